Source: an optimization exercise on an open RTL-to-GDS flow (aim: small area, a short achievable clock period and few clock cycles). Production flows keep margins and buffers that such runs may drop.
RTL that was checked went through simulation tests only; none was proved equivalent to the original.
Order is by start time. A run may have started before the one above it ended, and the first run may already hold edits.
Not every run is shown, and edits may drop behaviour that the tests do not exercise.
For runs 2 and 4, only the layout was checked, not whether the RTL still works.
No activity file was given, so power comes from the tool's default toggle rates.

`flow/config.mk`:
```
export PLATFORM = sky130hd
export DESIGN_NAME = JAM
export DESIGN_NICKNAME = JAM
export VERILOG_FILES = /design/flow/design.v
export SDC_FILE = /design/flow/constraint.sdc
export NUM_CORES = 4
export LEC_CHECK = 0
export CAP_MARGIN = 20
export CORE_MARGIN = 2
export CORE_UTILIZATION = 40
export SLEW_MARGIN = 20
```
`flow/constraint.sdc`:
```
create_clock -name core_clock -period 5.0 [get_ports {CLK}]
set_input_delay 1.0000 -clock core_clock [delete_from_list [all_inputs] [get_ports {CLK}]]
set_output_delay 1.0000 -clock core_clock [all_outputs]
set_load 0.01 [all_outputs]
```
`flow/design.v`:
```
module JAM (
           input CLK,
           input RST,
           output reg [2:0] W,
           output reg [2:0] J,
           input [6:0] Cost,
           output reg [3:0] MatchCount,
           output reg [9:0] MinCost,
           output reg Valid );
reg [2:0] dictionary [7:0];
reg [2:0] dictionary_tmp [7:0];
reg [2:0] ptr0;
reg [2:0] ptr1;
wire [2:0] dic_cmpl = dictionary[ptr0];
wire [2:0] dic_cmpr = dictionary[ptr0+3'd1];
wire is_r_bigger_l = dic_cmpr > dic_cmpl;
reg [2:0] replace_ptr;
wire [2:0] replace = dictionary[replace_ptr];
reg [2:0] min_num_ptr;
reg find_flg0,find_flg1, finish_flg;
reg [2:0] tran_ptr_max;
reg [2:0] tran_ptr_min;
wire [2:0] tran_cmp = tran_ptr_max - tran_ptr_min;
reg [9:0] TotalCost;
localparam FSM_FIND_DIC_IDLE = 0,
           FSM_FIND_DIC_1 = 1,
           FSM_FIND_DIC_2 = 2,
           FSM_FIND_DIC_3 = 3;
localparam FSM_COST_IDLE = 0,
           FSM_COST_1 = 1,  
           FSM_COST_2 = 2,  
           FSM_COST_3 = 3;  
reg [1:0] cur_state0, nxt_state0;
reg [1:0] cur_state1, nxt_state1, cur_state_tmp1;
wire first_state = cur_state_tmp1!=cur_state1;
integer i;
wire fsm0_1_flg = is_r_bigger_l==1;
wire fsm0_2_flg = finish_flg;
wire fsm0_3_flg = (tran_cmp==0) || (tran_cmp==1);
wire fsm1_1_flg = (find_flg1==1);
reg fsm0_finish_flg;
reg fsm1_finish_flg;
wire all_done = cur_state0==FSM_FIND_DIC_1 && ptr0==7;
always @(posedge CLK) begin
    if(RST) begin
        fsm0_finish_flg <= 1;
    end
    else begin
        case(cur_state0)
            FSM_FIND_DIC_1: begin
                fsm0_finish_flg <= 0;
            end
            FSM_FIND_DIC_3: begin
                if (fsm0_3_flg) begin
                    fsm0_finish_flg <= 1;
                end
            end
        endcase
    end
end
always @(posedge CLK) begin
    if(RST) begin
        fsm1_finish_flg <= 1;
    end
    else begin
        case(cur_state1)
            FSM_COST_1: begin
                fsm1_finish_flg <= 0;
            end
            FSM_COST_2: begin
                fsm1_finish_flg <= 1;
            end
        endcase
    end
end
always @(posedge CLK) begin
    if(RST) begin
        cur_state0 <= FSM_FIND_DIC_IDLE;
    end
    else begin
        cur_state0 <= nxt_state0;
    end
end
always @(*) begin
    case(cur_state0)
        FSM_FIND_DIC_IDLE: begin
            if(fsm1_finish_flg) begin
                nxt_state0 = FSM_FIND_DIC_1;
            end
            else begin
                nxt_state0 = FSM_FIND_DIC_IDLE;
            end
        end
        FSM_FIND_DIC_1: begin
            if(fsm0_1_flg) begin
                nxt_state0 = FSM_FIND_DIC_2;
            end
            else begin
                if(ptr0==7) begin
                    nxt_state0 = FSM_FIND_DIC_IDLE;
                end
                else begin
                    nxt_state0 = FSM_FIND_DIC_1;
                end
            end
        end
        FSM_FIND_DIC_2: begin
            if(fsm0_2_flg) begin
                nxt_state0 = FSM_FIND_DIC_3;
            end
            else begin
                nxt_state0 = FSM_FIND_DIC_2;
            end
        end
        FSM_FIND_DIC_3: begin
            if(fsm0_3_flg) begin
                nxt_state0 = FSM_FIND_DIC_IDLE;
            end
            else begin
                nxt_state0 = FSM_FIND_DIC_3;
            end
        end
        default begin
            nxt_state0 = FSM_FIND_DIC_IDLE;
        end
    endcase
end
always @(posedge CLK) begin
    if(RST) begin
        cur_state1 <= FSM_COST_IDLE;
    end
    else begin
        cur_state1 <= nxt_state1;
    end
end
always @(posedge CLK) begin
    cur_state_tmp1 <= cur_state1;
end
always @(*) begin
    case(cur_state1)
        FSM_COST_IDLE: begin
            if(fsm0_finish_flg)
                nxt_state1 = FSM_COST_1;
            else begin
                if(all_done) begin
                    nxt_state1 = FSM_COST_3;
                end
                else begin
                    nxt_state1 = FSM_COST_IDLE;
                end
            end
        end
        FSM_COST_1: begin
            if(fsm1_1_flg) begin
                nxt_state1 = FSM_COST_2;
            end
            else begin
                nxt_state1 = FSM_COST_1;
            end
        end
        FSM_COST_2: begin
            nxt_state1 = FSM_COST_IDLE;
        end
        FSM_COST_3: begin
            nxt_state1 = FSM_COST_IDLE;
        end
        default begin
            nxt_state1 = FSM_COST_IDLE;
        end
    endcase
end
always @(posedge CLK) begin
    if(RST) begin
        finish_flg<=0;
    end
    else begin
        case(cur_state0)
            FSM_FIND_DIC_2: begin
                if(ptr0==7)
                    finish_flg <= 1;
                else
                    finish_flg<=0;
            end
            default begin
                finish_flg<=0;
            end
        endcase
    end
end
always @(posedge CLK) begin
    if(RST) begin
        for(i=0; i<8; i=i+1) begin
            dictionary[i] <= i;
        end
    end
    else begin
        case(cur_state0)
            FSM_FIND_DIC_2: begin
                if(fsm0_2_flg) begin
                    if(find_flg0) begin
                        dictionary[replace_ptr] <= dictionary[min_num_ptr];
                        dictionary[min_num_ptr] <= dictionary[replace_ptr];
                    end
                end
            end
            FSM_FIND_DIC_3: begin
                dictionary[tran_ptr_max] <= dictionary[tran_ptr_min];
                dictionary[tran_ptr_min] <= dictionary[tran_ptr_max];
            end
            default begin
                if(all_done) begin
                    for(i=0; i<8; i=i+1) begin
                        dictionary[i] <= i;
                    end
                end
                else begin
                    for(i=0; i<8; i=i+1) begin
                        dictionary[i] <= dictionary[i];
                    end
                end
            end
        endcase
    end
end
always @(posedge CLK) begin
    if(RST) begin
        for(i=0; i<8; i=i+1) begin
            dictionary_tmp[i] <= i;
        end
    end
    else begin
        case(cur_state1)
            FSM_COST_IDLE: begin
                if(fsm0_finish_flg) begin
                    for(i=0; i<8; i=i+1) begin
                        dictionary_tmp[i] <= dictionary[i];
                    end
                end
            end
            default begin
            end
        endcase
    end
end
always @(posedge CLK) begin
    if(RST) begin
        ptr0 <= 0;
    end
    else begin
        case(cur_state0)
            FSM_FIND_DIC_IDLE: begin
                ptr0 <= 6;
            end
            FSM_FIND_DIC_1: begin
                if(fsm0_1_flg)
                    ptr0 <= ptr0;
                else
                    ptr0 <= ptr0 - 1;
            end
            FSM_FIND_DIC_2: begin
                ptr0 <= ptr0 + 1;
            end
            FSM_FIND_DIC_3: begin
                ptr0 <= 0;
            end
            default begin
            end
        endcase
    end
end
always @(posedge CLK) begin
    if(RST) begin
        ptr1 <= 0;
    end
    else begin
        case(cur_state1)
            FSM_COST_IDLE: begin
                ptr1 <= 0;
            end
            FSM_COST_1: begin
                ptr1 <= ptr1 + 1;
            end
            FSM_COST_2: begin
                ptr1 <= 6;
            end
            default begin
            end
        endcase
    end
end
always @(posedge CLK) begin
    if(RST) begin
        replace_ptr <= 0;
    end
    else begin
        case(cur_state0)
            FSM_FIND_DIC_IDLE: begin
                replace_ptr <= 0;
            end
            FSM_FIND_DIC_1: begin
                if(fsm0_1_flg)
                    replace_ptr <= ptr0;
            end
            default begin
            end
        endcase
    end
end
always @(posedge CLK) begin
    if(RST) begin
        min_num_ptr <= 3'd0;
    end
    else begin
        case(cur_state0)
            FSM_FIND_DIC_IDLE: begin
                min_num_ptr <= 3'd0;
            end
            FSM_FIND_DIC_2: begin
                if ({1'b0,ptr0}+4'd1 <= 4'd7) begin
                    if (dictionary[ptr0+3'd1]>replace) begin
                        min_num_ptr <= ptr0+3'd1;
                    end
                end
            end
            default begin
            end
        endcase
    end
end
always @(posedge CLK) begin
    if(RST) begin
        find_flg0 <= 1'b0;
    end
    else begin
        case(cur_state0)
            FSM_FIND_DIC_IDLE: begin
                find_flg0 <= 1'b0;
            end
            FSM_FIND_DIC_2: begin
                if (dictionary[ptr0+3'd1]>replace) begin
                    find_flg0 <= 1'b1;
                end
            end
            FSM_FIND_DIC_3: begin
                find_flg0 <= 1'b0;
            end
            default begin
            end
        endcase
    end
end
always @(posedge CLK) begin
    if(RST) begin
        find_flg1 <= 1'b0;
    end
    else begin
        case(cur_state1)
            FSM_COST_IDLE: begin
                find_flg1 <= 1'b0;
            end
            FSM_COST_1: begin
                if (ptr1==7) begin
                    find_flg1 <= 1'b1;
                end
            end
            FSM_COST_2: begin
                find_flg1 <= 1'b0;
            end
            default begin
            end
        endcase
    end
end
always @(posedge CLK) begin
    if(RST) begin
        tran_ptr_max <= 3'd0;
        tran_ptr_min <= 3'd0;
    end
    else begin
        case(cur_state0)
            FSM_FIND_DIC_IDLE: begin
                tran_ptr_max <= 3'd0;
                tran_ptr_min <= 3'd0;
            end
            FSM_FIND_DIC_2: begin
                if(fsm0_2_flg) begin
                    tran_ptr_max <= 3'd7;
                    tran_ptr_min <= replace_ptr+3'd1;
                end
            end
            FSM_FIND_DIC_3: begin
                tran_ptr_max <= tran_ptr_max-3'd1;
                tran_ptr_min <= tran_ptr_min+3'd1;
            end
            default begin
            end
        endcase
    end
end
always @(posedge CLK) begin
    if(RST) begin
        W <= 3'd0;
        J <= 3'd0;
        TotalCost <= 10'd0;
    end
    else begin
        case(cur_state1)
            FSM_COST_1: begin
                W <= ptr1;
                J <= dictionary_tmp[ptr1];
                if(!first_state)
                    TotalCost <= TotalCost + {3'd0, Cost};
            end
            default begin
                W <= 3'd0;
                J <= 3'd0;
                TotalCost <= 10'd0;
            end
        endcase
    end
end
always @(posedge CLK) begin
    if(RST) begin
        MinCost <= {10{1'b1}};
        MatchCount <= 4'd0;
    end
    else begin
        case(cur_state1)
            FSM_COST_2: begin
                if(TotalCost == MinCost) begin
                    MatchCount <= MatchCount + 4'd1;
                end
                else if(TotalCost <= MinCost) begin
                    MatchCount <= 4'd1;
                    MinCost <= TotalCost;
                end
            end
            default begin
            end
        endcase
    end
end
reg last_flg;
always @(posedge CLK) begin
    if(RST) begin
        last_flg <= 1'd0;
    end
    else begin
        if(all_done) begin
            last_flg <= 1'd1;
        end
    end
end
always @(posedge CLK) begin
    if(RST) begin
        Valid <= 1'd0;
    end
    else begin
        if(last_flg && cur_state1==FSM_COST_2) begin
            Valid <= 1'd1;
        end
        else begin
            Valid <= 1'd0;
        end
    end
end
endmodule
```
`flow/run.sh`:
```
#!/bin/bash
# synth_recipe.tcl (not shown) runs the flow's synth.tcl, then flattens the netlist and writes it again
# the make line also repeats each setting of config.mk as NAME=value (left out here)
make -C /OpenROAD-flow-scripts/flow DESIGN_CONFIG=/design/flow/config.mk WORK_HOME=/design/flow/orfs CLKGATE_MAP_FILE= SYNTH_SCRIPT=/design/flow/synth_recipe.tcl finish
```
==> summary.md, run 1 <==
| Metric | Value |
|---|---|
| Power Total | around 0.0035 W |
| Leakage power | between 3 and 4 nW |
| P&R area growth vs syn | 13.6% |
| Drt pass-1 iters | 5 |
| Syn Inst Count | approximately 770 |
| Reg2Reg Depth | 10 |
| Fin crit share | about 72% |
| Placed cell count | slightly below 1k |
| Flops & latches, synth | between 100 and 150 |
| Post-synth EDFFs | 24 |
| Yosys warns | 2 |
| Synth Area per Inst | 9.51 um2 |
| Starting Density | 40.9% |
| Slew HR | 28.7% |
| Final Hold Fails | 0 |
| FF-to-FF Start | ptr0[0] |
| R2R Setup Slk | about 1.4 ns |
| Most used DFF post-synth | dfxtp_1 |
| Hold_buf cts | 0 |
| Fin cells | 1023 |
| Vias in the first global route | 6025 |
| Avg Vias per Cell | ~6.0 |
| DRC Markers | 0 |
| RePlAce Congestion | 0.865 |
| WL final | 19800 um |
| DRT antenna net count | 0 |
| Critical Path Source Type | register |
| Die Y | 139 um |
| Dpl hpwl | ~14000 um |
| CP Capture Type | register |
| Seq/Total Area, Yosys | a little under two fifths |
| Post-CTS setup repair buffer count | 0 |
| Setup Skew | 0.00928 ns |
| Vias | between 6k and 7k |
| Largest net degree at the start of global routing | a little over 70 |
| Synth cell types | 73 |
| WS Path Type | reg -> reg |
| CTS sink cnt | ~120 |
| Max_cap viols | 0 |
| Clock buffer depth | 2 |
| Pwr Density | ~420 nW/um2 |
| Post-cts resize count | 0 |
| RSZ-0062 raised after global routing | false |
| Slowest-stage cell, CP | dfxtp_1 |
| Status | complete, no violations |
| Peak Freq | roughly 280 MHz |
| Most used cell, CP | ha_1 |
| Mapped Area | 7340 um2 |
| Syn nets | slightly above 800 |
| Crit. Startpoint | ptr0[0] |
| Clock root cell | clkbuf_16 |
| Req. time, crit path | ~5.3 ns |
| H-tree levels | 4 |
| CP max stage delay | 0.64 ns |
| Row count | 49 |
| Nets | 836 |
| Setup TNS | 0 ns |
| Die width | 139 um |
| Crit path max fanout | 11 |
| Antenna cells | 0 |
| CP cell instances | inv_1 > ha_1 > mux4_2 > mux2_2 > ha_1 > nor2b_1 > o21a_1 > o211a_1 > or4_1 > a21oi_1 |
| Die ar. | roughly 19000 um2 |
| Clk slew on worst S/H paths | 0.06 ns |
| Hold depth | 0 |
| CTS tree | done |
| First-pass GRT wire length | approximately 32000 um |
| Minimum clock period | between 3 and 4 ns |
| Initial DRC count | between 700 and 800 |
| Share of flip-flops with an asynchronous set or reset | 0% |
| Hold WC Path Type | reg -> reg |
| Gr usage total | around 21% |
| Max Slew Vio Count | 0 |
| Num CTS Buffers | 17 |
| Core area | 18000 um2 |
| Final-report setup violation count | 0 |
| Global route total overflow | 0 |
| CP arrival | roughly 3.9 ns |
| Io pins | 30 |
| Share of cells above drive strength 1 | approximately 11% |
| PortBufs | 29 |
| WL/cell | a little under 20 um |
| Worst VDD drop | 0.320 mV |
| Worst-Skew Late Latency | approximately 0.42 ns |
| Antenna violations before repair | 0 |
| Worst slew pin tran | slightly above 1 ns |
==> cell type report <==
type	instances	area [um2]
clock buffers	17	425
flip-flops and latches	124	2720
repair buffers	32	308
multi-input cells	573	4300
clock inverters	15	173
well taps	229	287
inverters	33	124
fillers	1691	9630
==> power by group <==
part	total [W]	switching [W]	internal (W)
Combinational	0.000963	0.000551	0.000412
Clock	0.00125	0.000471	0.000780
Sequential	0.00126	0.000139	0.00112
==> cells in the final DEF (no fill, tap or decap), drive strengths merged, types with 5 or more instances in the layout <==
cell type	n
a22oi	15
nor2	51
and2	5
o211ai	7
clkbuf	17
a211oi	11
and3	10
nand3b	6
nand2	95
o21ai	26
nor2b	14
nor3	10
dfxtp	100
clkinv	7
o31ai	5
a21o	11
a31oi	10
or3	9
nand3	39
inv	34
mux4	31
o21a	5
o22ai	14
a21oi	61
clkdlybuf4s50	28
mux2	12
nand2b	7
edfxtp	24
ha	44
mux2i	24
a221oi	6
==> worst max-delay path: cells and delay by family, from the launching register on <==
kind                     cells  cell delay (ns)
buffers and inverters        1             0.15
adder cells (fa/ha/maj)      2             0.82
flip-flops                   1             0.64
AND/OR/NAND/NOR              2             0.61
multiplexers                 2             0.64
AO/OA/AOI/OAI                3             0.64
==> metrics by stage <==
step	util (%)	instance area, um2	worst slack, ns	hold WS [ns]
global placement	43.1	7740	1.57	0.416
CTS	46.4	8340	1.41	0.425
global route	46.4	8340	1.12	0.445
detailed placement	43.1	7740	1.43	0.417
floorplan	-	7340	1.48	0.393
finish	46.4	8340	1.42	0.424
==> routing by layer <==
metal / up-vias / wire, um / GRT usage, %
met5: - / 0 / 0
li1: 2876 / - / -
met2: 246 / 9380 / 33.6
met3: 54 / 1360 / 4.40
met1: 2975 / 8510 / 26.7
met4: 0 / 571 / 8.88
==> logic make-up (layout without fill, tap and decap cells) <==
group	after synthesis	in the layout	share of synthesized area (%)
simple gates	258	258	16.8
compound gates	196	196	18.3
xor+xnor	6	6	0.716
flops	124	124	37.1
fa+ha+maj	46	46	8.05
mux	67	67	14.6
buf+inv	75	97	4.33
==> worst min-delay path by stage <==
stage             startpoint                 to  slack, ns
6_report       cur_state1[0]  cur_state_tmp1[0]       0.42
5_1_grt        cur_state1[0]  cur_state_tmp1[0]       0.44
4_1_cts        cur_state1[0]  cur_state_tmp1[0]       0.42
3_5_place_dp   cur_state1[0]  cur_state_tmp1[0]       0.42
3_3_place_gp   cur_state1[0]  cur_state_tmp1[0]       0.42
2_1_floorplan  cur_state1[1]  cur_state_tmp1[1]       0.39
==> synthesized netlist by cell type, types with 4 or more instances <==
| library cell | instances | share of area [%] |
|---|---|---|
| a211o_1 | 4 | 0.48 |
| a211oi_1 | 10 | 1.0 |
| a21o_1 | 11 | 1.1 |
| a21oi_1 | 58 | 4.0 |
| a221oi_1 | 5 | 0.60 |
| a22oi_1 | 12 | 1.2 |
| a31oi_1 | 10 | 0.85 |
| and2_1 | 5 | 0.43 |
| and3_1 | 10 | 0.85 |
| buf_2 | 11 | 0.75 |
| clkbuf_1 | 27 | 1.4 |
| dfxtp_1 | 100 | 27 |
| edfxtp_1 | 24 | 9.8 |
| ha_1 | 44 | 7.5 |
| inv_1 | 32 | 1.6 |
| mux2_1 | 4 | 0.61 |
| mux2_2 | 8 | 1.2 |
| mux2i_1 | 24 | 3.3 |
| mux4_2 | 31 | 9.5 |
| nand2_1 | 95 | 4.9 |
| nand2b_1 | 7 | 0.60 |
| nand3_1 | 39 | 2.7 |
| nand3b_1 | 6 | 0.61 |
| nor2_1 | 50 | 2.6 |
| nor2b_1 | 14 | 1.2 |
| nor3_1 | 9 | 0.61 |
| o211ai_1 | 7 | 0.72 |
| o21a_1 | 5 | 0.51 |
| o21ai_0 | 20 | 1.4 |
| o21ai_1 | 6 | 0.41 |
| o21bai_1 | 4 | 0.41 |
| o22ai_1 | 14 | 1.2 |
| o31ai_1 | 5 | 0.51 |
| or3_1 | 8 | 0.68 |
| xnor2_1 | 4 | 0.48 |
Testbench counts, summed over its fixed seeds: cycles 10,752,360.
==> inputs of run 2 (changes only) <==
==> flow/design.v (replaced) <==
module JAM (
           input CLK,
           input RST,
           output reg [2:0] W,
           output reg [2:0] J,
           input [6:0] Cost,
           output reg [3:0] MatchCount,
           output reg [9:0] MinCost,
           output reg Valid );
localparam ST_FIRST = 3'd0,   
           ST_MATCH = 3'd1,   
           ST_SCAN  = 3'd2,   
           ST_FINAL = 3'd3,   
           ST_CNT   = 3'd4,   
           ST_DONE  = 3'd5;
reg [2:0] st;           
reg [6:0] nv  [0:7];    
reg [7:0] D   [0:7];    
reg [2:0] way [0:7];    
reg [2:0] p   [0:7];    
reg [7:0] m;            
reg [7:0] s;            
reg [2:0] i;            
reg [2:0] cstart;       
reg       fst;          
reg [6:0] nvq;          
reg signed [9:0] Kq;    
reg [7:0] Dq;           
reg [7:0] minval;
reg [2:0] minj;
reg [6:0] mu;           
reg signed [8:0] off;   
reg       walking;
reg [2:0] wj;
reg [7:0] mrow;
reg [7:0] bits;
reg       rowend;
reg [7:0] Z   [0:7];    
reg [7:0] Rm;           
reg [7:0] Cm;           
reg       elim;         
reg       ryser;
reg [7:0] kd;           
reg [7:0] S;            
reg [3:0] rs  [0:7];    
reg [3:0] tq;           
reg       tneg;
reg       tv;
reg       tlast;
integer k, r;
wire [6:0] nv_J = nv[J];
wire       m_J  = m[J];
wire [2:0] p_J  = p[J];
wire       m_mj = m[minj];
wire [2:0] p_mj = p[minj];
wire [7:0] cand1 = {1'b0, Cost} + {1'b0, nvq};
wire signed [9:0] cand2 = Kq + $signed({3'd0, Cost});
wire       impr  = cand2 < $signed({2'd0, Dq});
wire       c2    = cand2 < $signed({2'd0, minval});
wire       c3    = Dq < minval;
wire       newmin = fst || ((st == ST_FIRST) ? (cand1 < minval) : (impr ? c2 : c3));
wire [7:0] newD  = (st == ST_FIRST) ? cand1 : (impr ? cand2[7:0] : Dq);
wire [2:0] endj  = newmin ? J : minj;
wire [7:0] endd  = newmin ? newD : minval;
wire       endm  = newmin ? m_J : m_mj;
wire [2:0] endp  = newmin ? p_J : p_mj;
wire signed [8:0] offn = $signed({1'b0, Dq}) - $signed({2'd0, Cost}) - $signed({2'd0, nv_J});
wire [2:0] J1 = J + 3'd1;
wire       rowlast = (J1 == cstart);
reg [2:0] nxt, fus;
reg       has_nxt;
always @(*) begin
    nxt = 3'd0;
    has_nxt = 1'b0;
    fus = 3'd0;
    for (k = 7; k >= 0; k = k - 1) begin
        if (k > J && !s[k]) begin
            nxt = k;
            has_nxt = 1'b1;
        end
        if (!s[k]) fus = k;
    end
end
wire [2:0] jn = (st == ST_SCAN) ? nxt : (st == ST_MATCH) ? fus : J1;
wire [6:0] nv_n = nv[jn];
wire [7:0] D_n  = D[jn];
wire       s_n  = s[jn];
wire [6:0] nvn_n = nv_n + (s_n ? (mu - D_n[6:0]) : 7'd0);
wire signed [8:0] offs = (st == ST_MATCH) ? offn : off;
wire signed [9:0] Kn = offs + $signed({3'd0, nv_n});
wire [2:0] wr = way[wj];
reg [2:0] wc;
reg       wfound;
always @(*) begin
    wc = 3'd0;
    wfound = 1'b0;
    for (k = 0; k < 8; k = k + 1)
        if (m[k] && p[k] == wr) begin
            wc = k;
            wfound = 1'b1;
        end
end
wire       xlt   = fst || (cand1 < mrow);
wire       xeq   = (cand1 == mrow);
wire [7:0] oh    = 8'd1 << J;
wire [7:0] bitsn = xlt ? oh : (xeq ? (bits | oh) : bits);
wire [7:0] mrown = xlt ? cand1 : mrow;
function onehot8;
    input [7:0] v;
    begin
        onehot8 = (v != 8'd0) && ((v & (v - 8'd1)) == 8'd0);
    end
endfunction
reg [7:0] rdel, cdel, xr, yc;
always @(*) begin
    rdel = 8'd0;
    cdel = 8'd0;
    for (r = 0; r < 8; r = r + 1) begin
        xr = Z[r] & Cm;
        if (Rm[r] && onehot8(xr)) begin
            rdel[r] = 1'b1;
            cdel = cdel | xr;
        end
    end
    for (k = 0; k < 8; k = k + 1) begin
        for (r = 0; r < 8; r = r + 1)
            yc[r] = Z[r][k] & Rm[r];
        if (Cm[k] && onehot8(yc)) begin
            cdel[k] = 1'b1;
            rdel = rdel | yc;
        end
    end
end
wire [7:0] Cleft = Cm & ~cdel;
reg       rz;
reg [4:0] esum;
reg       sg;
reg [1:0] tt;
reg [3:0] odd, term;
always @(*) begin
    rz = 1'b0;
    esum = 5'd0;
    sg = 1'b0;
    tt = 2'd0;
    for (r = 0; r < 8; r = r + 1) begin
        if (Rm[r]) begin
            case (rs[r])
            4'd0: rz = 1'b1;
            4'd2: esum = esum + 5'd1;
            4'd3: begin sg = ~sg; tt = tt + 2'd3; end
            4'd4: esum = esum + 5'd2;
            4'd5: tt = tt + 2'd1;
            4'd6: begin esum = esum + 5'd1; sg = ~sg; tt = tt + 2'd3; end
            4'd7: begin sg = ~sg; tt = tt + 2'd2; end
            4'd8: esum = esum + 5'd3;
            default: ;
            endcase
        end
    end
    case ({sg, tt})
    3'b000: odd = 4'd1;
    3'b001: odd = 4'd5;
    3'b010: odd = 4'd9;
    3'b011: odd = 4'd13;
    3'b100: odd = 4'd15;
    3'b101: odd = 4'd11;
    3'b110: odd = 4'd7;
    default: odd = 4'd3;
    endcase
    term = odd << esum[1:0];
    if (rz || esum >= 5'd4) term = 4'd0;
end
wire [7:0] kdn = ((kd | ~Cm) + 8'd1) & Cm;
wire [7:0] tb  = kdn & ~(kdn - 8'd1);
wire [7:0] Sn  = S ^ tb;
wire       tadd = |(Sn & tb);
always @(posedge CLK) begin
    if (RST) begin
        st <= ST_FIRST;
        W <= 3'd0;
        J <= 3'd0;
        cstart <= 3'd0;
        i <= 3'd0;
        m <= 8'd0;
        s <= 8'd0;
        fst <= 1'b1;
        nvq <= 7'd0;
        walking <= 1'b0;
        rowend <= 1'b0;
        MinCost <= 10'd0;
        MatchCount <= 4'd0;
        Valid <= 1'b0;
        Rm <= 8'hff;
        Cm <= 8'hff;
        elim <= 1'b1;
        ryser <= 1'b0;
        kd <= 8'd0;
        S <= 8'd0;
        tv <= 1'b0;
        tlast <= 1'b0;
        for (k = 0; k < 8; k = k + 1) begin
            nv[k] <= 7'd0;
            rs[k] <= 4'd0;
        end
    end else begin
        if (walking) begin
            p[wj] <= wr;
            m[wj] <= 1'b1;
            if (wfound) wj <= wc;
            else walking <= 1'b0;
        end
        rowend <= 1'b0;
        MinCost <= MinCost - ((st == ST_FINAL && W == 3'd0) ? {3'd0, nvq} : 10'd0)
                           + (rowend ? {2'd0, mrow} : 10'd0);
        case (st)
        ST_FIRST, ST_SCAN: begin
            if (st == ST_FIRST) begin
                nv[J] <= nvq;
                s[J] <= 1'b0;
                D[J] <= cand1;
            end else if (impr) begin
                D[J] <= cand2[7:0];
                way[J] <= W;
            end
            if (newmin) begin
                minval <= newD;
                minj <= J;
            end
            fst <= 1'b0;
            if ((st == ST_FIRST) ? !rowlast : has_nxt) begin
                J <= jn;
                nvq <= nvn_n;
                Kq <= Kn;
                Dq <= D_n;
            end else begin
                if (st == ST_FIRST)
                    for (k = 0; k < 8; k = k + 1) way[k] <= i;
                s[endj] <= 1'b1;
                fst <= 1'b1;
                if (!endm) begin
                    mu <= endd[6:0];
                    walking <= 1'b1;
                    wj <= endj;
                    i <= i + 3'd1;
                    W <= (i == 3'd7) ? 3'd0 : i + 3'd1;
                    J <= fus;
                    cstart <= fus;
                    nvq <= nv[fus];
                    st <= (i == 3'd7) ? ST_FINAL : ST_FIRST;
                end else begin
                    W <= endp;
                    J <= endj;
                    Dq <= endd;
                    st <= ST_MATCH;
                end
            end
        end
        ST_MATCH: begin
            off <= offn;
            J <= jn;
            Kq <= Kn;
            Dq <= D_n;
            fst <= 1'b1;
            st <= ST_SCAN;
        end
        ST_FINAL: begin
            if (W == 3'd0) begin
                nv[J] <= nvq;
                s[J] <= 1'b0;
            end
            mrow <= mrown;
            bits <= bitsn;
            fst <= rowlast;
            J <= jn;
            nvq <= nvn_n;
            if (rowlast) begin
                Z[W] <= bitsn;
                rowend <= 1'b1;
                W <= W + 3'd1;
                if (W == 3'd7) st <= ST_CNT;
            end
        end
        ST_CNT: begin
            if (tv) MatchCount <= tneg ? MatchCount - tq : MatchCount + tq;
            if (tlast) begin
                Valid <= 1'b1;
                st <= ST_DONE;
            end
            if (elim) begin
                if (rdel != 8'd0) begin
                    Rm <= Rm & ~rdel;
                    Cm <= Cleft;
                    if (Cleft == 8'd0) begin
                        MatchCount <= 4'd1;
                        Valid <= 1'b1;
                        st <= ST_DONE;
                    end
                end else begin
                    elim <= 1'b0;
                    ryser <= 1'b1;
                end
            end
            if (ryser) begin
                tq <= term;
                tneg <= (^S) ^ (^Cm);
                tv <= 1'b1;
                kd <= kdn;
                S <= Sn;
                for (k = 0; k < 8; k = k + 1)
                    if (|(Z[k] & tb)) rs[k] <= tadd ? rs[k] + 4'd1 : rs[k] - 4'd1;
                if (kdn == 8'd0) begin
                    ryser <= 1'b0;
                    tlast <= 1'b1;
                end
            end
        end
        default: begin
        end
        endcase
    end
end
endmodule
==> summary.md, run 2 <==
| Metric | Value |
|---|---|
| Clock network power share | between 10% and 20% |
| WHS Endpoint | kd[1] |
| Slowest-stage cell, CP | fa_1 |
| Hold depth | 2 |
| Pwr Density | roughly 630 nW/um2 |
| Status | failed layout checks |
| Share of cells above drive strength 1 | a little under a quarter |
| Worst-Skew Late Latency | 0.65 ns |
| Worst reg2reg path endpoint | tq[1] |
| Vias in the first global route | approximately 26k |
| CP arrival | approximately 8.7 ns |
| Hold Path Origin | kd[1] |
| FF-to-FF Start | rs[0][1] |
| Initial DRC count | between 2k and 3k |
| RSZ-0062 raised after global routing | true |
| CP max stage delay | between 0.5 and 0.6 ns |
| Clk slew on worst S/H paths | roughly 0.06 ns |
| Global route total overflow | 0 |
| Final Hold Fails | 0 |
| Synth cell types | between 90 and 100 |
| Hold WC Path Type | reg -> reg |
| Nets | 3620 |
| Flip-flop and latch area | 11700 um2 |
| Reg2Reg Depth | 38 |
| Antenna cells | 0 |
| Fail Reasons | negative setup slack |
| RePlAce Congestion | between 0.9 and 1 |
| Clock root cell | clkbuf_16 |
| Die Y | ~280 um |
| Share of flip-flops with an asynchronous set or reset | 0% |
| Seq/Total Area, Yosys | approximately two fifths |
| Post-DP Area | ~34000 um2 |
| Net Sw Frac | roughly 40% |
| Largest net degree at the start of global routing | 78 |
| Post-synth EDFFs | ~300 |
| Minimum clock period | between 8 and 9 ns |
| DRT antenna net count | 0 |
| Biggest regs | D (64), Z (64), nv (56) |
| R2R Setup Slk | -3.28 ns |
| Row count | slightly below 100 |
| Most frequent cells in the layout | buf_4 (422), edfxtp_1 (301), nand2_1 (290), nor2_1 (205), inv_1 (166) |
| Crit path max fanout | 4 |
| Core area | between 70000 and 80000 um2 |
| Peak Freq | 121 MHz |
| Num CTS Buffers | between 50 and 60 |
| CP Capture Type | register |
| Starting Density | between 40% and 50% |
| Req. time, crit path | between 5 and 6 ns |
| Leakage power | 14.6 nW |
| WL final | ~100000 um |
| Max_cap viols | 0 |
| Die ar. | ~77000 um2 |
| Mapped Area | 29700 um2 |
| Post-route cell area | 36900 um2 |
| Most common cell after layout, fill and taps aside | buf_4 |
| Reg power frac | between 20% and 30% |
| Slew HR | around a quarter |
| CTS sink cnt | around 430 |
| Yosys warns | 2 |
| Synth Area per Inst | between 9 and 10 um2 |
| Part of the power in combinational logic | between 50% and 60% |
| Final worst slack | -3.28 ns |
| Crit. Startpoint | rs[0][1] |
| Syn Inst Count | just over 3k |
| WL/cell | approximately 23 um |
| Commonest cells post-synth | edfxtp_1 (301), nand2_1 (295), nor2_1 (217), a21oi_1 (190), inv_1 (176) |
| Count leader, synth | edfxtp_1 |
| CTS tree | done |
| Drt pass-1 iters | 9 |
| Antenna violations before repair | 1 |
| Flops & latches, synth | about 430 |
| Most used cell, CP | fa_1 |
| Avg Vias per Cell | 5.97 |
| Worst VDD drop | about 0.53 mV |
| P&R area growth vs syn | 24.2% |
| Setup Skew | 0.0606 ns |
| Vias | between 20k and 30k |
| Dpl hpwl | approximately 76000 um |
| Io pins | 30 |
| Most used DFF post-synth | edfxtp_1 |
| Critical Path Source Type | register |
| Synth area leader | edfxtp_1 |
| Gr usage total | approximately a quarter |
| Share of the synthesized area in the top cell type | a little over 30% |
| Clock buffer depth | 3 |
| Final-report setup violation count | 6 |
| Setup TNS | -13.30 ns |
| Switching pwr | 0.00921 W |
| Hold_buf cts | 0 |
| P_int | approximately 0.014 W |
| Max Slew Vio Count | 0 |
| Worst slew pin tran | roughly 1.1 ns |
| WS Path Type | reg -> reg |
| Fill count | about 6.6k |
| DRC Markers | 0 |
| Area of the multi-input gates | 17500 um2 |
| PortBufs | 29 |
| Fin crit share | 166% |
| Die width | 277 um |
| First-pass GRT wire length | between 150000 and 200000 um |
| Synth area leaders | edfxtp_1 (30%), dfxtp_1 (9.0%), ha_1 (6.4%) |
| H-tree levels | 2 |
| Syn nets | around 3.3k |
==> run 2: cell types whose count changed in the layout (fill, tap and decap cells not counted), sizes merged, moves of 49 or more <==
cell | before | now
a21oi | 61 | 190
and2 | 5 | 89
buf | 4 | 454
edfxtp | 24 | 301
ha | 44 | 152
inv | 34 | 180
mux2 | 12 | 61
mux2i | 24 | 88
nand2 | 95 | 295
nand3 | 39 | 88
nor2 | 51 | 217
o21ai | 26 | 152
xnor2 | 4 | 107
xor2 | 2 | 69
==> run 2: cell families (layout without fill, tap and decap cells) <==
family | Yosys count | count (layout) | share of synthesized area (%)
XOR/XNOR | 178 | 178 | 5.38
flip-flops | 434 | 434 | 39.3
multiplexers | 195 | 195 | 8.80
buffers and inverters | 345 | 758 | 4.44
AND/OR/NAND/NOR | 958 | 958 | 15.6
adder cells (fa/ha/maj) | 195 | 195 | 9.02
AO/OA/AOI/OAI | 750 | 750 | 17.4
==> run 2: layout make-up <==
class / count / area share (%)
Multi-Input combinational cell: 2276 / 47.5
Clock buffer: 60 / 3.71
Tap cell: 959 / 3.25
Inverter: 178 / 1.83
Timing Repair Buffer: 482 / 10.8
Sequential cell: 434 / 31.7
Clock inverter: 38 / 1.25
==> run 2: timing repair <==
action	in CTS	in global routing
setup buffers	25	17
endpoints found under the setup margin	63	60
pin swaps	60	91
resized for setup	73	88
gates cloned	2	0
==> run 2: per-stage QoR <==
stage	util [%]	power [W]	std cells	setup slack (ns)	hold slack, ns
after floorplan	-	0.0124	3055	-3.30	0.431
after global placement	46.5	0.0170	4291	-3.26	0.442
after detailed placement	46.5	0.0173	4291	-3.40	0.448
after CTS	49.7	0.0222	4415	-3.31	0.457
after global routing	50.4	0.0246	4427	-3.65	0.482
final	50.4	0.0232	4427	-3.28	0.455
==> run 2: power by group through the flow <==
stage / logic (W) / registers [W] / clock network, W
global route: 0.0149 / 0.00541 / 0.00425
finish: 0.0138 / 0.00536 / 0.00404
CTS: 0.0128 / 0.00535 / 0.00410
global placement: 0.0116 / 0.00539 / 0
floorplan: 0.00720 / 0.00522 / 0
detailed placement: 0.0118 / 0.00541 / 0
==> run 2: how the worst max path moves through the flow <==
| stage | end | slack, ns | depth (start not counted) |
|---|---|---|---|
| floorplan | tq[2] | -3.30 | 39 |
| global placement | tq[0] | -3.26 | 39 |
| detailed placement | tq[0] | -3.40 | 39 |
| CTS | tq[2] | -3.31 | 38 |
| global route | tq[2] | -3.65 | 38 |
| finish | tq[1] | -3.28 | 38 |
==> run 2: routing by layer <==
layer,wire length [um],global-route usage [%],vias up
met5,0,0,-
met4,3290,8.39,0
met3,8450,5.13,200
met2,46300,41.7,1128
met1,43600,34.9,13000
li1,-,-,12100
==> run 2: critical path: cells and delay by family (launching register included) <==
kind	cells	cell delay (ns)
flip-flops	1	0.33
AND/OR/NAND/NOR	16	2.83
buffers and inverters	5	0.26
adder cells (fa/ha/maj)	7	3.21
AO/OA/AOI/OAI	10	1.49
==> inputs of run 3 (changes only) <==
--- a/flow/design.v
+++ b/flow/design.v
@@ -15,5 +15,5 @@
            ST_DONE  = 3'd5;
 reg [2:0] st;           
-reg [6:0] nv  [0:7];    
+reg [7:0] nv  [0:7];    
 reg [7:0] D   [0:7];    
 reg [2:0] way [0:7];    
@@ -33,15 +33,7 @@
 reg       walking;
 reg [2:0] wj;
-reg [7:0] mrow;
-reg [7:0] bits;
 reg       rowend;
-reg [7:0] Z   [0:7];    
-reg [7:0] Rm;           
-reg [7:0] Cm;           
 reg       elim;         
 reg       ryser;
-reg [7:0] kd;           
-reg [7:0] S;            
-reg [3:0] rs  [0:7];    
 reg [3:0] tq;           
 reg       tneg;
@@ -49,5 +41,13 @@
 reg       tlast;
 integer k, r;
-wire [6:0] nv_J = nv[J];
+wire [7:0] mrow = minval;        
+wire [7:0] bits = Kq[7:0];       
+wire [7:0] Rm   = m;             
+wire [7:0] Cm   = s;             
+wire [7:0] kd   = minval;        
+wire [7:0] S    = Dq;            
+wire [7:0] nv_J = nv[J];
+wire [7:0] Joh  = 8'd1 << J;
+wire [7:0] mjoh = 8'd1 << minj;
 wire       m_J  = m[J];
 wire [2:0] p_J  = p[J];
@@ -55,7 +55,10 @@
 wire [2:0] p_mj = p[minj];
 wire [7:0] cand1 = {1'b0, Cost} + {1'b0, nvq};
-wire signed [9:0] cand2 = Kq + $signed({3'd0, Cost});
-wire       impr  = cand2 < $signed({2'd0, Dq});
-wire       c2    = cand2 < $signed({2'd0, minval});
+wire signed [9:0] cost_s   = {3'd0, Cost};
+wire signed [9:0] Dq_s     = {2'd0, Dq};
+wire signed [9:0] minval_s = {2'd0, minval};
+wire signed [9:0] cand2 = Kq + cost_s;
+wire       impr  = cand2 < Dq_s;
+wire       c2    = cand2 < minval_s;
 wire       c3    = Dq < minval;
 wire       newmin = fst || ((st == ST_FIRST) ? (cand1 < minval) : (impr ? c2 : c3));
@@ -65,5 +68,5 @@
 wire       endm  = newmin ? m_J : m_mj;
 wire [2:0] endp  = newmin ? p_J : p_mj;
-wire signed [8:0] offn = $signed({1'b0, Dq}) - $signed({2'd0, Cost}) - $signed({2'd0, nv_J});
+wire signed [8:0] offn = {1'b0, Dq} - {2'd0, Cost} - {2'd0, nv_J[6:0]};
 wire [2:0] J1 = J + 3'd1;
 wire       rowlast = (J1 == cstart);
@@ -82,11 +85,12 @@
     end
 end
-wire [2:0] jn = (st == ST_SCAN) ? nxt : (st == ST_MATCH) ? fus : J1;
-wire [6:0] nv_n = nv[jn];
-wire [7:0] D_n  = D[jn];
-wire       s_n  = s[jn];
-wire [6:0] nvn_n = nv_n + (s_n ? (mu - D_n[6:0]) : 7'd0);
+wire [7:0] nv_a  = nv[J1];
+wire [6:0] nvn_a = s[J1] ? nv_a[6:0] + mu : nv_a[6:0];
+wire [2:0] jb    = (st == ST_SCAN && has_nxt) ? nxt : fus;
+wire [7:0] nv_b  = nv[jb];
+wire [7:0] D_b   = D[jb];
 wire signed [8:0] offs = (st == ST_MATCH) ? offn : off;
-wire signed [9:0] Kn = offs + $signed({3'd0, nv_n});
+wire signed [9:0] nvb_s = {3'd0, nv_b[6:0]};
+wire signed [9:0] Kn = offs + nvb_s;
 wire [2:0] wr = way[wj];
 reg [2:0] wc;
@@ -117,5 +121,5 @@
     cdel = 8'd0;
     for (r = 0; r < 8; r = r + 1) begin
-        xr = Z[r] & Cm;
+        xr = D[r] & Cm;
         if (Rm[r] && onehot8(xr)) begin
             rdel[r] = 1'b1;
@@ -125,5 +129,5 @@
     for (k = 0; k < 8; k = k + 1) begin
         for (r = 0; r < 8; r = r + 1)
-            yc[r] = Z[r][k] & Rm[r];
+            yc[r] = D[r][k] & Rm[r];
         if (Cm[k] && onehot8(yc)) begin
             cdel[k] = 1'b1;
@@ -133,29 +137,43 @@
 end
 wire [7:0] Cleft = Cm & ~cdel;
-reg       rz;
-reg [4:0] esum;
-reg       sg;
-reg [1:0] tt;
-reg [3:0] odd, term;
-always @(*) begin
-    rz = 1'b0;
-    esum = 5'd0;
-    sg = 1'b0;
-    tt = 2'd0;
-    for (r = 0; r < 8; r = r + 1) begin
-        if (Rm[r]) begin
-            case (rs[r])
-            4'd0: rz = 1'b1;
-            4'd2: esum = esum + 5'd1;
-            4'd3: begin sg = ~sg; tt = tt + 2'd3; end
-            4'd4: esum = esum + 5'd2;
-            4'd5: tt = tt + 2'd1;
-            4'd6: begin esum = esum + 5'd1; sg = ~sg; tt = tt + 2'd3; end
-            4'd7: begin sg = ~sg; tt = tt + 2'd2; end
-            4'd8: esum = esum + 5'd3;
-            default: ;
-            endcase
-        end
+function [5:0] fcode;    
+    input [3:0] n;
+    input       alive;
+    begin
+        if (!alive) fcode = 6'b0_00_0_00;
+        else case (n)
+        4'd0: fcode = 6'b1_00_0_00;
+        4'd1: fcode = 6'b0_00_0_00;
+        4'd2: fcode = 6'b0_01_0_00;
+        4'd3: fcode = 6'b0_00_1_11;
+        4'd4: fcode = 6'b0_10_0_00;
+        4'd5: fcode = 6'b0_00_0_01;
+        4'd6: fcode = 6'b0_01_1_11;
+        4'd7: fcode = 6'b0_00_1_10;
+        default: fcode = 6'b0_11_0_00;
+        endcase
     end
+endfunction
+wire [5:0] fc0 = fcode(nv[0][3:0], Rm[0]);
+wire [5:0] fc1 = fcode(nv[1][3:0], Rm[1]);
+wire [5:0] fc2 = fcode(nv[2][3:0], Rm[2]);
+wire [5:0] fc3 = fcode(nv[3][3:0], Rm[3]);
+wire [5:0] fc4 = fcode(nv[4][3:0], Rm[4]);
+wire [5:0] fc5 = fcode(nv[5][3:0], Rm[5]);
+wire [5:0] fc6 = fcode(nv[6][3:0], Rm[6]);
+wire [5:0] fc7 = fcode(nv[7][3:0], Rm[7]);
+wire       rz   = fc0[5] | fc1[5] | fc2[5] | fc3[5] | fc4[5] | fc5[5] | fc6[5] | fc7[5];
+wire [2:0] e01  = fc0[4:3] + fc1[4:3];
+wire [2:0] e23  = fc2[4:3] + fc3[4:3];
+wire [2:0] e45  = fc4[4:3] + fc5[4:3];
+wire [2:0] e67  = fc6[4:3] + fc7[4:3];
+wire [3:0] e03  = e01 + e23;
+wire [3:0] e47  = e45 + e67;
+wire [4:0] esum = e03 + e47;
+wire       sg   = fc0[2] ^ fc1[2] ^ fc2[2] ^ fc3[2] ^ fc4[2] ^ fc5[2] ^ fc6[2] ^ fc7[2];
+wire [1:0] tt   = ((fc0[1:0] + fc1[1:0]) + (fc2[1:0] + fc3[1:0]))
+                + ((fc4[1:0] + fc5[1:0]) + (fc6[1:0] + fc7[1:0]));
+reg [3:0] odd;
+always @(*) begin
     case ({sg, tt})
     3'b000: odd = 4'd1;
@@ -168,11 +186,11 @@
     default: odd = 4'd3;
     endcase
-    term = odd << esum[1:0];
-    if (rz || esum >= 5'd4) term = 4'd0;
 end
-wire [7:0] kdn = ((kd | ~Cm) + 8'd1) & Cm;
-wire [7:0] tb  = kdn & ~(kdn - 8'd1);
-wire [7:0] Sn  = S ^ tb;
-wire       tadd = |(Sn & tb);
+wire [3:0] term = (rz || esum >= 5'd4) ? 4'd0 : (odd << esum[1:0]);
+wire [7:0] ykd = ~kd & Cm;
+wire [7:0] tb  = ykd & ~(ykd - 8'd1);
+wire [7:0] kdn = (kd & ~(tb - 8'd1)) | tb;
+wire       tadd = |(~S & tb);
+wire       klast = (kd == Cm);
 always @(posedge CLK) begin
     if (RST) begin
@@ -191,16 +209,10 @@
         MatchCount <= 4'd0;
         Valid <= 1'b0;
-        Rm <= 8'hff;
-        Cm <= 8'hff;
         elim <= 1'b1;
         ryser <= 1'b0;
-        kd <= 8'd0;
-        S <= 8'd0;
         tv <= 1'b0;
         tlast <= 1'b0;
-        for (k = 0; k < 8; k = k + 1) begin
-            nv[k] <= 7'd0;
-            rs[k] <= 4'd0;
-        end
+        for (k = 0; k < 8; k = k + 1)
+            nv[k] <= 8'd0;
     end else begin
         if (walking) begin
@@ -216,5 +228,5 @@
         ST_FIRST, ST_SCAN: begin
             if (st == ST_FIRST) begin
-                nv[J] <= nvq;
+                nv[J] <= {1'b0, nvq};
                 s[J] <= 1'b0;
                 D[J] <= cand1;
@@ -229,12 +241,11 @@
             fst <= 1'b0;
             if ((st == ST_FIRST) ? !rowlast : has_nxt) begin
-                J <= jn;
-                nvq <= nvn_n;
+                J <= (st == ST_FIRST) ? J1 : jb;
+                nvq <= nvn_a;
                 Kq <= Kn;
-                Dq <= D_n;
+                Dq <= D_b;
             end else begin
                 if (st == ST_FIRST)
                     for (k = 0; k < 8; k = k + 1) way[k] <= i;
-                s[endj] <= 1'b1;
                 fst <= 1'b1;
                 if (!endm) begin
@@ -246,7 +257,8 @@
                     J <= fus;
                     cstart <= fus;
-                    nvq <= nv[fus];
+                    nvq <= nv_b[6:0];
                     st <= (i == 3'd7) ? ST_FINAL : ST_FIRST;
                 end else begin
+                    s <= (s & ~((st == ST_FIRST) ? Joh : 8'd0)) | (newmin ? Joh : mjoh);
                     W <= endp;
                     J <= endj;
@@ -258,7 +270,8 @@
         ST_MATCH: begin
             off <= offn;
-            J <= jn;
+            nv[J] <= nv_J - Dq;
+            J <= jb;
             Kq <= Kn;
-            Dq <= D_n;
+            Dq <= D_b;
             fst <= 1'b1;
             st <= ST_SCAN;
@@ -266,17 +279,23 @@
         ST_FINAL: begin
             if (W == 3'd0) begin
-                nv[J] <= nvq;
+                nv[J] <= {1'b0, nvq};
                 s[J] <= 1'b0;
             end
-            mrow <= mrown;
-            bits <= bitsn;
+            minval <= mrown;
+            Kq <= {2'd0, bitsn};
             fst <= rowlast;
-            J <= jn;
-            nvq <= nvn_n;
+            J <= J1;
+            nvq <= nvn_a;
             if (rowlast) begin
-                Z[W] <= bitsn;
+                D[W] <= bitsn;
                 rowend <= 1'b1;
                 W <= W + 3'd1;
-                if (W == 3'd7) st <= ST_CNT;
+                if (W == 3'd7) begin
+                    st <= ST_CNT;
+                    m <= 8'hff;
+                    s <= 8'hff;
+                    for (k = 0; k < 8; k = k + 1)
+                        nv[k] <= 8'd0;
+                end
             end
         end
@@ -289,6 +308,6 @@
             if (elim) begin
                 if (rdel != 8'd0) begin
-                    Rm <= Rm & ~rdel;
-                    Cm <= Cleft;
+                    m <= Rm & ~rdel;
+                    s <= Cleft;
                     if (Cleft == 8'd0) begin
                         MatchCount <= 4'd1;
@@ -299,4 +318,6 @@
                     elim <= 1'b0;
                     ryser <= 1'b1;
+                    minval <= 8'd0;
+                    Dq <= 8'd0;
                 end
             end
@@ -305,9 +326,9 @@
                 tneg <= (^S) ^ (^Cm);
                 tv <= 1'b1;
-                kd <= kdn;
-                S <= Sn;
+                minval <= kdn;
+                Dq <= S ^ tb;
                 for (k = 0; k < 8; k = k + 1)
-                    if (|(Z[k] & tb)) rs[k] <= tadd ? rs[k] + 4'd1 : rs[k] - 4'd1;
-                if (kdn == 8'd0) begin
+                    if (|(D[k] & tb)) nv[k][3:0] <= tadd ? nv[k][3:0] + 4'd1 : nv[k][3:0] - 4'd1;
+                if (klast) begin
                     ryser <= 1'b0;
                     tlast <= 1'b1;
==> summary.md, run 3 <==
| Metric | Value |
|---|---|
| Status | failed layout checks |
| Fail Reasons | negative setup slack |
| Share of the synthesized area in the top cell type | 26.2% |
| Most used DFF post-synth | edfxtp_1 |
| Worst hold slack | 0.471 ns |
| WL met2 | approximately 50000 um |
| Seq/Total Area, Yosys | 31.7% |
| Synth cell types | 89 |
| Slew HR | about a quarter |
| RSZ-0062 raised after global routing | true |
| Biggest regs | D (64), nv (56) |
| Worst slew pin tran | about 1.1 ns |
| Initial DRC count | roughly 3.2k |
| Pwr Density | ~710 nW/um2 |
| Die ar. | about 65000 um2 |
| Vias in the first global route | between 20k and 25k |
| P&R area growth vs syn | 21.5% |
| Share of cells above drive strength 1 | about a fifth |
| Max reg flops | between 60 and 70 |
| Commonest cells post-synth | nand2_1 (290), edfxtp_1 (221), nor2_1 (180), a21oi_1 (176), ha_1 (169) |
| Clk slew on worst S/H paths | 0.05 ns |
| Die Y | between 200 and 300 um |
| Highest routed metal layer | met4 |
| Crit path max fanout | 5 |
| Synth Area in Simple Gates | about 16% |
| PortBufs | 29 |
| First-pass GRT wire length | between 150000 and 200000 um |
| Post-route cell area | approximately 31000 um2 |
| Syn Inst Count | 2796 |
| Mapped Area | approximately 25000 um2 |
| Antenna violations before repair | 0 |
| Mux contribution to synthesized area | 8.56% |
| Metal3 WL | 11300 um |
| WL/cell | between 20 and 30 um |
| Avg Vias per Cell | ~6.4 |
| Worst VDD drop | 0.310 mV |
| Leakage power | ~12 nW |
| Complex-gate fraction of the synthesized area | 21.8% |
| CTS sink cnt | 290 |
| Fin crit share | 103% |
| CP Capture Type | register |
| Fill count | ~6k |
| Max Slew Vio Count | 0 |
| Setup Skew | 0.0226 ns |
| Biggest register | D |
| H-tree levels | 2 |
| Clock buffer depth | 3 |
| Most frequent cells in the layout | buf_4 (373), nand2_1 (287), edfxtp_1 (221), nor2_1 (170), a21oi_1 (167) |
| Flip-flop and latch area | 8020 um2 |
| Post-Synth Adder-Cell Area | between 10% and 20% |
| Syn nets | between 3k and 4k |
| WL final | roughly 110000 um |
| Vias | about 25k |
| Post-DP Area | a little under 30000 um2 |
| Final-report setup violation count | 31 |
| Starting Density | 40.3% |
| Share of flip-flops with an asynchronous set or reset | 0% |
| Combinational family with the most area after synthesis | compound AO/OA/AOI/OAI gates |
| Synth Area per Inst | between 9 and 10 um2 |
| DRT antenna net count | 0 |
| Most common cell after layout, fill and taps aside | buf_4 |
| Drt pass-1 iters | 6 |
| Die width | 256 um |
| Row count | 92 |
| CTS tree | done |
| Yosys warns | 1 |
| XOR/XNOR Fraction of Synth Area | roughly 4.7% |
| Gr usage total | 33.1% |
| Critical Path Source Type | input port |
| Worst-Skew Late Latency | approximately 0.57 ns |
| Global route total overflow | 0 |
| Post-synth EDFFs | 221 |
| Flops & latches, synth | just under 300 |
| Nets | between 3k and 4k |
| Count leader, synth | nand2_1 |
| CP arrival | between 5 and 6 ns |
| Largest net degree at the start of global routing | 50 |
| Peak Freq | between 150 and 200 MHz |
| DRC Markers | 0 |
| M1 WL | between 40000 and 50000 um |
| Max_cap viols | 0 |
| RePlAce Congestion | ~1 |
| Req. time, crit path | approximately 5.4 ns |
| Num CTS Buffers | 38 |
| Final Hold Fails | 0 |
| Hold WC Path Type | reg -> reg |
| Minimum clock period | between 5 and 6 ns |
| WS Path Type | in -> reg |
| Clock root cell | clkbuf_16 |
| Dpl hpwl | ~86000 um |
| Synth area leader | edfxtp_1 |
| Synth area leaders | edfxtp_1 (26%), ha_1 (8.4%), dfxtp_1 (5.5%) |
| Core area | 62900 um2 |
| R2R Setup Slk | -0.05 ns |
| Final worst slack | -0.171 ns |
| Hold_buf cts | 0 |
| Area of the multi-input gates | 16500 um2 |
| Io pins | 30 |
-- run 3: cell types whose count changed after synthesis, sizes merged, moves of 18 or more --
cell	change
edfxtp	-80
dfxtp	-64
and2	-53
o22ai	+46
mux2	-37
nor2	-37
a22oi	+25
xnor2	-25
o21ai	-23
a211oi	+19
buf	+18
clkbuf	+18
-- run 3: logic make-up after synthesis --
family / Yosys count
simple gates: 831
compound gates: 800
buf+inv: 370
flops: 290
fa+ha+maj: 216
mux: 153
xor+xnor: 136
-- run 3: per-stage QoR --
stage               total power, W  setup WS (ns)  setup TNS [ns]  utilization (%)  std cells
finish                      0.0220         -0.171           -2.21             48.9       3926
global route                0.0231         -0.343          -13.06             48.9       3925
CTS                         0.0212        -0.0779           -1.26             48.3       3906
detailed placement          0.0180          -1.30         -134.15             45.9       3826
global placement            0.0178          -1.22         -146.90             45.9       3824
floorplan                   0.0123         -0.299           -9.31                -       2796
-- run 3: report_power, final --
group / internal [W] / leakage [nW] / switching, W
registers: 0.00357 / 2.68 / 0.000758
logic: 0.00635 / 8.80 / 0.00850
clock network: 0.00164 / 0.584 / 0.00116
-- run 3: final timing paths --
kind / from / to / cells after the start
min reg2reg: cstart[0] / cstart[0] / 2
max: Cost[1] / W[1] / 25
min: cstart[0] / cstart[0] / 2
max reg2reg: Kq[1] / W[1] / 24
-- run 3: metal layers --
| metal | vias to the layer above | track usage, % |
|---|---|---|
| li1 | 11000 | - |
| met5 | - | 0 |
| met3 | 358 | 6.46 |
| met1 | 12400 | 43.8 |
| met4 | 0 | 18.0 |
| met2 | 1526 | 50.9 |
-- run 3: worst max-delay path, stage by stage --
cell and delay (ns):
buf_8 0.10, buf_4 0.13, ha_1 0.28, a21o_1 0.21, a21oi_2 0.17, o21bai_1 0.10
a21oi_2 0.18, o21bai_1 0.08, a21o_1 0.19, ha_1 0.31, nand4_1 0.14, a21oi_2 0.18
a2111oi_4 0.06, buf_4 0.16, a221oi_4 0.32, a31oi_4 0.13, buf_12 0.15, mux2i_4 0.19
inv_4 0.13, mux2i_4 0.33, o221ai_4 0.17, buf_6 0.16, a221oi_2 0.28, a311oi_1 0.08
o41ai_1 0.34
-- run 3: cell type report --
type | count | area share (%)
timing repair buffer | 418 | 10.8
antenna | 1 | 0.00814
clock inverter | 22 | 0.781
sequential | 290 | 26.1
multi-input combinational | 2137 | 53.6
inverter | 167 | 2.05
tap | 846 | 3.44
clock buffer | 45 | 3.25
-- run 3: timing repair --
item                       CTS  global route
setup buffers               13            17
pin swaps                   31            38
resized for setup           47            60
gates cloned                 0             2
setup endpoints to repair   76            66
Testbench counts for the RTL of run 3, summed over its fixed seeds: cycles 4,688.
==> inputs of run 4 (changes only) <==
==> flow/design.v (replaced) <==
module JAM (
           input CLK,
           input RST,
           output reg [2:0] W,
           output reg [2:0] J,
           input [6:0] Cost,
           output reg [3:0] MatchCount,
           output reg [9:0] MinCost,
           output reg Valid );
localparam ST_FIRST = 3'd0,   
           ST_MATCH = 3'd1,   
           ST_SCAN  = 3'd2,   
           ST_FINAL = 3'd3,   
           ST_FLUSH = 3'd4,   
           ST_CNT   = 3'd5,   
           ST_DONE  = 3'd6;
reg [2:0] st;           
reg       fst;          
reg [2:0] cstart;       
reg signed [9:0] X;     
reg [7:0] Dq;           
reg [7:0] nv  [0:7];    
reg [7:0] D   [0:7];    
reg [2:0] way [0:7];    
reg [2:0] p   [0:7];    
reg [7:0] m;            
reg [7:0] s;            
reg [2:0] i;            
reg [7:0] minval;       
reg [2:0] minj;
reg [6:0] mu;           
reg signed [8:0] off;   
reg       walking;
reg [2:0] wj;
reg       bv;
reg [2:0] bt;
reg [2:0] bj;
reg [2:0] bW;
reg       blast;
reg       bfst;
reg [7:0] bcand;        
reg       bnew;         
reg       bimpr;        
reg       beq;          
reg       elim;         
reg       ryser;
reg [3:0] tq;           
reg       tneg;
reg       tv;
reg       tlast;
wire [7:0] mrow = minval;        
wire [7:0] bits = Dq;            
wire [7:0] Rm   = m;             
wire [7:0] Cm   = s;             
wire [7:0] kd   = minval;        
wire [7:0] S    = Dq;            
integer k, r;
wire       bsrch = bv && (bt == ST_FIRST || bt == ST_SCAN);
wire       bfin  = bv && (bt == ST_FINAL);
wire [2:0] endj  = bnew ? bj : minj;
wire [7:0] endd  = bnew ? bcand : minval;
wire       endm  = m[endj];
wire [2:0] endp  = p[endj];
wire       bend  = bsrch && blast;               
wire       bdone = bend && !endm;                
wire [2:0] gj    = bfst ? bj : minj;
wire       gdone = bfst || !m[gj];
wire       wrong = bend && bnew && !bfst && !(gdone && !endm);
wire [7:0] minv_e = (bsrch && bnew) ? bcand : minval;
wire [2:0] minj_e = (bsrch && bnew) ? bj : minj;
wire [6:0] mu_e   = bdone ? endd[6:0] : mu;
wire [7:0] bj_oh  = 8'd1 << bj;
wire [7:0] bitsf  = bnew ? bj_oh : (beq ? (bits | bj_oh) : bits);
wire [7:0] mrowf  = bnew ? bcand : mrow;
wire [7:0] mrow_e = bfin ? mrowf : mrow;
wire       bwrD   = bv && (bt == ST_FIRST || (bt == ST_SCAN && bimpr));
wire [7:0] nv_J = nv[J];
wire [7:0] cand1 = {1'b0, Cost} + {1'b0, X[6:0]};
wire signed [9:0] cost_s   = {3'd0, Cost};
wire signed [9:0] Dq_s     = {2'd0, Dq};
wire signed [9:0] minv_s   = {2'd0, minv_e};
wire signed [9:0] cand2 = X + cost_s;
wire       impr  = cand2 < Dq_s;
wire       c2    = cand2 < minv_s;
wire       c3    = Dq < minv_e;
wire       newmin = fst || ((st == ST_FIRST) ? (cand1 < minv_e) : (impr ? c2 : c3));
wire [7:0] newD  = (st == ST_FIRST) ? cand1 : (impr ? cand2[7:0] : Dq);
wire       xlt   = fst || (cand1 < mrow_e);
wire       xeq   = (cand1 == mrow_e);
wire signed [8:0] offn = {1'b0, Dq} - {2'd0, Cost} - {2'd0, nv_J[6:0]};
wire [2:0] J1 = J + 3'd1;
wire       rowlast = (J1 == cstart);
wire [7:0] J_oh = 8'd1 << J;
reg [2:0] nxt, fus, fus2;
reg       has_nxt;
always @(*) begin
    nxt = 3'd0;
    has_nxt = 1'b0;
    fus = 3'd0;
    fus2 = 3'd0;
    for (k = 7; k >= 0; k = k - 1) begin
        if (k > J && !s[k]) begin
            nxt = k;
            has_nxt = 1'b1;
        end
        if (!s[k]) fus = k;
        if (!s[k] && k != J) fus2 = k;
    end
end
wire alast = (st == ST_SCAN) ? !has_nxt : rowlast;
wire [7:0] nv_a  = nv[J1];
wire [6:0] nvn_a = s[J1] ? nv_a[6:0] + mu_e : nv_a[6:0];
wire [2:0] jb    = (st == ST_SCAN) ? nxt : fus2;
wire [7:0] nv_b  = nv[jb];
wire [7:0] D_b   = (bwrD && bj == jb) ? bcand : D[jb];
wire signed [8:0] offs = (st == ST_MATCH) ? offn : off;
wire signed [9:0] nvb_s = {3'd0, nv_b[6:0]};
wire signed [9:0] Kn = offs + nvb_s;
wire [2:0] sgj   = fst ? J : minj_e;
wire       sgdone = fst || !m[sgj];
wire [7:0] nv_f  = nv[fus];
wire [2:0] wr = way[wj];
reg [2:0] wc;
reg       wfound;
always @(*) begin
    wc = 3'd0;
    wfound = 1'b0;
    for (k = 0; k < 8; k = k + 1)
        if (m[k] && p[k] == wr) begin
            wc = k;
            wfound = 1'b1;
        end
end
function onehot8;
    input [7:0] v;
    begin
        onehot8 = (v != 8'd0) && ((v & (v - 8'd1)) == 8'd0);
    end
endfunction
reg [7:0] rdel, cdel, xr, yc;
always @(*) begin
    rdel = 8'd0;
    cdel = 8'd0;
    for (r = 0; r < 8; r = r + 1) begin
        xr = D[r] & Cm;
        if (Rm[r] && onehot8(xr)) begin
            rdel[r] = 1'b1;
            cdel = cdel | xr;
        end
    end
    for (k = 0; k < 8; k = k + 1) begin
        for (r = 0; r < 8; r = r + 1)
            yc[r] = D[r][k] & Rm[r];
        if (Cm[k] && onehot8(yc)) begin
            cdel[k] = 1'b1;
            rdel = rdel | yc;
        end
    end
end
wire [7:0] Cleft = Cm & ~cdel;
function [5:0] fcode;    
    input [3:0] n;
    input       alive;
    begin
        if (!alive) fcode = 6'b0_00_0_00;
        else case (n)
        4'd0: fcode = 6'b1_00_0_00;
        4'd1: fcode = 6'b0_00_0_00;
        4'd2: fcode = 6'b0_01_0_00;
        4'd3: fcode = 6'b0_00_1_11;
        4'd4: fcode = 6'b0_10_0_00;
        4'd5: fcode = 6'b0_00_0_01;
        4'd6: fcode = 6'b0_01_1_11;
        4'd7: fcode = 6'b0_00_1_10;
        default: fcode = 6'b0_11_0_00;
        endcase
    end
endfunction
wire [5:0] fc0 = fcode(nv[0][3:0], Rm[0]);
wire [5:0] fc1 = fcode(nv[1][3:0], Rm[1]);
wire [5:0] fc2 = fcode(nv[2][3:0], Rm[2]);
wire [5:0] fc3 = fcode(nv[3][3:0], Rm[3]);
wire [5:0] fc4 = fcode(nv[4][3:0], Rm[4]);
wire [5:0] fc5 = fcode(nv[5][3:0], Rm[5]);
wire [5:0] fc6 = fcode(nv[6][3:0], Rm[6]);
wire [5:0] fc7 = fcode(nv[7][3:0], Rm[7]);
wire       rz   = fc0[5] | fc1[5] | fc2[5] | fc3[5] | fc4[5] | fc5[5] | fc6[5] | fc7[5];
wire [2:0] e01  = fc0[4:3] + fc1[4:3];
wire [2:0] e23  = fc2[4:3] + fc3[4:3];
wire [2:0] e45  = fc4[4:3] + fc5[4:3];
wire [2:0] e67  = fc6[4:3] + fc7[4:3];
wire [3:0] e03  = e01 + e23;
wire [3:0] e47  = e45 + e67;
wire [4:0] esum = e03 + e47;
wire       sg   = fc0[2] ^ fc1[2] ^ fc2[2] ^ fc3[2] ^ fc4[2] ^ fc5[2] ^ fc6[2] ^ fc7[2];
wire [1:0] tt   = ((fc0[1:0] + fc1[1:0]) + (fc2[1:0] + fc3[1:0]))
                + ((fc4[1:0] + fc5[1:0]) + (fc6[1:0] + fc7[1:0]));
reg [3:0] odd;
always @(*) begin
    case ({sg, tt})
    3'b000: odd = 4'd1;
    3'b001: odd = 4'd5;
    3'b010: odd = 4'd9;
    3'b011: odd = 4'd13;
    3'b100: odd = 4'd15;
    3'b101: odd = 4'd11;
    3'b110: odd = 4'd7;
    default: odd = 4'd3;
    endcase
end
wire [3:0] term = (rz || esum >= 5'd4) ? 4'd0 : (odd << esum[1:0]);
wire [7:0] ykd = ~kd & Cm;
wire [7:0] tb  = ykd & ~(ykd - 8'd1);
wire [7:0] kdn = (kd & ~(tb - 8'd1)) | tb;
wire       tadd = |(~S & tb);
wire       klast = (kd == Cm);
always @(posedge CLK) begin
    if (RST) begin
        st <= ST_FIRST;
        W <= 3'd0;
        J <= 3'd0;
        cstart <= 3'd0;
        i <= 3'd0;
        m <= 8'd0;
        s <= 8'd0;
        fst <= 1'b1;
        X <= 10'sd0;
        bv <= 1'b0;
        walking <= 1'b0;
        MinCost <= 10'd0;
        MatchCount <= 4'd0;
        Valid <= 1'b0;
        elim <= 1'b1;
        ryser <= 1'b0;
        tv <= 1'b0;
        tlast <= 1'b0;
        for (k = 0; k < 8; k = k + 1)
            nv[k] <= 8'd0;
    end else begin
        if (walking) begin
            p[wj] <= wr;
            m[wj] <= 1'b1;
            if (wfound) wj <= wc;
            else walking <= 1'b0;
        end
        if (bwrD) D[bj] <= bcand;
        if (bv && bt == ST_SCAN && bimpr) way[bj] <= bW;
        if (bsrch && bnew) begin
            minval <= bcand;
            minj <= bj;
        end
        if (bfin) begin
            minval <= mrowf;
            Dq <= bitsf;
            if (blast) begin
                D[bW] <= bitsf;
                MinCost <= MinCost + {2'd0, mrowf};
            end
        end
        if (bend) begin
            if (bt == ST_FIRST)
                for (k = 0; k < 8; k = k + 1) way[k] <= i;
            if (!endm) begin
                mu <= endd[6:0];
                walking <= 1'b1;
                wj <= endj;
                i <= i + 3'd1;
            end else begin
                s <= s | (8'd1 << endj);
            end
        end
        bv <= 1'b0;
        if (wrong) begin
            fst <= 1'b1;
            if (!endm) begin
                W <= (i == 3'd7) ? 3'd0 : i + 3'd1;
                J <= fus;
                cstart <= fus;
                X <= {3'd0, nv_f[6:0]};
                st <= (i == 3'd7) ? ST_FINAL : ST_FIRST;
            end else begin
                W <= endp;
                J <= endj;
                Dq <= endd;
                st <= ST_MATCH;
            end
        end else begin
            bt <= st;
            bj <= J;
            bW <= W;
            blast <= alast;
            bfst <= fst;
            case (st)
            ST_FIRST, ST_SCAN: begin
                bv <= 1'b1;
                bcand <= newD;
                bnew <= newmin;
                bimpr <= impr;
                if (st == ST_FIRST) begin
                    nv[J] <= {1'b0, X[6:0]};
                    s[J] <= 1'b0;
                end
                fst <= 1'b0;
                if (!alast) begin
                    J <= (st == ST_FIRST) ? J1 : jb;
                    X <= (st == ST_FIRST) ? {3'd0, nvn_a} : Kn;
                    Dq <= D_b;
                end else begin
                    fst <= 1'b1;
                    if (sgdone) begin
                        W <= (i == 3'd7) ? 3'd0 : i + 3'd1;
                        J <= fus;
                        cstart <= fus;
                        X <= {3'd0, nv_f[6:0]};
                        st <= (i == 3'd7) ? ST_FINAL : ST_FIRST;
                    end else begin
                        W <= p[sgj];
                        J <= sgj;
                        Dq <= minv_e;
                        st <= ST_MATCH;
                    end
                end
            end
            ST_MATCH: begin
                off <= offn;
                nv[J] <= nv_J - Dq;
                J <= jb;
                X <= Kn;
                Dq <= D_b;
                fst <= 1'b1;
                st <= ST_SCAN;
            end
            ST_FINAL: begin
                bv <= 1'b1;
                bcand <= cand1;
                bnew <= xlt;
                beq <= xeq;
                if (W == 3'd0) begin
                    nv[J] <= {1'b0, X[6:0]};
                    s[J] <= 1'b0;
                    MinCost <= MinCost - {3'd0, X[6:0]};
                end
                fst <= rowlast;
                J <= J1;
                X <= {3'd0, nvn_a};
                if (rowlast) begin
                    W <= W + 3'd1;
                    if (W == 3'd7) st <= ST_FLUSH;
                end
            end
            ST_FLUSH: begin
                st <= ST_CNT;
                m <= 8'hff;
                s <= 8'hff;
                for (k = 0; k < 8; k = k + 1)
                    nv[k] <= 8'd0;
            end
            ST_CNT: begin
                if (tv) MatchCount <= tneg ? MatchCount - tq : MatchCount + tq;
                if (tlast) begin
                    Valid <= 1'b1;
                    st <= ST_DONE;
                end
                if (elim) begin
                    if (rdel != 8'd0) begin
                        m <= Rm & ~rdel;
                        s <= Cleft;
                        if (Cleft == 8'd0) begin
                            MatchCount <= 4'd1;
                            Valid <= 1'b1;
                            st <= ST_DONE;
                        end
                    end else begin
                        elim <= 1'b0;
                        ryser <= 1'b1;
                        minval <= 8'd0;
                        Dq <= 8'd0;
                    end
                end
                if (ryser) begin
                    tq <= term;
                    tneg <= (^S) ^ (^Cm);
                    tv <= 1'b1;
                    minval <= kdn;
                    Dq <= S ^ tb;
                    for (k = 0; k < 8; k = k + 1)
                        if (|(D[k] & tb)) nv[k][3:0] <= tadd ? nv[k][3:0] + 4'd1 : nv[k][3:0] - 4'd1;
                    if (klast) begin
                        ryser <= 1'b0;
                        tlast <= 1'b1;
                    end
                end
            end
            default: begin
            end
            endcase
        end
    end
end
endmodule
==> summary.md, run 4 <==
| Metric | Value |
|---|---|
| Status | complete, no violations |
| Synth area leaders | edfxtp_1 (26%), ha_1 (7.6%), mux4_2 (6.3%) |
| Synth area leader | edfxtp_1 |
| Complex-gate fraction of the synthesized area | a little over a fifth |
| Share of the synthesized area in the top cell type | roughly 26% |
| WL/cell | between 20 and 30 um |
| Hold_buf cts | 0 |
| Core area | between 60000 and 70000 um2 |
| Antenna cells | 0 |
| Commonest cells post-synth | nand2_1 (410), nor2_1 (235), edfxtp_1 (233), a21oi_1 (165), ha_1 (164) |
| Post-route cell area | approximately 30000 um2 |
| Seq/Total Area, Yosys | between 30% and 40% |
| Antenna violations before repair | 5 |
| Max_cap viols | 0 |
| Die ar. | about 70000 um2 |
| Drt pass-1 iters | 9 |
| Leakage power | about 12 nW |
| Largest net degree at the start of global routing | 44 |
| Post-DP Area | 29000 um2 |
| Synth cell types | between 90 and 100 |
| Clk slew on worst S/H paths | about 0.06 ns |
| Cell family with most CP delay | adder cells |
| Post-Synth Adder-Cell Area | a little over a tenth |
| CP Capture Type | register |
| First-pass GRT wire length | ~170000 um |
| Syn Inst Count | 3037 |
| Max Slew Vio Count | 0 |
| Biggest regs | D (64), nv (56) |
| Pwr Density | about 470 nW/um2 |
| Yosys warns | 1 |
| Global route total overflow | 0 |
| RePlAce Congestion | around 1.1 |
| Final worst slack | 0.204 ns |
| Initial DRC count | around 3.6k |
| Crit path max fanout | 5 |
| Syn nets | 3247 |
| Worst slew pin tran | between 1 and 1.5 ns |
| Io pins | 30 |
| Die Y | approximately 260 um |
| Peak Freq | between 200 and 250 MHz |
| Worst-Skew Late Latency | around 0.60 ns |
| Vias in the first global route | 25.3k |
| DRT antenna net count | 0 |
| Most common cell after layout, fill and taps aside | nand2_1 |
| Hold WC Path Type | reg -> reg |
| Req. time, crit path | 5.44 ns |
| Share of flip-flops with an asynchronous set or reset | 0% |
| CTS tree | done |
| DRC Markers | 0 |
| Slowest-stage cell, CP | fa_1 |
| Starting Density | 40.3% |
| Critical Path Source Type | register |
| Setup Skew | 0.0244 ns |
| Gr usage total | about a third |
| Mapped Area | approximately 27000 um2 |
| Vias | about 26k |
| Most used DFF post-synth | edfxtp_1 |
| Clock buffer depth | 3 |
| Fin crit share | a little over nine tenths |
| Avg Vias per Cell | about 6.6 |
| Dpl hpwl | 90900 um |
| RSZ-0062 raised after global routing | false |
| WS Path Type | reg -> reg |
| Minimum clock period | roughly 4.8 ns |
| XOR/XNOR Fraction of Synth Area | under 10% |
| Worst VDD drop | around 0.26 mV |
| Synth Area per Inst | between 8 and 9 um2 |
| Most used cell, CP | fa_1 |
| Count leader, synth | nand2_1 |
| Die width | between 200 and 300 um |
| Final Hold Fails | 0 |
| WL final | roughly 120000 um |
| Most frequent cells in the layout | nand2_1 (410), edfxtp_1 (233), nor2_1 (233), buf_4 (196) |
| Mux contribution to synthesized area | approximately a tenth |
| CTS sink cnt | 302 |
| H-tree levels | 2 |
| Final-report setup violation count | 0 |
| CP arrival | 5.24 ns |
| Synth Area in Simple Gates | 18.0% |
| P&R area growth vs syn | 12.8% |
| Flops & latches, synth | a little over 300 |
| Num CTS Buffers | 39 |
| Max reg flops | 64 |
| Share of cells above drive strength 1 | between 10% and 20% |
| CP cell instances | inv_1 > ha_1 > a21o_1 > nand2_1 > fa_1 > fa_1 > inv_1 > fa_1 > fa_1 > ha_1 > fa_1 > nor3_1 > nand4_1 > or2_2 > nor2_1 |
| Slew HR | a little under a fifth |
| Row count | 95 |
| Biggest register | D |
| Clock root cell | clkbuf_16 |
| Post-synth EDFFs | around 230 |
| Buffers & Inverters on Critical Path | 2 |
| Setup TNS | 0 ns |
| Nets | about 3.3k |
| Combinational family with the most area after synthesis | compound AO/OA/AOI/OAI gates |
| CP max stage delay | 0.57 ns |
| PortBufs | 29 |
| Place WS | between 0.04 and 0.05 ns |
==> run 4: kinds of logic after synthesis <==
group | Yosys count
AOI/OAI and AO/OA | 841
xor gates and xnor gates | 137
adders and majority gates | 203
buffers and inverters | 357
DFF | 302
muxes | 161
and+or+nand+nor | 1036
==> run 4: what timing repair did <==
action,CTS,global route
resized for setup,0,7
buffers inserted,0,6
setup endpoints to repair,0,8
==> run 4: metal layers <==
metal  share of wire (%)  vias up  track usage, %
met5               0.039        -               0
met4                 6.6        6            19.1
met3                 9.9      370            7.17
met2                  44     1697            51.1
met1                  40    12900            43.9
li1                    -    11500               -
==> run 4: layout make-up <==
class | count | area, um2
Tap cell | 873 | 1090
Timing Repair Buffer | 229 | 1830
Clock buffer | 42 | 1010
Clock inverter | 30 | 303
Inverter | 145 | 544
Multi-Input combinational cell | 2378 | 17300
Fill cell | 6419 | 36500
Sequential cell | 302 | 8380
==> run 4: path summary, 6_finish.rpt <==
| kind | cells past startpoint | end | startpoint | slack (ns) |
|---|---|---|---|---|
| worst max-delay path | 15 | tq[1] | nv[3][0] | 0.20 |
| worst min-delay path | 2 | X[9] | X[9] | 0.49 |
| worst max register to register | 15 | tq[1] | nv[3][0] | 0.20 |
| worst min register to register | 2 | X[9] | X[9] | 0.49 |
==> run 4: worst register-to-register path: stages (launching register included) <==
cell and delay [ns]:
edfxtp_1 0.40, inv_1 0.21, ha_1 0.23, a21o_1 0.15, nand2_1 0.09, fa_1 0.49
fa_1 0.57, inv_1 0.05, fa_1 0.51, fa_1 0.43, ha_1 0.23, fa_1 0.47
nor3_1 0.18, nand4_1 0.18, or2_2 0.34, nor2_1 0.11
==> run 4: metrics by stage <==
stage	instances	hold WS (ns)	total power, W	util (%)
after CTS	3993	0.479	0.0140	45.4
after global routing	3999	0.495	0.0149	45.5
after floorplan	3037	0.406	0.00842	-
after global placement	3921	0.462	0.0109	43.4
final	3999	0.487	0.0142	45.5
after detailed placement	3921	0.471	0.0110	43.4
==> run 4: where the power goes <==
| group | switching [W] | internal (W) |
|---|---|---|
| combinational | 0.00450 | 0.00306 |
| sequential | 0.000449 | 0.00319 |
| clock | 0.00128 | 0.00169 |
==> inputs of run 5 (changes only) <==
--- a/flow/design.v
+++ b/flow/design.v
@@ -64,10 +64,9 @@
 wire       bend  = bsrch && blast;               
 wire       bdone = bend && !endm;                
-wire [2:0] gj    = bfst ? bj : minj;
-wire       gdone = bfst || !m[gj];
-wire       wrong = bend && bnew && !bfst && !(gdone && !endm);
+wire       m_bj  = m[bj];
+wire       wrong = bend && bnew && !bfst && (m[minj] || m_bj);
 wire [7:0] minv_e = (bsrch && bnew) ? bcand : minval;
 wire [2:0] minj_e = (bsrch && bnew) ? bj : minj;
-wire [6:0] mu_e   = bdone ? endd[6:0] : mu;
+wire [6:0] mu_e   = bend ? endd[6:0] : mu;
 wire [7:0] bj_oh  = 8'd1 << bj;
 wire [7:0] bitsf  = bnew ? bj_oh : (beq ? (bits | bj_oh) : bits);
@@ -134,6 +133,12 @@
 function onehot8;
     input [7:0] v;
+    reg [3:0] a1, m1;
+    reg [1:0] a2, m2;
     begin
-        onehot8 = (v != 8'd0) && ((v & (v - 8'd1)) == 8'd0);
+        a1 = {v[7] | v[6], v[5] | v[4], v[3] | v[2], v[1] | v[0]};
+        m1 = {v[7] & v[6], v[5] & v[4], v[3] & v[2], v[1] & v[0]};
+        a2 = {a1[3] | a1[2], a1[1] | a1[0]};
+        m2 = {m1[3] | m1[2] | (a1[3] & a1[2]), m1[1] | m1[0] | (a1[1] & a1[0])};
+        onehot8 = (a2[1] ^ a2[0]) ? !(m2[1] | m2[0]) : 1'b0;
     end
 endfunction
@@ -185,15 +190,24 @@
 wire [5:0] fc6 = fcode(nv[6][3:0], Rm[6]);
 wire [5:0] fc7 = fcode(nv[7][3:0], Rm[7]);
-wire       rz   = fc0[5] | fc1[5] | fc2[5] | fc3[5] | fc4[5] | fc5[5] | fc6[5] | fc7[5];
-wire [2:0] e01  = fc0[4:3] + fc1[4:3];
-wire [2:0] e23  = fc2[4:3] + fc3[4:3];
-wire [2:0] e45  = fc4[4:3] + fc5[4:3];
-wire [2:0] e67  = fc6[4:3] + fc7[4:3];
-wire [3:0] e03  = e01 + e23;
-wire [3:0] e47  = e45 + e67;
-wire [4:0] esum = e03 + e47;
-wire       sg   = fc0[2] ^ fc1[2] ^ fc2[2] ^ fc3[2] ^ fc4[2] ^ fc5[2] ^ fc6[2] ^ fc7[2];
-wire [1:0] tt   = ((fc0[1:0] + fc1[1:0]) + (fc2[1:0] + fc3[1:0]))
-                + ((fc4[1:0] + fc5[1:0]) + (fc6[1:0] + fc7[1:0]));
+reg        prz, psg;
+reg  [2:0] pe01, pe23, pe45, pe67;
+reg  [1:0] pt01, pt23, pt45, pt67;
+reg        pneg, pv, plast;
+always @(posedge CLK) begin
+    prz  <= fc0[5] | fc1[5] | fc2[5] | fc3[5] | fc4[5] | fc5[5] | fc6[5] | fc7[5];
+    psg  <= fc0[2] ^ fc1[2] ^ fc2[2] ^ fc3[2] ^ fc4[2] ^ fc5[2] ^ fc6[2] ^ fc7[2];
+    pe01 <= fc0[4:3] + fc1[4:3];
+    pe23 <= fc2[4:3] + fc3[4:3];
+    pe45 <= fc4[4:3] + fc5[4:3];
+    pe67 <= fc6[4:3] + fc7[4:3];
+    pt01 <= fc0[1:0] + fc1[1:0];
+    pt23 <= fc2[1:0] + fc3[1:0];
+    pt45 <= fc4[1:0] + fc5[1:0];
+    pt67 <= fc6[1:0] + fc7[1:0];
+end
+wire       rz   = prz;
+wire       sg   = psg;
+wire [4:0] esum = (pe01 + pe23) + (pe45 + pe67);
+wire [1:0] tt   = (pt01 + pt23) + (pt45 + pt67);
 reg [3:0] odd;
 always @(*) begin
@@ -211,6 +225,12 @@
 wire [3:0] term = (rz || esum >= 5'd4) ? 4'd0 : (odd << esum[1:0]);
 wire [7:0] ykd = ~kd & Cm;
-wire [7:0] tb  = ykd & ~(ykd - 8'd1);
-wire [7:0] kdn = (kd & ~(tb - 8'd1)) | tb;
+reg  [7:0] por;          
+always @(*) begin
+    por[0] = ykd[0];
+    for (k = 1; k < 8; k = k + 1)
+        por[k] = por[k-1] | ykd[k];
+end
+wire [7:0] tb  = ykd & ~{por[6:0], 1'b0};
+wire [7:0] kdn = (kd & por) | tb;
 wire       tadd = |(~S & tb);
 wire       klast = (kd == Cm);
@@ -233,4 +253,6 @@
         elim <= 1'b1;
         ryser <= 1'b0;
+        pv <= 1'b0;
+        plast <= 1'b0;
         tv <= 1'b0;
         tlast <= 1'b0;
@@ -273,5 +295,5 @@
         if (wrong) begin
             fst <= 1'b1;
-            if (!endm) begin
+            if (!m_bj) begin
                 W <= (i == 3'd7) ? 3'd0 : i + 3'd1;
                 J <= fus;
@@ -280,7 +302,7 @@
                 st <= (i == 3'd7) ? ST_FINAL : ST_FIRST;
             end else begin
-                W <= endp;
-                J <= endj;
-                Dq <= endd;
+                W <= p[bj];
+                J <= bj;
+                Dq <= bcand;
                 st <= ST_MATCH;
             end
@@ -378,8 +400,11 @@
                     end
                 end
+                tq <= term;
+                tneg <= pneg;
+                tv <= pv;
+                tlast <= plast;
                 if (ryser) begin
-                    tq <= term;
-                    tneg <= (^S) ^ (^Cm);
-                    tv <= 1'b1;
+                    pneg <= (^S) ^ (^Cm);
+                    pv <= 1'b1;
                     minval <= kdn;
                     Dq <= S ^ tb;
@@ -388,5 +413,5 @@
                     if (klast) begin
                         ryser <= 1'b0;
-                        tlast <= 1'b1;
+                        plast <= 1'b1;
                     end
                 end
==> summary.md, run 5 <==
| Metric | Value |
|---|---|
| Slew HR | 14.8% |
| Yosys warns | 1 |
| Vias | about 26k |
| CTS tree | done |
| DRC Markers | 0 |
| PortBufs | 29 |
| Antenna violations before repair | 3 |
| Final-report setup violation count | 0 |
| Crit path max fanout | 7 |
| Setup Skew | about 0.038 ns |
| Die width | about 270 um |
| Clk slew on worst S/H paths | approximately 0.06 ns |
| CP cell instances | mux4_2 > mux2i_1 > buf_4 > fa_1 > ha_1 > xnor2_1 > o21ai_0 > ha_1 > fa_1 > a21o_1 > a21oi_1 > nor2b_1 > o21ai_0 > nand2b_1 > a21oi_1 > nor2_1 > xnor2_1 > nand3_1 > a21oi_1 |
| First-pass GRT wire length | 167000 um |
| Seq/Total Area, Yosys | between 30% and 40% |
| Mapped Area | roughly 28000 um2 |
| Most used DFF post-synth | edfxtp_1 |
| Share of flip-flops with an asynchronous set or reset | 0% |
| Most used cell, CP | a21oi_1 |
| Hold WC Path Type | reg -> reg |
| Critical Path Source Type | register |
| Dpl hpwl | ~86000 um |
| P&R area growth vs syn | 12.5% |
| Most frequent cells in the layout | nand2_1 (291), nor2_1 (236), edfxtp_1 (234), a21oi_1 (192) |
| CP arrival | 5.29 ns |
| Share of cells above drive strength 1 | 14.1% |
| Largest net degree at the start of global routing | 59 |
| Syn Inst Count | roughly 3.0k |
| Status | complete, no violations |
| Initial DRC count | roughly 3.5k |
| Vias in the first global route | ~25k |
| Synth area leaders | edfxtp_1 (25%), ha_1 (7.8%), dfxtp_1 (6.9%) |
| Global route total overflow | 0 |
| Row count | between 90 and 100 |
| Gr usage total | 31.6% |
| Synth Area per Inst | between 9 and 10 um2 |
| Nets | 3228 |
| Fin crit share | between 90% and 100% |
| WL/cell | around 29 um |
| Final Hold Fails | 0 |
| Io pins | 30 |
| WS Path Type | reg -> reg |
| Hold_buf cts | 0 |
| Fill count | around 6.5k |
| H-tree levels | 2 |
| Slowest-stage cell, CP | edfxtp_1 |
| Max_cap viols | 0 |
| Synth area leader | edfxtp_1 |
| Clock buffer depth | 3 |
| Drt pass-1 iters | 8 |
| Count leader, synth | nand2_1 |
| Peak Freq | 209 MHz |
| Max reg flops | between 60 and 70 |
| Flip-flop and latch area | about 9000 um2 |
| DRT antenna net count | 0 |
| Worst slew pin tran | between 1 and 1.5 ns |
| Avg Vias per Cell | between 6 and 7 |
| Final worst slack | 0.224 ns |
| CP max stage delay | 0.52 ns |
| Pwr Density | between 500 and 600 nW/um2 |
| Minimum clock period | about 4.8 ns |
| Max Slew Vio Count | 0 |
| Setup TNS | 0 ns |
| Share of the synthesized area in the top cell type | 25.4% |
| Starting Density | between 40 and 50% |
| WL final | ~110000 um |
| Area of the multi-input gates | roughly 17000 um2 |
| CP Capture Type | register |
| Num CTS Buffers | between 40 and 50 |
| Post-cts resize count | 0 |
| Biggest register | D |
| CTS sink cnt | 330 |
| Commonest cells post-synth | nand2_1 (291), nor2_1 (236), edfxtp_1 (234), a21oi_1 (193), ha_1 (173) |
| Core area | 68600 um2 |
| Post-synth EDFFs | about 230 |
| Flops & latches, synth | 330 |
| Most common cell after layout, fill and taps aside | nand2_1 |
| Worst-Skew Late Latency | 0.61 ns |
| Syn nets | between 3k and 4k |
| Synth cell types | between 100 and 150 |
| Die ar. | between 70000 and 80000 um2 |
| Clock root cell | clkbuf_16 |
| Post-CTS setup repair buffer count | 0 |
| Biggest regs | D (64), nv (56) |
| Worst VDD drop | 0.294 mV |
| RePlAce Congestion | approximately 1.1 |
| Die Y | 267 um |
| Place WS | approximately 0.066 ns |
| Leakage power | between 10 and 15 nW |
| Req. time, crit path | between 5 and 6 ns |
## run 5: kinds of logic (layout without fill, tap and decap cells)
group,Yosys count,after routing,share of synthesized area [%]
AND/OR/NAND/NOR,895,895,15.7
AO/OA/AOI/OAI,834,834,20.8
buffers and inverters,347,434,5.35
flip-flops,330,330,32.3
adder cells (fa/ha/maj),207,207,10.2
multiplexers,207,207,11.1
XOR/XNOR,140,140,4.46
other,0,1,0
## run 5: stage by stage
stage               util (%)  hold WS, ns  instance area [um2]  instances  total power (W)
finish                  45.4        0.456                31100       3979           0.0169
global route            45.4        0.480                31100       3978           0.0178
CTS                     45.3        0.456                31100       3977           0.0167
detailed placement      43.2        0.447                29600       3899           0.0133
global placement        43.2        0.452                29600       3899           0.0132
floorplan                  -        0.400                27700       2960           0.0103
## run 5: cell type report
cell class,instances,share of cell area [%]
Tap cell,931,3.74
Clock buffer,56,3.75
Multi-Input combinational cell,2283,55.5
Clock inverter,22,0.928
Inverter,148,1.78
Sequential cell,330,28.8
Antenna cell,1,0.00804
Timing Repair Buffer,208,5.50
## run 5: critical path, delay by kind of cell, from the launching register on
family	cells	cell delay, ns
fa+ha+maj	4	1.49
mux	2	0.81
flops	1	0.52
buf+inv	1	0.19
compound gates	6	1.04
simple gates	4	0.34
xor+xnor	2	0.32
## run 5: where the power goes
group | internal [W] | switching (W) | leakage (nW) | total (W)
Clock | 0.00196 | 0.00135 | 0.711 | 0.00331
Sequential | 0.00352 | 0.000532 | 3.02 | 0.00405
Combinational | 0.00387 | 0.00563 | 8.14 | 0.00950
## run 5: worst paths after layout
kind | endpoint | from | cells past startpoint | slack (ns)
max reg2reg | X[8] | nv[6][0] | 19 | 0.22
min | tlast | plast | 2 | 0.46
min reg2reg | tlast | plast | 2 | 0.46
max | X[8] | nv[6][0] | 19 | 0.22
## run 5: routing by layer
layer	GRT usage, %	vias to the layer above	share of wire, %
met4	17.8	2	6.3
met2	47.1	1616	43
li1	-	11300	-
met3	6.88	394	10
met1	42.4	12700	41
met5	0	-	0.012
Testbench counts for the RTL of run 5, summed over its fixed seeds: cycles 4,752.
==> inputs of run 6 (changes only) <==
--- a/flow/design.v
+++ b/flow/design.v
@@ -72,19 +72,21 @@
 wire [7:0] bitsf  = bnew ? bj_oh : (beq ? (bits | bj_oh) : bits);
 wire [7:0] mrowf  = bnew ? bcand : mrow;
-wire [7:0] mrow_e = bfin ? mrowf : mrow;
 wire       bwrD   = bv && (bt == ST_FIRST || (bt == ST_SCAN && bimpr));
 wire [7:0] nv_J = nv[J];
-wire [7:0] cand1 = {1'b0, Cost} + {1'b0, X[6:0]};
-wire signed [9:0] cost_s   = {3'd0, Cost};
-wire signed [9:0] Dq_s     = {2'd0, Dq};
-wire signed [9:0] minv_s   = {2'd0, minv_e};
-wire signed [9:0] cand2 = X + cost_s;
-wire       impr  = cand2 < Dq_s;
-wire       c2    = cand2 < minv_s;
-wire       c3    = Dq < minv_e;
-wire       newmin = fst || ((st == ST_FIRST) ? (cand1 < minv_e) : (impr ? c2 : c3));
-wire [7:0] newD  = (st == ST_FIRST) ? cand1 : (impr ? cand2[7:0] : Dq);
-wire       xlt   = fst || (cand1 < mrow_e);
-wire       xeq   = (cand1 == mrow_e);
+wire [7:0] Y_e = (bv && bnew) ? bcand : minval;    
+wire signed [9:0] cost_s = {3'd0, Cost};
+wire signed [9:0] Y_s    = {2'd0, Y_e};
+wire signed [9:0] Dq_s   = {2'd0, Dq};
+wire signed [9:0] Tm     = Y_s - X;
+wire signed [9:0] TD     = Dq_s - X;
+wire       lt    = cost_s < Tm;       
+wire       eqm   = cost_s == Tm;      
+wire       impr  = cost_s < TD;       
+wire       c3    = Dq < Y_e;
+wire signed [9:0] sum = X + cost_s;
+wire       newmin = fst || ((st == ST_FIRST) ? lt : (impr ? lt : c3));
+wire [7:0] newD  = (st == ST_SCAN && !impr) ? Dq : sum[7:0];
+wire       xlt   = fst || lt;
+wire       xeq   = eqm;
 wire signed [8:0] offn = {1'b0, Dq} - {2'd0, Cost} - {2'd0, nv_J[6:0]};
 wire [2:0] J1 = J + 3'd1;
@@ -355,5 +357,5 @@
             ST_FINAL: begin
                 bv <= 1'b1;
-                bcand <= cand1;
+                bcand <= sum[7:0];
                 bnew <= xlt;
                 beq <= xeq;
--- a/flow/config.mk
+++ b/flow/config.mk
@@ -9,3 +9,4 @@
 export CORE_MARGIN = 2
 export CORE_UTILIZATION = 40
+export SETUP_SLACK_MARGIN = 0.8
 export SLEW_MARGIN = 20
==> summary.md, run 6 <==
| Metric | Value |
|---|---|
| Final-report setup violation count | 0 |
| DRT antenna net count | 0 |
| Setup TNS | 0 ns |
| Hold_buf cts | 0 |
| CP arrival | about 4.7 ns |
| Biggest register | D |
| Antenna cells | 0 |
| Most common cell after layout, fill and taps aside | nand2_1 |
| Fill count | between 6k and 7k |
| CTS sink cnt | 330 |
| Starting Density | roughly two fifths |
| Core area | 68800 um2 |
| Complex-gate fraction of the synthesized area | 19.2% |
| Avg Vias per Cell | 6.48 |
| Leakage power | 12.3 nW |
| Clk slew on worst S/H paths | ~0.060 ns |
| Power Total | 0.0158 W |
| Yosys warns | 1 |
| Synth Area per Inst | ~9.4 um2 |
| RSZ-0062 raised after global routing | true |
| Io pins | 30 |
| WL/cell | around 28 um |
| Synth area leaders | edfxtp_1 (25%), ha_1 (8.0%), dfxtp_1 (6.9%) |
| Most frequent cells in the layout | nand2_1 (256), edfxtp_1 (234), nor2_1 (224), buf_4 (198), ha_1 (174) |
| Share of flip-flops with an asynchronous set or reset | 0% |
| Final Hold Fails | 0 |
| DRC Markers | 0 |
| Status | complete, no violations |
| Flip-flop and latch area | 8970 um2 |
| Worst-Skew Late Latency | 0.59 ns |
| Clock buffer depth | 3 |
| Setup Skew | between 0.03 and 0.04 ns |
| Num CTS Buffers | 43 |
| Max reg flops | 64 |
| Post-synth EDFFs | between 200 and 250 |
| Gr usage total | just over 30% |
| RePlAce Congestion | about 1.0 |
| Peak Freq | between 200 and 250 MHz |
| Final worst slack | about 0.74 ns |
| Biggest regs | D (64), nv (56) |
| Dpl hpwl | about 85000 um |
| Mux contribution to synthesized area | between 10% and 20% |
| Area of the multi-input gates | around 18000 um2 |
| WS Path Type | reg -> reg |
| Die Y | about 270 um |
| WL final | 113000 um |
| Hold WC Path Type | reg -> reg |
| Synth Area in Simple Gates | between 15 and 20% |
| XOR/XNOR Fraction of Synth Area | 4.61% |
| Clock root cell | clkbuf_16 |
| Seq/Total Area, Yosys | 32.0% |
| PortBufs | 29 |
| Antenna violations before repair | 3 |
| Share of cells above drive strength 1 | 17.1% |
| Nets | approximately 3.3k |
| Syn nets | about 3.2k |
| Place WS | about 0.13 ns |
| Commonest cells post-synth | nand2_1 (257), edfxtp_1 (234), nor2_1 (225), a21oi_1 (183), ha_1 (179) |
| Syn Inst Count | about 3.0k |
| Max_cap viols | 0 |
| Die width | about 270 um |
| Row count | 96 |
| Global route total overflow | 0 |
| Most used DFF post-synth | edfxtp_1 |
| Post-Synth Adder-Cell Area | a little over a tenth |
| P&R area growth vs syn | 15.3% |
| Worst slew pin tran | approximately 1.2 ns |
| H-tree levels | 2 |
| Placed cell count | around 4k |
| Largest net degree at the start of global routing | 43 |
| Vias in the first global route | 24.8k |
| R2R Setup Slk | ~0.74 ns |
| Synth area leader | edfxtp_1 |
| Critical Path Source Type | register |
| Flops & latches, synth | 330 |
| Mapped Area | ~28000 um2 |
| Drt pass-1 iters | 9 |
| Share of the synthesized area in the top cell type | approximately a quarter |
| Initial DRC count | around 3.3k |
| Max Slew Vio Count | 0 |
| Die ar. | 72000 um2 |
| Pwr Density | 492 nW/um2 |
| First-pass GRT wire length | 165000 um |
| Slew HR | about a fifth |
| Minimum clock period | approximately 4.3 ns |
| Fin cells | slightly above 4k |
| Req. time, crit path | approximately 5.4 ns |
| CP Capture Type | register |
| Count leader, synth | nand2_1 |
| Post-route cell area | around 32000 um2 |
| Crit path max fanout | 7 |
| Synth cell types | about 100 |
| Worst VDD drop | 0.310 mV |
| Combinational family with the most area after synthesis | compound AO/OA/AOI/OAI gates |
| CTS tree | done |
| Post-DP Area | 29900 um2 |
| Vias | ~26k |
| Fin crit share | 85.1% |
[run 6: final cells by class]
class | count | share of cell area (%)
repair buffers | 237 | 5.99
clock buffers | 52 | 3.67
inverters | 152 | 1.79
clock inverters | 26 | 1.16
multi-input cells | 2300 | 55.9
well taps | 931 | 3.62
flip-flops and latches | 330 | 27.9
[run 6: final timing paths]
kind,start,end,cells after the start
worst max-delay path,register,X[6],16
worst min-delay path,tlast,tlast,2
worst max register to register,register,X[6],16
worst min register to register,tlast,tlast,2
[run 6: metal layers]
layer  up-vias  wire length [um]  global-route usage (%)
li1      11400                 -                       -
met1     12700             44400                    40.2
met2      1652             50900                    49.2
met3       333             11300                    5.93
met4         0              6750                    15.6
met5         -                 0                   0.203
[run 6: through the flow]
step / utilization [%] / hold WS (ns)
after floorplan: - / 0.400
after global placement: 43.5 / 0.446
after detailed placement: 43.5 / 0.453
after CTS: 46.2 / 0.460
after global routing: 46.8 / 0.473
final: 46.8 / 0.468
[run 6: cells by family (layout without fill, tap and decap cells)]
| group | Yosys count | in the layout |
|---|---|---|
| flops | 330 | 330 |
| mux | 233 | 233 |
| xor+xnor | 147 | 147 |
| buf+inv | 352 | 467 |
| compound gates | 789 | 789 |
| fa+ha+maj | 215 | 215 |
| simple gates | 913 | 916 |
[run 6: critical path, stage by stage, from the launching register on]
cell	delay (ns)
dfxtp_4	0.42
mux4_2	0.58
mux2i_4	0.22
fa_1	0.48
ha_1	0.30
xnor2_1	0.18
o21ai_1	0.11
ha_2	0.23
fa_2	0.36
a21o_1	0.21
a21oi_2	0.16
nor2b_1	0.07
o21ai_1	0.12
nand2b_1	0.11
xor2_1	0.16
a222oi_1	0.27
a211oi_1	0.12
[run 6: what timing repair did]
| action | in CTS | in global routing |
|---|---|---|
| setup endpoints to repair | 61 | 63 |
| cloned | 2 | 1 |
| setup buffers | 19 | 27 |
| gates resized for setup | 38 | 42 |
| pin swaps | 9 | 22 |
[run 6: report_power, final]
part	total (W)	switching, W	internal, W
Combinational	0.00841	0.00473	0.00368
Sequential	0.00399	0.000560	0.00343
Clock	0.00345	0.00133	0.00212
Testbench counts for the RTL of run 6, summed over its fixed seeds: cycles 4,752.
==> inputs of run 7 (changes only) <==
--- a/flow/design.v
+++ b/flow/design.v
@@ -31,4 +31,5 @@
 reg [6:0] mu;           
 reg signed [8:0] off;   
+reg [7:0] rem;          
 reg       walking;
 reg [2:0] wj;
@@ -44,4 +45,5 @@
 reg       beq;          
 reg       elim;         
+reg       chg;          
 reg       ryser;
 reg [3:0] tq;           
@@ -51,5 +53,4 @@
 wire [7:0] mrow = minval;        
 wire [7:0] bits = Dq;            
-wire [7:0] Rm   = m;             
 wire [7:0] Cm   = s;             
 wire [7:0] kd   = minval;        
@@ -73,4 +74,33 @@
 wire [7:0] mrowf  = bnew ? bcand : mrow;
 wire       bwrD   = bv && (bt == ST_FIRST || (bt == ST_SCAN && bimpr));
+reg [7:0] pm_oh;
+always @(*)
+    for (k = 0; k < 8; k = k + 1)
+        pm_oh[k] = (p[k] == bW);
+function [9:0] ks10;
+    input [9:0] a;
+    input [9:0] b;
+    input       cin;
+    reg [9:0] p, g, gg, pp, gn, pn;
+    integer q, d;
+    begin
+        p = a ^ b;
+        g = a & b;
+        gg = g;
+        gg[0] = g[0] | (p[0] & cin);
+        pp = p;
+        for (d = 1; d < 10; d = d * 2) begin
+            gn = gg;
+            pn = pp;
+            for (q = d; q < 10; q = q + 1) begin
+                gn[q] = gg[q] | (pp[q] & gg[q-d]);
+                pn[q] = pp[q] & pp[q-d];
+            end
+            gg = gn;
+            pp = pn;
+        end
+        ks10 = p ^ {gg[8:0], cin};
+    end
+endfunction
 wire [7:0] nv_J = nv[J];
 wire [7:0] Y_e = (bv && bnew) ? bcand : minval;    
@@ -78,45 +108,82 @@
 wire signed [9:0] Y_s    = {2'd0, Y_e};
 wire signed [9:0] Dq_s   = {2'd0, Dq};
-wire signed [9:0] Tm     = Y_s - X;
-wire signed [9:0] TD     = Dq_s - X;
+wire signed [9:0] Tm     = ks10(Y_s, ~X, 1'b1);
+wire signed [9:0] TD     = ks10(Dq_s, ~X, 1'b1);
 wire       lt    = cost_s < Tm;       
 wire       eqm   = cost_s == Tm;      
 wire       impr  = cost_s < TD;       
 wire       c3    = Dq < Y_e;
-wire signed [9:0] sum = X + cost_s;
+wire signed [9:0] sum = ks10(X, cost_s, 1'b0);
 wire       newmin = fst || ((st == ST_FIRST) ? lt : (impr ? lt : c3));
 wire [7:0] newD  = (st == ST_SCAN && !impr) ? Dq : sum[7:0];
 wire       xlt   = fst || lt;
 wire       xeq   = eqm;
-wire signed [8:0] offn = {1'b0, Dq} - {2'd0, Cost} - {2'd0, nv_J[6:0]};
+wire [9:0] ma  = {2'd0, Dq};
+wire [9:0] mb  = ~{3'd0, Cost};
+wire [9:0] mc  = ~{3'd0, nv_J[6:0]};
+wire [9:0] ms1 = ma ^ mb ^ mc;
+wire [9:0] mc1 = {(ma[8:0] & mb[8:0]) | (ma[8:0] & mc[8:0]) | (mb[8:0] & mc[8:0]), 1'b1};
+wire [9:0] offw = ks10(ms1, mc1, 1'b1);
+wire signed [8:0] offn = offw[8:0];
 wire [2:0] J1 = J + 3'd1;
 wire       rowlast = (J1 == cstart);
 wire [7:0] J_oh = 8'd1 << J;
-reg [2:0] nxt, fus, fus2;
-reg       has_nxt;
+function [7:0] lowbit;
+    input [7:0] v;
+    reg [7:0] below;
+    integer q;
+    begin
+        below[0] = 1'b0;
+        for (q = 1; q < 8; q = q + 1)
+            below[q] = below[q-1] | v[q-1];
+        lowbit = v & ~below;
+    end
+endfunction
+function [2:0] enc8;
+    input [7:0] v;
+    begin
+        enc8 = {v[7] | v[6] | v[5] | v[4], v[7] | v[6] | v[3] | v[2],
+                v[7] | v[5] | v[3] | v[1]};
+    end
+endfunction
+reg [2:0] fus;
 always @(*) begin
-    nxt = 3'd0;
-    has_nxt = 1'b0;
     fus = 3'd0;
-    fus2 = 3'd0;
-    for (k = 7; k >= 0; k = k - 1) begin
-        if (k > J && !s[k]) begin
-            nxt = k;
-            has_nxt = 1'b1;
-        end
+    for (k = 7; k >= 0; k = k - 1)
         if (!s[k]) fus = k;
-        if (!s[k] && k != J) fus2 = k;
-    end
 end
+wire [7:0] nxt_oh = lowbit(rem);
+wire       has_nxt = |rem;
 wire alast = (st == ST_SCAN) ? !has_nxt : rowlast;
-wire [7:0] nv_a  = nv[J1];
-wire [6:0] nvn_a = s[J1] ? nv_a[6:0] + mu_e : nv_a[6:0];
-wire [2:0] jb    = (st == ST_SCAN) ? nxt : fus2;
-wire [7:0] nv_b  = nv[jb];
-wire [7:0] D_b   = (bwrD && bj == jb) ? bcand : D[jb];
-wire signed [8:0] offs = (st == ST_MATCH) ? offn : off;
+wire [7:0] J1_oh = {J_oh[6:0], J_oh[7]};
+reg  [6:0] nv_a;
+always @(*) begin
+    nv_a = 7'd0;
+    for (k = 0; k < 8; k = k + 1)
+        nv_a = nv_a | (nv[k][6:0] & {7{J1_oh[k]}});
+end
+wire [6:0] nvm_a = nv_a + mu_e;
+wire [6:0] nvn_a = |(s & J1_oh) ? nvm_a : nv_a;
+wire [7:0] jb_oh = nxt_oh;
+wire [2:0] jb    = enc8(jb_oh);
+reg  [7:0] nv_b, D_r;
+always @(*) begin
+    nv_b = 8'd0;
+    D_r = 8'd0;
+    for (k = 0; k < 8; k = k + 1) begin
+        nv_b = nv_b | (nv[k] & {8{jb_oh[k]}});
+        D_r = D_r | (D[k] & {8{jb_oh[k]}});
+    end
+end
+wire [7:0] D_b   = (bwrD && |(bj_oh & jb_oh)) ? bcand : D_r;
 wire signed [9:0] nvb_s = {3'd0, nv_b[6:0]};
-wire signed [9:0] Kn = offs + nvb_s;
+wire [9:0] ms2 = ms1 ^ mc1 ^ nvb_s;
+wire [9:0] mc2 = {(ms1[8:0] & mc1[8:0]) | (ms1[8:0] & nvb_s[8:0]) | (mc1[8:0] & nvb_s[8:0]), 1'b0};
+wire signed [9:0] Km = ks10(ms2, mc2, 1'b1);
+wire signed [9:0] Ks = ks10({off[8], off}, nvb_s, 1'b0);
+wire signed [9:0] Kn = (st == ST_MATCH) ? Km : Ks;
 wire [2:0] sgj   = fst ? J : minj_e;
+wire [7:0] s_e   = (st == ST_FIRST) ? (s & ~J_oh) : s;
+wire [7:0] rem_g = ~s_e & ~(8'd1 << sgj);
 wire       sgdone = fst || !m[sgj];
 wire [7:0] nv_f  = nv[fus];
@@ -145,25 +212,13 @@
     end
 endfunction
-reg [7:0] rdel, cdel, xr, yc;
+reg [7:0] forced, yc;
 always @(*) begin
-    rdel = 8'd0;
-    cdel = 8'd0;
-    for (r = 0; r < 8; r = r + 1) begin
-        xr = D[r] & Cm;
-        if (Rm[r] && onehot8(xr)) begin
-            rdel[r] = 1'b1;
-            cdel = cdel | xr;
-        end
-    end
     for (k = 0; k < 8; k = k + 1) begin
         for (r = 0; r < 8; r = r + 1)
-            yc[r] = D[r][k] & Rm[r];
-        if (Cm[k] && onehot8(yc)) begin
-            cdel[k] = 1'b1;
-            rdel = rdel | yc;
-        end
+            yc[r] = D[r][k];
+        forced[k] = Cm[k] && (((D[k] & Cm) == 8'd0) || ((yc & Cm) == 8'd0));
     end
 end
-wire [7:0] Cleft = Cm & ~cdel;
+wire [7:0] Cleft = Cm & ~forced;
 function [5:0] fcode;    
     input [3:0] n;
@@ -184,12 +239,12 @@
     end
 endfunction
-wire [5:0] fc0 = fcode(nv[0][3:0], Rm[0]);
-wire [5:0] fc1 = fcode(nv[1][3:0], Rm[1]);
-wire [5:0] fc2 = fcode(nv[2][3:0], Rm[2]);
-wire [5:0] fc3 = fcode(nv[3][3:0], Rm[3]);
-wire [5:0] fc4 = fcode(nv[4][3:0], Rm[4]);
-wire [5:0] fc5 = fcode(nv[5][3:0], Rm[5]);
-wire [5:0] fc6 = fcode(nv[6][3:0], Rm[6]);
-wire [5:0] fc7 = fcode(nv[7][3:0], Rm[7]);
+wire [5:0] fc0 = fcode(nv[0][3:0], Cm[0]);
+wire [5:0] fc1 = fcode(nv[1][3:0], Cm[1]);
+wire [5:0] fc2 = fcode(nv[2][3:0], Cm[2]);
+wire [5:0] fc3 = fcode(nv[3][3:0], Cm[3]);
+wire [5:0] fc4 = fcode(nv[4][3:0], Cm[4]);
+wire [5:0] fc5 = fcode(nv[5][3:0], Cm[5]);
+wire [5:0] fc6 = fcode(nv[6][3:0], Cm[6]);
+wire [5:0] fc7 = fcode(nv[7][3:0], Cm[7]);
 reg        prz, psg;
 reg  [2:0] pe01, pe23, pe45, pe67;
@@ -278,5 +333,5 @@
             Dq <= bitsf;
             if (blast) begin
-                D[bW] <= bitsf;
+                D[enc8(pm_oh)] <= bitsf & ~pm_oh;
                 MinCost <= MinCost + {2'd0, mrowf};
             end
@@ -306,4 +361,5 @@
                 W <= p[bj];
                 J <= bj;
+                rem <= ~s & ~bj_oh;
                 Dq <= bcand;
                 st <= ST_MATCH;
@@ -328,4 +384,5 @@
                 if (!alast) begin
                     J <= (st == ST_FIRST) ? J1 : jb;
+                    rem <= rem & ~nxt_oh;
                     X <= (st == ST_FIRST) ? {3'd0, nvn_a} : Kn;
                     Dq <= D_b;
@@ -341,4 +398,5 @@
                         W <= p[sgj];
                         J <= sgj;
+                        rem <= rem_g;
                         Dq <= minv_e;
                         st <= ST_MATCH;
@@ -350,4 +408,5 @@
                 nv[J] <= nv_J - Dq;
                 J <= jb;
+                rem <= rem & ~nxt_oh;
                 X <= Kn;
                 Dq <= D_b;
@@ -375,5 +434,5 @@
             ST_FLUSH: begin
                 st <= ST_CNT;
-                m <= 8'hff;
+                chg <= 1'b1;
                 s <= 8'hff;
                 for (k = 0; k < 8; k = k + 1)
@@ -387,17 +446,16 @@
                 end
                 if (elim) begin
-                    if (rdel != 8'd0) begin
-                        m <= Rm & ~rdel;
-                        s <= Cleft;
-                        if (Cleft == 8'd0) begin
-                            MatchCount <= 4'd1;
-                            Valid <= 1'b1;
-                            st <= ST_DONE;
-                        end
-                    end else begin
+                    if (Cm == 8'd0) begin
+                        MatchCount <= 4'd1;
+                        Valid <= 1'b1;
+                        st <= ST_DONE;
+                    end else if (!chg) begin
                         elim <= 1'b0;
                         ryser <= 1'b1;
                         minval <= 8'd0;
                         Dq <= 8'd0;
+                    end else begin
+                        s <= Cleft;
+                        chg <= |forced;
                     end
                 end
@@ -412,5 +470,5 @@
                     Dq <= S ^ tb;
                     for (k = 0; k < 8; k = k + 1)
-                        if (|(D[k] & tb)) nv[k][3:0] <= tadd ? nv[k][3:0] + 4'd1 : nv[k][3:0] - 4'd1;
+                        if (|(D[k] & tb) || tb[k]) nv[k][3:0] <= tadd ? nv[k][3:0] + 4'd1 : nv[k][3:0] - 4'd1;
                     if (klast) begin
                         ryser <= 1'b0;
--- a/flow/config.mk
+++ b/flow/config.mk
@@ -9,4 +9,4 @@
 export CORE_MARGIN = 2
 export CORE_UTILIZATION = 40
-export SETUP_SLACK_MARGIN = 0.8
+export SETUP_SLACK_MARGIN = 1.0
 export SLEW_MARGIN = 20
==> summary.md, run 7 <==
| Metric | Value |
|---|---|
| WL/cell | between 20 and 30 um |
| Final worst slack | 1.06 ns |
| Leakage power | 11.7 nW |
| Share of flip-flops with an asynchronous set or reset | 0% |
| Drt pass-1 iters | 9 |
| Post-synth EDFFs | 243 |
| Crit path max fanout | 5 |
| Place WS | 0.281 ns |
| Syn nets | between 3k and 4k |
| Vias | ~24k |
| Avg Vias per Cell | 6.55 |
| Largest net degree at the start of global routing | between 40 and 50 |
| CTS sink cnt | around 340 |
| Slew HR | approximately a fifth |
| Status | complete, no violations |
| Fin cells | roughly 3.7k |
| Max_cap viols | 0 |
| Post-DP Area | 27900 um2 |
| RePlAce Congestion | ~1 |
| Clock network power share | between 10% and 20% |
| Worst VDD drop | about 0.44 mV |
| DRT antenna net count | 0 |
| Worst slew pin tran | between 1 and 1.5 ns |
| Starting Density | between 40% and 50% |
| M1 WL | roughly 45000 um |
| CTS tree | done |
| CP Capture Type | register |
| Post-route cell area | roughly 30000 um2 |
| Count leader, synth | nor2_1 |
| Yosys warns | 1 |
| Setup TNS | 0 ns |
| Highest routed metal layer | met4 |
| P_int | between 0.01 and 0.015 W |
| Synth area leaders | edfxtp_1 (28%), ha_1 (9.1%), dfxtp_1 (7.3%) |
| Switching pwr | 0.0114 W |
| Metal3 WL | between 9000 and 10000 um |
| Io pins | 30 |
| Max reg flops | 64 |
| Share of the synthesized area in the top cell type | between 20% and 30% |
| P&R area growth vs syn | 14.7% |
| Setup Skew | roughly 0.022 ns |
| Biggest register | D |
| Worst-Skew Late Latency | 0.60 ns |
| WL final | around 110000 um |
| Flops & latches, synth | ~340 |
| Hold_buf cts | 0 |
| Synth cell types | 86 |
| Max Slew Vio Count | 0 |
| Nets | roughly 3.1k |
| DRC Markers | 0 |
| Clock buffer depth | 3 |
| PortBufs | 29 |
| Net Sw Frac | ~49% |
| First-pass GRT wire length | between 150000 and 200000 um |
| Part of the power in combinational logic | between 60% and 70% |
| Seq/Total Area, Yosys | a little over a third |
| Final Hold Fails | 0 |
| Antenna cells | 0 |
| Final-report setup violation count | 0 |
| WL met2 | slightly below 50000 um |
| Req. time, crit path | 5.45 ns |
| CP cell instances | buf_4 > mux4_2 > mux2_4 > fa_1 > inv_1 > fa_1 > ha_4 > a211oi_2 > o21bai_1 > a21oi_2 > xor2_1 > o32ai_1 > o31ai_1 > a31oi_1 |
| Critical Path Source Type | register |
| Fin crit share | 78.8% |
| H-tree levels | 2 |
| Die ar. | 67600 um2 |
| Syn Inst Count | 2772 |
| Clock root cell | clkbuf_16 |
| Share of cells above drive strength 1 | between 10% and 20% |
| Synth Area per Inst | about 9.5 um2 |
| Most used DFF post-synth | edfxtp_1 |
| Reg power frac | ~20% |
| Placed cell count | ~3.6k |
| Most common cell after layout, fill and taps aside | nor2_1 |
| Global route total overflow | 0 |
| Dpl hpwl | 83400 um |
| RSZ-0062 raised after global routing | true |
| CP arrival | 4.39 ns |
| Core area | roughly 65000 um2 |
| Peak Freq | approximately 250 MHz |
| Vias in the first global route | approximately 23k |
| Synth area leader | edfxtp_1 |
| Initial DRC count | around 3.2k |
| Clk slew on worst S/H paths | approximately 0.060 ns |
| Most frequent cells in the layout | nor2_1 (244), edfxtp_1 (243), nand2_1 (208), ha_1 (180), a21oi_1 (179) |
| Die Y | between 200 and 300 um |
| Slowest-stage cell, CP | fa_1 |
| Mapped Area | between 20000 and 30000 um2 |
| Minimum clock period | a little under 4 ns |
| CP max stage delay | around 0.52 ns |
| Die width | between 200 and 300 um |
| Commonest cells post-synth | nor2_1 (244), edfxtp_1 (243), nand2_1 (213), ha_1 (191), a21oi_1 (184) |
| Gr usage total | between 30% and 40% |
| Antenna violations before repair | 0 |
| Pwr Density | between 700 and 800 nW/um2 |
| WS Path Type | reg -> reg |
| Row count | a little over 90 |
| Num CTS Buffers | 43 |
| Worst hold slack | between 0.4 and 0.5 ns |
| Biggest regs | D (64), nv (56) |
| Hold WC Path Type | reg -> reg |
| Most used cell, CP | fa_1 |
run 7: metal layers:
layer / GRT usage, % / up-vias
met1: 42.5 / 11900
met4: 17.4 / 0
met3: 4.97 / 379
met2: 49.3 / 1574
met5: 0 / -
li1: - / 10600
run 7: cell families (layout without fill, tap and decap cells):
group	after synthesis	after routing	synth area share, %
AO/OA/AOI/OAI	827	827	21.7
XOR/XNOR	164	164	5.48
adder cells (fa/ha/maj)	234	234	12.4
buffers and inverters	313	418	4.57
flip-flops	339	339	35.2
multiplexers	148	148	7.42
AND/OR/NAND/NOR	747	747	13.3
run 7: power groups by stage:
stage	clock [W]	sequential [W]	combinational (W)
3_5_place_dp	0	0.00466	0.0138
6_report	0.00333	0.00462	0.0153
3_3_place_gp	0	0.00466	0.0137
2_1_floorplan	0	0.00429	0.00956
5_1_grt	0.00346	0.00465	0.0164
4_1_cts	0.00336	0.00459	0.0143
run 7: critical path: cells and delay by family, from the launching register on:
kind | cells | cell delay, ns
compound gates | 6 | 0.95
xor+xnor | 1 | 0.17
fa+ha+maj | 3 | 1.24
buf+inv | 2 | 0.21
mux | 2 | 0.82
flops | 1 | 0.40
run 7: through the flow:
step | power [W] | util, %
after detailed placement | 0.0184 | 43.2
final | 0.0233 | 46.5
after floorplan | 0.0139 | -
after CTS | 0.0222 | 45.9
after global placement | 0.0183 | 43.2
after global routing | 0.0245 | 46.5
run 7: cell type report:
type                       count  area, um2
fill                        6081      34500
multi-input combinational   2120      16200
sequential                   339       9230
timing repair buffer         187       1540
clock buffer                  56       1220
tap                          855       1070
inverter                     151        574
clock inverter                24        274
run 7: final timing paths:
path | to | cells past startpoint | slack (ns) | from
worst max-delay path | X[6] | 14 | 1.06 | register
worst min-delay path | tlast | 2 | 0.48 | plast
worst max register to register | X[6] | 14 | 1.06 | register
worst min register to register | tlast | 2 | 0.48 | plast
run 7: what timing repair did:
item | CTS | global route
setup endpoints to repair | 36 | 45
cloned | 0 | 0
pin swaps | 4 | 22
gates resized for setup | 39 | 53
endpoints found under the hold margin | 0 | 0
buffers inserted | 12 | 23
Testbench counts for the RTL of run 7, summed over its fixed seeds: cycles 4,776.
==> inputs of run 8 (changes only) <==
--- a/flow/config.mk
+++ b/flow/config.mk
@@ -9,4 +9,4 @@
 export CORE_MARGIN = 2
 export CORE_UTILIZATION = 40
-export SETUP_SLACK_MARGIN = 1.0
+export SETUP_SLACK_MARGIN = 1.4
 export SLEW_MARGIN = 20
==> summary.md, run 8 <==
| Metric | Value |
|---|---|
| PortBufs | 29 |
| Gr usage total | about 31% |
| Fill count | 6044 |
| Max Slew Vio Count | 0 |
| Combinational family with the most area after synthesis | compound AO/OA/AOI/OAI gates |
| Clock root cell | clkbuf_16 |
| WL/cell | around 28 um |
| RePlAce Congestion | between 1 and 1.5 |
| Pwr Density | roughly 780 nW/um2 |
| Area of the multi-input gates | between 15000 and 20000 um2 |
| Synth Area per Inst | between 9 and 10 um2 |
| Share of cells above drive strength 1 | ~18% |
| Most frequent cells in the layout | edfxtp_1 (243), nor2_1 (238), nand2_1 (206), buf_4 (171), a21oi_1 (168) |
| Share of flip-flops with an asynchronous set or reset | 0% |
| Hold_buf cts | 0 |
| Cell family with most CP delay | compound AO/OA/AOI/OAI gates |
| Die ar. | 67600 um2 |
| Worst VDD drop | 0.567 mV |
| Nets | 3115 |
| Post-Synth Adder-Cell Area | 12.4% |
| Worst hold slack | about 0.46 ns |
| Part of the power in combinational logic | 67.1% |
| Synth Area in Simple Gates | a little over an eighth |
| Hold Path Origin | tlast |
| DRC Markers | 0 |
| Final-report setup violation count | 0 |
| Num CTS Buffers | 43 |
| Core Util, Final | between 40% and 50% |
| Clock network power share | 13.6% |
| Synth area leaders | edfxtp_1 (28%), ha_1 (9.1%), dfxtp_1 (7.3%) |
| Core area | ~65000 um2 |
| Syn nets | between 3k and 4k |
| Mapped Area | about 26000 um2 |
| First-pass GRT wire length | 156000 um |
| Largest net degree at the start of global routing | 47 |
| Leakage power | around 12 nW |
| Clock buffer depth | 3 |
| CP Capture Type | register |
| Seq/Total Area, Yosys | 35.2% |
| Flip-flop and latch area | roughly 9000 um2 |
| Vias in the first global route | 23.5k |
| Mux contribution to synthesized area | between 7 and 8% |
| Most used cell, CP | inv_2 |
| Hold WC Path Type | reg -> reg |
| Most used DFF post-synth | edfxtp_1 |
| Fin crit share | between 70% and 80% |
| Peak Freq | 252 MHz |
| Die Y | 260 um |
| Setup TNS | 0 ns |
| Worst-Skew Late Latency | just over 0.6 ns |
| Worst slew pin tran | about 1.2 ns |
| Synth area leader | edfxtp_1 |
| Max_cap viols | 0 |
| P&R area growth vs syn | 17.6% |
| Most common cell after layout, fill and taps aside | edfxtp_1 |
| Dpl hpwl | 80000 um |
| Req. time, crit path | ~5.5 ns |
| Io pins | 30 |
| Setup Skew | between 0.03 and 0.04 ns |
| RSZ-0062 raised after global routing | true |
| Max reg flops | 64 |
| Final Hold Fails | 0 |
| DRT antenna net count | 0 |
| Antenna violations before repair | 1 |
| Crit path max fanout | 7 |
| M1 WL | approximately 42000 um |
| CTS sink cnt | 339 |
| Crit. Startpoint | rem[1] |
| Row count | 93 |
| Flops & latches, synth | around 340 |
| CP max stage delay | just over 0.5 ns |
| Biggest register | D |
| WS Path Type | reg -> reg |
| CP cell instances | buf_6 > nor4_4 > and2_2 > a221o_1 > a221oi_2 > nand2_4 > inv_2 > fa_1 > inv_2 > fa_2 > a211oi_2 > o21bai_1 > a21oi_2 > xor2_1 > o32ai_2 > o31ai_1 > a31oi_1 |
| Minimum clock period | 3.96 ns |
| Global route total overflow | 0 |
| Biggest regs | D (64), nv (56) |
| Critical Path Source Type | register |
| Highest routed metal layer | met5 |
| H-tree levels | 2 |
| Vias | about 24k |
| Share of the synthesized area in the top cell type | 27.9% |
| Metal3 WL | between 10000 and 15000 um |
| Syn Inst Count | 2772 |
| Starting Density | between 40% and 50% |
| Reg power frac | just under 20% |
| Yosys warns | 1 |
| Count leader, synth | nor2_1 |
| Avg Vias per Cell | between 6 and 7 |
| Post-synth EDFFs | ~240 |
| CP arrival | 4.45 ns |
| Slew HR | between 15 and 20% |
| Buffers & Inverters on Critical Path | 3 |
| WL final | ~110000 um |
| WL met2 | between 40000 and 50000 um |
| CTS tree | done |
| Status | complete, no violations |
| XOR/XNOR Fraction of Synth Area | 5.48% |
| Switching pwr | about 0.012 W |
| Commonest cells post-synth | nor2_1 (244), edfxtp_1 (243), nand2_1 (213), ha_1 (191), a21oi_1 (184) |
| Drt pass-1 iters | 11 |
| Clk slew on worst S/H paths | about 0.07 ns |
| Net Sw Frac | 48.4% |
| FF-to-FF Start | rem[1] |
| Slowest-stage cell, CP | fa_1 |
| Initial DRC count | ~4.2k |
| Complex-gate fraction of the synthesized area | about 22% |
| P_int | 0.0124 W |
| Die width | 260 um |
| Synth cell types | between 80 and 90 |
-- run 8: routing by layer --
layer / up-vias / GRT usage [%]
li1: 10600 / -
met1: 11900 / 40.3
met2: 1553 / 48.0
met3: 400 / 6.68
met4: 4 / 16.2
met5: - / 1.78
-- run 8: cells by family (layout without fill, tap and decap cells) --
| logic type | count (synthesis) | count (layout) |
|---|---|---|
| AO/OA/AOI/OAI | 827 | 827 |
| AND/OR/NAND/NOR | 747 | 747 |
| flip-flops | 339 | 339 |
| buffers and inverters | 313 | 448 |
| adder cells (fa/ha/maj) | 234 | 234 |
| XOR/XNOR | 164 | 164 |
| multiplexers | 148 | 148 |
| other | 0 | 1 |
-- run 8: tightest hold or removal path: cells and delay by family (launching register included) --
| family | cells | cell delay, ns |
|---|---|---|
| AO/OA/AOI/OAI | 1 | 0.06 |
| AND/OR/NAND/NOR | 1 | 0.05 |
| flip-flops | 1 | 0.31 |
-- run 8: worst paths after layout --
| check | to | slack [ns] | cells past startpoint |
|---|---|---|---|
| max reg2reg | X[6] | 1.04 | 17 |
| min reg2reg | tlast | 0.46 | 2 |
| min | tlast | 0.46 | 2 |
| max | X[6] | 1.04 | 17 |
-- run 8: final cells by class --
class / instances / share of cell area [%]
multi-input cells: 2120 / 54.0
flip-flops and latches: 339 / 30.0
repair buffers: 217 / 5.79
clock buffers: 56 / 4.10
well taps: 855 / 3.47
inverters: 151 / 1.89
clock inverters: 24 / 0.719
diodes: 1 / 0.00812
-- run 8: power by group through the flow --
stage | Combinational [W] | Clock (W) | Sequential (W)
final | 0.0161 | 0.00327 | 0.00462
after global routing | 0.0172 | 0.00339 | 0.00466
after CTS | 0.0153 | 0.00330 | 0.00457
after detailed placement | 0.0141 | 0 | 0.00468
after global placement | 0.0138 | 0 | 0.00468
after floorplan | 0.0100 | 0 | 0.00431
-- run 8: what timing repair did --
action,4_1_cts,5_1_grt
pin swaps,32,29
endpoints found under the setup margin,181,134
setup buffers,58,19
gates cloned,0,0
resized for setup,97,67
-- run 8: per-stage QoR --
stage	setup WS, ns	total power, W	cell area [um2]	instances
finish	1.04	0.0240	30800	3763
global placement	0.474	0.0185	28100	3605
global route	0.911	0.0253	30800	3762
CTS	1.15	0.0232	30400	3743
detailed placement	0.522	0.0188	28100	3605
floorplan	1.22	0.0143	26600	2772
==> inputs of run 9 (changes only) <==
--- a/flow/design.v
+++ b/flow/design.v
@@ -45,5 +45,4 @@
 reg       beq;          
 reg       elim;         
-reg       chg;          
 reg       ryser;
 reg [3:0] tq;           
@@ -434,5 +433,4 @@
             ST_FLUSH: begin
                 st <= ST_CNT;
-                chg <= 1'b1;
                 s <= 8'hff;
                 for (k = 0; k < 8; k = k + 1)
@@ -446,9 +444,5 @@
                 end
                 if (elim) begin
-                    if (Cm == 8'd0) begin
-                        MatchCount <= 4'd1;
-                        Valid <= 1'b1;
-                        st <= ST_DONE;
-                    end else if (!chg) begin
+                    if (forced == 8'd0) begin
                         elim <= 1'b0;
                         ryser <= 1'b1;
@@ -457,5 +451,9 @@
                     end else begin
                         s <= Cleft;
-                        chg <= |forced;
+                        if (Cleft == 8'd0) begin
+                            MatchCount <= 4'd1;
+                            Valid <= 1'b1;
+                            st <= ST_DONE;
+                        end
                     end
                 end
--- a/flow/config.mk
+++ b/flow/config.mk
@@ -9,4 +9,4 @@
 export CORE_MARGIN = 2
 export CORE_UTILIZATION = 40
-export SETUP_SLACK_MARGIN = 1.4
+export SETUP_SLACK_MARGIN = 1.0
 export SLEW_MARGIN = 20
==> summary.md, run 9 <==
| Metric | Value |
|---|---|
| Status | complete, no violations |
| Most used DFF post-synth | edfxtp_1 |
| Synth Area per Inst | around 9.4 um2 |
| Leakage power | between 10 and 15 nW |
| Mapped Area | approximately 26000 um2 |
| Placed cell count | around 3.7k |
| DRC Markers | 0 |
| Synth cell types | 89 |
| Share of the synthesized area in the top cell type | around 28% |
| Setup TNS | 0 ns |
| Crit path max fanout | 5 |
| Dpl hpwl | 80100 um |
| Clock root cell | clkbuf_16 |
| Avg Vias per Cell | approximately 6.3 |
| Minimum clock period | around 4.2 ns |
| Drt pass-1 iters | 6 |
| CTS sink cnt | approximately 340 |
| Slowest-stage cell, CP | fa_1 |
| Gr usage total | 30.5% |
| Place WS | between 0.2 and 0.25 ns |
| CP arrival | approximately 4.6 ns |
| Final-report setup violation count | 0 |
| Largest net degree at the start of global routing | between 40 and 50 |
| Slew HR | roughly 26% |
| Flops & latches, synth | approximately 340 |
| First-pass GRT wire length | ~150000 um |
| Final worst slack | slightly above 0.8 ns |
| Fin cells | around 3.8k |
| Io pins | 30 |
| Clk slew on worst S/H paths | roughly 0.07 ns |
| Setup Skew | approximately 0.043 ns |
| Synth area leader | edfxtp_1 |
| Row count | 93 |
| WL/cell | approximately 28 um |
| Req. time, crit path | approximately 5.4 ns |
| Worst slew pin tran | 1.09 ns |
| Hold WC Path Type | reg -> reg |
| Yosys warns | 1 |
| Num CTS Buffers | between 40 and 50 |
| CP cell instances | buf_6 > mux4_2 > mux2_4 > fa_1 > inv_2 > fa_1 > ha_4 > a21o_1 > a21oi_2 > nor2b_1 > o21a_1 > o41a_1 > xnor2_1 > a22o_1 > nand3_1 > a21oi_1 |
| RePlAce Congestion | 1.02 |
| Seq/Total Area, Yosys | around a third |
| PortBufs | 29 |
| Worst-Skew Late Latency | 0.60 ns |
| Syn nets | about 3.0k |
| Fin crit share | 83.4% |
| Vias | roughly 24k |
| Synth area leaders | edfxtp_1 (28%), ha_1 (9.0%), dfxtp_1 (7.4%) |
| WS Path Type | reg -> reg |
| Pwr Density | 636 nW/um2 |
| Die Y | between 200 and 300 um |
| Die ar. | 67100 um2 |
| Commonest cells post-synth | nand2_1 (246), edfxtp_1 (242), nor2_1 (242), a21oi_1 (216), ha_1 (187) |
| Count leader, synth | nand2_1 |
| Post-synth EDFFs | approximately 240 |
| Buffers & Inverters on Critical Path | 2 |
| Syn Inst Count | approximately 2.8k |
| Core Util, Final | between 40% and 50% |
| Cell family with most CP delay | adder cells |
| Vias in the first global route | 23.1k |
| Antenna violations before repair | 2 |
| Starting Density | between 40 and 50% |
| Worst VDD drop | ~0.51 mV |
| Most frequent cells in the layout | nand2_1 (243), edfxtp_1 (242), nor2_1 (237), a21oi_1 (212), buf_4 (195) |
| Critical Path Source Type | register |
| Final Hold Fails | 0 |
| Initial DRC count | between 3k and 4k |
| Peak Freq | around 240 MHz |
| Core area | 64300 um2 |
| Nets | ~3.1k |
| Share of flip-flops with an asynchronous set or reset | 0% |
| Max Slew Vio Count | 0 |
| Most used cell, CP | fa_1 |
| Max reg flops | 64 |
| Most common cell after layout, fill and taps aside | nand2_1 |
| CP max stage delay | about 0.52 ns |
| Biggest regs | D (64), nv (56) |
| P&R area growth vs syn | 16.2% |
| H-tree levels | 2 |
| CP Capture Type | register |
| WL final | 105000 um |
| RSZ-0062 raised after global routing | true |
| DRT antenna net count | 0 |
| Worst hold slack | around 0.47 ns |
| CTS tree | done |
| Antenna cells | 0 |
| Global route total overflow | 0 |
| Clock buffer depth | 3 |
| Max_cap viols | 0 |
| Die width | around 260 um |
| Share of cells above drive strength 1 | 15.6% |
| Biggest register | D |
-- run 9: final timing paths --
| check | start | cells past startpoint | endpoint | slack, ns |
|---|---|---|---|---|
| worst max-delay path | register | 16 | X[8] | 0.83 |
| worst min-delay path | pv | 2 | tv | 0.47 |
| worst max register to register | register | 16 | X[8] | 0.83 |
| worst min register to register | pv | 2 | tv | 0.47 |
-- run 9: logic make-up (layout without fill, tap and decap cells) --
kind of cell | after synthesis | in the layout | share of synthesized area, %
AO/OA/AOI/OAI | 790 | 790 | 20.2
AND/OR/NAND/NOR | 785 | 785 | 13.9
flip-flops | 338 | 338 | 35.3
buffers and inverters | 317 | 465 | 4.79
adder cells (fa/ha/maj) | 230 | 230 | 12.3
XOR/XNOR | 168 | 168 | 5.66
multiplexers | 153 | 153 | 7.79
-- run 9: routing by layer --
layer  up-vias  wire, um  GRT usage (%)
met4         4      5800           15.0
li1      10500         -              -
met3       298      9520           5.19
met2      1312     46800           47.9
met1     11700     42500           40.7
met5         -        23              0
-- run 9: layout make-up --
cell class	count	area, um2
clock buffer	57	1290
clock inverter	21	198
fill	6044	34100
inverter	152	582
multi-input combinational	2126	16000
sequential	338	9200
tap	855	1070
timing repair buffer	235	1920
-- run 9: where the power goes --
group | switching (W) | internal [W]
clock network | 0.00131 | 0.00197
registers | 0.000643 | 0.00369
logic | 0.00660 | 0.00502
-- run 9: per-stage QoR --
step	total power, W	cell area, um2
2_1_floorplan	0.0111	26200
3_3_place_gp	0.0143	28100
3_5_place_dp	0.0145	28100
4_1_cts	0.0186	29900
5_1_grt	0.0203	30200
6_report	0.0192	30200
-- run 9: what timing repair did --
item                                   4_1_cts  5_1_grt
setup endpoints to repair                   20       31
pin swaps                                   11       12
setup buffers                               25       19
hold buffers                                 0        0
endpoints found under the hold margin        0        0
resized for setup                           45       36
-- run 9: tightest hold or removal path, stage by stage, from the launching register on --
cell,delay [ns]
dfxtp_1,0.31
nand2_1,0.06
a21oi_1,0.05
Testbench counts for the RTL of run 9, summed over its fixed seeds: cycles 4,752.
==> inputs of run 10 (changes only) <==
--- a/flow/design.v
+++ b/flow/design.v
@@ -45,4 +45,5 @@
 reg       beq;          
 reg       elim;         
+reg       chg;          
 reg       ryser;
 reg [3:0] tq;           
@@ -433,4 +434,5 @@
             ST_FLUSH: begin
                 st <= ST_CNT;
+                chg <= 1'b1;
                 s <= 8'hff;
                 for (k = 0; k < 8; k = k + 1)
@@ -444,5 +446,9 @@
                 end
                 if (elim) begin
-                    if (forced == 8'd0) begin
+                    if (Cm == 8'd0) begin
+                        MatchCount <= 4'd1;
+                        Valid <= 1'b1;
+                        st <= ST_DONE;
+                    end else if (!chg) begin
                         elim <= 1'b0;
                         ryser <= 1'b1;
@@ -451,9 +457,5 @@
                     end else begin
                         s <= Cleft;
-                        if (Cleft == 8'd0) begin
-                            MatchCount <= 4'd1;
-                            Valid <= 1'b1;
-                            st <= ST_DONE;
-                        end
+                        chg <= |forced;
                     end
                 end
--- a/flow/config.mk
+++ b/flow/config.mk
@@ -8,5 +8,5 @@
 export CAP_MARGIN = 20
 export CORE_MARGIN = 2
-export CORE_UTILIZATION = 40
+export CORE_UTILIZATION = 60
 export SETUP_SLACK_MARGIN = 1.0
 export SLEW_MARGIN = 20
==> summary.md, run 10 <==
| Metric | Value |
|---|---|
| Status | complete, no violations |
| Cell family with most CP delay | multiplexers |
| Synth Area per Inst | between 9 and 10 um2 |
| Pwr Density | between 700 and 800 nW/um2 |
| WL met2 | about 44000 um |
| Vias | roughly 25k |
| Final Hold Fails | 0 |
| Initial DRC count | around 4k |
| Crit path max fanout | 9 |
| Synth area leader | edfxtp_1 |
| Gr usage total | 45.7% |
| Flops & latches, synth | around 340 |
| Most frequent cells in the layout | edfxtp_1 (243), nor2_1 (243), nand2_1 (209), ha_1 (186), a21oi_1 (177) |
| First-pass GRT wire length | 152000 um |
| Highest routed metal layer | met4 |
| DRT antenna net count | 0 |
| Slowest-stage cell, CP | mux4_2 |
| Setup TNS | 0 ns |
| Die width | approximately 210 um |
| Peak Freq | ~240 MHz |
| M1 WL | 38300 um |
| Syn nets | 3015 |
| Fin crit share | roughly 80% |
| Minimum clock period | just over 4 ns |
| CP Capture Type | register |
| Share of the synthesized area in the top cell type | 27.9% |
| CTS tree | done |
| Max Slew Vio Count | 0 |
| Seq/Total Area, Yosys | 35.2% |
| Post-synth EDFFs | roughly 240 |
| Worst-Skew Late Latency | just under 0.6 ns |
| DRC Markers | 0 |
| Nets | around 3.1k |
| Synth area leaders | edfxtp_1 (28%), ha_1 (9.1%), dfxtp_1 (7.3%) |
| Syn Inst Count | roughly 2.8k |
| Clock buffer depth | 3 |
| Place WS | 0.392 ns |
| Die Y | 213 um |
| Antenna violations before repair | 3 |
| Die ar. | between 40000 and 50000 um2 |
| Final-report setup violation count | 0 |
| Dpl hpwl | 77800 um |
| Largest net degree at the start of global routing | between 40 and 50 |
| Metal3 WL | between 10000 and 15000 um |
| Most used DFF post-synth | edfxtp_1 |
| Commonest cells post-synth | nor2_1 (244), edfxtp_1 (243), nand2_1 (213), ha_1 (191), a21oi_1 (184) |
| Clk slew on worst S/H paths | roughly 0.070 ns |
| Fin cells | 3462 |
| Biggest regs | D (64), nv (56) |
| Clock root cell | clkbuf_16 |
| Vias in the first global route | roughly 24k |
| Starting Density | about three fifths |
| WS Path Type | reg -> reg |
| Io pins | 30 |
| CP arrival | approximately 4.5 ns |
| Flip-flop and latch area | slightly above 9000 um2 |
| Max reg flops | 64 |
| Buffers & Inverters on Critical Path | 0 |
| WL/cell | roughly 30 um |
| Share of flip-flops with an asynchronous set or reset | 0% |
| CP max stage delay | approximately 0.63 ns |
| Max_cap viols | 0 |
| Core Util, Final | slightly below 70% |
| RSZ-0062 raised after global routing | true |
| Biggest register | D |
| Drt pass-1 iters | 10 |
| Leakage power | 11.6 nW |
| Num CTS Buffers | 40 |
| CTS sink cnt | ~340 |
| Row count | 76 |
| Share of cells above drive strength 1 | a little over an eighth |
| H-tree levels | 2 |
| Setup Skew | between 0.015 and 0.02 ns |
| Mapped Area | approximately 26000 um2 |
| Req. time, crit path | ~5.4 ns |
| Worst VDD drop | between 0.6 and 0.7 mV |
| Critical Path Source Type | register |
| Avg Vias per Cell | around 7.2 |
| Synth cell types | 86 |
| PortBufs | 29 |
| Fill count | between 3k and 4k |
| CP cell instances | and4bb_1 > mux2_2 > mux2i_4 > mux4_2 > a22oi_4 > mux2i_1 > a211o_1 > a211oi_2 |
| Core area | between 40000 and 50000 um2 |
| WL final | 104000 um |
| Area of the multi-input gates | about 16000 um2 |
| Count leader, synth | nor2_1 |
| Global route total overflow | 0 |
| Power Total | 0.0229 W |
| Slew HR | slightly below 20% |
| P&R area growth vs syn | 13.0% |
| Placed cell count | between 3k and 4k |
| Final worst slack | just under 0.9 ns |
| Worst slew pin tran | 1.19 ns |
| Yosys warns | 1 |
| Hold WC Path Type | reg -> reg |
| RePlAce Congestion | roughly 1.1 |
run 10: power by group:
| part | internal [W] | total (W) | switching (W) | leakage (nW) |
|---|---|---|---|---|
| logic | 0.00603 | 0.0151 | 0.00911 | 7.86 |
| registers | 0.00387 | 0.00467 | 0.000799 | 3.11 |
| clock network | 0.00181 | 0.00313 | 0.00132 | 0.652 |
run 10: final cells by class:
class | instances | share of cell area [%]
inverter | 151 | 1.94
multi-input combinational | 2120 | 54.4
tap | 585 | 2.47
timing repair buffer | 193 | 5.34
clock buffer | 51 | 3.92
clock inverter | 22 | 0.744
sequential | 339 | 31.2
antenna | 1 | 0.00845
run 10: final timing paths:
check | to | depth (start not counted) | slack (ns) | start
setup / recovery | J[0] | 8 | 0.89 | bt[0]
hold / removal | tlast | 2 | 0.46 | plast
setup reg to reg | J[0] | 8 | 0.89 | bt[0]
hold reg to reg | tlast | 2 | 0.46 | plast
run 10: kinds of logic after synthesis:
logic type	count (synthesis)	share of synthesized area, %
buffers and inverters	313	4.57
adder cells (fa/ha/maj)	234	12.4
AND/OR/NAND/NOR	747	13.3
AO/OA/AOI/OAI	827	21.7
multiplexers	148	7.42
XOR/XNOR	164	5.48
flip-flops	339	35.2
run 10: tightest hold or removal path: cells and delay by family, from the launching register on:
kind / cells / cell delay [ns]
compound gates: 1 / 0.05
flops: 1 / 0.31
simple gates: 1 / 0.05
run 10: per-layer routing:
| metal | GRT usage, % | vias up |
|---|---|---|
| met2 | 68.5 | 2044 |
| met3 | 11.0 | 511 |
| met1 | 58.9 | 11900 |
| li1 | - | 10600 |
| met5 | 0 | - |
| met4 | 30.0 | 0 |
run 10: stage by stage:
| step | hold slack [ns] | cell area, um2 |
|---|---|---|
| global route | 0.477 | 29600 |
| detailed placement | 0.452 | 27500 |
| finish | 0.460 | 29600 |
| floorplan | 0.400 | 26300 |
| CTS | 0.449 | 29200 |
| global placement | 0.438 | 27500 |
run 10: repair_timing:
action,4_1_cts,5_1_grt
hold buffers,0,0
pin swaps,4,16
setup endpoints to repair,41,58
resized for setup,33,45
setup buffers,15,34
Testbench counts for the RTL of run 10, summed over its fixed seeds: cycles 4,776.
==> inputs of run 11 (changes only) <==
--- a/flow/config.mk
+++ b/flow/config.mk
@@ -8,5 +8,5 @@
 export CAP_MARGIN = 20
 export CORE_MARGIN = 2
-export CORE_UTILIZATION = 60
-export SETUP_SLACK_MARGIN = 1.0
+export CORE_UTILIZATION = 40
+export SETUP_SLACK_MARGIN = 1.15
 export SLEW_MARGIN = 20
==> summary.md, run 11 <==
| Metric | Value |
|---|---|
| Clock root cell | clkbuf_16 |
| Post-route cell area | a little over 30000 um2 |
| Fill count | about 6k |
| Buffers & Inverters on Critical Path | 2 |
| Fin cells | around 3.8k |
| Global route total overflow | 0 |
| Synth area leader | edfxtp_1 |
| P&R area growth vs syn | 16.1% |
| WL final | between 100000 and 150000 um |
| Avg Vias per Cell | between 6 and 7 |
| CP Capture Type | register |
| Most frequent cells in the layout | edfxtp_1 (243), nor2_1 (241), nand2_1 (208), a21oi_1 (177), buf_4 (171) |
| Biggest regs | D (64), nv (56) |
| Syn nets | approximately 3k |
| Slowest-stage cell, CP | a21oi_1 |
| Vias | 24.5k |
| Setup Skew | ~0.026 ns |
| Drt pass-1 iters | 8 |
| Max Slew Vio Count | 0 |
| Final-report setup violation count | 0 |
| Slew HR | between 20% and 30% |
| Vias in the first global route | ~24k |
| Io pins | 30 |
| Mapped Area | 26200 um2 |
| Synth cell types | 86 |
| Hold_buf cts | 0 |
| RSZ-0062 raised after global routing | true |
| Commonest cells post-synth | nor2_1 (244), edfxtp_1 (243), nand2_1 (213), ha_1 (191), a21oi_1 (184) |
| Die Y | 260 um |
| Syn Inst Count | approximately 2.8k |
| Gr usage total | 32.1% |
| Count leader, synth | nor2_1 |
| Yosys warns | 1 |
| Final worst slack | between 0.9 and 1 ns |
| Starting Density | 40.6% |
| Leakage power | 11.7 nW |
| RePlAce Congestion | ~1.0 |
| CTS sink cnt | 339 |
| DRC Markers | 0 |
| First-pass GRT wire length | about 160000 um |
| Crit path max fanout | 15 |
| Dpl hpwl | roughly 83000 um |
| Max reg flops | between 60 and 70 |
| Clk slew on worst S/H paths | around 0.070 ns |
| Most common cell after layout, fill and taps aside | edfxtp_1 |
| Initial DRC count | 3423 |
| WS Path Type | reg -> reg |
| Worst-Skew Late Latency | ~0.60 ns |
| Worst slew pin tran | around 1.1 ns |
| Setup TNS | 0 ns |
| PortBufs | 29 |
| Num CTS Buffers | 40 |
| Status | complete, no violations |
| Max_cap viols | 0 |
| Pwr Density | roughly 800 nW/um2 |
| CP max stage delay | roughly 0.57 ns |
| Req. time, crit path | roughly 5.3 ns |
| DRT antenna net count | 0 |
| WL/cell | 29.4 um |
| Critical Path Source Type | register |
| Cell family with most CP delay | compound AO/OA/AOI/OAI gates |
| Post-synth EDFFs | about 240 |
| Core area | 64600 um2 |
| Die width | 260 um |
| Antenna cells | 0 |
| Die ar. | 67600 um2 |
| Synth area leaders | edfxtp_1 (28%), ha_1 (9.1%), dfxtp_1 (7.3%) |
| Hold WC Path Type | reg -> reg |
| Peak Freq | 245 MHz |
| Flops & latches, synth | around 340 |
| Synth Area per Inst | ~9.5 um2 |
| CTS tree | done |
| Share of cells above drive strength 1 | 15.6% |
| Nets | around 3.1k |
| Antenna violations before repair | 2 |
| Row count | between 90 and 100 |
| Minimum clock period | ~4.1 ns |
| Biggest register | D |
| Share of the synthesized area in the top cell type | between 20% and 30% |
| Final Hold Fails | 0 |
| Place WS | approximately 0.38 ns |
| Seq/Total Area, Yosys | between 30% and 40% |
| Worst VDD drop | ~0.53 mV |
| Fin crit share | about four fifths |
| Most used DFF post-synth | edfxtp_1 |
| Share of flip-flops with an asynchronous set or reset | 0% |
| Power Total | roughly 0.024 W |
| CP cell instances | buf_4 > ha_1 > ha_2 > xor2_1 > and3_1 > a21oi_1 > inv_1 > nand2_1 > a311oi_1 > a31oi_1 > nor2_1 > a31o_2 |
| H-tree levels | 2 |
| Placed cell count | 3613 |
| Clock buffer depth | 3 |
| CP arrival | between 4 and 5 ns |
| Largest net degree at the start of global routing | between 40 and 50 |
| Post-DP Area | ~28000 um2 |
run 11: cell types whose count changed in the layout (fill, tap and decap cells not counted), sizes merged:
cell	change
bufinv	+4
clkinvlp	-4
dlygate4sd2	+1
buf	+19
diode	-1
clkinv	+1
clkdlybuf4s50	-1
clkbuf	-2
inv	+1
run 11: per-stage QoR:
step,util [%],hold WS (ns)
2_1_floorplan,-,0.400
3_3_place_gp,43.5,0.451
3_5_place_dp,43.5,0.454
4_1_cts,46.4,0.469
5_1_grt,47.1,0.496
6_report,47.1,0.471
run 11: worst min-delay path, cell delays in order (launching register included):
cell and delay [ns]:
dfxtp_1 0.33, nor2_1 0.05, nor2_1 0.06
run 11: logic make-up after synthesis:
kind of cell | share of synthesized area, %
XOR/XNOR | 5.48
AND/OR/NAND/NOR | 13.3
flip-flops | 35.2
adder cells (fa/ha/maj) | 12.4
AO/OA/AOI/OAI | 21.7
buffers and inverters | 4.57
multiplexers | 7.42
run 11: metal layers:
layer  global-route usage, %  wire (um)  vias up
li1                        -          -    10600
met1                    43.0      44900    12000
met2                    49.5      48000     1544
met3                    6.13      10900      353
met4                    16.3       6460        0
met5                       0          0        -
run 11: layout make-up:
| class | instances | area, um2 | share of cell area [%] |
|---|---|---|---|
| inverters | 151 | 579 | 1.90 |
| repair buffers | 212 | 1740 | 5.73 |
| multi-input cells | 2120 | 16400 | 54.0 |
| clock inverters | 24 | 313 | 1.03 |
| clock buffers | 49 | 1070 | 3.51 |
| flip-flops and latches | 339 | 9230 | 30.4 |
| well taps | 855 | 1070 | 3.52 |
run 11: final timing paths:
check	depth (start not counted)	endpoint	slack [ns]	startpoint
min	2	pv	0.47	pv
max	12	rem[4]	0.92	J[1]
max reg2reg	12	rem[4]	0.92	J[1]
min reg2reg	2	pv	0.47	pv
run 11: timing repair:
action                                  CTS  global route
endpoints found under the hold margin     0             0
buffers inserted                         33            31
pin swaps                                18            31
endpoints found under the setup margin   67           106
resized for setup                        58            47
run 11: power by group:
part           switching [W]  total, W  internal (W)
logic                0.00936    0.0160       0.00661
clock network        0.00130   0.00318       0.00188
registers           0.000841   0.00471       0.00387
total                 0.0115    0.0239        0.0124
==> inputs of run 12 (changes only) <==
--- a/flow/design.v
+++ b/flow/design.v
@@ -45,5 +45,4 @@
 reg       beq;          
 reg       elim;         
-reg       chg;          
 reg       ryser;
 reg [3:0] tq;           
@@ -78,29 +77,4 @@
     for (k = 0; k < 8; k = k + 1)
         pm_oh[k] = (p[k] == bW);
-function [9:0] ks10;
-    input [9:0] a;
-    input [9:0] b;
-    input       cin;
-    reg [9:0] p, g, gg, pp, gn, pn;
-    integer q, d;
-    begin
-        p = a ^ b;
-        g = a & b;
-        gg = g;
-        gg[0] = g[0] | (p[0] & cin);
-        pp = p;
-        for (d = 1; d < 10; d = d * 2) begin
-            gn = gg;
-            pn = pp;
-            for (q = d; q < 10; q = q + 1) begin
-                gn[q] = gg[q] | (pp[q] & gg[q-d]);
-                pn[q] = pp[q] & pp[q-d];
-            end
-            gg = gn;
-            pp = pn;
-        end
-        ks10 = p ^ {gg[8:0], cin};
-    end
-endfunction
 wire [7:0] nv_J = nv[J];
 wire [7:0] Y_e = (bv && bnew) ? bcand : minval;    
@@ -108,11 +82,11 @@
 wire signed [9:0] Y_s    = {2'd0, Y_e};
 wire signed [9:0] Dq_s   = {2'd0, Dq};
-wire signed [9:0] Tm     = ks10(Y_s, ~X, 1'b1);
-wire signed [9:0] TD     = ks10(Dq_s, ~X, 1'b1);
+wire signed [9:0] Tm     = Y_s - X;
+wire signed [9:0] TD     = Dq_s - X;
 wire       lt    = cost_s < Tm;       
 wire       eqm   = cost_s == Tm;      
 wire       impr  = cost_s < TD;       
 wire       c3    = Dq < Y_e;
-wire signed [9:0] sum = ks10(X, cost_s, 1'b0);
+wire signed [9:0] sum = X + cost_s;
 wire       newmin = fst || ((st == ST_FIRST) ? lt : (impr ? lt : c3));
 wire [7:0] newD  = (st == ST_SCAN && !impr) ? Dq : sum[7:0];
@@ -124,5 +98,5 @@
 wire [9:0] ms1 = ma ^ mb ^ mc;
 wire [9:0] mc1 = {(ma[8:0] & mb[8:0]) | (ma[8:0] & mc[8:0]) | (mb[8:0] & mc[8:0]), 1'b1};
-wire [9:0] offw = ks10(ms1, mc1, 1'b1);
+wire [9:0] offw = ms1 + mc1 + 10'd1;
 wire signed [8:0] offn = offw[8:0];
 wire [2:0] J1 = J + 3'd1;
@@ -180,6 +154,6 @@
 wire [9:0] ms2 = ms1 ^ mc1 ^ nvb_s;
 wire [9:0] mc2 = {(ms1[8:0] & mc1[8:0]) | (ms1[8:0] & nvb_s[8:0]) | (mc1[8:0] & nvb_s[8:0]), 1'b0};
-wire signed [9:0] Km = ks10(ms2, mc2, 1'b1);
-wire signed [9:0] Ks = ks10({off[8], off}, nvb_s, 1'b0);
+wire signed [9:0] Km = ms2 + mc2 + 10'sd1;
+wire signed [9:0] Ks = off + nvb_s;
 wire signed [9:0] Kn = (st == ST_MATCH) ? Km : Ks;
 wire [2:0] sgj   = fst ? J : minj_e;
@@ -434,5 +408,4 @@
             ST_FLUSH: begin
                 st <= ST_CNT;
-                chg <= 1'b1;
                 s <= 8'hff;
                 for (k = 0; k < 8; k = k + 1)
@@ -446,9 +419,5 @@
                 end
                 if (elim) begin
-                    if (Cm == 8'd0) begin
-                        MatchCount <= 4'd1;
-                        Valid <= 1'b1;
-                        st <= ST_DONE;
-                    end else if (!chg) begin
+                    if (forced == 8'd0) begin
                         elim <= 1'b0;
                         ryser <= 1'b1;
@@ -457,5 +426,9 @@
                     end else begin
                         s <= Cleft;
-                        chg <= |forced;
+                        if (Cleft == 8'd0) begin
+                            MatchCount <= 4'd1;
+                            Valid <= 1'b1;
+                            st <= ST_DONE;
+                        end
                     end
                 end
--- a/flow/config.mk
+++ b/flow/config.mk
@@ -9,4 +9,4 @@
 export CORE_MARGIN = 2
 export CORE_UTILIZATION = 40
-export SETUP_SLACK_MARGIN = 1.15
+export SETUP_SLACK_MARGIN = 1.0
 export SLEW_MARGIN = 20
==> summary.md, run 12 <==
| Metric | Value |
|---|---|
| Syn nets | between 2k and 3k |
| Fin crit share | between 80 and 90% |
| Vias in the first global route | approximately 23k |
| Max_cap viols | 0 |
| Biggest regs | D (64), nv (56) |
| Synth Area per Inst | about 9.7 um2 |
| CP Capture Type | register |
| Antenna cells | 0 |
| Largest net degree at the start of global routing | 38 |
| Vias | 23.4k |
| WS Path Type | reg -> reg |
| Count leader, synth | nand2_1 |
| Synth area leaders | edfxtp_1 (28%), ha_1 (9.1%), dfxtp_1 (7.4%) |
| CTS tree | done |
| Most common cell after layout, fill and taps aside | nand2_1 |
| Clk slew on worst S/H paths | about 0.070 ns |
| Worst VDD drop | 0.467 mV |
| Max reg flops | 64 |
| Crit path max fanout | 6 |
| CP arrival | a little under 5 ns |
| Status | complete, no violations |
| Post-synth EDFFs | 242 |
| Dpl hpwl | approximately 80000 um |
| Final-report setup violation count | 0 |
| Share of flip-flops with an asynchronous set or reset | 0% |
| Worst-Skew Late Latency | 0.60 ns |
| Drt pass-1 iters | 11 |
| DRC Markers | 0 |
| Clock root cell | clkbuf_16 |
| Minimum clock period | 4.39 ns |
| Share of the synthesized area in the top cell type | about 28% |
| Nets | around 3k |
| Starting Density | between 40% and 50% |
| Initial DRC count | roughly 3.7k |
| Req. time, crit path | about 5.5 ns |
| Place WS | ~0.24 ns |
| Die ar. | 66600 um2 |
| Most used DFF post-synth | edfxtp_1 |
| Final Hold Fails | 0 |
| RSZ-0062 raised after global routing | true |
| WL/cell | 28.2 um |
| Power Total | approximately 0.017 W |
| Commonest cells post-synth | nand2_1 (246), edfxtp_1 (242), nor2_1 (225), ha_1 (187), a21oi_1 (170) |
| Worst slew pin tran | ~1.1 ns |
| Row count | slightly above 90 |
| First-pass GRT wire length | around 150000 um |
| Critical Path Source Type | register |
| P&R area growth vs syn | 14.5% |
| RePlAce Congestion | 1.04 |
| Synth area leader | edfxtp_1 |
| Pwr Density | 575 nW/um2 |
| Avg Vias per Cell | 6.41 |
| Num CTS Buffers | 42 |
| Hold WC Path Type | reg -> reg |
| Max Slew Vio Count | 0 |
| Peak Freq | approximately 230 MHz |
| Synth cell types | a little over 100 |
| Biggest register | D |
| Clock buffer depth | 3 |
| PortBufs | 29 |
| Gr usage total | 30.3% |
| Final worst slack | 0.614 ns |
| Antenna violations before repair | 0 |
| Seq/Total Area, Yosys | between 30 and 40% |
| Global route total overflow | 0 |
| DRT antenna net count | 0 |
| CTS sink cnt | 338 |
| Setup Skew | around 0.031 ns |
| Die width | 258 um |
| Mapped Area | 25800 um2 |
| Leakage power | roughly 11 nW |
| WL final | between 100000 and 150000 um |
| Syn Inst Count | ~2.7k |
| Io pins | 30 |
| Core area | 64100 um2 |
| H-tree levels | 2 |
| Setup TNS | 0 ns |
| Most frequent cells in the layout | nand2_1 (243), edfxtp_1 (242), nor2_1 (223), ha_1 (184), a21oi_1 (166) |
| Slew HR | 24.1% |
| Flops & latches, synth | roughly 340 |
| Share of cells above drive strength 1 | between 10% and 20% |
| Die Y | 258 um |
| Yosys warns | 1 |
==> run 12: changes by cell type after synthesis, moves of 13 or more <==
cell,previous run,this run
mux2i_1,72,50
a21oi_1,184,170
clkbuf_1,132,100
nand3_1,70,54
o21ai_0,123,93
mux4_2,32,49
xor2_1,81,94
nand2_1,213,246
buf_2,6,23
nor3_1,41,54
nor2_1,244,225
mux2_2,41,24
o2111ai_1,1,14
==> run 12: kinds of logic (layout without fill, tap and decap cells) <==
logic type | Yosys count | after routing | share of synthesized area, %
buffers and inverters | 303 | 431 | 4.63
xor gates and xnor gates | 167 | 167 | 5.66
adders and majority gates | 231 | 231 | 12.5
AOI/OAI and AO/OA | 744 | 744 | 20.0
DFF | 338 | 338 | 35.6
and+or+nand+nor | 757 | 758 | 13.9
muxes | 131 | 131 | 7.86
==> run 12: metrics by stage <==
stage	instance area [um2]	utilization (%)	hold WS, ns	cells
6_report	29600	46.1	0.458	3655
5_1_grt	29600	46.1	0.490	3655
4_1_cts	29300	45.6	0.460	3628
3_5_place_dp	27600	43.1	0.445	3543
3_3_place_gp	27600	43.1	0.440	3543
2_1_floorplan	25900	-	0.400	2671
==> run 12: layer usage <==
metal  vias to the layer above  global-route usage [%]  share of wire [%]
met5                         -                       0                  0
met4                         0                    13.6                5.5
met3                       351                    5.95                9.8
met2                      1527                    48.4                 45
met1                     11400                    39.7                 39
li1                      10200                       -                  -
==> run 12: timing repair <==
action                     in CTS  in global routing
buffers inserted                7                 26
cloned                          0                  1
pin swaps                       4                 11
hold buffers                    0                  0
setup endpoints to repair      30                 57
gates resized for setup        22                 23
==> run 12: worst max-delay path, stage by stage (launching register included) <==
cell and delay [ns]:
edfxtp_1 0.41, or4_4 0.62, nor4b_4 0.43, buf_4 0.20, a221oi_1 0.07, nand2_1 0.17, inv_1 0.09, fa_1 0.55
inv_1 0.05, ha_1 0.34, a21oi_2 0.15, nor2b_1 0.08, o21a_1 0.19, o41ai_2 0.25, xnor2_1 0.16, a22oi_1 0.10
or3_1 0.32, a21oi_1 0.14
==> run 12: cell type report <==
class,count,area (um2)
fillers,5976,34500
multi-input cells,2031,15600
flip-flops and latches,338,9200
repair buffers,198,1590
clock buffers,54,1150
well taps,855,1070
inverters,155,592
clock inverters,24,343
==> run 12: final timing paths <==
kind | endpoint | cells past startpoint | slack [ns] | startpoint
worst min register to register | tlast | 2 | 0.46 | plast
worst max register to register | X[8] | 17 | 0.61 | rem[0]
worst max-delay path | X[8] | 17 | 0.61 | rem[0]
worst min-delay path | tlast | 2 | 0.46 | plast
==> run 12: where the power goes <==
part	switching (W)	leakage [nW]	internal, W	total [W]
clock	0.00137	0.715	0.00201	0.00337
combinational	0.00552	7.67	0.00395	0.00946
sequential	0.000600	3.09	0.00358	0.00418
Testbench counts for the RTL of run 12, summed over its fixed seeds: cycles 4,752.
==> inputs of run 13 (changes only) <==
--- a/flow/design.v
+++ b/flow/design.v
@@ -32,4 +32,5 @@
 reg signed [8:0] off;   
 reg [7:0] rem;          
+reg [7:0] nxo;          
 reg       walking;
 reg [2:0] wj;
@@ -77,5 +78,4 @@
     for (k = 0; k < 8; k = k + 1)
         pm_oh[k] = (p[k] == bW);
-wire [7:0] nv_J = nv[J];
 wire [7:0] Y_e = (bv && bnew) ? bcand : minval;    
 wire signed [9:0] cost_s = {3'd0, Cost};
@@ -95,5 +95,5 @@
 wire [9:0] ma  = {2'd0, Dq};
 wire [9:0] mb  = ~{3'd0, Cost};
-wire [9:0] mc  = ~{3'd0, nv_J[6:0]};
+wire [9:0] mc  = ~{1'b0, off};           
 wire [9:0] ms1 = ma ^ mb ^ mc;
 wire [9:0] mc1 = {(ma[8:0] & mb[8:0]) | (ma[8:0] & mc[8:0]) | (mb[8:0] & mc[8:0]), 1'b1};
@@ -127,5 +127,6 @@
         if (!s[k]) fus = k;
 end
-wire [7:0] nxt_oh = lowbit(rem);
+wire [7:0] nxt_oh = nxo;
+wire [7:0] rem_n  = rem & ~nxo;
 wire       has_nxt = |rem;
 wire alast = (st == ST_SCAN) ? !has_nxt : rowlast;
@@ -334,6 +335,8 @@
             end else begin
                 W <= p[bj];
+                off <= {2'd0, nv[bj][6:0]};
                 J <= bj;
                 rem <= ~s & ~bj_oh;
+                nxo <= lowbit(~s & ~bj_oh);
                 Dq <= bcand;
                 st <= ST_MATCH;
@@ -358,5 +361,6 @@
                 if (!alast) begin
                     J <= (st == ST_FIRST) ? J1 : jb;
-                    rem <= rem & ~nxt_oh;
+                    rem <= rem_n;
+                    nxo <= lowbit(rem_n);
                     X <= (st == ST_FIRST) ? {3'd0, nvn_a} : Kn;
                     Dq <= D_b;
@@ -371,6 +375,8 @@
                     end else begin
                         W <= p[sgj];
+                        off <= {2'd0, nv[sgj][6:0]};
                         J <= sgj;
                         rem <= rem_g;
+                        nxo <= lowbit(rem_g);
                         Dq <= minv_e;
                         st <= ST_MATCH;
@@ -380,7 +386,8 @@
             ST_MATCH: begin
                 off <= offn;
-                nv[J] <= nv_J - Dq;
+                nv[J] <= {1'b0, off[6:0]} - Dq;
                 J <= jb;
-                rem <= rem & ~nxt_oh;
+                rem <= rem_n;
+                nxo <= lowbit(rem_n);
                 X <= Kn;
                 Dq <= D_b;
==> summary.md, run 13 <==
| Metric | Value |
|---|---|
| Fin crit share | approximately four fifths |
| Critical Path Source Type | register |
| Fill count | around 6.3k |
| Post-route cell area | ~30000 um2 |
| Crit path depth | 8 |
| Reg2Reg Depth | 8 |
| CP Capture Type | register |
| First-pass GRT wire length | about 170000 um |
| Biggest regs | D (64), nv (56) |
| Buffers & Inverters on Critical Path | 2 |
| CP cell instances | inv_1 > nor2_1 > o21ai_0 > a32oi_1 > a22oi_2 > or4_4 > a311oi_1 > buf_4 |
| Status | complete, no violations |
| RSZ-0062 raised after global routing | true |
| Most frequent cells in the layout | edfxtp_1 (249), nor2_1 (232), nand2_1 (232), a21oi_1 (197), ha_1 (185) |
| Pwr Density | just over 600 nW/um2 |
| Synth area leader | edfxtp_1 |
| Antenna violations before repair | 3 |
| DRC Markers | 0 |
| Antenna cells | 0 |
| RePlAce Congestion | just under 1 |
| CP arrival | 4.25 ns |
| Dpl hpwl | about 86000 um |
| Slew HR | roughly a quarter |
| Max_cap viols | 0 |
| Synth Area per Inst | 9.33 um2 |
| Req. time, crit path | 5.27 ns |
| Synth cell types | between 90 and 100 |
| Worst hold slack | approximately 0.46 ns |
| CP max stage delay | ~0.9 ns |
| DRT antenna net count | 0 |
| WL final | 114000 um |
| Setup TNS | 0 ns |
| Row count | 95 |
| Clock root cell | clkbuf_16 |
| Hold_buf cts | 0 |
| Avg Vias per Cell | roughly 6.6 |
| Die width | approximately 260 um |
| Peak Freq | between 200 and 300 MHz |
| Hold Path Origin | pv |
| Power Total | between 0.015 and 0.02 W |
| CTS sink cnt | 342 |
| Slowest-stage cell, CP | dfxtp_1 |
| Worst-Skew Late Latency | 0.60 ns |
| Worst reg2reg path endpoint | off[7] |
| Syn nets | between 3k and 4k |
| Setup Skew | between 0.03 and 0.04 ns |
| Die ar. | around 70000 um2 |
| Most common cell after layout, fill and taps aside | edfxtp_1 |
| Synth area leaders | edfxtp_1 (28%), ha_1 (8.8%), dfxtp_1 (6.9%) |
| Hold WC Path Type | reg -> reg |
| Mapped Area | 27000 um2 |
| Vias | ~25k |
| WL/cell | approximately 30 um |
| Gr usage total | 32.0% |
| FF-to-FF Start | fst |
| P&R area growth vs syn | 12.9% |
| Crit path max fanout | 15 |
| Vias in the first global route | approximately 24k |
| Largest net degree at the start of global routing | 53 |
| Biggest register | D |
| Post-DP Area | about 29000 um2 |
| Share of flip-flops with an asynchronous set or reset | 0% |
| Clock buffer depth | 3 |
| Share of cells above drive strength 1 | between 10% and 20% |
| Nets | approximately 3.2k |
| Drt pass-1 iters | 10 |
| CTS tree | done |
| R2R Setup Slk | 1.02 ns |
| Count leader, synth | edfxtp_1 |
| Max Slew Vio Count | 0 |
| WS Path Type | reg -> reg |
| H-tree levels | 2 |
| Num CTS Buffers | 44 |
| Final-report setup violation count | 0 |
| Share of the synthesized area in the top cell type | between 20% and 30% |
| Initial DRC count | between 3k and 4k |
| PortBufs | 29 |
| Clk slew on worst S/H paths | about 0.07 ns |
| Minimum clock period | roughly 4 ns |
| Hold depth | 2 |
| Starting Density | roughly 40% |
| Flops & latches, synth | about 340 |
| Global route total overflow | 0 |
| Max reg flops | 64 |
| Cell family with most CP delay | compound AO/OA/AOI/OAI gates |
| Post-synth EDFFs | ~250 |
| Die Y | approximately 260 um |
| Worst slew pin tran | 1.13 ns |
| Leakage power | approximately 12 nW |
| Syn Inst Count | between 2k and 3k |
| Most used DFF post-synth | edfxtp_1 |
| Io pins | 30 |
| Place WS | approximately 0.33 ns |
| Yosys warns | 1 |
| Final Hold Fails | 0 |
| Final worst slack | roughly 1.0 ns |
| Core area | about 67000 um2 |
| WHS Endpoint | tv |
| Commonest cells post-synth | edfxtp_1 (249), nand2_1 (234), nor2_1 (233), a21oi_1 (203), ha_1 (190) |
| Seq/Total Area, Yosys | 34.6% |
| Worst VDD drop | 0.411 mV |
## run 13: cell types whose count changed after synthesis, sizes merged, moves of 17 or more
cell / change
o211ai: +24
mux2i: +17
clkbuf: +23
o21ai: +44
a21oi: +33
a22oi: +37
## run 13: repair_timing
item | 4_1_cts | 5_1_grt
setup endpoints to repair | 23 | 47
pin swaps | 1 | 6
gates resized for setup | 18 | 27
setup buffers | 5 | 10
cloned | 0 | 0
## run 13: report_power, final
group	switching, W	internal, W	total, W
clock network	0.00135	0.00206	0.00341
registers	0.000780	0.00369	0.00447
logic	0.00639	0.00419	0.0106
## run 13: worst max-delay path by stage
stage	startpoint	to	slack, ns
3_5_place_dp	Cost[0]	X[8]	0.33
3_3_place_gp	Cost[0]	X[8]	0.27
4_1_cts	Dq[0]	bcand[0]	1.0
5_1_grt	J[0]	X[6]	0.87
2_1_floorplan	Cost[1]	X[8]	1.07
6_report	fst	off[7]	1.02
## run 13: kinds of logic after synthesis
group | Yosys count | share of synthesized area, %
AND/OR/NAND/NOR | 808 | 14.2
buffers and inverters | 336 | 4.86
AO/OA/AOI/OAI | 866 | 21.8
XOR/XNOR | 166 | 5.38
adder cells (fa/ha/maj) | 233 | 12.0
flip-flops | 342 | 34.6
multiplexers | 145 | 7.19
## run 13: layout make-up
type / instances / area [um2] / area share (%)
clock buffers: 64 / 1320 / 4.34
clock inverters: 18 / 221 / 0.726
inverters: 157 / 602 / 1.97
multi-input cells: 2218 / 16500 / 54.1
flip-flops and latches: 342 / 9350 / 30.7
well taps: 873 / 1090 / 3.58
repair buffers: 176 / 1420 / 4.66
## run 13: layer usage
metal	wire, um	share of wire (%)	GRT usage, %	vias up
li1	-	-	-	11000
met1	46600	41	43.1	12400
met2	50700	44	50.1	1577
met3	11300	9.9	6.18	303
met4	5540	4.9	13.7	4
met5	27	0.024	0	-
## run 13: tightest hold or removal path, cell delays in order, from the launching register on
cell and delay, ns:
dfxtp_1 0.31, nand2_1 0.05, a21oi_1 0.05
## run 13: stage by stage
stage	util (%)	instances
floorplan	-	2896
global placement	42.8	3751
detailed placement	42.8	3751
CTS	45.3	3838
global route	45.5	3848
finish	45.5	3848
Testbench counts for the RTL of run 13, summed over its fixed seeds: cycles 4,752.
==> inputs of run 14 (changes only) <==
--- a/flow/config.mk
+++ b/flow/config.mk
@@ -9,4 +9,4 @@
 export CORE_MARGIN = 2
 export CORE_UTILIZATION = 40
-export SETUP_SLACK_MARGIN = 1.0
+export SETUP_SLACK_MARGIN = 1.3
 export SLEW_MARGIN = 20
==> summary.md, run 14 <==
| Metric | Value |
|---|---|
| Status | complete, no violations |
| Drt pass-1 iters | 9 |
| Cell family with most CP delay | compound AO/OA/AOI/OAI gates |
| FF-to-FF Start | J[1] |
| First-pass GRT wire length | 164000 um |
| RSZ-0062 raised after global routing | true |
| Mapped Area | 27000 um2 |
| Flops & latches, synth | 342 |
| Leakage power | ~12 nW |
| Final Hold Fails | 0 |
| Count leader, synth | edfxtp_1 |
| Antenna violations before repair | 4 |
| Buffers & Inverters on Critical Path | 3 |
| R2R Setup Slk | ~1.3 ns |
| Critical Path Source Type | register |
| Share of flip-flops with an asynchronous set or reset | 0% |
| Synth area leader | edfxtp_1 |
| Most used DFF post-synth | edfxtp_1 |
| Dpl hpwl | 84700 um |
| Slowest-stage cell, CP | fa_1 |
| Worst VDD drop | 0.369 mV |
| Hold WC Path Type | reg -> reg |
| Max_cap viols | 0 |
| Row count | 95 |
| WL final | about 110000 um |
| DRT antenna net count | 0 |
| Hold Path Origin | plast |
| Max Slew Vio Count | 0 |
| Pwr Density | between 600 and 700 nW/um2 |
| Num CTS Buffers | between 40 and 50 |
| CTS tree | done |
| Setup TNS | 0 ns |
| H-tree levels | 2 |
| Post-synth EDFFs | around 250 |
| Core area | 67000 um2 |
| Slew HR | about a quarter |
| Syn Inst Count | between 2k and 3k |
| Req. time, crit path | roughly 5.5 ns |
| Nets | between 3k and 4k |
| Seq/Total Area, Yosys | between 30% and 40% |
| Synth cell types | 94 |
| Commonest cells post-synth | edfxtp_1 (249), nand2_1 (234), nor2_1 (233), a21oi_1 (203), ha_1 (190) |
| Power Total | 0.0189 W |
| Biggest register | D |
| Die ar. | about 70000 um2 |
| Reg2Reg Depth | 17 |
| Starting Density | around two fifths |
| Share of cells above drive strength 1 | approximately 15% |
| Yosys warns | 1 |
| Clock buffer depth | 3 |
| Avg Vias per Cell | between 6 and 7 |
| Worst slew pin tran | between 1 and 1.5 ns |
| Gr usage total | 31.4% |
| Crit path max fanout | 13 |
| Global route total overflow | 0 |
| CP arrival | between 4 and 5 ns |
| Die width | roughly 260 um |
| Hold depth | 2 |
| Post-DP Area | 28900 um2 |
| Clock root cell | clkbuf_16 |
| Fin crit share | about three quarters |
| Io pins | 30 |
| CP max stage delay | roughly 0.46 ns |
| Final worst slack | ~1.3 ns |
| WL/cell | 28.8 um |
| Synth Area per Inst | slightly above 9 um2 |
| Place WS | 0.485 ns |
| Most frequent cells in the layout | edfxtp_1 (249), nand2_1 (231), nor2_1 (228), buf_4 (196), a21oi_1 (185) |
| Final-report setup violation count | 0 |
| Max reg flops | 64 |
| Peak Freq | about 270 MHz |
| Initial DRC count | ~3.3k |
| WHS Endpoint | tlast |
| Biggest regs | D (64), nv (56) |
| Syn nets | 3138 |
| CTS sink cnt | 342 |
| WS Path Type | reg -> reg |
| Worst-Skew Late Latency | between 0.6 and 0.7 ns |
| Vias in the first global route | around 25k |
| Post-route cell area | between 30000 and 40000 um2 |
| Largest net degree at the start of global routing | 34 |
| Share of the synthesized area in the top cell type | 27.7% |
| Synth area leaders | edfxtp_1 (28%), ha_1 (8.8%), dfxtp_1 (6.9%) |
| Clk slew on worst S/H paths | 0.06 ns |
| RePlAce Congestion | a little over 1 |
| Most common cell after layout, fill and taps aside | edfxtp_1 |
| P&R area growth vs syn | 15.5% |
| PortBufs | 29 |
| Most used cell, CP | ha_1 |
| Vias | ~25k |
| Die Y | about 260 um |
| Worst reg2reg path endpoint | X[6] |
| CP Capture Type | register |
| DRC Markers | 0 |
| Setup Skew | roughly 0.033 ns |
| CP cell instances | clkinvlp_4 > buf_4 > ha_1 > a221oi_1 > o21ai_2 > ha_1 > inv_1 > fa_1 > nor2b_1 > o21ai_1 > a21oi_1 > or3_1 > nand3_1 > xnor2_1 > a221oi_2 > o22ai_1 > o21a_1 |
| Minimum clock period | ~3.7 ns |
==> run 14: cell counts after synthesis <==
Identical to the previous run, type by type.
==> run 14: layer usage <==
metal  vias to the layer above  global-route usage (%)  wire, um
li1                      11000                       -         -
met1                     12400                    42.0     44900
met2                      1625                    48.5     49200
met3                       353                    7.46     12600
met4                         6                    13.5      5530
met5                         -                       0        42
==> run 14: cells by family after synthesis <==
logic type	count (synthesis)	synth area share [%]
xor+xnor	166	5.38
compound gates	866	21.8
fa+ha+maj	233	12.0
mux	145	7.19
flops	342	34.6
buf+inv	336	4.86
simple gates	808	14.2
==> run 14: how the worst max path moves through the flow <==
| stage | startpoint | endpoint | slack, ns | cells after the start |
|---|---|---|---|---|
| 4_1_cts | J[0] | X[6] | 1.15 | 16 |
| 3_3_place_gp | Cost[0] | X[9] | 0.47 | 14 |
| 6_report | J[1] | X[6] | 1.27 | 17 |
| 5_1_grt | J[1] | X[6] | 1.09 | 17 |
| 2_1_floorplan | Cost[1] | X[9] | 1.29 | 13 |
| 3_5_place_dp | Cost[2] | X[8] | 0.48 | 14 |
==> run 14: tightest hold or removal path, stage by stage, from the launching register on <==
cell,delay [ns]
dfxtp_1,0.31
nand2_1,0.05
a21oi_1,0.05
==> run 14: report_power, final <==
group          internal (W)  switching (W)  total, W
clock               0.00192        0.00135   0.00327
sequential          0.00369       0.000682   0.00437
combinational       0.00455        0.00670    0.0113
==> run 14: final cells by class <==
class	instances	area, um2
Clock inverter	25	337
Timing Repair Buffer	230	1830
Tap cell	873	1090
Inverter	157	612
Antenna cell	1	2.50
Fill cell	6282	35800
Sequential cell	342	9350
Clock buffer	51	1110
Multi-Input combinational cell	2218	16900
==> run 14: per-stage QoR <==
step           hold slack [ns]  util, %  instances
2_1_floorplan            0.400        -       2896
3_3_place_gp             0.437     43.0       3742
3_5_place_dp             0.446     43.0       3742
4_1_cts                  0.455     45.6       3841
5_1_grt                  0.488     46.5       3896
6_report                 0.456     46.5       3897
==> run 14: timing repair <==
item | 4_1_cts | 5_1_grt
buffers inserted | 23 | 55
endpoints found under the hold margin | 0 | 0
hold buffers | 0 | 0
gates resized for setup | 37 | 52
endpoints found under the setup margin | 97 | 74
pin swaps | 11 | 26
==> inputs of run 15 (changes only) <==
--- a/flow/config.mk
+++ b/flow/config.mk
@@ -9,4 +9,4 @@
 export CORE_MARGIN = 2
 export CORE_UTILIZATION = 40
-export SETUP_SLACK_MARGIN = 1.3
+export SETUP_SLACK_MARGIN = 1.45
 export SLEW_MARGIN = 20
==> summary.md, run 15 <==
| Metric | Value |
|---|---|
| Status | complete, no violations |
| Most frequent cells in the layout | edfxtp_1 (249), nand2_1 (232), buf_4 (230), nor2_1 (228), a21oi_1 (182) |
| Core area | 67000 um2 |
| Yosys warns | 1 |
| Vias in the first global route | between 20k and 25k |
| CTS sink cnt | 342 |
| CP Capture Type | register |
| WL/cell | approximately 29 um |
| CP arrival | approximately 4.0 ns |
| Place WS | roughly 0.40 ns |
| Global route total overflow | 0 |
| First-pass GRT wire length | ~170000 um |
| DRT antenna net count | 0 |
| PortBufs | 29 |
| Synth area leader | edfxtp_1 |
| Cell family with most CP delay | compound AO/OA/AOI/OAI gates |
| Drt pass-1 iters | 10 |
| Share of flip-flops with an asynchronous set or reset | 0% |
| Pwr Density | between 600 and 700 nW/um2 |
| Met2 Use GR | roughly half |
| Row count | 95 |
| CP max stage delay | between 0.4 and 0.5 ns |
| Die Y | around 260 um |
| Clock root cell | clkbuf_16 |
| Num CTS Buffers | 43 |
| Final-report setup violation count | 0 |
| Leakage power | approximately 12 nW |
| Setup TNS | 0 ns |
| Setup Skew | approximately 0.034 ns |
| WS Path Type | reg -> reg |
| Count leader, synth | edfxtp_1 |
| Biggest regs | D (64), nv (56) |
| Die width | around 260 um |
| Max reg flops | between 60 and 70 |
| Hold WC Path Type | reg -> reg |
| Max_cap viols | 0 |
| Nets | ~3.3k |
| Die ar. | roughly 70000 um2 |
| Io pins | 30 |
| Final Hold Fails | 0 |
| Commonest cells post-synth | edfxtp_1 (249), nand2_1 (234), nor2_1 (233), a21oi_1 (203), ha_1 (190) |
| Gr usage total | a little under a third |
| Slew HR | around a fifth |
| Core Util, Final | 47.4% |
| CP cell instances | nand2_4 > buf_4 > mux2_2 > ha_1 > a21o_1 > a21o_1 > a311oi_1 > xor2_1 > ha_1 > nand2_1 > nor2_2 > o21ai_1 > nand3b_1 > a21oi_2 > a221o_1 |
| Vias | roughly 26k |
| Synth area leaders | edfxtp_1 (28%), ha_1 (8.8%), dfxtp_1 (6.9%) |
| Syn nets | between 3k and 4k |
| WL final | 115000 um |
| Crit path max fanout | 4 |
| Fin crit share | around 73% |
| Seq/Total Area, Yosys | around a third |
| Share of cells above drive strength 1 | 18.1% |
| Mapped Area | approximately 27000 um2 |
| H-tree levels | 2 |
| Initial DRC count | approximately 3.6k |
| Most common cell after layout, fill and taps aside | edfxtp_1 |
| Most used DFF post-synth | edfxtp_1 |
| Worst slew pin tran | 1.18 ns |
| Global routing's busiest layer | met2 |
| Global Route met1 Usage | 42.7% |
| Worst VDD drop | between 0.3 and 0.4 mV |
| Antenna violations before repair | 3 |
| Syn Inst Count | roughly 2.9k |
| RSZ-0062 raised after global routing | true |
| Max Slew Vio Count | 0 |
| Buffers & Inverters on Critical Path | 1 |
| Clock buffer depth | 3 |
| Starting Density | 40.3% |
| Fill count | 6260 |
| Share of the synthesized area in the top cell type | 27.7% |
| Largest net degree at the start of global routing | 34 |
| Post-synth EDFFs | ~250 |
| Clk slew on worst S/H paths | ~0.06 ns |
| Flops & latches, synth | 342 |
| Worst hold slack | 0.451 ns |
| Met3 Usage GRT | 6.40% |
| Final worst slack | 1.37 ns |
| Critical Path Source Type | register |
| Worst-Skew Late Latency | approximately 0.6 ns |
| CTS tree | done |
| Biggest register | D |
| Avg Vias per Cell | ~6.5 |
| Slowest-stage cell, CP | edfxtp_1 |
| Minimum clock period | between 3 and 4 ns |
| Dpl hpwl | approximately 86000 um |
| Antenna cells | 0 |
| R2R Setup Slk | roughly 1.4 ns |
| Req. time, crit path | 5.33 ns |
| Peak Freq | roughly 280 MHz |
| RePlAce Congestion | a little under 1 |
| P&R area growth vs syn | 17.7% |
| Synth Area per Inst | 9.33 um2 |
| Synth cell types | 94 |
| DRC Markers | 0 |
| Hold_buf cts | 0 |
## run 15: final cells by class
type / count / area (um2) / share of cell area, %
clock inverter: 26 / 211 / 0.665
clock buffer: 54 / 1200 / 3.79
inverter: 157 / 621 / 1.95
timing repair buffer: 275 / 2220 / 6.98
sequential: 342 / 9350 / 29.4
tap: 873 / 1090 / 3.44
multi-input combinational: 2218 / 17100 / 53.8
## run 15: metrics by stage
| stage | instances | area, um2 | power (W) |
|---|---|---|---|
| after detailed placement | 3744 | 28900 | 0.0146 |
| after floorplan | 2896 | 27300 | 0.0111 |
| after global placement | 3744 | 28900 | 0.0144 |
| after global routing | 3945 | 31800 | 0.0202 |
| final | 3945 | 31800 | 0.0192 |
| after CTS | 3875 | 30900 | 0.0184 |
## run 15: cell families after synthesis
| group | after synthesis | share of synthesized area [%] |
|---|---|---|
| xor+xnor | 166 | 5.38 |
| simple gates | 808 | 14.2 |
| fa+ha+maj | 233 | 12.0 |
| compound gates | 866 | 21.8 |
| mux | 145 | 7.19 |
| flops | 342 | 34.6 |
| buf+inv | 336 | 4.86 |
## run 15: worst paths after layout
check,from,to,cells after the start
worst max-delay path,bnew,bnew,15
worst min-delay path,plast,tlast,2
worst max register to register,bnew,bnew,15
worst min register to register,plast,tlast,2
## run 15: layer usage
metal / up-vias / routed length [um]
met5: - / 19
met4: 2 / 6530
met3: 366 / 11800
met2: 1646 / 50400
met1: 12500 / 46400
li1: 11200 / -
## run 15: timing repair
item                                    4_1_cts  5_1_grt
pin swaps                                    23       30
gates resized for setup                      74       74
cloned                                        0        0
endpoints found under the hold margin         0        0
setup buffers                                51       70
endpoints found under the setup margin      164      101
## run 15: power by group
part / internal [W] / total, W / switching, W / leakage, nW
logic: 0.00483 / 0.0117 / 0.00689 / 8.48
registers: 0.00369 / 0.00439 / 0.000692 / 3.13
clock network: 0.00174 / 0.00312 / 0.00138 / 0.688
## run 15: worst min-delay path: stages (launching register included)
cell	delay, ns
dfxtp_1	0.31
nand2_1	0.05
a21oi_1	0.05
==> inputs of run 16 (changes only) <==
--- a/flow/config.mk
+++ b/flow/config.mk
@@ -9,4 +9,4 @@
 export CORE_MARGIN = 2
 export CORE_UTILIZATION = 40
-export SETUP_SLACK_MARGIN = 1.45
+export SETUP_SLACK_MARGIN = 1.6
 export SLEW_MARGIN = 20
==> summary.md, run 16 <==
| Metric | Value |
|---|---|
| Core area | between 60000 and 70000 um2 |
| Biggest register | D |
| Max_cap viols | 0 |
| Most used DFF post-synth | edfxtp_1 |
| Clock root cell | clkbuf_16 |
| Share of flip-flops with an asynchronous set or reset | 0% |
| CTS tree | done |
| Hold depth | 2 |
| Synth Area per Inst | about 9.3 um2 |
| Starting Density | about two fifths |
| Synth cell types | 94 |
| Slowest-stage cell, CP | edfxtp_1 |
| Syn nets | around 3.1k |
| R2R Setup Slk | 1.38 ns |
| Share of the synthesized area in the top cell type | between 20 and 30% |
| Share of cells above drive strength 1 | around 22% |
| Post-synth EDFFs | about 250 |
| CP max stage delay | around 0.44 ns |
| Crit path max fanout | 5 |
| Yosys warns | 1 |
| Worst-Skew Late Latency | just over 0.6 ns |
| RePlAce Congestion | 1.04 |
| Status | complete, no violations |
| H-tree levels | 2 |
| DRT antenna net count | 0 |
| Clock buffer depth | 3 |
| Fill count | about 6.3k |
| Worst slew pin tran | ~1.2 ns |
| Core Util, Final | roughly half |
| CTS sink cnt | 342 |
| First-pass GRT wire length | about 170000 um |
| Hold WC Path Type | reg -> reg |
| Global route total overflow | 0 |
| Max reg flops | 64 |
| CP cell instances | nand2_4 > buf_4 > mux2_2 > ha_1 > a21o_1 > a21o_1 > a311oi_2 > xor2_1 > ha_1 > nand2_1 > nor2_2 > o21ai_1 > nand3b_1 > a21oi_2 > a221o_1 |
| Die width | 264 um |
| Syn Inst Count | 2896 |
| Dpl hpwl | ~87000 um |
| RSZ-0062 raised after global routing | true |
| WL/cell | 30.0 um |
| Leakage power | about 13 nW |
| Global routing's busiest layer | met2 |
| Req. time, crit path | roughly 5.4 ns |
| Die ar. | just under 70000 um2 |
| Most frequent cells in the layout | buf_4 (267), edfxtp_1 (249), nand2_1 (224), nor2_1 (220), a21oi_1 (171) |
| Critical Path Source Type | register |
| Antenna violations before repair | 4 |
| Synth area leader | edfxtp_1 |
| Flops & latches, synth | about 340 |
| Fin crit share | 72.3% |
| Peak Freq | roughly 280 MHz |
| CP arrival | a little under 4 ns |
| Commonest cells post-synth | edfxtp_1 (249), nand2_1 (234), nor2_1 (233), a21oi_1 (203), ha_1 (190) |
| Reg2Reg Depth | 15 |
| Die Y | between 200 and 300 um |
| WL final | around 120000 um |
| Synth area leaders | edfxtp_1 (28%), ha_1 (8.8%), dfxtp_1 (6.9%) |
| Minimum clock period | between 3 and 4 ns |
| Final Hold Fails | 0 |
| Nets | around 3.3k |
| Initial DRC count | ~3.7k |
| Met2 Use GR | roughly 51% |
| PortBufs | 29 |
| CP Capture Type | register |
| Seq/Total Area, Yosys | ~35% |
| P&R area growth vs syn | 22.7% |
| Vias | ~26k |
| Setup TNS | 0 ns |
| Biggest regs | D (64), nv (56) |
| Drt pass-1 iters | 12 |
| WS Path Type | reg -> reg |
| Count leader, synth | edfxtp_1 |
| Met3 Usage GRT | under 10% |
| Slew HR | a little under a fifth |
| Mapped Area | ~27000 um2 |
| Row count | 95 |
| Area of the multi-input gates | roughly 18000 um2 |
| Io pins | 30 |
| DRC Markers | 0 |
| Pwr Density | around 610 nW/um2 |
| Final-report setup violation count | 0 |
| Most common cell after layout, fill and taps aside | buf_4 |
| Largest net degree at the start of global routing | 54 |
| Max Slew Vio Count | 0 |
| Vias in the first global route | roughly 25k |
| Worst VDD drop | ~0.35 mV |
| Flip-flop and latch area | between 9000 and 10000 um2 |
| Gr usage total | 33.5% |
| Clk slew on worst S/H paths | ~0.070 ns |
| Global Route met1 Usage | a little over two fifths |
| Avg Vias per Cell | between 6 and 7 |
| Num CTS Buffers | 42 |
| Setup Skew | 0.0423 ns |
## run 16: final timing paths
| check | start | to |
|---|---|---|
| min reg2reg | tlast | tlast |
| min | tlast | tlast |
| max | bnew | bnew |
| max reg2reg | bnew | bnew |
## run 16: layout make-up
cell class                      instances  area share, %
Antenna cell                            1        0.00755
Clock buffer                           58           3.57
Clock inverter                         18          0.517
Inverter                              157           1.88
Multi-Input combinational cell       2219           54.0
Sequential cell                       342           28.2
Tap cell                              873           3.30
Timing Repair Buffer                  335           8.53
## run 16: timing repair
action                                  4_1_cts  5_1_grt
cloned                                        2        0
endpoints found under the setup margin      270      196
gates resized for setup                     150      165
buffers inserted                            112       67
hold buffers                                  0        0
pin swaps                                    58       88
## run 16: critical path, delay by kind of cell, from the launching register on
kind,cells,cell delay [ns]
AOI/OAI and AO/OA,6,1.23
adders and majority gates,2,0.61
and+or+nand+nor,4,0.45
DFF,1,0.44
muxes,1,0.38
xor gates and xnor gates,1,0.15
buffers and inverters,1,0.12
## run 16: kinds of logic (layout without fill, tap and decap cells)
logic type,count (synthesis),count (layout),share of synthesized area [%]
buffers and inverters,336,568,4.86
adder cells (fa/ha/maj),233,233,12.0
flip-flops,342,342,34.6
other,0,1,0
AND/OR/NAND/NOR,808,808,14.2
multiplexers,145,145,7.19
XOR/XNOR,166,166,5.38
AO/OA/AOI/OAI,866,867,21.8
## run 16: through the flow
step / hold WS, ns / instance area, um2 / std cells / worst slack, ns / power (W)
after floorplan: 0.400 / 27400 / 2896 / 1.17 / 0.0111
after global placement: 0.437 / 29000 / 3744 / 0.334 / 0.0146
after detailed placement: 0.449 / 29000 / 3744 / 0.416 / 0.0147
after CTS: 0.457 / 31800 / 3934 / 1.40 / 0.0189
after global routing: 0.501 / 33100 / 4002 / 1.22 / 0.0213
final: 0.457 / 33100 / 4003 / 1.38 / 0.0203
## run 16: power by group
part           total (W)  switching [W]  internal, W
sequential       0.00440       0.000705      0.00370
combinational     0.0128        0.00741      0.00543
clock            0.00308        0.00132      0.00176
## run 16: layer usage
layer  share of wire, %  up-vias
met5              0.047        -
met4                6.8        8
met3                 12      436
met2                 42     1794
met1                 38    12700
li1                   -    11300

afterwards: timing with drivers on the ports:
Ports are ideal in the flow. The routed layouts listed here were re-timed in OpenROAD.
Step 1: set_driving_cell puts a clkbuf_16 on CLK and a buf_2 on each other input, an assumption about the parent block.
Step 2 times the ports against the registers' clock, not the clock port: input delays grow and output delays shrink by t, the midpoint of the rising clock arrivals with the driver on.
Slacks: ideal / step 1 / step 2; pairs: ideal / step 1.
| run | t, ns | setup WS [ns] | hold WS [ns] |
|---|---|---|---|
| run 1 | 0.461 | 1.417 / 1.417 / 1.373 | 0.424 / 0.424 / 0.424 |
| run 2 | 0.684 | -3.284 / -3.284 / -3.284 | 0.455 / 0.455 / 0.455 |
| run 3 | 0.617 | -0.171 / -0.160 / -0.778 | 0.471 / 0.471 / 0.471 |
| run 4 | 0.660 | 0.204 / 0.204 / 0.007 | 0.487 / 0.487 / 0.487 |
| run 5 | 0.653 | 0.224 / 0.224 / -0.016 | 0.456 / 0.456 / 0.456 |
| run 6 | 0.640 | 0.745 / 0.745 / 0.294 | 0.468 / 0.468 / 0.468 |
| run 7 | 0.652 | 1.060 / 1.060 / 0.607 | 0.478 / 0.478 / 0.478 |
| run 8 | 0.667 | 1.036 / 1.036 / 0.622 | 0.464 / 0.464 / 0.464 |
| run 9 | 0.639 | 0.829 / 0.829 / 0.303 | 0.467 / 0.467 / 0.467 |
| run 10 | 0.639 | 0.893 / 0.893 / 0.560 | 0.460 / 0.460 / 0.460 |
| run 11 | 0.645 | 0.920 / 0.920 / 0.537 | 0.471 / 0.471 / 0.471 |
| run 12 | 0.651 | 0.614 / 0.614 / 0.240 | 0.458 / 0.458 / 0.458 |
| run 13 | 0.647 | 1.020 / 1.020 / 0.592 | 0.456 / 0.456 / 0.456 |
| run 14 | 0.659 | 1.265 / 1.265 / 0.868 | 0.456 / 0.456 / 0.456 |
| run 15 | 0.653 | 1.366 / 1.366 / 0.888 | 0.451 / 0.451 / 0.451 |
| run 16 | 0.651 | 1.384 / 1.384 / 0.956 | 0.457 / 0.457 / 0.457 |
With both steps, setup timing fails in run 5, where it was met with ideal ports. For run 3, which loses most, drivers alone change the setup slack by +0.011 ns; drivers and shift together by -0.607 ns.
